Background: an optimization exercise with open tools, aiming at small area, a short achievable clock period and few clock cycles. Do not read the settings as production practice.
Only simulation tests tie the RTL to the original design; equivalence was not proved.
Order is by start time. A run may have started before the one above it ended, and the first run may already hold edits.
Some runs may be left out. An edit can pass the tests and still lose a function that they never use.

`flow/run.sh`:
```
#!/bin/bash
# synth_recipe.tcl (not shown) runs the flow's synth.tcl, then flattens the netlist and writes it again
# the make line also repeats each setting of config.mk as NAME=value (left out here)
make -C /OpenROAD-flow-scripts/flow DESIGN_CONFIG=/design/flow/config.mk WORK_HOME=/design/flow/orfs CLKGATE_MAP_FILE= SYNTH_SCRIPT=/design/flow/synth_recipe.tcl finish
```
`flow/config.mk`:
```
export PLATFORM = sky130hd
export DESIGN_NAME = divider
export DESIGN_NICKNAME = divider
export VERILOG_FILES = /design/flow/design.v
export SDC_FILE = /design/flow/constraint.sdc
export NUM_CORES = 4
export LEC_CHECK = 0
export CAP_MARGIN = 20
export CORE_MARGIN = 2
export CORE_UTILIZATION = 40
export SLEW_MARGIN = 20
```
`flow/constraint.sdc`:
```
create_clock -name core_clock -period 4.0 [get_ports {clk}]
set_input_delay 0.8000 -clock core_clock [delete_from_list [all_inputs] [get_ports {clk}]]
set_output_delay 0.8000 -clock core_clock [all_outputs]
set_load 0.01 [all_outputs]
```
`flow/design.v`:
```
module divider (
  input clk, rst_n,
  input start,
  input [31:0] div, dsr,
  output [31:0] q, r,
  output err,
  output done
);
  wire clr_q, inc_q;
  wire clr_r, ld_r, dec_r;
  wire ld_div, ld_dsr;
  wire ld_err, clr_err;
  wire rltdsr;
  datapath dp (
    clk, rst_n,
    div, dsr,
    q, r,
    err,
    clr_q,
    inc_q,
    clr_r,
    ld_r,
    dec_r,
    ld_div,
    ld_dsr,
    ld_err,
    clr_err,
    rltdsr
  );
  controller ct (
    clk, rst_n,
    start,
    done,
    clr_q,
    inc_q,
    clr_r,
    ld_r,
    dec_r,
    ld_div,
    ld_dsr,
    ld_err,
    clr_err,
    err,
    rltdsr
  );
endmodule
module controller (
  input clk, rst_n,
  input start,
  output reg done,
  output reg clr_q,
  output reg inc_q,
  output reg clr_r,
  output reg ld_r,
  output reg dec_r,
  output reg ld_div,
  output reg ld_dsr,
  output reg ld_err,
  output reg clr_err,
  input err,
  input rltdsr
);
  parameter S0   = 3'd0;
  parameter S1   = 3'd1;
  parameter S2   = 3'd2;
  parameter S3   = 3'd3;
  parameter DONE = 3'd4;
  reg [2:0] cstate, nstate;
  always @( posedge clk )
    if( !rst_n )
      cstate <= S0;
    else
      cstate <= nstate;
  always @* begin
    done    <= 0;
    clr_q   <= 0;
    inc_q   <= 0;
    clr_r   <= 0;
    ld_r    <= 0;
    dec_r   <= 0;
    ld_div  <= 0;
    ld_dsr  <= 0;
    ld_err  <= 0;
    clr_err <= 0;
    case( cstate )
      S0 : begin
        if( start ) begin
          ld_div  <= 1;
          ld_dsr  <= 1;
          ld_err  <= 1;
          nstate  <= S1;
        end
        else begin
          ld_div  <= 0;
          ld_dsr  <= 0;
          ld_err  <= 0;
          nstate  <= S0;
        end
      end
      S1 : begin
        clr_q  <= 1;
        ld_r   <= 1;
        if( err ) begin
          clr_r  <= 1;
          nstate <= DONE;
        end
        else begin
          clr_r  <= 0;
          nstate <= S2;
        end
      end
      S2 : begin
        if( rltdsr )
          nstate <= DONE;
        else
          nstate <= S3;
      end
      S3 : begin
        if( rltdsr ) begin
          dec_r  <= 0;
          inc_q  <= 0;
          nstate <= DONE;
        end
        else begin
          dec_r  <= 1;
          inc_q  <= 1;
          nstate <= S3;
        end
      end
      DONE : begin
        done    <= 1;
        nstate  <= S0;
      end
      default : begin
        nstate <= S0;
      end
    endcase
  end
endmodule
module datapath (
  input clk, rst_n,
  input [31:0] div, dsr,
  output reg [31:0] q, r,
  output reg err,
  input clr_q,
  input inc_q,
  input clr_r,
  input ld_r,
  input dec_r,
  input ld_div,
  input ld_dsr,
  input ld_err,
  input clr_err,
  output rltdsr
);
  reg [31:0] div_reg, dsr_reg;
  wire dsr_zero;
  always @( posedge clk )
    if( !rst_n )
      q <= 32'd0;
    else
      if( clr_q )
        q <= 32'd0;
      else
        if( inc_q )
          q <= q + 32'd1;
        else
          q <= q;
  always @( posedge clk )
    if( !rst_n )
      r <= 32'd0;
    else
      if( clr_r )
        r <= 32'd0;
      else
        if( ld_r )
          r <= div_reg;
        else
          if( dec_r )
            r <= r - dsr_reg;
          else
            r <= r;
  assign rltdsr = ( r < dsr_reg );
  always @( posedge clk )
    if( !rst_n )
      div_reg <= 32'd0;
    else
      if( ld_div )
        div_reg <= div;
      else
        div_reg <= div_reg;
  always @( posedge clk )
    if( !rst_n )
      dsr_reg <= 32'd0;
    else
      if( ld_dsr )
        dsr_reg <= dsr;
      else
        dsr_reg <= dsr_reg;
  always @( posedge clk )
    if( !rst_n )
      err <= 0;
    else
      if( clr_err )
        err <= 0;
      else
        if( ld_err )
          err <= dsr_zero;
        else
          err <= err;
  assign dsr_zero = ( dsr == 32'd0 );
endmodule
```
==> results_dict.tcl, run 1 <==
set metrics [dict create \
    first_pass_iters 6 \
    yosysWarnings 2 \
    hold_viol_final 0 \
    r2r-start "dp.r[0]$_SDFFE_PP0P_" \
    viasPerCell 5.41 \
    drv_slew 0 \
    worstHoldStart "dp.div_reg[27]$_SDFFE_PN0P_" \
    die_w_um 139 \
    synth_cell_types 70 \
    final_common_cell "nand2_1" \
    drt-total-wl_um 21300 \
    drive_above_1_share_pct 6.42 \
    syn_area_per_cell_um2 7.98 \
    port_buffers 132 \
    critPathKind "reg2reg" \
    hold_path_depth 2 \
    finalSetupViolations 0 \
    grt_max_degree 56 \
    drtIter0Drc 475 \
    outcome "finished clean" \
    cp_max_fo 4 \
    r2r_setup_slack_ns 0.69 \
    ys_seq_elements 132 \
    cts.sinks 132 \
    ys_async_sr_fraction_pct 0 \
    finalClockSkew_ns 0.00647 \
    htree_levels 4 \
    fin_crit_ns 3.31 \
    dp_hpwl_um 16100 \
    wire_per_inst_um 16.7 \
    tightest_slew_ns 0.816 \
    hold_class "reg2reg" \
    min_to "dp.div_reg[27]$_SDFFE_PN0P_" \
    synth_area_um2 7310 \
    grt_usage_pct 22.2 \
    diodes 0 \
    synth_edf_count 0 \
    core-area_um2 18000 \
    ant_nets 0 \
    vias 6883 \
    fillers 1785 \
    grt_setup_unrepaired "false" \
    clockRootBuffer "clkbuf_16" \
    arrival_ns 3.60 \
    die-area_um2 19400 \
    die_height_um 139 \
    final_cell_mix "174 x nand2_1, 132 x dfxtp_1, 131 x clkdlybuf4s50_1" \
    cts_max_path_buffers 2 \
    grt_pass1_vias 6531 \
    synth_ff_type "dfxtp_1" \
    cts-resized-gates 0 \
    start_kind "register" \
    crit_required_ns 4.29 \
    post_cts_buffers 0 \
    gr-total-overflow 0 \
    grt_use_met2_pct 33.1 \
    antenna_found_initial 0 \
    gp_congestion 0.903 \
    clkLatencyLatePin_ns 0.42 \
    fin_setup_tns_ns 0 \
    cap_violations 0 \
    final_nets 1133 \
    use_met1_pct 32.5 \
    cts_tree "built" \
    initial_utilization_pct 40.7 \
    syn_to_final_growth_pct 28.6 \
    top_usage_layer "met2" \
    yosysSeqAreaShare_pct 36.2 \
    r2r_end "dp.r[26]$_SDFFE_PP0P_" \
    drc 0 \
    ctsHoldBuffers 0 \
    met3_usage_pct 4.01 \
    rows 49 \
    cts_buffers 17 \
    syn_inst 916 \
    syn_nets 1017 \
    endpoint_kind "register" \
    slew_headroom_pct 45.5 \
    clkTransAtPathRegs_ns 0.06 \
    rr_worst_depth 11 \
    io_pins 133 \
    fin_crit_sh_pct 82.7 \
    fmax_mhz 302 \
    grt_pass1_wl_um 34500 \
]
[metrics by stage]
stage	cell area (um2)	hold slack (ns)	cells	util, %	setup slack, ns
6_report	9400	0.464	1273	52.3	0.694
5_1_grt	9400	0.481	1273	52.3	0.434
4_1_cts	9400	0.467	1273	52.3	0.705
3_5_place_dp	8790	0.459	1242	49.0	0.764
3_3_place_gp	8790	0.451	1242	49.0	0.770
2_1_floorplan	7310	0.436	916	-	1.29
[worst max-delay path: stages (launching register included)]
cell,delay [ns]
dfxtp_1,0.32
inv_1,0.06
ha_1,0.22
fa_1,0.40
nand2b_1,0.18
a21oi_1,0.34
o21ai_0,0.27
a2111oi_0,0.73
nor3_1,0.14
nor3_1,0.28
xnor2_1,0.14
o21ai_0,0.09
[per-layer routing]
layer / wire, um / vias to the layer above / part of all wire (%)
met5: 0 / - / 0
met4: 367 / 0 / 1.7
met3: 1210 / 22 / 5.7
met2: 9070 / 220 / 43
met1: 10600 / 3172 / 50
li1: - / 3469 / -
[cell type report]
| cell class | count | area, um2 | share of cell area, % |
|---|---|---|---|
| Timing Repair Buffer | 141 | 1380 | 14.7 |
| Tap cell | 229 | 287 | 3.05 |
| Clock buffer | 19 | 453 | 4.82 |
| Sequential cell | 132 | 2640 | 28.1 |
| Inverter | 46 | 173 | 1.84 |
| Multi-Input combinational cell | 694 | 4310 | 45.8 |
| Clock inverter | 12 | 154 | 1.64 |
[cells in the mapped netlist (10+ instances only)]
master / instances / area (um2)
nand2_1: 174 / 653
dfxtp_1: 132 / 2640
a21boi_0: 64 / 480
a21oi_1: 62 / 310
nor2_1: 54 / 203
inv_1: 46 / 173
o21ai_0: 37 / 185
ha_1: 33 / 413
clkbuf_1: 31 / 116
xnor2_1: 30 / 263
nand3_1: 22 / 110
nor4_1: 16 / 100
xor2_1: 15 / 131
nand4_1: 14 / 87.6
nor3_1: 14 / 70.1
or3_1: 14 / 87.6
a21o_1: 13 / 97.6
and3_1: 13 / 81.3
a22oi_1: 10 / 75.1
nand2b_1: 10 / 62.6
[how the worst max path moves through the flow]
| stage | start | end | depth (start not counted) |
|---|---|---|---|
| 2_1_floorplan | dp.r[0]$_SDFFE_PP0P_ | dp.r[26]$_SDFFE_PP0P_ | 11 |
| 3_3_place_gp | dp.r[0]$_SDFFE_PP0P_ | dp.r[26]$_SDFFE_PP0P_ | 11 |
| 3_5_place_dp | dp.r[0]$_SDFFE_PP0P_ | dp.r[26]$_SDFFE_PP0P_ | 11 |
| 4_1_cts | dp.r[0]$_SDFFE_PP0P_ | dp.r[26]$_SDFFE_PP0P_ | 11 |
| 5_1_grt | dp.r[0]$_SDFFE_PP0P_ | dp.r[26]$_SDFFE_PP0P_ | 11 |
| 6_report | dp.r[0]$_SDFFE_PP0P_ | dp.r[26]$_SDFFE_PP0P_ | 11 |
[cells by family (layout without fill, tap and decap cells)]
family / after synthesis / after routing / synth area share, %
buffers and inverters: 90 / 218 / 4.98
muxes: 1 / 1 / 0.137
xor gates and xnor gates: 45 / 45 / 5.39
AOI/OAI and AO/OA: 251 / 251 / 23.8
DFF: 132 / 132 / 36.2
and+or+nand+nor: 363 / 363 / 23.6
adders and majority gates: 34 / 34 / 5.92
Testbench counts, summed over its fixed seeds: cycles 1,052,470.
Power of run 1 is not shown: the default activity estimate is doubtful for this run.
==> run 2, diff against run 1 <==
==> flow/design.v (replaced) <==
module divider (
  input clk, rst_n,
  input start,
  input [31:0] div, dsr,
  output [31:0] q, r,
  output err,
  output done
);
  wire       idle, align, iter, last, ge;
  wire       k_neg, k_zero, dsr_zero;
  datapath dp (
    .clk(clk),
    .div(div), .dsr(dsr),
    .idle(idle), .align(align), .iter(iter),
    .q(q), .r(r), .err(err),
    .ge(ge), .last(last),
    .k_neg(k_neg), .k_zero(k_zero), .dsr_zero(dsr_zero)
  );
  controller ct (
    .clk(clk), .rst_n(rst_n), .start(start),
    .k_neg(k_neg), .k_zero(k_zero), .dsr_zero(dsr_zero), .last(last),
    .idle(idle), .align(align), .iter(iter), .done(done)
  );
endmodule
module controller (
  input      clk, rst_n,
  input      start,
  input      k_neg, k_zero, dsr_zero, last,
  output     idle,
  output reg align, iter, done
);
  assign idle = !(align || iter || done);
  always @( posedge clk )
    if( !rst_n ) begin
      align <= 1'b0;
      iter  <= 1'b0;
      done  <= 1'b0;
    end
    else begin
      align <= idle && start && !dsr_zero && !k_neg && !k_zero;
      iter  <= (idle && start && !dsr_zero && k_zero) || align || (iter && !last);
      done  <= (idle && start && (dsr_zero || k_neg)) || (iter && last);
    end
endmodule
module datapath (
  input             clk,
  input      [31:0] div, dsr,
  input             idle, align, iter,
  output reg [31:0] q, r,
  output reg        err,
  output            ge, last,
  output            k_neg, k_zero, dsr_zero
);
  reg [31:0] d;       
  reg  [4:0] k;       
  function [4:0] msb;
    input [31:0] x;
    integer i;
    begin
      msb = 5'd0;
      for( i = 0; i < 32; i = i + 1 )
        if( x[i] )
          msb = i;
    end
  endfunction
  wire [5:0] kd = {1'b0, msb(div)} - {1'b0, msb(dsr)};
  assign dsr_zero = ( dsr == 32'd0 );
  assign k_neg    = kd[5];
  assign k_zero   = ( kd == 6'd0 );
  wire [32:0] diff = {1'b0, r} - {1'b0, d};
  assign ge   = !diff[32];
  assign last = ( k == 5'd0 );
  always @( posedge clk ) begin
    if( idle ) begin
      r   <= dsr_zero ? 32'd0 : div;
      d   <= dsr;
      k   <= kd[4:0];
      q   <= 32'd0;
      err <= dsr_zero;
    end
    else if( align ) begin
      d   <= d << k;
    end
    else if( iter ) begin
      if( ge )
        r <= diff[31:0];
      q <= {q[30:0], ge};
      d <= d >> 1;
      k <= k - 5'd1;
    end
  end
endmodule
==> run 2 against run 1 <==
  * Still clean on timing, DRC and antenna
  * Highest routed layer unchanged
  * Worst setup slack worse by 0.54 ns
  * Count of clock-buffer cells in the layout is 10 lower
  * Core utilization is 0.24 points higher
  * Clock skew is 0.0056 ns higher
==> results_dict.tcl, run 2 <==
set metrics [dict create \
    grt_pass1_wl_um 42500 \
    synth_ff_type "edfxtp_1" \
    grt_usage_pct 24.8 \
    r2r_end "dp.r[0]$_DFFE_PP_" \
    synth_cell_types 70 \
    synth_commonest_cells "171 x nand2_1, 94 x a21oi_1, 88 x nor2_1" \
    cts.sinks 105 \
    dp_hpwl_um 20000 \
    worstHoldStart "dp.q[1]$_SDFFE_PP0P_" \
    finalClockSkew_ns 0.0121 \
    finalSetupViolations 0 \
    rows 52 \
    fmax_mhz 260 \
    r2r-start "dp.d[0]$_DFFE_PP_" \
    crit_required_ns 4.06 \
    port_buffers 132 \
    cts_tree "built" \
    start_kind "register" \
    vias 8259 \
    tightest_slew_ns 0.967 \
    clkLatencyLatePin_ns 0.37 \
    synth_edf_count 70 \
    yosysMostFrequentCell "nand2_1" \
    top_regs "dp.d (32), dp.q (32), dp.r (32)" \
    syn_area_per_cell_um2 8.21 \
    htree_levels 3 \
    syn_inst 999 \
    drv_slew 0 \
    drt-total-wl_um 27100 \
    holdWs_ns 0.458 \
    synth.area.top_cells "edfxtp_1 26%, dfxtp_1 8.5%, nand2_1 7.8%, ha_1 5.8%, mux4_2 5.8%" \
    ys_async_sr_fraction_pct 0 \
    cp-startpoint "dp.d[0]$_DFFE_PP_" \
    diodes 0 \
    final_cell_mix "171 x nand2_1, 123 x clkdlybuf4s50_1, 92 x a21oi_1" \
    hold_viol_final 0 \
    core-area_um2 20200 \
    wire_per_inst_um 18.9 \
    cts_max_path_buffers 2 \
    cpMaxStageDelayCell "a2111oi_1" \
    rr_worst_depth 12 \
    ys_seq_elements 105 \
    initial_utilization_pct 40.7 \
    cp_max_fo 32 \
    die_w_um 147 \
    clockRootBuffer "clkbuf_16" \
    dpl_cell_area_um2 10100 \
    dp_slack_ns -0.445 \
    slew_headroom_pct 35.4 \
    synth_area_um2 8200 \
    gp_congestion 0.952 \
    crit_chain "ha_1 -> fa_1 -> nor2b_4 -> o31a_1 -> o41ai_4 -> a2111oi_1 -> o31ai_1 -> nor2b_1 -> o21ai_1 -> a21oi_1 -> o21ai_2 -> buf_12" \
    fin_crit_ns 3.84 \
    synth_top_area_share_pct 25.6 \
    antenna_found_initial 0 \
    ctsHoldBuffers 0 \
    die-area_um2 21700 \
    grt_pass1_vias 7769 \
    drtIter0Drc 632 \
    viasPerCell 5.78 \
    fin_crit_sh_pct 96.1 \
    ant_nets 0 \
    grt_max_degree 50 \
    syn_to_final_growth_pct 29.3 \
    setup_ws_ns 0.157 \
    first_pass_iters 7 \
    critPathKind "reg2reg" \
    syn_nets 1106 \
    final_common_cell "nand2_1" \
    arrival_ns 3.90 \
    min_to "dp.q[2]$_SDFFE_PP0P_" \
    hold_path_depth 2 \
    drive_above_1_share_pct 11.9 \
    gr-total-overflow 0 \
    io_pins 133 \
    r2r_setup_slack_ns 0.16 \
    final_nets 1262 \
    endpoint_kind "register" \
    die_height_um 147 \
    cap_violations 0 \
    yosysSeqAreaShare_pct 34.2 \
    clkTransAtPathRegs_ns 0.09 \
    synth_top_area_cell "edfxtp_1" \
    path_buf_inv 1 \
    yosysWarnings 2 \
    final_area_um2 10600 \
    cp_slowest_stage_delay_ns 0.74 \
    crit_family "compound AO/OA/AOI/OAI gates" \
    grt_setup_unrepaired "true" \
    outcome "finished clean" \
    hold_class "reg2reg" \
    cts_buffers 9 \
    drc 0 \
]
-- run 2: changes by cell type after synthesis, moves of 21 or more --
| cell | change |
|---|---|
| a21boi_0 | -60 |
| mux4_2 | +21 |
| a21oi_1 | +32 |
| edfxtp_1 | +70 |
| nor2_1 | +34 |
| o21ai_0 | +41 |
| dfxtp_1 | -97 |
-- run 2: metal layers --
metal,vias to the layer above,share of wire (%),track usage (%)
li1,3952,-,-
met1,3870,43,33.3
met2,383,46,39.9
met3,54,8.0,5.00
met4,0,3.4,8.80
met5,-,0,0
-- run 2: cells by family (layout without fill, tap and decap cells) --
| family | after synthesis | count (layout) | share of synthesized area [%] |
|---|---|---|---|
| AO/OA/AOI/OAI | 324 | 324 | 24.9 |
| XOR/XNOR | 30 | 30 | 3.20 |
| adder cells (fa/ha/maj) | 40 | 40 | 6.29 |
| buffers and inverters | 112 | 273 | 5.16 |
| flip-flops | 105 | 105 | 34.2 |
| multiplexers | 40 | 40 | 8.10 |
| AND/OR/NAND/NOR | 348 | 348 | 18.2 |
-- run 2: worst max-delay path by stage --
stage | end | slack (ns) | cells after the start
after floorplan | dp.r[0]$_DFFE_PP_ | 0.28 | 12
after global placement | ct.done$_SDFF_PN0_ | -0.35 | 19
after detailed placement | ct.done$_SDFF_PN0_ | -0.45 | 19
after CTS | ct.done$_SDFF_PN0_ | 0.003 | 21
after global routing | dp.k[4]$_DFFE_PP_ | -0.004 | 18
final | dp.r[0]$_DFFE_PP_ | 0.16 | 12
-- run 2: final cells by class --
class / instances / area [um2]
fillers: 1943 / 9560
multi-input cells: 782 / 5090
well taps: 270 / 338
clock buffers: 9 / 225
flip-flops and latches: 105 / 2800
repair buffers: 194 / 1820
inverters: 63 / 236
clock inverters: 7 / 88.8
-- run 2: tightest hold or removal path: stages (launching register included) --
cell and delay [ns]:
dfxtp_1 0.32, nand2_1 0.05, a21oi_1 0.05
-- run 2: through the flow --
step | instances | setup TNS [ns] | utilization (%)
floorplan | 999 | 0 | -
global placement | 1411 | -1.53 | 50.3
detailed placement | 1411 | -1.96 | 50.3
CTS | 1427 | 0 | 51.9
global route | 1430 | -0.00433 | 52.6
finish | 1430 | 0 | 52.6
-- run 2: repair_timing --
action | 4_1_cts | 5_1_grt
hold endpoints to repair | 0 | 0
buffers inserted | 0 | 3
pin swaps | 0 | 19
gates resized for setup | 2 | 33
gates cloned | 0 | 0
setup endpoints to repair | 2 | 6
Testbench counts for the RTL of run 2, summed over its fixed seeds: cycles 12,035.
Power of run 2 is not shown: the default activity estimate is doubtful for this run.
==> run 3, diff against run 2 <==
--- a/flow/config.mk
+++ b/flow/config.mk
@@ -9,3 +9,4 @@
 export CORE_MARGIN = 2
 export CORE_UTILIZATION = 40
+export SETUP_SLACK_MARGIN = 1.8
 export SLEW_MARGIN = 20
==> run 3 against run 2 <==
  * Largest cell class unchanged
  * Count of clock-buffer cells in the layout increased by 1
  * Maximum frequency is 16% higher
  * Via count grew 8.8%
  * Hold slack better by 0.0041 ns
  * Die area unchanged
  * Final cell count increased by 7.8%
  * Still clean
==> results_dict.tcl, run 3 <==
set metrics [dict create \
    outcome "finished clean" \
    core-area_um2 20200 \
    drtIter0Drc 802 \
    yosysMostFrequentCell "nand2_1" \
    finalSetupViolations 0 \
    grt_setup_unrepaired "true" \
    syn_to_final_growth_pct 52.8 \
    final_nets 1369 \
    ctsHoldBuffers 0 \
    synth_commonest_cells "171 x nand2_1, 94 x a21oi_1, 88 x nor2_1" \
    ant_nets 0 \
    hold_viol_final 0 \
    cts.sinks 105 \
    fmax_mhz 301 \
    vias 8985 \
    r2r_setup_slack_ns 0.76 \
    synth.area.top_cells "edfxtp_1 26%, dfxtp_1 8.5%, nand2_1 7.8%, ha_1 5.8%, mux4_2 5.8%" \
    final_cells 1542 \
    tightest_slew_ns 0.692 \
    viasPerCell 5.83 \
    yosysSeqAreaShare_pct 34.2 \
    yosysWarnings 2 \
    die_height_um 147 \
    wire_per_inst_um 20.9 \
    synth_top_area_cell "edfxtp_1" \
    grt_max_degree 48 \
    cts_max_path_buffers 2 \
    io_pins 133 \
    synth_top_area_share_pct 25.6 \
    gr-total-overflow 0 \
    start_kind "primary input" \
    synth_cell_types 70 \
    crit_end "ct.iter$_SDFF_PN0_" \
    endpoint_kind "register" \
    arrival_ns 3.63 \
    final_common_cell "nand2_1" \
    hold_class "reg2reg" \
    die-area_um2 21700 \
    synth_ff_type "edfxtp_1" \
    grt_pass1_vias 8447 \
    r2r-start "dp.d[0]$_DFFE_PP_" \
    die_w_um 147 \
    cap_violations 0 \
    synth_area_um2 8200 \
    cp_max_fo 2 \
    grt_pass1_wl_um 47100 \
    clkTransAtPathRegs_ns 0.08 \
    drv_slew 0 \
    drive_above_1_share_pct 30.5 \
    cts_tree "built" \
    cts_buffers 9 \
    synth_edf_count 70 \
    fin_setup_tns_ns 0 \
    dp_hpwl_um 21300 \
    initial_utilization_pct 40.7 \
    syn_nets 1106 \
    clockRootBuffer "clkbuf_16" \
    ys_async_sr_fraction_pct 0 \
    port_buffers 132 \
    rows 52 \
    drt-total-wl_um 32200 \
    antenna_found_initial 5 \
    grt_usage_pct 28.1 \
    finalClockSkew_ns 0.00797 \
    r2r_end "dp.r[1]$_DFFE_PP_" \
    syn_inst 999 \
    fin_crit_sh_pct 83.0 \
    final_cell_mix "160 x nand2_1, 119 x buf_4, 99 x clkdlybuf4s50_1" \
    crit_required_ns 4.31 \
    top_regs "dp.d (32), dp.q (32), dp.r (32)" \
    gp_congestion 0.954 \
    ys_seq_elements 105 \
    clkLatencyLatePin_ns 0.37 \
    drc 0 \
    fin_crit_ns 3.32 \
    htree_levels 3 \
    rr_worst_depth 13 \
    slew_headroom_pct 53.7 \
    syn_area_per_cell_um2 8.21 \
    cp-startpoint "dsr[2]" \
    dp.cells 1401 \
    critPathKind "in2reg" \
    first_pass_iters 5 \
]
-- run 3: cell counts after synthesis --
No cell type changed its count.
-- run 3: repair_timing --
action	in CTS	in global routing
buffers inserted	79	38
cloned	3	0
pin swaps	61	89
gates resized for setup	173	143
setup endpoints to repair	145	102
-- run 3: cells by family (layout without fill, tap and decap cells) --
kind of cell,after synthesis,count (layout),synth area share [%]
xor+xnor,30,30,3.20
other cells,0,5,0
compound gates,324,324,24.9
simple gates,348,348,18.2
mux,40,40,8.10
buf+inv,112,380,5.16
fa+ha+maj,40,40,6.29
flops,105,105,34.2
-- run 3: worst max-delay path, stage by stage --
cell and delay, ns:
buf_8 0.11, inv_4 0.05, a21oi_2 0.05, o21bai_1 0.15, a21oi_1 0.10, o21bai_1 0.19, a21oi_2 0.09, o41ai_2 0.21
buf_4 0.18, a2111oi_4 0.07, o31ai_2 0.22, ha_2 0.22, inv_2 0.05, fa_2 0.37, a21o_1 0.19, a21oi_2 0.17
xnor2_2 0.09, nor3b_2 0.19, nand2_1 0.08, nand2_1 0.05
-- run 3: routing by layer --
metal	up-vias	track usage, %	share of wire, %
li1	4175	-	-
met1	4264	38.8	41
met2	455	44.5	46
met3	91	4.41	9.0
met4	0	10.3	3.6
met5	-	0	0
-- run 3: per-stage QoR --
step / hold WS [ns] / cell area (um2) / utilization [%] / worst slack (ns)
global placement: 0.448 / 10200 / 50.8 / -0.184
CTS: 0.465 / 11700 / 58.0 / 0.602
global route: 0.486 / 12500 / 62.1 / 0.510
finish: 0.462 / 12500 / 62.1 / 0.679
detailed placement: 0.453 / 10300 / 50.8 / -0.256
floorplan: 0.481 / 8390 / - / 0.677
-- run 3: final cells by class --
class | instances | area [um2]
diodes | 5 | 12.5
clock buffers | 10 | 250
clock inverters | 6 | 65.1
fillers | 1687 | 7630
inverters | 63 | 248
multi-input cells | 782 | 5960
flip-flops and latches | 105 | 2800
well taps | 270 | 338
repair buffers | 301 | 2850
-- run 3: worst min path at each step --
stage,start,to,depth (start not counted)
after floorplan,dp.q[31]$_SDFFE_PP0P_,dp.q[31]$_SDFFE_PP0P_,2
after global placement,dp.q[31]$_SDFFE_PP0P_,dp.q[31]$_SDFFE_PP0P_,2
after detailed placement,dp.q[31]$_SDFFE_PP0P_,dp.q[31]$_SDFFE_PP0P_,2
after CTS,dp.q[31]$_SDFFE_PP0P_,dp.q[31]$_SDFFE_PP0P_,2
after global routing,dp.q[1]$_SDFFE_PP0P_,dp.q[2]$_SDFFE_PP0P_,2
final,dp.q[31]$_SDFFE_PP0P_,dp.q[31]$_SDFFE_PP0P_,2
Power of run 3 is not shown: the default activity estimate is doubtful for this run.
==> run 4, diff against run 3 <==
--- a/flow/config.mk
+++ b/flow/config.mk
@@ -9,4 +9,4 @@
 export CORE_MARGIN = 2
 export CORE_UTILIZATION = 40
-export SETUP_SLACK_MARGIN = 1.8
+export SETUP_SLACK_MARGIN = 1.2
 export SLEW_MARGIN = 20
==> run 4 against run 3 <==
  * Hold slack better by 0.0018 ns
  * Non-clock buffer count down 40
  * Final cell count fell by 2.9%
  * Synthesized cell count did not move
  * Worst setup slack worse by 0.16 ns
  * Clock skew grew 0.0050 ns
  * Sequential cell count stayed put
  * Sequential share of layout area up 1.5 points
  * Wire length decreased by 4.7%
  * Critical endpoint is now dp.d[2]$_DFFE_PP_
  * Highest routed layer unchanged
==> results_dict.tcl, run 4 <==
set metrics [dict create \
    outcome "finished clean" \
    gp_congestion 0.977 \
    synth_ff_type "edfxtp_1" \
    drc 0 \
    grt_setup_unrepaired "true" \
    clockRootBuffer "clkbuf_16" \
    cts_max_path_buffers 2 \
    ys_seq_elements 105 \
    syn_nets 1106 \
    syn_to_final_growth_pct 43.1 \
    grt_max_degree 40 \
    wire_per_inst_um 20.5 \
    dpl_cell_area_um2 10100 \
    gr-total-overflow 0 \
    dp_hpwl_um 21300 \
    syn_area_per_cell_um2 8.21 \
    cts_buffers 9 \
    antenna_found_initial 0 \
    drt-total-wl_um 30700 \
    hold_viol_final 0 \
    io_pins 133 \
    syn_inst 999 \
    hold_path_depth 2 \
    hold_class "reg2reg" \
    dp_slack_ns -0.231 \
    clkTransAtPathRegs_ns 0.09 \
    synth_area_um2 8200 \
    drtIter0Drc 876 \
    final_area_um2 11700 \
    synth_cell_types 70 \
    top_regs "dp.d (32), dp.q (32), dp.r (32)" \
    synth_commonest_cells "171 x nand2_1, 94 x a21oi_1, 88 x nor2_1" \
    setup_ws_ns 0.520 \
    htree_levels 3 \
    die_w_um 147 \
    cap_violations 0 \
    finalClockSkew_ns 0.0130 \
    grt_usage_pct 28.1 \
    ant_nets 0 \
    synth_edf_count 70 \
    finalSetupViolations 0 \
    yosysMostFrequentCell "nand2_1" \
    die-area_um2 21700 \
    grt_pass1_wl_um 47500 \
    endpoint_kind "register" \
    core-area_um2 20200 \
    ys_async_sr_fraction_pct 0 \
    fin_setup_tns_ns 0 \
    initial_utilization_pct 40.7 \
    fillers 1848 \
    ctsHoldBuffers 0 \
    tightest_slew_ns 0.907 \
    synth.area.top_cells "edfxtp_1 26%, dfxtp_1 8.5%, nand2_1 7.8%, ha_1 5.8%, mux4_2 5.8%" \
    fin_crit_ns 3.48 \
    slew_headroom_pct 39.3 \
    clkLatencyLatePin_ns 0.37 \
    first_pass_iters 7 \
    final_cell_mix "170 x nand2_1, 115 x buf_4, 102 x clkdlybuf4s50_1" \
    cts_tree "built" \
    yosysWarnings 2 \
    cpMostUsedCell "buf_4" \
    final_nets 1329 \
    drv_slew 0 \
    port_buffers 132 \
    diodes 0 \
    viasPerCell 5.85 \
    fmax_mhz 287 \
    rows 52 \
    fin_crit_sh_pct 87.0 \
    grt_pass1_vias 8466 \
    critPathKind "in2reg" \
    vias 8752 \
    synth_top_area_cell "edfxtp_1" \
    yosysSeqAreaShare_pct 34.2 \
    rr_worst_depth 13 \
    cpMaxStageDelayCell "buf_4" \
    crit_required_ns 4.22 \
    cp_max_fo 2 \
    final_cells 1497 \
    arrival_ns 3.70 \
    start_kind "primary input" \
    drive_above_1_share_pct 24.7 \
    dp.cells 1400 \
    cp_slowest_stage_delay_ns 0.13 \
    die_height_um 147 \
    cts.sinks 105 \
    final_common_cell "nand2_1" \
    synth_top_area_share_pct 25.6 \
]
-- run 4: routing by layer --
metal	vias up	track usage, %	wire (um)
met5	-	0	0
met4	0	10.2	1110
met1	4121	39.2	13200
met3	86	5.93	2720
li1	4096	-	-
met2	449	43.2	13600
-- run 4: worst paths after layout --
check	endpoint	startpoint	slack (ns)
max reg2reg	dp.r[31]$_DFFE_PP_	dp.d[0]$_DFFE_PP_	0.75
max	dp.d[2]$_DFFE_PP_	dsr[2]	0.52
min	dp.q[5]$_SDFFE_PP0P_	dp.q[4]$_SDFFE_PP0P_	0.46
min reg2reg	dp.q[5]$_SDFFE_PP0P_	dp.q[4]$_SDFFE_PP0P_	0.46
-- run 4: cell families after synthesis --
family	after synthesis	share of synthesized area (%)
adders and majority gates	40	6.29
and+or+nand+nor	348	18.2
xor gates and xnor gates	30	3.20
AOI/OAI and AO/OA	324	24.9
buffers and inverters	112	5.16
DFF	105	34.2
muxes	40	8.10
-- run 4: final cells by class --
class	count	area, um2	area share, %
Clock inverter	7	76.3	0.651
Clock buffer	9	225	1.92
Inverter	63	239	2.04
Multi-Input combinational cell	782	5670	48.3
Tap cell	270	338	2.88
Timing Repair Buffer	261	2380	20.3
Sequential cell	105	2800	23.9
-- run 4: worst max-delay path: cells and delay by family --
family / cells / cell delay (ns)
buf+inv: 24 / 2.77
compound gates: 1 / 0.10
-- run 4: what timing repair did --
item	CTS	global route
pin swaps	56	61
setup buffers	63	15
resized for setup	148	77
hold endpoints to repair	0	0
setup endpoints to repair	70	61
cloned	2	1
-- run 4: through the flow --
stage / util (%) / hold slack (ns)
finish: 58.2 / 0.463
global route: 58.2 / 0.483
CTS: 55.9 / 0.470
detailed placement: 50.2 / 0.457
global placement: 50.1 / 0.446
floorplan: - / 0.481
Power of run 4 is not shown: the default activity estimate is doubtful for this run.
==> run 5, diff against run 4 <==
==> flow/design.v (replaced) <==
module divider (
  input clk, rst_n,
  input start,
  input [31:0] div, dsr,
  output [31:0] q, r,
  output err,
  output done
);
  wire idle, align, iter, last, ge, skip;
  datapath dp (
    .clk(clk),
    .div(div), .dsr(dsr),
    .idle(idle), .align(align), .iter(iter),
    .q(q), .r(r), .err(err),
    .ge(ge), .last(last), .skip(skip)
  );
  controller ct (
    .clk(clk), .rst_n(rst_n), .start(start),
    .skip(skip), .last(last),
    .idle(idle), .align(align), .iter(iter), .done(done)
  );
endmodule
module controller (
  input      clk, rst_n,
  input      start,
  input      skip, last,
  output     idle,
  output reg align, iter, done
);
  assign idle = !(align || iter || done);
  always @( posedge clk )
    if( !rst_n ) begin
      align <= 1'b0;
      iter  <= 1'b0;
      done  <= 1'b0;
    end
    else begin
      align <= idle && start;
      iter  <= (align && !skip) || (iter && !last);
      done  <= (align && skip) || (iter && last);
    end
endmodule
module datapath (
  input             clk,
  input      [31:0] div, dsr,
  input             idle, align, iter,
  output reg [31:0] q, r,
  output reg        err,
  output            ge, last, skip
);
  reg [31:0] d;       
  reg  [4:0] k;       
  reg  [4:0] m;       
  function [4:0] msb;
    input [31:0] x;
    reg   [31:0] t, oh;
    integer i, b;
    begin
      t = x;
      for( i = 1; i < 32; i = i * 2 )
        t = t | ( t >> i );
      oh = t & ~( t >> 1 );
      for( b = 0; b < 5; b = b + 1 ) begin
        msb[b] = 1'b0;
        for( i = 0; i < 32; i = i + 1 )
          if( i & ( 1 << b ) )
            msb[b] = msb[b] | oh[i];
      end
    end
  endfunction
  wire dsr_zero = ( dsr == 32'd0 );
  wire [5:0] kd = {1'b0, k} - {1'b0, m};
  assign skip = err || kd[5];
  wire [31:0] diff;
  wire [31:0] gk [0:5];
  wire [31:0] pk [0:5];
  assign gk[0] = r & ~d;
  assign pk[0] = r | ~d;
  genvar lv, bi;
  generate
    for( lv = 0; lv < 5; lv = lv + 1 ) begin : ks
      for( bi = 0; bi < 32; bi = bi + 1 ) begin : bt
        if( bi >= (1 << lv) ) begin : comb
          assign gk[lv+1][bi] = gk[lv][bi] | ( pk[lv][bi] & gk[lv][bi - (1 << lv)] );
          assign pk[lv+1][bi] = pk[lv][bi] & pk[lv][bi - (1 << lv)];
        end
        else begin : pass
          assign gk[lv+1][bi] = gk[lv][bi];
          assign pk[lv+1][bi] = pk[lv][bi];
        end
      end
    end
  endgenerate
  wire [32:0] cy = {gk[5] | pk[5], 1'b1};
  assign diff = r ^ ~d ^ cy[31:0];
  assign ge   = cy[32];
  assign last = ( k == m );
  always @( posedge clk ) begin
    if( idle ) begin
      r   <= dsr_zero ? 32'd0 : div;
      d   <= dsr;
      k   <= msb(div);
      m   <= msb(dsr);
      q   <= 32'd0;
      err <= dsr_zero;
    end
    else if( align ) begin
      d   <= d << kd[4:0];
    end
    else if( iter ) begin
      if( ge )
        r <= diff;
      q <= {q[30:0], ge};
      d <= d >> 1;
      k <= k - 5'd1;
    end
  end
endmodule
--- a/flow/config.mk
+++ b/flow/config.mk
@@ -9,4 +9,3 @@
 export CORE_MARGIN = 2
 export CORE_UTILIZATION = 40
-export SETUP_SLACK_MARGIN = 1.2
 export SLEW_MARGIN = 20
==> run 5 against run 4 <==
  * Synthesized cell count grew 4.9%
  * Still clean
  * Design area fell by 6.0%
  * Core utilization fell by 9.0 points
  * Worst setup slack better by 0.035 ns
  * First-iteration DRC count shrank 27%
  * Register-to-register slack got worse by 0.20 ns
==> results_dict.tcl, run 5 <==
set metrics [dict create \
    outcome "finished clean" \
    cts_buffers 9 \
    ctsHoldBuffers 0 \
    antenna_found_initial 0 \
    dp_hpwl_um 22100 \
    top_layer "met4" \
    finalClockSkew_ns 0.00973 \
    finalSetupViolations 0 \
    initial_utilization_pct 40.5 \
    grt_pass1_wl_um 44700 \
    synth.area.top_cells "edfxtp_1 25%, ha_1 9.6%, dfxtp_1 7.7%, nand2_1 6.0%, inv_1 4.5%" \
    slew_headroom_pct 41.5 \
    cts_tree "built" \
    start_kind "register" \
    drtIter0Drc 640 \
    die_height_um 155 \
    tightest_slew_ns 0.873 \
    first_pass_iters 5 \
    cp_max_fo 32 \
    hold_viol_final 0 \
    wl_met2_um 13500 \
    fmax_mhz 290 \
    viasPerCell 5.78 \
    clkTransAtPathRegs_ns 0.08 \
    synth_ff_type "edfxtp_1" \
    gr-total-overflow 0 \
    syn_nets 1186 \
    core-area_um2 22400 \
    post_cts_buffers 0 \
    grt_pass1_vias 8119 \
    grt_max_degree 58 \
    drt-total-wl_um 28400 \
    ys_async_sr_fraction_pct 0 \
    fin_crit_ns 3.45 \
    diodes 0 \
    ys_seq_elements 110 \
    port_buffers 132 \
    syn_inst 1048 \
    cap_violations 0 \
    wire_per_inst_um 19.6 \
    synth_area_um2 9080 \
    top_regs "dp.d (32), dp.q (32), dp.r (32)" \
    syn_to_final_growth_pct 21.5 \
    fin_crit_sh_pct 86.1 \
    cts.sinks 110 \
    vias 8389 \
    yosysSeqAreaShare_pct 32.5 \
    fillers 2161 \
    io_pins 133 \
    die-area_um2 23900 \
    syn_area_per_cell_um2 8.66 \
    hold_class "reg2reg" \
    ant_nets 0 \
    yosysWarnings 2 \
    grt_setup_unrepaired "false" \
    clkLatencyLatePin_ns 0.36 \
    wl_met3_um 1700 \
    htree_levels 3 \
    fin_setup_tns_ns 0 \
    synth_top_area_share_pct 24.8 \
    drc 0 \
    synth_top_area_cell "edfxtp_1" \
    synth_cell_types 81 \
    synth_edf_count 75 \
    met1_length_um 12600 \
    gp_congestion 0.889 \
    clockRootBuffer "clkbuf_16" \
    final_cell_mix "146 x nand2_1, 132 x clkdlybuf4s50_1, 108 x inv_1" \
    grt_usage_pct 23.7 \
    die_w_um 155 \
    final_nets 1299 \
    yosysMostFrequentCell "nand2_1" \
    final_common_cell "nand2_1" \
    endpoint_kind "register" \
    arrival_ns 3.45 \
    drive_above_1_share_pct 7.80 \
    rows 55 \
    synth_commonest_cells "146 x nand2_1, 109 x inv_1, 81 x a21oi_1" \
    crit_required_ns 4.00 \
    drv_slew 0 \
    cts-resized-gates 0 \
    critPathKind "reg2reg" \
    cts_max_path_buffers 2 \
]
run 5: cell types whose count changed in the layout (fill, tap and decap cells not counted), sizes merged, moves of 16 or more:
cell	delta
buf	-115
inv	+45
ha	+32
clkdlybuf4s50	+30
nor2	-26
nand2	-25
mux2i	+21
o22ai	-20
o221ai	+16
run 5: path summary, 6_finish.rpt:
path / from / end / slack [ns] / cells after the start
min: dp.q[31]$_SDFFE_PP0P_ / dp.q[31]$_SDFFE_PP0P_ / 0.46 / 2
max: dp.d[0]$_DFFE_PP_ / dp.r[0]$_DFFE_PP_ / 0.55 / 10
min reg2reg: dp.q[31]$_SDFFE_PP0P_ / dp.q[31]$_SDFFE_PP0P_ / 0.46 / 2
max reg2reg: dp.d[0]$_DFFE_PP_ / dp.r[0]$_DFFE_PP_ / 0.55 / 10
run 5: layout make-up:
| class | instances | area [um2] | area share (%) |
|---|---|---|---|
| clock buffers | 10 | 229 | 2.08 |
| clock inverters | 6 | 55.1 | 0.499 |
| inverters | 109 | 410 | 3.72 |
| multi-input cells | 775 | 5510 | 50.0 |
| flip-flops and latches | 110 | 2950 | 26.8 |
| well taps | 285 | 357 | 3.23 |
| repair buffers | 156 | 1510 | 13.7 |
run 5: cells by family (layout without fill, tap and decap cells):
family                   Yosys count  in the layout  synth area share, %
XOR/XNOR                          30             30                 2.98
AO/OA/AOI/OAI                    292            292                 22.0
AND/OR/NAND/NOR                  321            321                 16.6
multiplexers                      61             61                 8.89
buffers and inverters            163            281                 7.15
adder cells (fa/ha/maj)           71             71                 9.87
flip-flops                       110            110                 32.5
run 5: layer usage:
layer / global-route usage, % / vias up
met5: 0 / -
li1: - / 4017
met3: 4.12 / 37
met4: 7.05 / 0
met1: 32.2 / 4056
met2: 38.9 / 279
run 5: per-stage QoR:
stage	setup slack, ns	utilization (%)	hold WS, ns	instances	cell area (um2)
6_report	0.555	49.1	0.460	1451	11000
4_1_cts	0.559	49.1	0.463	1451	11000
3_3_place_gp	0.439	47.9	0.452	1435	10700
2_1_floorplan	0.618	-	0.481	1048	9080
5_1_grt	0.361	49.1	0.495	1451	11000
3_5_place_dp	0.392	47.9	0.451	1435	10700
run 5: worst max-delay path: stages, from the launching register on:
cell and delay (ns):
edfxtp_1 0.51, ha_1 0.26, nor2b_4 0.14, o21a_4 0.20, o31ai_4 0.38, a211oi_4 0.16
o2111ai_2 0.32, a41oi_2 0.25, o211ai_1 0.22, a21boi_4 0.19, buf_4 0.44
Testbench counts for the RTL of run 5, summed over its fixed seeds: cycles 12,149.
Power of run 5 is not shown: the default activity estimate is doubtful for this run.
==> run 6, diff against run 5 <==
--- a/flow/design.v
+++ b/flow/design.v
@@ -72,9 +72,10 @@
   wire [5:0] kd = {1'b0, k} - {1'b0, m};
   assign skip = err || kd[5];
-  wire [31:0] diff;
-  wire [31:0] gk [0:5];
-  wire [31:0] pk [0:5];
-  assign gk[0] = r & ~d;
-  assign pk[0] = r | ~d;
+  wire [31:0] g0 = {r[31:1] & ~d[31:1], r[0] | ~d[0]};
+  wire [31:0] p0 = {r[31:1] | ~d[31:1], 1'b0};
+  wire [31:0] gl [0:5];    
+  wire [31:0] pl [0:5];
+  assign gl[0] = g0;
+  assign pl[0] = p0;
   genvar lv, bi;
   generate
@@ -82,17 +83,25 @@
       for( bi = 0; bi < 32; bi = bi + 1 ) begin : bt
         if( bi >= (1 << lv) ) begin : comb
-          assign gk[lv+1][bi] = gk[lv][bi] | ( pk[lv][bi] & gk[lv][bi - (1 << lv)] );
-          assign pk[lv+1][bi] = pk[lv][bi] & pk[lv][bi - (1 << lv)];
+          if( lv % 2 == 0 ) begin : pn
+            ks_pn c ( .gh(gl[lv][bi]), .ph(pl[lv][bi]),
+                      .gl(gl[lv][bi - (1 << lv)]), .pl(pl[lv][bi - (1 << lv)]),
+                      .g(gl[lv+1][bi]), .p(pl[lv+1][bi]) );
+          end
+          else begin : np
+            ks_np c ( .gh(gl[lv][bi]), .ph(pl[lv][bi]),
+                      .gl(gl[lv][bi - (1 << lv)]), .pl(pl[lv][bi - (1 << lv)]),
+                      .g(gl[lv+1][bi]), .p(pl[lv+1][bi]) );
+          end
         end
         else begin : pass
-          assign gk[lv+1][bi] = gk[lv][bi];
-          assign pk[lv+1][bi] = pk[lv][bi];
+          assign gl[lv+1][bi] = !gl[lv][bi];
+          assign pl[lv+1][bi] = !pl[lv][bi];
         end
       end
     end
   endgenerate
-  wire [32:0] cy = {gk[5] | pk[5], 1'b1};
-  assign diff = r ^ ~d ^ cy[31:0];
-  assign ge   = cy[32];
+  wire [32:0] cy = {~gl[5], 1'b1};
+  wire [31:0] diff = ~( r ^ d ) ^ cy[31:0];
+  assign ge = cy[32];
   assign last = ( k == m );
   always @( posedge clk ) begin
@@ -117,2 +126,16 @@
   end
 endmodule
+module ks_pn (
+  input  gh, ph, gl, pl,
+  output g, p
+);
+  assign g = !( gh || ( ph && gl ) );
+  assign p = !( ph && pl );
+endmodule
+module ks_np (
+  input  gh, ph, gl, pl,
+  output g, p
+);
+  assign g = !( gh && ( ph || gl ) );
+  assign p = !( ph || pl );
+endmodule
--- a/flow/config.mk
+++ b/flow/config.mk
@@ -9,3 +9,5 @@
 export CORE_MARGIN = 2
 export CORE_UTILIZATION = 40
+export SETUP_SLACK_MARGIN = 1.2
 export SLEW_MARGIN = 20
+export SYNTH_HIERARCHICAL = 1
==> run 6 against run 5 <==
  * Wire length rose by 28%
  * Sequential share of layout area decreased by 3.2 points
  * Core utilization increased by 2.2 points
  * Critical path type unchanged
  * Largest cell class unchanged
  * First-iteration DRC count is 25% higher
  * Still clean on timing, DRC and antenna
  * Final cell count increased by 12%
  * Highest routed layer unchanged
==> results_dict.tcl, run 6 <==
set metrics [dict create \
    grt_pass1_vias 9030 \
    clkTransAtPathRegs_ns 0.08 \
    cp_max_fo 6 \
    path_buf_inv 3 \
    cts_buffers 9 \
    syn_to_final_growth_pct 25.6 \
    tightest_slew_ns 0.734 \
    port_buffers 132 \
    top_regs "dp.d (32), dp.q (32), dp.r (32)" \
    core-area_um2 24400 \
    gp_congestion 0.970 \
    fin_crit_ns 2.82 \
    antenna_found_initial 0 \
    htree_levels 3 \
    crit_chain "inv_2 -> ha_4 -> inv_2 -> fa_2 -> buf_12 -> mux4_2 -> and2_4 -> a31o_4 -> mux2i_1 -> o221ai_1" \
    endpoint_kind "register" \
    cap_violations 0 \
    synth_area_um2 9970 \
    critPathKind "reg2reg" \
    cp-startpoint "dp.k[0]$_DFFE_PP_" \
    crit_required_ns 4.09 \
    r2r_setup_slack_ns 1.18 \
    final_cell_mix "143 x nand2_1, 126 x clkdlybuf4s50_1, 118 x inv_1" \
    drive_above_1_share_pct 21.5 \
    drt-total-wl_um 36500 \
    fin_crit_sh_pct 70.6 \
    grt_setup_unrepaired "true" \
    worstHoldStart "dp.q[31]$_SDFFE_PP0P_" \
    ant_nets 0 \
    vias 9303 \
    rows 57 \
    grt_usage_pct 27.7 \
    r2r-start "dp.k[0]$_DFFE_PP_" \
    clkLatencyLatePin_ns 0.37 \
    syn_area_per_cell_um2 8.63 \
    yosysWarnings 8 \
    initial_utilization_pct 40.9 \
    die_w_um 162 \
    gr-total-overflow 0 \
    cts.sinks 110 \
    fin_setup_tns_ns 0 \
    die_height_um 162 \
    cpMostUsedCell "inv_2" \
    io_pins 133 \
    viasPerCell 5.72 \
    crit_family "adder cells" \
    cpMaxStageDelayCell "fa_2" \
    cts_tree "built" \
    grt_pass1_wl_um 54700 \
    die-area_um2 26200 \
    clockRootBuffer "clkbuf_16" \
    outcome "finished clean" \
    final_nets 1434 \
    finalSetupViolations 0 \
    fmax_mhz 354 \
    dp_hpwl_um 28400 \
    arrival_ns 2.92 \
    final_common_cell "nand2_1" \
    hold_class "reg2reg" \
    cp_slowest_stage_delay_ns 0.55 \
    drv_slew 0 \
    first_pass_iters 6 \
    cts_max_path_buffers 2 \
    hold_viol_final 0 \
    start_kind "register" \
    drtIter0Drc 798 \
    finalClockSkew_ns 0.0133 \
    grt_max_degree 71 \
    wire_per_inst_um 22.4 \
    syn_nets 1292 \
    diodes 0 \
    slew_headroom_pct 51.1 \
    drc 0 \
    syn_inst 1155 \
]
## run 6: what timing repair did
item / 4_1_cts / 5_1_grt
endpoints found under the setup margin: 93 / 92
resized for setup: 33 / 41
gates cloned: 2 / 0
setup buffers: 11 / 11
hold endpoints to repair: 0 / 0
pin swaps: 10 / 13
hold buffers: 0 / 0
## run 6: path summary, 6_finish.rpt
kind                           end  depth (start not counted)
max             dp.d[29]$_DFFE_PP_                         10
min          dp.q[31]$_SDFFE_PP0P_                          2
max reg2reg     dp.d[29]$_DFFE_PP_                         10
min reg2reg  dp.q[31]$_SDFFE_PP0P_                          2
## run 6: per-layer routing
layer	up-vias	wire, um	global-route usage, %
met1	4378	15200	35.5
li1	4415	-	-
met4	0	2220	15.8
met3	82	2910	6.41
met2	428	16200	42.7
met5	-	0	0
## run 6: cell type report
cell class | instances | area (um2)
Timing Repair Buffer | 180 | 1850
Tap cell | 324 | 405
Inverter | 121 | 454
Multi-Input combinational cell | 875 | 6580
Fill cell | 2321 | 11900
Sequential cell | 110 | 2950
Clock buffer | 10 | 229
Clock inverter | 6 | 51.3
## run 6: through the flow
stage          instances  utilization [%]  hold WS [ns]  cell area (um2)  setup slack [ns]
6_report            1626             51.3         0.463            12500              1.18
4_1_cts             1614             50.2         0.466            12200              1.17
3_5_place_dp        1585             47.8         0.455            11700             0.524
3_3_place_gp        1585             47.8         0.445            11700             0.566
5_1_grt             1626             51.3         0.490            12500              1.10
2_1_floorplan       1155                -         0.481             9980              1.29
## run 6: worst reg2reg max path: stages, from the launching register on
cell,delay [ns]
edfxtp_1,0.42
inv_2,0.11
ha_4,0.13
inv_2,0.03
fa_2,0.55
buf_12,0.13
mux4_2,0.52
and2_4,0.16
a31o_4,0.20
mux2i_1,0.16
o221ai_1,0.15
Testbench counts for the RTL of run 6, summed over its fixed seeds: cycles 12,149.
Power of run 6 is not shown: the default activity estimate is doubtful for this run.
==> run 7, diff against run 6 <==
--- a/flow/design.v
+++ b/flow/design.v
@@ -52,36 +52,28 @@
   reg  [4:0] k;       
   reg  [4:0] m;       
-  function [4:0] msb;
-    input [31:0] x;
-    reg   [31:0] t, oh;
-    integer i, b;
-    begin
-      t = x;
-      for( i = 1; i < 32; i = i * 2 )
-        t = t | ( t >> i );
-      oh = t & ~( t >> 1 );
-      for( b = 0; b < 5; b = b + 1 ) begin
-        msb[b] = 1'b0;
-        for( i = 0; i < 32; i = i + 1 )
-          if( i & ( 1 << b ) )
-            msb[b] = msb[b] | oh[i];
-      end
-    end
-  endfunction
+  wire [4:0] msb_div, msb_dsr;
+  msb32 mdiv ( .x(div), .y(msb_div) );
+  msb32 mdsr ( .x(dsr), .y(msb_dsr) );
   wire dsr_zero = ( dsr == 32'd0 );
-  wire [5:0] kd = {1'b0, k} - {1'b0, m};
+  wire [5:0] kd;
+  sub5 ksub ( .a(k), .b(m), .y(kd) );
   assign skip = err || kd[5];
-  wire [31:0] g0 = {r[31:1] & ~d[31:1], r[0] | ~d[0]};
-  wire [31:0] p0 = {r[31:1] | ~d[31:1], 1'b0};
+  wire [31:0] sh0, sh1, sh2, sh3, sh4;
+  shl_stage #( .S(1),  .FILL(1'b1) ) st0 ( .x(d),   .s(kd[0]), .y(sh0) );
+  shl_stage #( .S(2),  .FILL(1'b0) ) st1 ( .x(sh0), .s(kd[1]), .y(sh1) );
+  shl_stage #( .S(4),  .FILL(1'b1) ) st2 ( .x(sh1), .s(kd[2]), .y(sh2) );
+  shl_stage #( .S(8),  .FILL(1'b0) ) st3 ( .x(sh2), .s(kd[3]), .y(sh3) );
+  shl_stage #( .S(16), .FILL(1'b1) ) st4 ( .x(sh3), .s(kd[4]), .y(sh4) );
   wire [31:0] gl [0:5];    
   wire [31:0] pl [0:5];
-  assign gl[0] = g0;
-  assign pl[0] = p0;
   genvar lv, bi;
   generate
+    for( bi = 0; bi < 32; bi = bi + 1 ) begin : pg
+      ks_pg0 #( .CARRY_IN( bi == 0 ) ) c ( .r(r[bi]), .d(d[bi]), .gn(gl[0][bi]), .pn(pl[0][bi]) );
+    end
     for( lv = 0; lv < 5; lv = lv + 1 ) begin : ks
       for( bi = 0; bi < 32; bi = bi + 1 ) begin : bt
         if( bi >= (1 << lv) ) begin : comb
-          if( lv % 2 == 0 ) begin : pn
+          if( lv % 2 == 1 ) begin : pn
             ks_pn c ( .gh(gl[lv][bi]), .ph(pl[lv][bi]),
                       .gl(gl[lv][bi - (1 << lv)]), .pl(pl[lv][bi - (1 << lv)]),
@@ -101,5 +93,5 @@
     end
   endgenerate
-  wire [32:0] cy = {~gl[5], 1'b1};
+  wire [32:0] cy = {gl[5], 1'b1};
   wire [31:0] diff = ~( r ^ d ) ^ cy[31:0];
   assign ge = cy[32];
@@ -107,13 +99,15 @@
   always @( posedge clk ) begin
     if( idle ) begin
-      r   <= dsr_zero ? 32'd0 : div;
+      r   <= div;
       d   <= dsr;
-      k   <= msb(div);
-      m   <= msb(dsr);
+      k   <= msb_div;
+      m   <= msb_dsr;
       q   <= 32'd0;
       err <= dsr_zero;
     end
     else if( align ) begin
-      d   <= d << kd[4:0];
+      if( err )
+        r <= 32'd0;
+      d   <= ~sh4;
     end
     else if( iter ) begin
@@ -140,2 +134,60 @@
   assign p = !( ph || pl );
 endmodule
+module ks_pg0 #( parameter CARRY_IN = 0 ) (
+  input  r, d,
+  output gn, pn
+);
+  assign gn = CARRY_IN ? ( !r && d ) : !( r && !d );
+  assign pn = CARRY_IN ? 1'b1 : ( !r && d );
+endmodule
+module sub5 (
+  input  [4:0] a, b,
+  output [5:0] y
+);
+  wire [5:0] bw;    
+  borrow5 bc ( .a(a), .b(b), .bw(bw) );
+  assign y = {bw[5], a[4:1] ^ b[4:1] ^ bw[4:1], a[0] ^ b[0]};
+endmodule
+module borrow5 (
+  input  [4:0] a, b,
+  output [5:0] bw
+);
+  wire [4:0] g = ~a & b;    
+  wire [4:0] t = ~a | b;    
+  assign bw[0] = 1'b0;
+  assign bw[1] = g[0];
+  assign bw[2] = g[1] | ( t[1] & g[0] );
+  assign bw[3] = g[2] | ( t[2] & g[1] ) | ( t[2] & t[1] & g[0] );
+  assign bw[4] = g[3] | ( t[3] & g[2] ) | ( t[3] & t[2] & g[1] ) | ( t[3] & t[2] & t[1] & g[0] );
+  assign bw[5] = g[4] | ( t[4] & bw[4] );
+endmodule
+module shl_stage #( parameter S = 1, parameter FILL = 1'b1 ) (
+  input  [31:0] x,
+  input         s,
+  output [31:0] y
+);
+  assign y = s ? {~x[31-S:0], {S{FILL}}} : ~x;
+endmodule
+module msb32 (
+  input  [31:0] x,
+  output [4:0]  y
+);
+  function [4:0] msb;
+    input [31:0] x;
+    reg   [31:0] t, oh;
+    integer i, b;
+    begin
+      t = x;
+      for( i = 1; i < 32; i = i * 2 )
+        t = t | ( t >> i );
+      oh = t & ~( t >> 1 );
+      for( b = 0; b < 5; b = b + 1 ) begin
+        msb[b] = 1'b0;
+        for( i = 0; i < 32; i = i + 1 )
+          if( i & ( 1 << b ) )
+            msb[b] = msb[b] | oh[i];
+      end
+    end
+  endfunction
+  assign y = msb(x);
+endmodule
--- a/flow/config.mk
+++ b/flow/config.mk
@@ -9,5 +9,5 @@
 export CORE_MARGIN = 2
 export CORE_UTILIZATION = 40
-export SETUP_SLACK_MARGIN = 1.2
+export SETUP_SLACK_MARGIN = 1.3
 export SLEW_MARGIN = 20
 export SYNTH_HIERARCHICAL = 1
==> run 7 against run 6 <==
  * Still clean
  * Wire length shrank 6.5%
  * Final cell count grew 1.4%
  * Register-to-register slack better by 0.07 ns
  * Synthesized area grew 3.4%
  * Global-route usage shrank 3.0 points
  * Via count increased by 0.59%
  * Worst setup slack improved by 0.071 ns
  * Maximum frequency is 2.6% higher
  * Largest cell class unchanged
  * Highest routed layer unchanged
==> results_dict.tcl, run 7 <==
set metrics [dict create \
    start_kind "register" \
    met3_usage_pct 4.27 \
    grt_usage_pct 24.7 \
    final_common_cell "nand2_1" \
    path_buf_inv 2 \
    cp_max_fo 8 \
    die-area_um2 27100 \
    clkTransAtPathRegs_ns 0.09 \
    ant_nets 0 \
    syn_inst 1194 \
    cts_max_path_buffers 2 \
    top_usage_layer "met2" \
    holdWs_ns 0.470 \
    crit_required_ns 4.10 \
    syn_to_final_growth_pct 20.3 \
    finalClockSkew_ns 0.00875 \
    syn_area_per_cell_um2 8.63 \
    cpMaxStageDelayCell "edfxtp_1" \
    syn_nets 1262 \
    arrival_ns 2.85 \
    drc 0 \
    tightest_slew_ns 0.775 \
    clkLatencyLatePin_ns 0.37 \
    grt_pass1_wl_um 50800 \
    hold_path_depth 2 \
    fin_crit_sh_pct 68.8 \
    die_height_um 164 \
    rr_worst_depth 10 \
    drive_above_1_share_pct 20.1 \
    slew_headroom_pct 48.3 \
    outcome "finished clean" \
    grt_setup_unrepaired "true" \
    hold_viol_final 0 \
    final_area_um2 12400 \
    finalSetupViolations 0 \
    drv_slew 0 \
    core-area_um2 25300 \
    grt_use_met2_pct 36.9 \
    first_pass_iters 5 \
    vias 9358 \
    hold_class "reg2reg" \
    cts.sinks 110 \
    final_nets 1381 \
    min_to "dp.q[31]$_SDFFE_PP0P_" \
    fin_setup_tns_ns 0 \
    path_depth 10 \
    synth_area_um2 10300 \
    use_met1_pct 36.7 \
    wire_per_inst_um 20.7 \
    top_regs "dp.d (32), dp.q (32), dp.r (32)" \
    viasPerCell 5.67 \
    grt_max_degree 146 \
    yosysWarnings 9 \
    r2r-start "dp.m[0]$_DFFE_PP_" \
    fmax_mhz 363 \
    endpoint_kind "register" \
    port_buffers 132 \
    ctsHoldBuffers 0 \
    initial_utilization_pct 40.8 \
    r2r_setup_slack_ns 1.25 \
    cts_buffers 9 \
    clockRootBuffer "clkbuf_16" \
    fin_crit_ns 2.75 \
    antenna_found_initial 1 \
    dpl_cell_area_um2 11700 \
    drtIter0Drc 1008 \
    cap_violations 0 \
    critPathKind "reg2reg" \
    crit_family "adder cells" \
    gp_congestion 0.921 \
    cp_slowest_stage_delay_ns 0.43 \
    crit_chain "nor2b_4 -> maj3_2 -> o21a_1 -> maj3_2 -> xor3_2 -> buf_12 -> mux2i_1 -> inv_1 -> mux2i_1 -> o21ai_0" \
    dp_hpwl_um 25900 \
    drt-total-wl_um 34100 \
    io_pins 133 \
    r2r_end "dp.d[29]$_DFFE_PP_" \
    die_w_um 164 \
    rows 58 \
    cp-startpoint "dp.m[0]$_DFFE_PP_" \
    final_cell_mix "215 x nand2_1, 130 x clkdlybuf4s50_1, 116 x mux2i_1" \
    worstHoldStart "dp.q[31]$_SDFFE_PP0P_" \
    gr-total-overflow 0 \
    cts_tree "built" \
    htree_levels 3 \
    grt_pass1_vias 8627 \
]
[run 7: how the worst max path moves through the flow]
stage	endpoint	slack, ns
after floorplan	dp.d[29]$_DFFE_PP_	1.51
after global placement	dp.d[25]$_DFFE_PP_	1.0
after detailed placement	dp.d[29]$_DFFE_PP_	0.89
after CTS	dp.d[29]$_DFFE_PP_	1.27
after global routing	dp.d[29]$_DFFE_PP_	1.12
final	dp.d[29]$_DFFE_PP_	1.25
[run 7: worst reg2reg max path, stage by stage, from the launching register on]
cell	delay [ns]
edfxtp_1	0.43
nor2b_4	0.16
maj3_2	0.34
o21a_1	0.22
maj3_2	0.31
xor3_2	0.34
buf_12	0.19
mux2i_1	0.24
inv_1	0.06
mux2i_1	0.12
o21ai_0	0.09
[run 7: area by class of cell]
| class | instances | area (um2) |
|---|---|---|
| clock buffer | 9 | 225 |
| sequential | 110 | 2950 |
| clock inverter | 7 | 88.8 |
| antenna | 1 | 2.50 |
| multi-input combinational | 997 | 6900 |
| inverter | 29 | 109 |
| tap | 330 | 413 |
| timing repair buffer | 166 | 1700 |
| fill | 2484 | 12900 |
[run 7: what timing repair did]
action                     4_1_cts  5_1_grt
setup buffers                    7        7
pin swaps                        1        2
gates resized for setup         11       60
setup endpoints to repair       64       65
gates cloned                     0        3
[run 7: layer usage]
metal | part of all wire (%) | routed length, um | vias up
met1 | 47 | 16200 | 4421
met5 | 0 | 0 | -
met2 | 43 | 14600 | 389
met4 | 2.2 | 743 | 0
li1 | - | - | 4500
met3 | 7.8 | 2650 | 48
[run 7: through the flow]
stage	utilization [%]	std cells	setup slack [ns]
global route	49.1	1648	1.12
CTS	47.9	1638	1.27
finish	49.1	1649	1.25
detailed placement	46.3	1615	0.891
global placement	46.3	1615	1.00
floorplan	-	1194	1.51
Testbench counts for the RTL of run 7, summed over its fixed seeds: cycles 12,149.
Power of run 7 is not shown: the default activity estimate is doubtful for this run.
==> run 8, diff against run 7 <==
==> flow/flow/run.sh (new file) <==
#!/bin/bash
# The standard layout, with the port buffers that ORFS inserts before global
# placement made as sky130_fd_sc_hd__buf_1 cells rather than the default
# delay buffers; timing repair still resizes them where a path needs it.
set -euo pipefail
bash standard.sh 'BUFFER_PORTS_ARGS=-buffer_cell sky130_fd_sc_hd__buf_1' finish > standard_flow.log 2>&1
==> flow/standard.sh (new file) <==
#!/bin/bash
# synth_recipe.tcl (not shown) runs the flow's synth.tcl, then flattens the netlist and writes it again
# the make line also repeats each setting of config.mk as NAME=value (left out here)
make -C /OpenROAD-flow-scripts/flow DESIGN_CONFIG=/design/flow/config.mk WORK_HOME=/design/flow/orfs CLKGATE_MAP_FILE= SYNTH_SCRIPT=/design/flow/synth_recipe.tcl "${@:-finish}"
--- a/flow/config.mk
+++ b/flow/config.mk
@@ -8,5 +8,5 @@
 export CAP_MARGIN = 20
 export CORE_MARGIN = 2
-export CORE_UTILIZATION = 40
+export CORE_UTILIZATION = 60
 export SETUP_SLACK_MARGIN = 1.3
 export SLEW_MARGIN = 20
removed: flow/run.sh
==> run 8 against run 7 <==
  * Synthesized cell count stayed put
  * Register-to-register slack worse by 0.22 ns
  * Critical path type unchanged
  * Worst setup slack worse by 0.22 ns
  * Still clean on timing, DRC and antenna
  * Final cell count down 5.3%
  * Clock skew increased by 0.0018 ns
==> results_dict.tcl, run 8 <==
set metrics [dict create \
    arrival_ns 3.07 \
    grt_pass1_wl_um 48300 \
    die-area_um2 18200 \
    drc 0 \
    final_nets 1403 \
    dp_hpwl_um 23600 \
    critPathKind "reg2reg" \
    cap_violations 0 \
    grt_pass1_vias 8563 \
    rows 47 \
    syn_nets 1262 \
    ant_nets 0 \
    htree_levels 3 \
    syn_inst 1194 \
    grt_max_degree 113 \
    die_height_um 135 \
    antenna_found_initial 1 \
    fmax_mhz 337 \
    vias 9835 \
    finalSetupViolations 0 \
    wire_per_inst_um 21.8 \
    viasPerCell 6.30 \
    slew_headroom_pct 25.9 \
    endpoint_kind "register" \
    gr-total-overflow 0 \
    drt-total-wl_um 34000 \
    crit_chain "buf_6 -> xor2_4 -> buf_12 -> buf_12 -> mux2i_4 -> mux2i_1 -> mux2i_1 -> mux2i_1 -> mux2i_1 -> nand2_1 -> o21ai_0 -> o21ai_1" \
    outcome "finished clean" \
    cts.sinks 110 \
    cp_max_fo 8 \
    tightest_slew_ns 1.11 \
    cpMaxStageDelayCell "edfxtp_1" \
    gp_congestion 1.01 \
    final_cell_mix "216 x nand2_1, 132 x buf_1, 96 x mux2i_1" \
    top_regs "dp.d (32), dp.q (32), dp.r (32)" \
    clockRootBuffer "clkbuf_16" \
    initial_utilization_pct 61.7 \
    drive_above_1_share_pct 22.5 \
    fin_crit_sh_pct 74.2 \
    core-area_um2 16700 \
    yosysWarnings 9 \
    syn_area_per_cell_um2 8.63 \
    crit_family "multiplexers" \
    fin_crit_ns 2.97 \
    grt_setup_unrepaired "true" \
    drtIter0Drc 1007 \
    die_w_um 135 \
    start_kind "register" \
    drv_slew 0 \
    cts_tree "built" \
    hold_viol_final 0 \
    grt_usage_pct 34.4 \
    crit_required_ns 4.10 \
    first_pass_iters 6 \
    cpMostUsedCell "mux2i_1" \
    syn_to_final_growth_pct 14.6 \
    fin_setup_tns_ns 0 \
    clkTransAtPathRegs_ns 0.09 \
    final_common_cell "nand2_1" \
    port_buffers 132 \
    cts_buffers 9 \
    synth_area_um2 10300 \
    hold_class "reg2reg" \
    cts_max_path_buffers 2 \
    finalClockSkew_ns 0.0105 \
    cp_slowest_stage_delay_ns 0.48 \
    io_pins 133 \
    clkLatencyLatePin_ns 0.38 \
    path_buf_inv 3 \
]
## run 8: routing by layer
metal	vias to the layer above	wire length [um]	share of wire, %	global-route usage (%)
li1	4554	-	-	-
met1	4545	14500	43	51.5
met2	641	14300	42	50.4
met3	95	4070	12	6.72
met4	0	1140	3.4	9.61
met5	-	0	0	0
## run 8: metrics by stage
step / utilization [%] / hold slack (ns) / std cells / setup WS [ns] / instance area [um2]
final: 70.7 / 0.469 / 1561 / 1.03 / 11800
after detailed placement: 63.9 / 0.463 / 1500 / 1.07 / 10700
after global routing: 70.7 / 0.490 / 1560 / 1.02 / 11800
after global placement: 63.9 / 0.442 / 1500 / 1.10 / 10700
after floorplan: - / 0.481 / 1194 / 1.51 / 10300
after CTS: 66.7 / 0.476 / 1526 / 1.31 / 11100
## run 8: worst reg2reg max path, stage by stage, from the launching register on
cell and delay [ns]:
edfxtp_1 0.48, buf_6 0.18, xor2_4 0.23, buf_12 0.19, buf_12 0.12, mux2i_4 0.23, mux2i_1 0.17, mux2i_1 0.36
mux2i_1 0.20, mux2i_1 0.18, nand2_1 0.11, o21ai_0 0.16, o21ai_1 0.08
## run 8: repair_timing
item	CTS	global route
gates cloned	2	5
setup endpoints to repair	32	63
pin swaps	0	8
buffers inserted	8	29
hold buffers	0	0
gates resized for setup	11	82
## run 8: layout make-up
cell class	instances	area (um2)
Antenna cell	1	2.50
Sequential cell	110	2950
Tap cell	220	275
Clock inverter	7	93.8
Clock buffer	9	225
Multi-Input combinational cell	998	7070
Inverter	29	109
Fill cell	1384	4890
Timing Repair Buffer	187	1080
## run 8: worst paths after layout
| check | from | end | slack, ns | cells past startpoint |
|---|---|---|---|---|
| worst min-delay path | dp.q[31]$_SDFFE_PP0P_ | dp.q[31]$_SDFFE_PP0P_ | 0.47 | 2 |
| worst max register to register | dp.k[0]$_DFFE_PP_ | dp.d[24]$_DFFE_PP_ | 1.03 | 12 |
| worst max-delay path | dp.k[0]$_DFFE_PP_ | dp.d[24]$_DFFE_PP_ | 1.03 | 12 |
| worst min register to register | dp.q[31]$_SDFFE_PP0P_ | dp.q[31]$_SDFFE_PP0P_ | 0.47 | 2 |
Power of run 8 is not shown: the default activity estimate is doubtful for this run.
==> run 9, diff against run 8 <==
--- a/flow/design.v
+++ b/flow/design.v
@@ -74,5 +74,16 @@
     for( lv = 0; lv < 5; lv = lv + 1 ) begin : ks
       for( bi = 0; bi < 32; bi = bi + 1 ) begin : bt
-        if( bi >= (1 << lv) ) begin : comb
+        if( bi >= (1 << lv) && ( bi < (2 << lv) || lv == 4 ) ) begin : gonly
+          if( lv % 2 == 1 ) begin : pn
+            ks_pn_g c ( .gh(gl[lv][bi]), .ph(pl[lv][bi]), .gl(gl[lv][bi - (1 << lv)]),
+                        .g(gl[lv+1][bi]) );
+          end
+          else begin : np
+            ks_np_g c ( .gh(gl[lv][bi]), .ph(pl[lv][bi]), .gl(gl[lv][bi - (1 << lv)]),
+                        .g(gl[lv+1][bi]) );
+          end
+          assign pl[lv+1][bi] = 1'b0;
+        end
+        else if( bi >= (1 << lv) ) begin : comb
           if( lv % 2 == 1 ) begin : pn
             ks_pn c ( .gh(gl[lv][bi]), .ph(pl[lv][bi]),
@@ -88,5 +99,5 @@
         else begin : pass
           assign gl[lv+1][bi] = !gl[lv][bi];
-          assign pl[lv+1][bi] = !pl[lv][bi];
+          assign pl[lv+1][bi] = 1'b0;
         end
       end
@@ -94,11 +105,18 @@
   endgenerate
   wire [32:0] cy = {gl[5], 1'b1};
-  wire [31:0] diff = ~( r ^ d ) ^ cy[31:0];
+  wire [31:1] diff_h;
+  xor_late #( .W(31) ) dx ( .x(~( r[31:1] ^ d[31:1] )), .c(cy[31:1]), .y(diff_h) );
+  wire [31:0] diff = {diff_h, r[0] ^ d[0]};
   assign ge = cy[32];
   assign last = ( k == m );
+  wire [31:0] d_next;
+  sel_late #( .W(32) ) dsel ( .s(align), .an(sh4), .b(idle ? dsr : {1'b0, d[31:1]}), .y(d_next) );
+  always @( posedge clk ) begin
+    if( idle || align || iter )
+      d <= d_next;
+  end
   always @( posedge clk ) begin
     if( idle ) begin
       r   <= div;
-      d   <= dsr;
       k   <= msb_div;
       m   <= msb_dsr;
@@ -109,5 +127,4 @@
       if( err )
         r <= 32'd0;
-      d   <= ~sh4;
     end
     else if( iter ) begin
@@ -115,5 +132,4 @@
         r <= diff;
       q <= {q[30:0], ge};
-      d <= d >> 1;
       k <= k - 5'd1;
     end
@@ -127,4 +143,16 @@
   assign p = !( ph && pl );
 endmodule
+module ks_pn_g (
+  input  gh, ph, gl,
+  output g
+);
+  assign g = !( gh || ( ph && gl ) );
+endmodule
+module ks_np_g (
+  input  gh, ph, gl,
+  output g
+);
+  assign g = !( gh && ( ph || gl ) );
+endmodule
 module ks_np (
   input  gh, ph, gl, pl,
@@ -145,20 +173,36 @@
   output [5:0] y
 );
-  wire [5:0] bw;    
-  borrow5 bc ( .a(a), .b(b), .bw(bw) );
-  assign y = {bw[5], a[4:1] ^ b[4:1] ^ bw[4:1], a[0] ^ b[0]};
-endmodule
-module borrow5 (
-  input  [4:0] a, b,
-  output [5:0] bw
-);
-  wire [4:0] g = ~a & b;    
-  wire [4:0] t = ~a | b;    
-  assign bw[0] = 1'b0;
-  assign bw[1] = g[0];
-  assign bw[2] = g[1] | ( t[1] & g[0] );
-  assign bw[3] = g[2] | ( t[2] & g[1] ) | ( t[2] & t[1] & g[0] );
-  assign bw[4] = g[3] | ( t[3] & g[2] ) | ( t[3] & t[2] & g[1] ) | ( t[3] & t[2] & t[1] & g[0] );
-  assign bw[5] = g[4] | ( t[4] & bw[4] );
+  wire [4:0] gl [0:3];    
+  wire [4:0] pl [0:3];
+  genvar lv, bi;
+  generate
+    for( bi = 0; bi < 5; bi = bi + 1 ) begin : pg
+      ks_pg0 #( .CARRY_IN( bi == 0 ) ) c ( .r(a[bi]), .d(b[bi]), .gn(gl[0][bi]), .pn(pl[0][bi]) );
+    end
+    for( lv = 0; lv < 3; lv = lv + 1 ) begin : ks
+      for( bi = 0; bi < 5; bi = bi + 1 ) begin : bt
+        if( bi >= (1 << lv) ) begin : comb
+          if( lv % 2 == 1 ) begin : pn
+            ks_pn c ( .gh(gl[lv][bi]), .ph(pl[lv][bi]),
+                      .gl(gl[lv][bi - (1 << lv)]), .pl(pl[lv][bi - (1 << lv)]),
+                      .g(gl[lv+1][bi]), .p(pl[lv+1][bi]) );
+          end
+          else begin : np
+            ks_np c ( .gh(gl[lv][bi]), .ph(pl[lv][bi]),
+                      .gl(gl[lv][bi - (1 << lv)]), .pl(pl[lv][bi - (1 << lv)]),
+                      .g(gl[lv+1][bi]), .p(pl[lv+1][bi]) );
+          end
+        end
+        else begin : pass
+          assign gl[lv+1][bi] = !gl[lv][bi];
+          assign pl[lv+1][bi] = 1'b0;
+        end
+      end
+    end
+  endgenerate
+  wire [5:0] cy = {gl[3], 1'b1};
+  wire [4:1] yl;
+  xor_late #( .W(4) ) yx ( .x(~( a[4:1] ^ b[4:1] )), .c(cy[4:1]), .y(yl) );
+  assign y = {!cy[5], yl, a[0] ^ b[0]};
 endmodule
 module shl_stage #( parameter S = 1, parameter FILL = 1'b1 ) (
@@ -192,2 +236,15 @@
   assign y = msb(x);
 endmodule
+module xor_late #( parameter W = 1 ) (
+  input  [W-1:0] x, c,
+  output [W-1:0] y
+);
+  assign y = x ^ c;
+endmodule
+module sel_late #( parameter W = 1 ) (
+  input          s,
+  input  [W-1:0] an, b,
+  output [W-1:0] y
+);
+  assign y = s ? ~an : b;
+endmodule
==> run 9 against run 8 <==
  * Clock skew down 0.0027 ns
  * Critical endpoint is now dp.d[29]$_DFFE_PP_
  * Wire length down 10%
  * Critical path type unchanged
  * Critical path depth shrank 2
  * Sequential share of layout area rose by 0.74 points
  * Global-route usage shrank 1.4 points
  * Core utilization down 3.9 points
==> results_dict.tcl, run 9 <==
set metrics [dict create \
    dp_hpwl_um 23700 \
    ctsHoldBuffers 0 \
    final_cell_mix "160 x mux2i_1, 132 x buf_1, 126 x nand2_1" \
    vias 9068 \
    dpl_cell_area_um2 11000 \
    cts_buffers 9 \
    gp_congestion 0.940 \
    fmax_mhz 389 \
    grt_pass1_wl_um 46500 \
    final_nets 1337 \
    hold_viol_final 0 \
    r2r_end "dp.d[29]$_DFFE_PP_" \
    wire_per_inst_um 20.4 \
    yosysWarnings 10 \
    first_pass_iters 4 \
    finalClockSkew_ns 0.00778 \
    outcome "finished clean" \
    postLayoutCoreUtil_pct 66.8 \
    diodes 0 \
    hold_class "reg2reg" \
    initial_utilization_pct 60.9 \
    grt_max_degree 61 \
    syn_inst 1147 \
    syn_nets 1215 \
    final_common_cell "mux2i_1" \
    slew_headroom_pct 51.0 \
    drive_above_1_share_pct 21.6 \
    min_to "dp.q[31]$_SDFFE_PP0P_" \
    grt_setup_unrepaired "false" \
    cts_max_path_buffers 2 \
    start_kind "register" \
    die_height_um 136 \
    hold_path_depth 2 \
    syn_to_final_growth_pct 9.56 \
    top_regs "dp.d (32), dp.q (32), dp.r (32)" \
    drc 0 \
    die_w_um 136 \
    r2r_setup_slack_ns 1.43 \
    cp_max_fo 32 \
    viasPerCell 6.05 \
    fin_setup_tns_ns 0 \
    grt_pass1_vias 8560 \
    ant_nets 0 \
    worstHoldStart "dp.q[31]$_SDFFE_PP0P_" \
    endpoint_kind "register" \
    rows 48 \
    die-area_um2 18500 \
    port_buffers 132 \
    holdWs_ns 0.463 \
    io_pins 133 \
    critPathKind "reg2reg" \
    drv_slew 0 \
    syn_area_per_cell_um2 9.12 \
    fin_crit_ns 2.57 \
    drtIter0Drc 643 \
    synth_area_um2 10500 \
    grt_usage_pct 33.0 \
    final_area_um2 11500 \
    cts.sinks 110 \
    cts_tree "built" \
    htree_levels 3 \
    cap_violations 0 \
    gr-total-overflow 0 \
    arrival_ns 2.78 \
    tightest_slew_ns 0.735 \
    core-area_um2 17200 \
    antenna_found_initial 0 \
    r2r-start "dp.k[0]$_DFFE_PP_" \
    drt-total-wl_um 30600 \
    fin_crit_sh_pct 64.2 \
    finalSetupViolations 0 \
    crit_required_ns 4.21 \
    clockRootBuffer "clkbuf_16" \
    clkTransAtPathRegs_ns 0.08 \
    clkLatencyLatePin_ns 0.37 \
    rr_worst_depth 10 \
]
## run 9: layout make-up
class	count	area (um2)
fillers	1525	5710
multi-input cells	923	6960
clock buffers	10	229
inverters	68	255
clock inverters	6	52.6
repair buffers	157	732
flip-flops and latches	110	2950
well taps	225	282
## run 9: timing repair
action | 4_1_cts | 5_1_grt
endpoints found under the setup margin | 55 | 62
setup buffers | 3 | 6
gates resized for setup | 3 | 12
gates cloned | 2 | 0
pin swaps | 2 | 0
## run 9: stage by stage
step,instances,setup WS (ns)
floorplan,1147,1.37
global placement,1472,1.11
detailed placement,1472,1.09
CTS,1493,1.29
global route,1499,1.30
finish,1499,1.43
## run 9: critical path, cell delays in order (launching register included)
cell and delay [ns]:
edfxtp_1 0.45, buf_12 0.17, nor2b_4 0.14, inv_1 0.13
xor2_4 0.20, buf_12 0.24, mux2i_1 0.32, mux2i_1 0.17
mux2i_2 0.28, mux2i_1 0.13, mux2i_1 0.15
## run 9: how the worst max path moves through the flow
stage                                  from                  to  slack [ns]
after global placement    dp.k[0]$_DFFE_PP_  dp.d[24]$_DFFE_PP_        1.11
after detailed placement  dp.k[0]$_DFFE_PP_  dp.d[24]$_DFFE_PP_        1.09
after global routing      dp.d[1]$_DFFE_PP_   dp.r[1]$_DFFE_PP_        1.30
final                     dp.k[0]$_DFFE_PP_  dp.d[29]$_DFFE_PP_        1.43
after floorplan           dp.d[1]$_DFFE_PP_   dp.r[0]$_DFFE_PP_        1.37
after CTS                 dp.m[0]$_DFFE_PP_  dp.d[18]$_DFFE_PP_        1.29
## run 9: per-layer routing
metal	GRT usage [%]	wire length, um	share of wire, %
met4	13.2	1080	3.5
met3	5.63	1650	5.4
met1	43.6	13600	45
met2	53.9	14200	47
met5	0	0	0
Testbench counts for the RTL of run 9, summed over its fixed seeds: cycles 12,149.
Power of run 9 is not shown: the default activity estimate is doubtful for this run.
==> run 10, diff against run 9 <==
--- a/flow/config.mk
+++ b/flow/config.mk
@@ -8,5 +8,5 @@
 export CAP_MARGIN = 20
 export CORE_MARGIN = 2
-export CORE_UTILIZATION = 60
+export CORE_UTILIZATION = 45
 export SETUP_SLACK_MARGIN = 1.3
 export SLEW_MARGIN = 20
==> run 10 against run 9 <==
  * Still clean on timing, DRC and antenna
  * Global-route usage decreased by 7.1 points
  * Synthesized area unchanged
  * Hold slack got worse by 0.0059 ns
  * Design area increased by 1.3%
  * Sequential share of layout area decreased by 0.34 points
  * Final cell count increased by 4.5%
  * First-iteration DRC count increased by 21%
  * Via count decreased by 1.5%
  * Core utilization decreased by 16 points
  * Clock skew increased by 0.0030 ns
  * Critical endpoint is now dp.d[27]$_DFFE_PP_
==> results_dict.tcl, run 10 <==
set metrics [dict create \
    final_cell_mix "158 x mux2i_1, 132 x buf_1, 126 x nand2_1" \
    fin_crit_sh_pct 66.3 \
    final_nets 1344 \
    fin_setup_tns_ns 0 \
    htree_levels 3 \
    die-area_um2 24500 \
    finalSetupViolations 0 \
    gr-total-overflow 0 \
    fillers 2255 \
    clkTransAtPathRegs_ns 0.09 \
    top_regs "dp.d (32), dp.q (32), dp.r (32)" \
    finalClockSkew_ns 0.0108 \
    syn_inst 1147 \
    cts_tree "built" \
    tightest_slew_ns 0.811 \
    first_pass_iters 5 \
    core-area_um2 22700 \
    outcome "finished clean" \
    cp_slowest_stage_delay_ns 0.43 \
    hold_class "reg2reg" \
    slew_headroom_pct 45.9 \
    wire_per_inst_um 20.4 \
    port_buffers 132 \
    cpMostUsedCell "mux2i_1" \
    endpoint_kind "register" \
    clockRootBuffer "clkbuf_16" \
    crit_required_ns 4.21 \
    r2r_setup_slack_ns 1.35 \
    grt_pass1_vias 8361 \
    cp_max_fo 9 \
    initial_utilization_pct 46.1 \
    worstHoldStart "dp.q[31]$_SDFFE_PP0P_" \
    syn_to_final_growth_pct 11.0 \
    arrival_ns 2.86 \
    ant_nets 0 \
    fmax_mhz 377 \
    r2r_end "dp.d[27]$_DFFE_PP_" \
    gp_congestion 0.946 \
    grt_pass1_wl_um 48500 \
    drive_above_1_share_pct 22.2 \
    syn_area_per_cell_um2 9.12 \
    r2r-start "dp.k[0]$_DFFE_PP_" \
    cts_max_path_buffers 2 \
    antenna_found_initial 0 \
    syn_nets 1215 \
    vias 8936 \
    fin_crit_ns 2.65 \
    die_w_um 157 \
    dp_hpwl_um 24900 \
    cts.sinks 110 \
    min_to "dp.q[31]$_SDFFE_PP0P_" \
    cts_buffers 9 \
    clkLatencyLatePin_ns 0.37 \
    diodes 0 \
    io_pins 133 \
    viasPerCell 5.71 \
    start_kind "register" \
    die_height_um 157 \
    yosysWarnings 10 \
    drtIter0Drc 777 \
    rr_worst_depth 11 \
    drv_slew 0 \
    critPathKind "reg2reg" \
    hold_viol_final 0 \
    hold_path_depth 2 \
    drt-total-wl_um 32000 \
    grt_max_degree 67 \
    final_common_cell "mux2i_1" \
    rows 55 \
    drc 0 \
    grt_usage_pct 25.9 \
    cap_violations 0 \
    crit_chain "buf_4 -> nor2b_4 -> inv_1 -> xor2_4 -> buf_12 -> buf_4 -> mux2i_1 -> mux2i_1 -> mux2i_1 -> mux2i_1 -> mux2i_1" \
    cpMaxStageDelayCell "edfxtp_1" \
    synth_area_um2 10500 \
    grt_setup_unrepaired "true" \
]
==> run 10: per-layer routing <==
layer | global-route usage [%] | share of wire (%)
met3 | 3.79 | 6.6
met4 | 7.25 | 1.9
met2 | 38.8 | 44
met1 | 38.5 | 48
met5 | 0 | 0
==> run 10: worst max path at each step <==
stage	from	end	slack, ns
after floorplan	dp.d[1]$_DFFE_PP_	dp.r[0]$_DFFE_PP_	1.37
after global placement	dp.k[0]$_DFFE_PP_	dp.d[29]$_DFFE_PP_	0.92
after detailed placement	dp.k[0]$_DFFE_PP_	dp.d[29]$_DFFE_PP_	0.85
after CTS	dp.k[0]$_DFFE_PP_	dp.d[26]$_DFFE_PP_	1.27
after global routing	dp.k[0]$_DFFE_PP_	dp.d[27]$_DFFE_PP_	1.25
final	dp.k[0]$_DFFE_PP_	dp.d[27]$_DFFE_PP_	1.35
==> run 10: what timing repair did <==
action	4_1_cts	5_1_grt
buffers inserted	11	5
setup endpoints to repair	58	59
hold buffers	0	0
gates cloned	1	0
pin swaps	2	1
gates resized for setup	4	11
==> run 10: critical path, delay by kind of cell, from the launching register on <==
family        cells  cell delay, ns
simple gates      1            0.16
buf+inv           4            0.57
mux               5            1.13
flops             1            0.43
xor+xnor          1            0.17
==> run 10: layout make-up <==
| class | instances | area, um2 | share of cell area (%) |
|---|---|---|---|
| Clock inverter | 7 | 81.3 | 0.700 |
| Multi-Input combinational cell | 922 | 6940 | 59.8 |
| Timing Repair Buffer | 165 | 805 | 6.92 |
| Sequential cell | 110 | 2950 | 25.4 |
| Inverter | 68 | 255 | 2.20 |
| Clock buffer | 9 | 225 | 1.94 |
| Tap cell | 285 | 357 | 3.07 |
==> run 10: metrics by stage <==
| stage | std cells | worst slack, ns | hold WS (ns) | utilization, % | instance area (um2) |
|---|---|---|---|---|---|
| detailed placement | 1533 | 0.849 | 0.450 | 48.7 | 11100 |
| global route | 1566 | 1.25 | 0.486 | 51.2 | 11600 |
| CTS | 1561 | 1.27 | 0.462 | 50.8 | 11500 |
| global placement | 1533 | 0.916 | 0.441 | 48.7 | 11100 |
| finish | 1566 | 1.35 | 0.457 | 51.2 | 11600 |
| floorplan | 1147 | 1.37 | 0.481 | - | 10500 |
Power of run 10 is not shown: the default activity estimate is doubtful for this run.
==> run 11, diff against run 10 <==
--- a/flow/design.v
+++ b/flow/design.v
@@ -52,4 +52,5 @@
   reg  [4:0] k;       
   reg  [4:0] m;       
+  reg  [1:0] kdl;     
   wire [4:0] msb_div, msb_dsr;
   msb32 mdiv ( .x(div), .y(msb_div) );
@@ -60,9 +61,10 @@
   assign skip = err || kd[5];
   wire [31:0] sh0, sh1, sh2, sh3, sh4;
-  shl_stage #( .S(1),  .FILL(1'b1) ) st0 ( .x(d),   .s(kd[0]), .y(sh0) );
-  shl_stage #( .S(2),  .FILL(1'b0) ) st1 ( .x(sh0), .s(kd[1]), .y(sh1) );
+  shl_stage #( .S(1),  .FILL(1'b1) ) st0 ( .x(d),   .s(kdl[0]), .y(sh0) );
+  shl_stage #( .S(2),  .FILL(1'b0) ) st1 ( .x(sh0), .s(kdl[1]), .y(sh1) );
   shl_stage #( .S(4),  .FILL(1'b1) ) st2 ( .x(sh1), .s(kd[2]), .y(sh2) );
   shl_stage #( .S(8),  .FILL(1'b0) ) st3 ( .x(sh2), .s(kd[3]), .y(sh3) );
   shl_stage #( .S(16), .FILL(1'b1) ) st4 ( .x(sh3), .s(kd[4]), .y(sh4) );
+  wire r_load = idle || ( align && err );
   wire [31:0] gl [0:5];    
   wire [31:0] pl [0:5];
@@ -70,5 +72,6 @@
   generate
     for( bi = 0; bi < 32; bi = bi + 1 ) begin : pg
-      ks_pg0 #( .CARRY_IN( bi == 0 ) ) c ( .r(r[bi]), .d(d[bi]), .gn(gl[0][bi]), .pn(pl[0][bi]) );
+      ks_pg0e #( .CARRY_IN( bi == 0 ), .FORCE( bi == 31 ) ) c (
+        .r(r[bi]), .d(d[bi]), .en(iter), .f(r_load), .gn(gl[0][bi]), .pn(pl[0][bi]) );
     end
     for( lv = 0; lv < 5; lv = lv + 1 ) begin : ks
@@ -117,18 +120,16 @@
   end
   always @( posedge clk ) begin
+    if( ge )
+      r <= idle ? div : ( iter ? diff : 32'd0 );
+  end
+  always @( posedge clk ) begin
     if( idle ) begin
-      r   <= div;
       k   <= msb_div;
+      kdl <= {msb_div[1] ^ msb_dsr[1] ^ ( !msb_div[0] && msb_dsr[0] ), msb_div[0] ^ msb_dsr[0]};
       m   <= msb_dsr;
       q   <= 32'd0;
       err <= dsr_zero;
     end
-    else if( align ) begin
-      if( err )
-        r <= 32'd0;
-    end
     else if( iter ) begin
-      if( ge )
-        r <= diff;
       q <= {q[30:0], ge};
       k <= k - 5'd1;
@@ -161,4 +162,12 @@
   assign g = !( gh && ( ph || gl ) );
   assign p = !( ph || pl );
+endmodule
+module ks_pg0e #( parameter CARRY_IN = 0, parameter FORCE = 0 ) (
+  input  r, d, en, f,
+  output gn, pn
+);
+  wire g = CARRY_IN ? ( r || !d ) : ( r && !d );
+  assign gn = !( ( g && en ) || ( FORCE && f ) );
+  assign pn = CARRY_IN ? 1'b1 : ( !r && d );
 endmodule
 module ks_pg0 #( parameter CARRY_IN = 0 ) (
--- a/flow/config.mk
+++ b/flow/config.mk
@@ -8,5 +8,5 @@
 export CAP_MARGIN = 20
 export CORE_MARGIN = 2
-export CORE_UTILIZATION = 45
+export CORE_UTILIZATION = 60
 export SETUP_SLACK_MARGIN = 1.3
 export SLEW_MARGIN = 20
==> run 11 against run 10 <==
  * Still clean
  * Core utilization increased by 16 points
  * Global-route usage is 8.0 points higher
  * Hold slack improved by 0.064 ns
  * First-iteration DRC count grew 0.90%
  * Final cell count decreased by 6.6%
  * Maximum frequency rose by 1.5%
  * Critical path depth is 2 lower
  * Sequential cell count increased by 2
  * Critical path type is now in2reg
  * Critical endpoint is now dp.kdl[1]$_DFFE_PP_
==> results_dict.tcl, run 11 <==
set metrics [dict create \
    outcome "finished clean" \
    cts_tree "built" \
    first_pass_iters 5 \
    die-area_um2 18500 \
    finalClockSkew_ns 0.0163 \
    viasPerCell 6.06 \
    die_w_um 136 \
    cp_max_fo 7 \
    r2r_setup_slack_ns 1.40 \
    slew_headroom_pct 43.4 \
    crit_chain "buf_1 -> nor4_4 -> and4_1 -> nand3_2 -> o221a_1 -> nand4_1 -> ha_1 -> xnor2_1 -> xnor2_1" \
    drive_above_1_share_pct 18.1 \
    vias 8860 \
    core-area_um2 17200 \
    ctsHoldBuffers 0 \
    synth_area_um2 10500 \
    io_pins 133 \
    die_height_um 136 \
    cts.sinks 112 \
    crit_family "simple AND/OR/NAND/NOR gates" \
    final_cell_mix "194 x mux2i_1, 132 x buf_1, 121 x nor2_1" \
    cts_max_path_buffers 2 \
    drt-total-wl_um 31700 \
    yosysWarnings 10 \
    initial_utilization_pct 60.9 \
    grt_use_met2_pct 49.9 \
    fin_crit_sh_pct 65.3 \
    syn_area_per_cell_um2 9.41 \
    fillers 1496 \
    fin_setup_tns_ns 0 \
    rr_worst_depth 9 \
    start_kind "primary input" \
    worstHoldStart "dp.q[31]$_SDFFE_PP0P_" \
    final_nets 1301 \
    met3_usage_pct 8.13 \
    cpMostUsedCell "xnor2_1" \
    syn_nets 1180 \
    rows 48 \
    top_regs "dp.d (32), dp.q (32), dp.r (32)" \
    cpMaxStageDelayCell "nor4_4" \
    syn_to_final_growth_pct 9.60 \
    drv_slew 0 \
    cp-startpoint "dsr[30]" \
    grt_setup_unrepaired "true" \
    antenna_found_initial 2 \
    grt_pass1_vias 8227 \
    drtIter0Drc 784 \
    syn_inst 1111 \
    cap_violations 0 \
    fmax_mhz 383 \
    hold_class "reg2reg" \
    use_met1_pct 49.2 \
    gp_congestion 0.942 \
    port_buffers 132 \
    clkTransAtPathRegs_ns 0.09 \
    hold_path_depth 2 \
    ant_nets 0 \
    gr-total-overflow 0 \
    tightest_slew_ns 0.847 \
    r2r-start "dp.m[0]$_DFFE_PP_" \
    dp_hpwl_um 24100 \
    min_to "dp.q[31]$_SDFFE_PP0P_" \
    critPathKind "in2reg" \
    grt_max_degree 66 \
    grt_usage_pct 33.9 \
    drc 0 \
    crit_required_ns 4.13 \
    arrival_ns 2.74 \
    clkLatencyLatePin_ns 0.37 \
    grt_pass1_wl_um 47400 \
    wire_per_inst_um 21.7 \
    fin_crit_ns 2.61 \
    cts_buffers 9 \
    final_common_cell "mux2i_1" \
    hold_viol_final 0 \
    htree_levels 3 \
    top_usage_layer "met2" \
    r2r_end "dp.d[23]$_DFFE_PP_" \
    cp_slowest_stage_delay_ns 0.43 \
    path_buf_inv 1 \
    endpoint_kind "register" \
    clockRootBuffer "clkbuf_16" \
    finalSetupViolations 0 \
]
## run 11: layout make-up
| cell class | instances | area, um2 | share of cell area (%) |
|---|---|---|---|
| Multi-Input combinational cell | 882 | 6860 | 59.8 |
| Sequential cell | 112 | 3020 | 26.3 |
| Timing Repair Buffer | 154 | 708 | 6.18 |
| Tap cell | 225 | 282 | 2.46 |
| Inverter | 73 | 274 | 2.39 |
| Clock buffer | 9 | 225 | 1.97 |
| Clock inverter | 7 | 93.8 | 0.819 |
| Antenna cell | 1 | 2.50 | 0.0218 |
## run 11: per-stage QoR
step | utilization (%) | setup slack (ns) | hold WS (ns) | instances | area (um2)
floorplan | - | 1.34 | 0.508 | 1111 | 10500
global placement | 63.7 | 0.893 | 0.475 | 1436 | 10900
detailed placement | 63.7 | 0.887 | 0.505 | 1436 | 10900
CTS | 66.0 | 1.32 | 0.529 | 1456 | 11300
global route | 66.7 | 1.29 | 0.551 | 1462 | 11500
finish | 66.7 | 1.39 | 0.521 | 1463 | 11500
## run 11: how the worst max path moves through the flow
stage | to | slack, ns | cells past startpoint
global route | dp.d[29]$_DFFE_PP_ | 1.29 | 9
CTS | dp.kdl[1]$_DFFE_PP_ | 1.32 | 10
floorplan | dp.kdl[1]$_DFFE_PP_ | 1.34 | 10
finish | dp.kdl[1]$_DFFE_PP_ | 1.39 | 9
global placement | dp.kdl[1]$_DFFE_PP_ | 0.89 | 10
detailed placement | dp.kdl[1]$_DFFE_PP_ | 0.89 | 10
## run 11: timing repair
item                                    4_1_cts  5_1_grt
gates resized for setup                       6       10
pin swaps                                     1        3
endpoints found under the setup margin       51       61
buffers inserted                              3        6
cloned                                        1        0
## run 11: routing by layer
| layer | part of all wire [%] | vias up |
|---|---|---|
| met3 | 9.1 | 49 |
| met1 | 45 | 4182 |
| met5 | 0 | - |
| met4 | 2.7 | 0 |
| li1 | - | 4239 |
| met2 | 43 | 390 |
## run 11: tightest hold or removal path, delay by kind of cell, from the launching register on
| kind | cells | cell delay, ns |
|---|---|---|
| AND/OR/NAND/NOR | 1 | 0.08 |
| flip-flops | 1 | 0.34 |
| multiplexers | 1 | 0.07 |
Testbench counts for the RTL of run 11, summed over its fixed seeds: cycles 12,149.
Power of run 11 is not shown: the default activity estimate is doubtful for this run.
==> run 12, diff against run 11 <==
--- a/flow/design.v
+++ b/flow/design.v
@@ -52,5 +52,4 @@
   reg  [4:0] k;       
   reg  [4:0] m;       
-  reg  [1:0] kdl;     
   wire [4:0] msb_div, msb_dsr;
   msb32 mdiv ( .x(div), .y(msb_div) );
@@ -61,10 +60,9 @@
   assign skip = err || kd[5];
   wire [31:0] sh0, sh1, sh2, sh3, sh4;
-  shl_stage #( .S(1),  .FILL(1'b1) ) st0 ( .x(d),   .s(kdl[0]), .y(sh0) );
-  shl_stage #( .S(2),  .FILL(1'b0) ) st1 ( .x(sh0), .s(kdl[1]), .y(sh1) );
+  shl_stage #( .S(1),  .FILL(1'b1) ) st0 ( .x(d),   .s(kd[0]), .y(sh0) );
+  shl_stage #( .S(2),  .FILL(1'b0) ) st1 ( .x(sh0), .s(kd[1]), .y(sh1) );
   shl_stage #( .S(4),  .FILL(1'b1) ) st2 ( .x(sh1), .s(kd[2]), .y(sh2) );
   shl_stage #( .S(8),  .FILL(1'b0) ) st3 ( .x(sh2), .s(kd[3]), .y(sh3) );
   shl_stage #( .S(16), .FILL(1'b1) ) st4 ( .x(sh3), .s(kd[4]), .y(sh4) );
-  wire r_load = idle || ( align && err );
   wire [31:0] gl [0:5];    
   wire [31:0] pl [0:5];
@@ -72,6 +70,5 @@
   generate
     for( bi = 0; bi < 32; bi = bi + 1 ) begin : pg
-      ks_pg0e #( .CARRY_IN( bi == 0 ), .FORCE( bi == 31 ) ) c (
-        .r(r[bi]), .d(d[bi]), .en(iter), .f(r_load), .gn(gl[0][bi]), .pn(pl[0][bi]) );
+      ks_pg0 #( .CARRY_IN( bi == 0 ) ) c ( .r(r[bi]), .d(d[bi]), .gn(gl[0][bi]), .pn(pl[0][bi]) );
     end
     for( lv = 0; lv < 5; lv = lv + 1 ) begin : ks
@@ -120,16 +117,18 @@
   end
   always @( posedge clk ) begin
-    if( ge )
-      r <= idle ? div : ( iter ? diff : 32'd0 );
-  end
-  always @( posedge clk ) begin
     if( idle ) begin
+      r   <= div;
       k   <= msb_div;
-      kdl <= {msb_div[1] ^ msb_dsr[1] ^ ( !msb_div[0] && msb_dsr[0] ), msb_div[0] ^ msb_dsr[0]};
       m   <= msb_dsr;
       q   <= 32'd0;
       err <= dsr_zero;
     end
+    else if( align ) begin
+      if( err )
+        r <= 32'd0;
+    end
     else if( iter ) begin
+      if( ge )
+        r <= diff;
       q <= {q[30:0], ge};
       k <= k - 5'd1;
@@ -162,12 +161,4 @@
   assign g = !( gh && ( ph || gl ) );
   assign p = !( ph || pl );
-endmodule
-module ks_pg0e #( parameter CARRY_IN = 0, parameter FORCE = 0 ) (
-  input  r, d, en, f,
-  output gn, pn
-);
-  wire g = CARRY_IN ? ( r || !d ) : ( r && !d );
-  assign gn = !( ( g && en ) || ( FORCE && f ) );
-  assign pn = CARRY_IN ? 1'b1 : ( !r && d );
 endmodule
 module ks_pg0 #( parameter CARRY_IN = 0 ) (
--- a/flow/config.mk
+++ b/flow/config.mk
@@ -9,5 +9,5 @@
 export CORE_MARGIN = 2
 export CORE_UTILIZATION = 60
-export SETUP_SLACK_MARGIN = 1.3
+export SETUP_SLACK_MARGIN = 1.0
 export SLEW_MARGIN = 20
 export SYNTH_HIERARCHICAL = 1
==> run 12 against run 11 <==
  * Design area fell by 1.3%
  * Wire length is 3.9% lower
  * Synthesized cell count grew 3.2%
  * Critical path type is now reg2reg
==> results_dict.tcl, run 12 <==
set metrics [dict create \
    outcome "finished clean" \
    final_nets 1328 \
    antenna_found_initial 0 \
    gp_congestion 0.940 \
    cts_buffers 9 \
    dp.cells 1472 \
    crit_chain "nor2b_4 -> o21ai_2 -> xor2_4 -> buf_4 -> mux2i_1 -> mux2i_1 -> mux2i_1 -> mux2i_1" \
    cpMaxStageDelayCell "edfxtp_1" \
    drc 0 \
    diodes 0 \
    fmax_mhz 347 \
    final_cell_mix "161 x mux2i_1, 132 x buf_1, 126 x nand2_1" \
    hold_class "reg2reg" \
    port_buffers 132 \
    dp_hpwl_um 23700 \
    endpoint_kind "register" \
    arrival_ns 2.98 \
    final_common_cell "mux2i_1" \
    viasPerCell 6.02 \
    cts.sinks 110 \
    syn_area_per_cell_um2 9.12 \
    drive_above_1_share_pct 20.6 \
    gr-total-overflow 0 \
    rr_worst_depth 8 \
    critPathKind "reg2reg" \
    crit_required_ns 4.09 \
    finalSetupViolations 0 \
    finalClockSkew_ns 0.00821 \
    cts_max_path_buffers 2 \
    wl_met2_um 14300 \
    fin_setup_tns_ns 0 \
    fillers 1558 \
    clkTransAtPathRegs_ns 0.08 \
    synth_area_um2 10500 \
    die_height_um 136 \
    slew_headroom_pct 39.9 \
    rows 48 \
    dp_slack_ns 1.09 \
    clockRootBuffer "clkbuf_16" \
    drv_slew 0 \
    die_w_um 136 \
    grt_setup_unrepaired "false" \
    final_cells 1490 \
    io_pins 133 \
    ant_nets 0 \
    cts_tree "built" \
    tightest_slew_ns 0.901 \
    drt-total-wl_um 30500 \
    top_regs "dp.d (32), dp.q (32), dp.r (32)" \
    drtIter0Drc 731 \
    syn_to_final_growth_pct 8.02 \
    cp_slowest_stage_delay_ns 0.58 \
    grt_max_degree 61 \
    cap_violations 0 \
    yosysWarnings 10 \
    grt_pass1_wl_um 45900 \
    wire_per_inst_um 20.5 \
    wl_met3_um 1620 \
    syn_nets 1215 \
    hold_viol_final 0 \
    grt_pass1_vias 8453 \
    htree_levels 3 \
    fin_crit_sh_pct 72.1 \
    setup_ws_ns 1.12 \
    clkLatencyLatePin_ns 0.37 \
    met1_length_um 13600 \
    vias 8967 \
    fin_crit_ns 2.88 \
    first_pass_iters 4 \
    top_layer "met4" \
    initial_utilization_pct 60.9 \
    cpMostUsedCell "mux2i_1" \
    die-area_um2 18500 \
    start_kind "register" \
    syn_inst 1147 \
    core-area_um2 17200 \
    hold_path_depth 2 \
    grt_usage_pct 32.5 \
    cp_max_fo 32 \
]
[run 12: through the flow]
step	cell area (um2)	hold WS (ns)	utilization (%)
6_report	11300	0.463	65.8
5_1_grt	11300	0.483	65.8
4_1_cts	11300	0.464	65.6
3_5_place_dp	11000	0.453	64.0
3_3_place_gp	11000	0.445	64.0
2_1_floorplan	10500	0.481	-
[run 12: timing repair]
action                     CTS  global route
hold buffers                 0             0
resized for setup            0             1
setup endpoints to repair    0            11
buffers inserted             0             0
[run 12: final timing paths]
| check | from | endpoint | slack, ns |
|---|---|---|---|
| worst max register to register | dp.m[0]$_DFFE_PP_ | dp.d[29]$_DFFE_PP_ | 1.12 |
| worst min register to register | dp.q[31]$_SDFFE_PP0P_ | dp.q[31]$_SDFFE_PP0P_ | 0.46 |
| worst min-delay path | dp.q[31]$_SDFFE_PP0P_ | dp.q[31]$_SDFFE_PP0P_ | 0.46 |
| worst max-delay path | dp.m[0]$_DFFE_PP_ | dp.d[29]$_DFFE_PP_ | 1.12 |
[run 12: final cells by class]
type	instances	area (um2)	share of cell area, %
inverter	68	255	2.26
multi-input combinational	923	6910	61.2
clock inverter	6	52.6	0.465
timing repair buffer	148	619	5.48
tap	225	282	2.49
clock buffer	10	229	2.03
sequential	110	2950	26.1
[run 12: layer usage]
layer,vias to the layer above,track usage (%)
met5,-,0
met4,0,11.3
met3,56,5.33
met2,289,53.5
met1,4318,43.4
li1,4304,-
[run 12: critical path, delay by kind of cell, from the launching register on]
family                 cells  cell delay [ns]
multiplexers               4             0.85
flip-flops                 1             0.58
buffers and inverters      1             0.45
AO/OA/AOI/OAI              1             0.32
AND/OR/NAND/NOR            1             0.22
XOR/XNOR                   1             0.17
Testbench counts for the RTL of run 12, summed over its fixed seeds: cycles 12,149.
Power of run 12 is not shown: the default activity estimate is doubtful for this run.
==> run 13, diff against run 12 <==
--- a/flow/design.v
+++ b/flow/design.v
@@ -52,4 +52,5 @@
   reg  [4:0] k;       
   reg  [4:0] m;       
+  reg  [1:0] kdl;     
   wire [4:0] msb_div, msb_dsr;
   msb32 mdiv ( .x(div), .y(msb_div) );
@@ -60,9 +61,10 @@
   assign skip = err || kd[5];
   wire [31:0] sh0, sh1, sh2, sh3, sh4;
-  shl_stage #( .S(1),  .FILL(1'b1) ) st0 ( .x(d),   .s(kd[0]), .y(sh0) );
-  shl_stage #( .S(2),  .FILL(1'b0) ) st1 ( .x(sh0), .s(kd[1]), .y(sh1) );
+  shl_stage #( .S(1),  .FILL(1'b1) ) st0 ( .x(d),   .s(kdl[0]), .y(sh0) );
+  shl_stage #( .S(2),  .FILL(1'b0) ) st1 ( .x(sh0), .s(kdl[1]), .y(sh1) );
   shl_stage #( .S(4),  .FILL(1'b1) ) st2 ( .x(sh1), .s(kd[2]), .y(sh2) );
   shl_stage #( .S(8),  .FILL(1'b0) ) st3 ( .x(sh2), .s(kd[3]), .y(sh3) );
   shl_stage #( .S(16), .FILL(1'b1) ) st4 ( .x(sh3), .s(kd[4]), .y(sh4) );
+  wire r_load = idle || ( align && err );
   wire [31:0] gl [0:5];    
   wire [31:0] pl [0:5];
@@ -70,5 +72,6 @@
   generate
     for( bi = 0; bi < 32; bi = bi + 1 ) begin : pg
-      ks_pg0 #( .CARRY_IN( bi == 0 ) ) c ( .r(r[bi]), .d(d[bi]), .gn(gl[0][bi]), .pn(pl[0][bi]) );
+      ks_pg0e #( .CARRY_IN( bi == 0 ), .FORCE( bi == 31 ) ) c (
+        .r(r[bi]), .d(d[bi]), .en(iter), .f(r_load), .gn(gl[0][bi]), .pn(pl[0][bi]) );
     end
     for( lv = 0; lv < 5; lv = lv + 1 ) begin : ks
@@ -112,23 +115,19 @@
   wire [31:0] d_next;
   sel_late #( .W(32) ) dsel ( .s(align), .an(sh4), .b(idle ? dsr : {1'b0, d[31:1]}), .y(d_next) );
+  always @( posedge clk )
+    d <= d_next;
   always @( posedge clk ) begin
-    if( idle || align || iter )
-      d <= d_next;
+    if( ge )
+      r <= idle ? div : ( iter ? diff : 32'd0 );
   end
   always @( posedge clk ) begin
     if( idle ) begin
-      r   <= div;
       k   <= msb_div;
+      kdl <= {msb_div[1] ^ msb_dsr[1] ^ ( !msb_div[0] && msb_dsr[0] ), msb_div[0] ^ msb_dsr[0]};
       m   <= msb_dsr;
       q   <= 32'd0;
       err <= dsr_zero;
     end
-    else if( align ) begin
-      if( err )
-        r <= 32'd0;
-    end
     else if( iter ) begin
-      if( ge )
-        r <= diff;
       q <= {q[30:0], ge};
       k <= k - 5'd1;
@@ -161,4 +160,12 @@
   assign g = !( gh && ( ph || gl ) );
   assign p = !( ph || pl );
+endmodule
+module ks_pg0e #( parameter CARRY_IN = 0, parameter FORCE = 0 ) (
+  input  r, d, en, f,
+  output gn, pn
+);
+  wire g = CARRY_IN ? ( r || !d ) : ( r && !d );
+  assign gn = !( ( g && en ) || ( FORCE && f ) );
+  assign pn = CARRY_IN ? 1'b1 : ( !r && d );
 endmodule
 module ks_pg0 #( parameter CARRY_IN = 0 ) (
--- a/flow/config.mk
+++ b/flow/config.mk
@@ -9,5 +9,5 @@
 export CORE_MARGIN = 2
 export CORE_UTILIZATION = 60
-export SETUP_SLACK_MARGIN = 1.0
+export SETUP_SLACK_MARGIN = 1.3
 export SLEW_MARGIN = 20
 export SYNTH_HIERARCHICAL = 1
==> run 13 against run 12 <==
  * Still clean on timing, DRC and antenna
  * Critical path depth increased by 1
  * Hold slack improved by 0.044 ns
  * Final cell count decreased by 2.3%
  * Die area decreased by 3.1%
  * Sequential cell count increased by 2
  * Worst setup slack improved by 0.23 ns
  * Synthesized cell count decreased by 3.2%
  * Sequential share of layout area decreased by 1.7 points
  * Design area decreased by 2.5%
  * Synthesized area decreased by 3.2%
  * Maximum frequency increased by 8.5%
  * Highest routed layer unchanged
==> results_dict.tcl, run 13 <==
set metrics [dict create \
    slew_headroom_pct 42.0 \
    critPathKind "in2reg" \
    die_height_um 134 \
    fin_crit_sh_pct 66.4 \
    grt_pass1_vias 8133 \
    syn_area_per_cell_um2 9.13 \
    grt_usage_pct 33.4 \
    initial_utilization_pct 61.3 \
    ctsHoldBuffers 0 \
    cts_max_path_buffers 2 \
    syn_nets 1179 \
    grt_pass1_wl_um 46100 \
    htree_levels 3 \
    drt-total-wl_um 30000 \
    syn_to_final_growth_pct 8.82 \
    fmax_mhz 376 \
    final_cell_mix "194 x mux2i_1, 132 x buf_1, 121 x nor2_1" \
    grt_max_degree 65 \
    rows 47 \
    gr-total-overflow 0 \
    yosysWarnings 10 \
    cts_tree "built" \
    cts_buffers 9 \
    die-area_um2 17900 \
    start_kind "primary input" \
    arrival_ns 2.77 \
    antenna_found_initial 1 \
    wire_per_inst_um 20.6 \
    clkTransAtPathRegs_ns 0.09 \
    port_buffers 132 \
    fillers 1477 \
    syn_inst 1110 \
    gp_congestion 1.02 \
    final_common_cell "mux2i_1" \
    core-area_um2 16500 \
    crit_required_ns 4.12 \
    drtIter0Drc 874 \
    fin_setup_tns_ns 0 \
    synth_area_um2 10100 \
    final_nets 1299 \
    cp_max_fo 6 \
    drv_slew 0 \
    hold_viol_final 0 \
    grt_setup_unrepaired "true" \
    drc 0 \
    ant_nets 0 \
    tightest_slew_ns 0.869 \
    finalSetupViolations 0 \
    viasPerCell 6.03 \
    holdWs_ns 0.508 \
    endpoint_kind "register" \
    hold_class "reg2reg" \
    dp_hpwl_um 23600 \
    first_pass_iters 5 \
    fin_crit_ns 2.66 \
    die_w_um 134 \
    final_area_um2 11000 \
    r2r_setup_slack_ns 1.43 \
    finalClockSkew_ns 0.0100 \
    drive_above_1_share_pct 17.8 \
    dpl_cell_area_um2 10600 \
    vias 8780 \
    top_regs "dp.d (32), dp.q (32), dp.r (32)" \
    io_pins 133 \
    clkLatencyLatePin_ns 0.37 \
    cap_violations 0 \
    cts.sinks 112 \
    outcome "finished clean" \
    clockRootBuffer "clkbuf_16" \
]
==> run 13: repair_timing <==
item / 4_1_cts / 5_1_grt
endpoints found under the hold margin: 0 / 0
setup endpoints to repair: 24 / 35
pin swaps: 2 / 2
resized for setup: 3 / 3
setup buffers: 2 / 8
==> run 13: area by class of cell <==
cell class	count	area, um2	area share (%)
clock buffers	9	225	2.04
inverters	73	274	2.48
well taps	220	275	2.50
multi-input cells	880	6780	61.5
diodes	1	2.50	0.0227
clock inverters	7	85.1	0.772
flip-flops and latches	112	2700	24.5
repair buffers	154	688	6.24
==> run 13: layer usage <==
layer	routed length (um)	global-route usage, %
met5	0	0
met4	859	10.6
met3	3030	8.05
met2	12700	49.4
met1	13500	48.0
==> run 13: metrics by stage <==
stage               util [%]  setup slack, ns  cells
floorplan                  -             1.34   1110
global placement        64.2            0.843   1429
detailed placement      64.2            0.837   1429
CTS                     66.2             1.30   1447
global route            66.7             1.22   1455
finish                  66.7             1.34   1456
==> run 13: final timing paths <==
| kind | depth (start not counted) | end | start |
|---|---|---|---|
| max | 9 | dp.kdl[1]$_DFFE_PP_ | dsr[24] |
| min | 2 | dp.q[31]$_SDFFE_PP0P_ | dp.q[31]$_SDFFE_PP0P_ |
| max reg2reg | 7 | dp.d[26]$_DFF_P_ | dp.k[2]$_DFFE_PP_ |
| min reg2reg | 2 | dp.q[31]$_SDFFE_PP0P_ | dp.q[31]$_SDFFE_PP0P_ |
==> run 13: critical path, stage by stage <==
cell and delay, ns:
buf_1 0.12, nor4_2 0.52, and4_1 0.44, nand3_2 0.13
o221a_1 0.23, nand4_1 0.14, ha_1 0.18, xnor2_1 0.13
xnor2_1 0.08
Testbench counts for the RTL of run 13, summed over its fixed seeds: cycles 12,149.
Power of run 13 is not shown: the default activity estimate is doubtful for this run.
==> run 14, diff against run 13 <==
--- a/flow/design.v
+++ b/flow/design.v
@@ -25,10 +25,9 @@
   input      start,
   input      skip, last,
-  output     idle,
-  output reg align, iter, done
-);
-  assign idle = !(align || iter || done);
+  output reg idle, align, iter, done
+);
   always @( posedge clk )
     if( !rst_n ) begin
+      idle  <= 1'b1;
       align <= 1'b0;
       iter  <= 1'b0;
@@ -36,4 +35,5 @@
     end
     else begin
+      idle  <= (idle && !start) || done;
       align <= idle && start;
       iter  <= (align && !skip) || (iter && !last);
==> run 14 against run 13 <==
  * Sequential cell count rose by 1
  * First-iteration DRC count fell by 7.7%
  * Count of clock-buffer cells in the layout rose by 10
  * Critical path depth rose by 1
  * Hold slack got worse by 0.056 ns
  * Final cell count rose by 0.62%
  * Core utilization rose by 1.1 points
  * Design area rose by 1.9%
  * Global-route usage rose by 0.69 points
  * Sequential share of layout area fell by 0.25 points
  * Non-clock buffer count fell by 10
  * Worst setup slack got worse by 0.012 ns
  * Critical endpoint unchanged
==> results_dict.tcl, run 14 <==
set metrics [dict create \
    outcome "finished clean" \
    grt_max_degree 84 \
    met1_length_um 13700 \
    initial_utilization_pct 61.3 \
    die_height_um 134 \
    drive_above_1_share_pct 18.3 \
    clockRootBuffer "clkbuf_16" \
    dp_hpwl_um 23600 \
    syn_nets 1181 \
    cts.sinks 113 \
    drc 0 \
    ant_nets 0 \
    die_w_um 134 \
    endpoint_kind "register" \
    syn_to_final_growth_pct 10.6 \
    ctsHoldBuffers 0 \
    fin_crit_sh_pct 66.7 \
    grt_pass1_vias 8329 \
    syn_inst 1112 \
    fin_setup_tns_ns 0 \
    synth_area_um2 10200 \
    critPathKind "in2reg" \
    cts_tree "built" \
    tightest_slew_ns 0.935 \
    cts_max_path_buffers 2 \
    gr-total-overflow 0 \
    core-area_um2 16600 \
    hold_viol_final 0 \
    drtIter0Drc 807 \
    fillers 1410 \
    antenna_found_initial 2 \
    fmax_mhz 375 \
    rows 47 \
    crit_required_ns 4.17 \
    grt_pass1_wl_um 46800 \
    r2r_setup_slack_ns 1.45 \
    first_pass_iters 6 \
    top_regs "dp.d (32), dp.q (32), dp.r (32)" \
    port_buffers 132 \
    start_kind "primary input" \
    arrival_ns 2.84 \
    finalClockSkew_ns 0.00996 \
    cts_buffers 17 \
    fin_crit_ns 2.67 \
    syn_area_per_cell_um2 9.14 \
    grt_usage_pct 34.1 \
    slew_headroom_pct 37.7 \
    clkTransAtPathRegs_ns 0.06 \
    vias 8870 \
    finalSetupViolations 0 \
    cp_max_fo 6 \
    cap_violations 0 \
    multi_input_area_um2 6790 \
    viasPerCell 6.05 \
    seq_area_um2 2720 \
    io_pins 133 \
    wl_met3_um 2710 \
    htree_levels 4 \
    hold_class "reg2reg" \
    yosysWarnings 10 \
    grt_setup_unrepaired "true" \
    final_nets 1299 \
    drv_slew 0 \
    clkLatencyLatePin_ns 0.42 \
    drt-total-wl_um 30500 \
    wl_met2_um 13100 \
    wire_per_inst_um 20.9 \
    final_cell_mix "194 x mux2i_1, 132 x buf_1, 121 x nor2_1" \
    top_layer "met4" \
    gp_congestion 0.992 \
    die-area_um2 18000 \
    final_common_cell "mux2i_1" \
]
[run 14: through the flow]
step           hold slack [ns]  util [%]  setup slack, ns  cell area (um2)  std cells
2_1_floorplan            0.486         -             1.34            10200       1112
3_3_place_gp             0.434      64.0            0.819            10600       1430
3_5_place_dp             0.432      64.0            0.784            10600       1430
4_1_cts                  0.452      67.6             1.30            11200       1462
5_1_grt                  0.492      67.8             1.24            11200       1463
6_report                 0.452      67.8             1.33            11200       1465
[run 14: critical path: stages]
cell and delay (ns):
buf_1 0.15, nor4_4 0.48, and4_2 0.40, nand3_2 0.10, o221a_1 0.25, nand4_1 0.11, inv_1 0.06, ha_1 0.20
xnor2_1 0.21, xnor2_1 0.08
[run 14: repair_timing]
action                     CTS  global route
setup endpoints to repair   34            47
gates resized for setup      3             4
setup buffers                0             1
pin swaps                    0             1
[run 14: cell type report]
| type | instances | share of cell area (%) |
|---|---|---|
| Sequential cell | 113 | 24.2 |
| Antenna cell | 2 | 0.0445 |
| Inverter | 73 | 2.44 |
| Clock buffer | 19 | 4.23 |
| Multi-Input combinational cell | 881 | 60.4 |
| Timing Repair Buffer | 144 | 5.24 |
| Clock inverter | 13 | 0.968 |
| Tap cell | 220 | 2.45 |
[run 14: worst paths after layout]
kind                                         start             endpoint  cells past startpoint
worst max-delay path                       div[24]  dp.kdl[1]$_DFFE_PP_                     10
worst max register to register   dp.k[2]$_DFFE_PP_     dp.d[24]$_DFF_P_                      7
worst min register to register  ct.done$_SDFF_PN0_   ct.idle$_SDFF_PN1_                      1
worst min-delay path            ct.done$_SDFF_PN0_   ct.idle$_SDFF_PN1_                      1
[run 14: metal layers]
| layer | up-vias | GRT usage, % |
|---|---|---|
| li1 | 4238 | - |
| met1 | 4169 | 47.7 |
| met2 | 394 | 50.5 |
| met3 | 69 | 7.94 |
| met4 | 0 | 14.2 |
| met5 | - | 0 |
Testbench counts for the RTL of run 14, summed over its fixed seeds: cycles 12,149.
Power of run 14 is not shown: the default activity estimate is doubtful for this run.
==> run 15, diff against run 14 <==
--- a/flow/design.v
+++ b/flow/design.v
@@ -25,9 +25,10 @@
   input      start,
   input      skip, last,
-  output reg idle, align, iter, done
-);
+  output     idle,
+  output reg align, iter, done
+);
+  assign idle = !(align || iter || done);
   always @( posedge clk )
     if( !rst_n ) begin
-      idle  <= 1'b1;
       align <= 1'b0;
       iter  <= 1'b0;
@@ -35,5 +36,4 @@
     end
     else begin
-      idle  <= (idle && !start) || done;
       align <= idle && start;
       iter  <= (align && !skip) || (iter && !last);
--- a/flow/config.mk
+++ b/flow/config.mk
@@ -9,5 +9,5 @@
 export CORE_MARGIN = 2
 export CORE_UTILIZATION = 60
-export SETUP_SLACK_MARGIN = 1.3
+export SETUP_SLACK_MARGIN = 1.6
 export SLEW_MARGIN = 20
 export SYNTH_HIERARCHICAL = 1
==> run 15 against run 14 <==
  * Still clean on timing, DRC and antenna
  * Critical path depth down 1
  * Hold slack better by 0.060 ns
  * Global-route usage up 1.2 points
  * Clock skew down 0.00063 ns
  * Count of clock-buffer cells in the layout down 9
  * Register-to-register slack better by 0.22 ns
  * Final cell count up 0.82%
  * Via count up 1.8%
  * Synthesized cell count down 0.18%
==> results_dict.tcl, run 15 <==
set metrics [dict create \
    outcome "finished clean" \
    antenna_found_initial 0 \
    clkLatencyLatePin_ns 0.37 \
    slew_headroom_pct 42.6 \
    syn_to_final_growth_pct 13.2 \
    grt_pass1_vias 8545 \
    rows 47 \
    gp_congestion 1.00 \
    htree_levels 3 \
    multi_input_area_um2 6980 \
    clockRootBuffer "clkbuf_16" \
    tightest_slew_ns 0.859 \
    cts.sinks 112 \
    cts_buffers 9 \
    drv_slew 0 \
    finalClockSkew_ns 0.00934 \
    dp_hpwl_um 24000 \
    fillers 1429 \
    start_kind "primary input" \
    drtIter0Drc 932 \
    r2r-start "dp.k[2]$_DFFE_PP_" \
    fin_crit_sh_pct 63.2 \
    cap_violations 0 \
    final_common_cell "mux2i_1" \
    die_w_um 134 \
    critPathKind "in2reg" \
    hold_viol_final 0 \
    worstHoldStart "dp.q[31]$_SDFFE_PP0P_" \
    cp_max_fo 5 \
    crit_required_ns 4.12 \
    clkTransAtPathRegs_ns 0.09 \
    fin_crit_ns 2.53 \
    seq_area_um2 2700 \
    core-area_um2 16500 \
    syn_area_per_cell_um2 9.13 \
    yosysWarnings 10 \
    die_height_um 134 \
    cts_max_path_buffers 2 \
    arrival_ns 2.65 \
    first_pass_iters 5 \
    fmax_mhz 396 \
    port_buffers 132 \
    ant_nets 0 \
    syn_nets 1179 \
    endpoint_kind "register" \
    grt_setup_unrepaired "true" \
    finalSetupViolations 0 \
    drive_above_1_share_pct 22.6 \
    vias 9032 \
    grt_pass1_wl_um 48500 \
    cts_tree "built" \
    gr-total-overflow 0 \
    grt_usage_pct 35.3 \
    drt-total-wl_um 31500 \
    grt_max_degree 70 \
    final_nets 1321 \
    wire_per_inst_um 21.3 \
    hold_class "reg2reg" \
    initial_utilization_pct 61.3 \
    top_regs "dp.d (32), dp.q (32), dp.r (32)" \
    final_cell_mix "192 x mux2i_1, 118 x nor2_1, 118 x buf_1" \
    cp-startpoint "dsr[14]" \
    die-area_um2 17900 \
    fin_setup_tns_ns 0 \
    ctsHoldBuffers 0 \
    drc 0 \
    syn_inst 1110 \
    io_pins 133 \
    viasPerCell 6.12 \
    diodes 0 \
    synth_area_um2 10100 \
]
run 15: routing by layer:
metal	share of wire, %	vias to the layer above	wire length, um	GRT usage (%)
met2	43	436	13700	53.5
met1	45	4297	14300	50.9
li1	-	4250	-	-
met5	0	-	0	0
met3	8.8	49	2780	6.88
met4	2.4	0	769	10.8
run 15: final timing paths:
check | end | slack, ns | cells after the start
max reg2reg | dp.d[23]$_DFF_P_ | 1.67 | 7
max | dp.kdl[1]$_DFFE_PP_ | 1.47 | 9
min reg2reg | dp.q[31]$_SDFFE_PP0P_ | 0.51 | 2
min | dp.q[31]$_SDFFE_PP0P_ | 0.51 | 2
run 15: cell type report:
type	count	area share [%]
clock buffers	10	2.08
clock inverters	6	0.632
inverters	73	2.39
multi-input cells	881	60.8
flip-flops and latches	112	23.5
well taps	220	2.40
repair buffers	175	8.16
run 15: metrics by stage:
stage | std cells | hold WS (ns) | area [um2] | setup WS [ns] | utilization, %
2_1_floorplan | 1110 | 0.521 | 10200 | 1.40 | -
5_1_grt | 1477 | 0.536 | 11500 | 1.45 | 69.4
3_3_place_gp | 1429 | 0.475 | 10600 | 0.884 | 64.3
6_report | 1477 | 0.512 | 11500 | 1.47 | 69.4
4_1_cts | 1464 | 0.508 | 11300 | 1.53 | 68.2
3_5_place_dp | 1429 | 0.487 | 10600 | 0.859 | 64.3
run 15: critical path, cell delays in order:
cell	delay, ns
buf_1	0.21
nor2_1	0.17
and4bb_2	0.29
and4_2	0.19
o31ai_1	0.18
nand4_1	0.28
ha_4	0.27
xnor2_2	0.13
xnor2_1	0.13
run 15: what timing repair did:
action | 4_1_cts | 5_1_grt
pin swaps | 16 | 10
gates resized for setup | 35 | 36
endpoints found under the setup margin | 101 | 59
setup buffers | 18 | 13
gates cloned | 1 | 0
hold endpoints to repair | 0 | 0
Testbench counts for the RTL of run 15, summed over its fixed seeds: cycles 12,149.
Power of run 15 is not shown: the default activity estimate is doubtful for this run.
==> run 16, diff against run 15 <==
--- a/flow/config.mk
+++ b/flow/config.mk
@@ -9,5 +9,6 @@
 export CORE_MARGIN = 2
 export CORE_UTILIZATION = 60
-export SETUP_SLACK_MARGIN = 1.6
+export PLACE_DENSITY = 0.75
+export SETUP_SLACK_MARGIN = 1.3
 export SLEW_MARGIN = 20
 export SYNTH_HIERARCHICAL = 1
==> run 16 against run 15 <==
  * Global-route usage shrank 1.8 points
  * Still clean
  * Largest cell class unchanged
  * Worst setup slack worse by 0.14 ns
  * Wire length is 3.6% lower
  * Synthesized cell count unchanged
  * Clock skew is 0.0099 ns higher
  * Hold slack better by 0.010 ns
  * First-iteration DRC count increased by 8.7%
  * Synthesized area is the same
  * Sequential cell count stayed put
  * Die area did not move
  * Core utilization fell by 2.5 points
==> results_dict.tcl, run 16 <==
set metrics [dict create \
    outcome "finished clean" \
    syn_area_per_cell_um2 9.13 \
    fin_crit_ns 2.66 \
    cts.sinks 112 \
    dp_slack_ns 0.826 \
    gp_congestion 0.970 \
    syn_to_final_growth_pct 9.16 \
    endpoint_kind "register" \
    final_area_um2 11100 \
    syn_inst 1110 \
    finalClockSkew_ns 0.0192 \
    port_buffers 132 \
    drc 0 \
    start_kind "primary input" \
    fin_setup_tns_ns 0 \
    die_height_um 134 \
    viasPerCell 6.09 \
    grt_pass1_wl_um 46600 \
    arrival_ns 2.80 \
    grt_usage_pct 33.5 \
    wire_per_inst_um 20.8 \
    ctsHoldBuffers 0 \
    fmax_mhz 375 \
    setup_ws_ns 1.34 \
    multi_input_area_um2 6800 \
    cts_max_path_buffers 2 \
    drtIter0Drc 1013 \
    synth_area_um2 10100 \
    finalSetupViolations 0 \
    grt_setup_unrepaired "true" \
    cts_buffers 9 \
    grt_max_degree 116 \
    drive_above_1_share_pct 18.0 \
    antenna_found_initial 2 \
    htree_levels 3 \
    core-area_um2 16500 \
    yosysWarnings 10 \
    cap_violations 0 \
    ant_nets 0 \
    syn_nets 1179 \
    final_common_cell "mux2i_1" \
    die-area_um2 17900 \
    slew_headroom_pct 41.6 \
    critPathKind "in2reg" \
    first_pass_iters 6 \
    cts_tree "built" \
    vias 8874 \
    crit_required_ns 4.13 \
    cp_max_fo 6 \
    tightest_slew_ns 0.875 \
    drt-total-wl_um 30400 \
    hold_class "reg2reg" \
    final_cell_mix "194 x mux2i_1, 132 x buf_1, 121 x nor2_1" \
    grt_pass1_vias 8333 \
    final_nets 1300 \
    io_pins 133 \
    hold_viol_final 0 \
    drv_slew 0 \
    rows 47 \
    gr-total-overflow 0 \
    clkTransAtPathRegs_ns 0.09 \
    clockRootBuffer "clkbuf_16" \
    postLayoutCoreUtil_pct 66.9 \
    initial_utilization_pct 61.3 \
    fin_crit_sh_pct 66.6 \
    fillers 1357 \
    dpl_cell_area_um2 10600 \
    dp_hpwl_um 23400 \
    die_w_um 134 \
    top_regs "dp.d (32), dp.q (32), dp.r (32)" \
    seq_area_um2 2700 \
    clkLatencyLatePin_ns 0.38 \
]
## run 16: metrics by stage
step	instances	hold slack, ns
floorplan	1110	0.501
global placement	1432	0.477
detailed placement	1432	0.512
CTS	1452	0.530
global route	1456	0.551
finish	1457	0.522
## run 16: path summary, 6_finish.rpt
kind,slack (ns),cells after the start,to,start
worst min register to register,0.52,2,dp.q[2]$_SDFFE_PP0P_,dp.q[1]$_SDFFE_PP0P_
worst max-delay path,1.34,10,dp.kdl[1]$_DFFE_PP_,div[30]
worst max register to register,1.45,8,dp.d[24]$_DFF_P_,dp.m[2]$_DFFE_PP_
worst min-delay path,0.52,2,dp.q[2]$_SDFFE_PP0P_,dp.q[1]$_SDFFE_PP0P_
## run 16: worst max-delay path, cell delays in order
cell and delay [ns]:
buf_1 0.19, nor4_4 0.45, and4_4 0.36, nand3_2 0.09
o221a_1 0.25, nand4_1 0.12, inv_1 0.06, ha_1 0.20
xnor2_1 0.19, xnor2_1 0.09
## run 16: per-layer routing
layer	track usage, %	up-vias	wire [um]
li1	-	4227	-
met1	47.7	4164	13700
met2	51.2	423	13200
met3	5.33	58	2540
met4	12.4	2	915
met5	0	-	11
## run 16: final cells by class
type,count,area share (%)
multi-input cells,881,61.5
repair buffers,154,6.35
diodes,1,0.0226
well taps,220,2.49
clock inverters,7,0.758
clock buffers,9,2.04
flip-flops and latches,112,24.4
inverters,73,2.48
## run 16: timing repair
action / CTS / global route
resized for setup: 3 / 3
hold endpoints to repair: 0 / 0
setup endpoints to repair: 24 / 15
setup buffers: 4 / 3
pin swaps: 2 / 2
cloned: 0 / 1
Power of run 16 is not shown: the default activity estimate is doubtful for this run.
==> run 17, diff against run 16 <==
--- a/flow/design.v
+++ b/flow/design.v
@@ -52,5 +52,5 @@
   reg  [4:0] k;       
   reg  [4:0] m;       
-  reg  [1:0] kdl;     
+  reg        kdl;     
   wire [4:0] msb_div, msb_dsr;
   msb32 mdiv ( .x(div), .y(msb_div) );
@@ -61,6 +61,6 @@
   assign skip = err || kd[5];
   wire [31:0] sh0, sh1, sh2, sh3, sh4;
-  shl_stage #( .S(1),  .FILL(1'b1) ) st0 ( .x(d),   .s(kdl[0]), .y(sh0) );
-  shl_stage #( .S(2),  .FILL(1'b0) ) st1 ( .x(sh0), .s(kdl[1]), .y(sh1) );
+  shl_stage #( .S(1),  .FILL(1'b1) ) st0 ( .x(d),   .s(kdl), .y(sh0) );
+  shl_stage #( .S(2),  .FILL(1'b0) ) st1 ( .x(sh0), .s(kd[1]), .y(sh1) );
   shl_stage #( .S(4),  .FILL(1'b1) ) st2 ( .x(sh1), .s(kd[2]), .y(sh2) );
   shl_stage #( .S(8),  .FILL(1'b0) ) st3 ( .x(sh2), .s(kd[3]), .y(sh3) );
@@ -124,5 +124,5 @@
     if( idle ) begin
       k   <= msb_div;
-      kdl <= {msb_div[1] ^ msb_dsr[1] ^ ( !msb_div[0] && msb_dsr[0] ), msb_div[0] ^ msb_dsr[0]};
+      kdl <= msb_div[0] ^ msb_dsr[0];
       m   <= msb_dsr;
       q   <= 32'd0;
--- a/flow/config.mk
+++ b/flow/config.mk
@@ -9,6 +9,5 @@
 export CORE_MARGIN = 2
 export CORE_UTILIZATION = 60
-export PLACE_DENSITY = 0.75
-export SETUP_SLACK_MARGIN = 1.3
+export SETUP_SLACK_MARGIN = 1.6
 export SLEW_MARGIN = 20
 export SYNTH_HIERARCHICAL = 1
==> run 17 against run 16 <==
  * Still clean on timing, DRC and antenna
  * Via count increased by 1.7%
  * Non-clock buffer count increased by 25
  * Maximum frequency increased by 2.4%
  * Core utilization increased by 3.0 points
  * Sequential share of layout area decreased by 1.2 points
  * Count of clock-buffer cells in the layout unchanged
  * Clock skew about the same
  * Design area increased by 4.4%
  * Wire length increased by 3.5%
  * Die area decreased by 0.48%
  * Hold slack got worse by 0.0088 ns
==> results_dict.tcl, run 17 <==
set metrics [dict create \
    outcome "finished clean" \
    hold_path_depth 2 \
    die_w_um 134 \
    endpoint_kind "register" \
    first_pass_iters 5 \
    syn_area_per_cell_um2 9.11 \
    fin_setup_tns_ns 0 \
    r2r_setup_slack_ns 1.40 \
    final_cell_mix "185 x mux2i_1, 132 x buf_1, 116 x nor2_1" \
    drtIter0Drc 913 \
    fmax_mhz 384 \
    cpMostUsedCell "mux2i_1" \
    seq_area_um2 2670 \
    final_common_cell "mux2i_1" \
    dp.cells 1428 \
    r2r-start "dp.k[0]$_DFFE_PP_" \
    drt-total-wl_um 31400 \
    gp_congestion 0.967 \
    clkLatencyLatePin_ns 0.37 \
    syn_to_final_growth_pct 14.5 \
    finalClockSkew_ns 0.0196 \
    rr_worst_depth 10 \
    port_buffers 132 \
    postLayoutCoreUtil_pct 69.9 \
    drive_above_1_share_pct 21.8 \
    core-area_um2 16500 \
    cp_slowest_stage_delay_ns 0.49 \
    cts_tree "built" \
    crit_required_ns 4.29 \
    drv_slew 0 \
    slew_headroom_pct 40.2 \
    viasPerCell 6.10 \
    dp_hpwl_um 23300 \
    fin_crit_ns 2.60 \
    clkTransAtPathRegs_ns 0.08 \
    cts.sinks 111 \
    io_pins 133 \
    final_nets 1323 \
    cpMaxStageDelayCell "edfxtp_1" \
    final_area_um2 11500 \
    htree_levels 3 \
    cap_violations 0 \
    min_to "dp.q[31]$_SDFFE_PP0P_" \
    vias 9027 \
    hold_viol_final 0 \
    syn_inst 1107 \
    wire_per_inst_um 21.2 \
    fin_crit_sh_pct 65.0 \
    syn_nets 1175 \
    final_cells 1480 \
    yosysWarnings 10 \
    grt_setup_unrepaired "true" \
    gr-total-overflow 0 \
    multi_input_area_um2 7040 \
    critPathKind "reg2reg" \
    synth_area_um2 10100 \
    cts_buffers 9 \
    hold_class "reg2reg" \
    start_kind "register" \
    die-area_um2 17900 \
    crit_chain "nor2b_4 -> clkinvlp_4 -> buf_12 -> xor2_4 -> clkbuf_16 -> mux2i_2 -> mux2i_1 -> mux2i_1 -> mux2i_1 -> mux2i_1" \
    drc 0 \
    initial_utilization_pct 61.0 \
    cp_max_fo 5 \
    rows 47 \
    dpl_cell_area_um2 10600 \
    worstHoldStart "dp.q[31]$_SDFFE_PP0P_" \
    ant_nets 0 \
    finalSetupViolations 0 \
    die_height_um 134 \
    grt_usage_pct 34.5 \
    top_regs "dp.d (32), dp.q (32), dp.r (32)" \
    clockRootBuffer "clkbuf_16" \
    ctsHoldBuffers 0 \
    r2r_end "dp.d[28]$_DFF_P_" \
    antenna_found_initial 0 \
    grt_max_degree 66 \
    grt_pass1_vias 8366 \
    cts_max_path_buffers 2 \
    fillers 1390 \
    diodes 0 \
    arrival_ns 2.89 \
    grt_pass1_wl_um 47500 \
    tightest_slew_ns 0.895 \
]
==> run 17: area by class of cell <==
class	instances	area share (%)
repair buffers	179	8.63
well taps	220	2.38
clock buffers	9	1.95
clock inverters	7	0.650
multi-input cells	884	60.9
inverters	70	2.33
flip-flops and latches	111	23.1
==> run 17: layer usage <==
| layer | GRT usage [%] | share of wire [%] | up-vias |
|---|---|---|---|
| met3 | 6.09 | 8.9 | 49 |
| met4 | 10.8 | 2.5 | 0 |
| li1 | - | - | 4277 |
| met2 | 52.5 | 44 | 487 |
| met5 | 0 | 0 | - |
| met1 | 49.9 | 45 | 4214 |
==> run 17: per-stage QoR <==
stage	setup WS, ns	hold WS (ns)
3_5_place_dp	1.18	0.494
2_1_floorplan	1.61	0.498
4_1_cts	1.58	0.519
3_3_place_gp	1.18	0.479
6_report	1.40	0.513
5_1_grt	1.33	0.541
==> run 17: worst max-delay path by stage <==
| stage | from | end | slack [ns] | depth (start not counted) |
|---|---|---|---|---|
| detailed placement | div[24] | dp.k[0]$_DFFE_PP_ | 1.18 | 8 |
| floorplan | ct.iter$_SDFF_PN0_ | dp.r[0]$_DFFE_PP_ | 1.61 | 6 |
| global placement | div[24] | dp.k[0]$_DFFE_PP_ | 1.18 | 8 |
| CTS | dp.m[1]$_DFFE_PP_ | dp.d[26]$_DFF_P_ | 1.58 | 10 |
| finish | dp.k[0]$_DFFE_PP_ | dp.d[28]$_DFF_P_ | 1.40 | 10 |
| global route | dp.k[0]$_DFFE_PP_ | dp.d[29]$_DFF_P_ | 1.33 | 10 |
==> run 17: critical path: cells and delay by family, from the launching register on <==
family	cells	cell delay [ns]
xor+xnor	1	0.22
mux	5	0.97
simple gates	1	0.23
flops	1	0.49
buf+inv	3	0.60
==> run 17: what timing repair did <==
| action | CTS | global route |
|---|---|---|
| buffers inserted | 11 | 21 |
| gates resized for setup | 17 | 30 |
| endpoints found under the setup margin | 103 | 76 |
| pin swaps | 4 | 4 |
| cloned | 3 | 1 |
Testbench counts for the RTL of run 17, summed over its fixed seeds: cycles 12,149.
Power of run 17 is not shown: the default activity estimate is doubtful for this run.
==> run 18, diff against run 17 <==
--- a/flow/config.mk
+++ b/flow/config.mk
@@ -9,5 +9,5 @@
 export CORE_MARGIN = 2
 export CORE_UTILIZATION = 60
-export SETUP_SLACK_MARGIN = 1.6
+export SETUP_SLACK_MARGIN = 2.0
 export SLEW_MARGIN = 20
 export SYNTH_HIERARCHICAL = 1
==> run 18 against run 17 <==
  * Via count is 12% higher
  * Sequential share of layout area is 3.5 points lower
  * Non-clock buffer count is 83 higher
  * Core utilization is 13 points higher
  * Largest cell class unchanged
==> results_dict.tcl, run 18 <==
set metrics [dict create \
    cts_tree "built" \
    port_buffers 132 \
    first_pass_iters 7 \
    syn_inst 1107 \
    grt_setup_unrepaired "true" \
    gr-total-overflow 0 \
    r2r_end "dp.d[24]$_DFF_P_" \
    fmax_mhz 419 \
    arrival_ns 2.67 \
    gp_congestion 0.971 \
    rows 47 \
    endpoint_kind "register" \
    viasPerCell 6.45 \
    r2r_setup_slack_ns 1.62 \
    drc 0 \
    final_common_cell "mux2i_1" \
    fin_crit_ns 2.38 \
    syn_to_final_growth_pct 36.6 \
    rr_worst_depth 10 \
    initial_utilization_pct 61.0 \
    clkLatencyLatePin_ns 0.38 \
    finalClockSkew_ns 0.0178 \
    hold_viol_final 0 \
    io_pins 133 \
    wire_per_inst_um 23.9 \
    cts_buffers 9 \
    r2r-start "dp.m[1]$_DFFE_PP_" \
    core-area_um2 16500 \
    die_w_um 134 \
    die_height_um 134 \
    drtIter0Drc 1304 \
    tightest_slew_ns 0.728 \
    diodes 0 \
    ctsHoldBuffers 0 \
    clkTransAtPathRegs_ns 0.08 \
    final_cells 1563 \
    cp-startpoint "dp.m[1]$_DFFE_PP_" \
    cp_max_fo 5 \
    final_cell_mix "145 x mux2i_1, 89 x buf_1, 84 x buf_4" \
    grt_usage_pct 37.9 \
    postLayoutCoreUtil_pct 83.3 \
    cts.sinks 111 \
    fin_setup_tns_ns 0 \
    hold_class "reg2reg" \
    final_nets 1406 \
    grt_pass1_vias 9082 \
    grt_pass1_wl_um 51800 \
    synth_area_um2 10100 \
    slew_headroom_pct 51.4 \
    antenna_found_initial 0 \
    grt_max_degree 58 \
    fillers 924 \
    start_kind "register" \
    dp.cells 1429 \
    cts_max_path_buffers 2 \
    drt-total-wl_um 37300 \
    crit_required_ns 4.29 \
    outcome "finished clean" \
    vias 10100 \
    dp_hpwl_um 22900 \
    finalSetupViolations 0 \
    drv_slew 0 \
    yosysWarnings 10 \
    fin_crit_sh_pct 59.6 \
    die-area_um2 17900 \
    drive_above_1_share_pct 42.9 \
    syn_nets 1175 \
    ant_nets 0 \
    syn_area_per_cell_um2 9.11 \
    critPathKind "reg2reg" \
    htree_levels 3 \
    clockRootBuffer "clkbuf_16" \
    crit_end "dp.d[24]$_DFF_P_" \
    cap_violations 0 \
    top_regs "dp.d (32), dp.q (32), dp.r (32)" \
    dp_slack_ns 1.08 \
    setup_ws_ns 1.62 \
]
-- run 18: layout make-up --
cell class	count	area (um2)	share of cell area, %
clock inverters	6	75.1	0.545
inverters	70	263	1.91
well taps	220	275	2.00
flip-flops and latches	111	2700	19.6
repair buffers	262	2170	15.7
multi-input cells	884	8040	58.4
clock buffers	10	250	1.82
-- run 18: worst min-delay path by stage --
| stage | startpoint | to | slack [ns] | cells after the start |
|---|---|---|---|---|
| global placement | dp.q[31]$_SDFFE_PP0P_ | dp.q[31]$_SDFFE_PP0P_ | 0.48 | 2 |
| finish | dp.q[31]$_SDFFE_PP0P_ | dp.q[31]$_SDFFE_PP0P_ | 0.51 | 2 |
| floorplan | ct.align$_SDFF_PN0_ | ct.iter$_SDFF_PN0_ | 0.52 | 2 |
| CTS | dp.q[31]$_SDFFE_PP0P_ | dp.q[31]$_SDFFE_PP0P_ | 0.52 | 2 |
| detailed placement | dp.q[31]$_SDFFE_PP0P_ | dp.q[31]$_SDFFE_PP0P_ | 0.49 | 2 |
| global route | dp.q[3]$_SDFFE_PP0P_ | dp.q[3]$_SDFFE_PP0P_ | 0.56 | 2 |
-- run 18: worst max-delay path: stages (launching register included) --
cell	delay, ns
edfxtp_1	0.52
xnor2_4	0.26
xor2_4	0.19
buf_12	0.16
buf_8	0.14
buf_16	0.14
mux2i_2	0.26
mux2i_1	0.12
mux2i_1	0.23
mux2i_2	0.13
mux2i_1	0.16
-- run 18: timing repair --
action	4_1_cts	5_1_grt
gates cloned	11	2
endpoints found under the setup margin	104	106
endpoints found under the hold margin	0	0
setup buffers	68	37
resized for setup	277	147
pin swaps	53	57
-- run 18: layer usage --
layer  vias up  routed length [um]  GRT usage (%)
met3       147                4180           10.2
met5         -                   0              0
met4         0                1710           14.1
li1       4444                   -              -
met2       692               17100           60.1
met1      4806               14400           49.8
-- run 18: stage by stage --
stage | instance area, um2 | hold slack (ns)
2_1_floorplan | 10200 | 0.521
3_3_place_gp | 10600 | 0.479
3_5_place_dp | 10600 | 0.493
4_1_cts | 12800 | 0.518
5_1_grt | 13800 | 0.556
6_report | 13800 | 0.513
Power of run 18 is not shown: the default activity estimate is doubtful for this run.
==> run 19, diff against run 18 <==
--- a/flow/design.v
+++ b/flow/design.v
@@ -52,5 +52,6 @@
   reg  [4:0] k;       
   reg  [4:0] m;       
-  reg        kdl;     
+  reg  [1:0] kdl;     
+  reg        kdb;     
   wire [4:0] msb_div, msb_dsr;
   msb32 mdiv ( .x(div), .y(msb_div) );
@@ -61,6 +62,6 @@
   assign skip = err || kd[5];
   wire [31:0] sh0, sh1, sh2, sh3, sh4;
-  shl_stage #( .S(1),  .FILL(1'b1) ) st0 ( .x(d),   .s(kdl), .y(sh0) );
-  shl_stage #( .S(2),  .FILL(1'b0) ) st1 ( .x(sh0), .s(kd[1]), .y(sh1) );
+  shl_stage #( .S(1),  .FILL(1'b1) ) st0 ( .x(d),   .s(kdl[0]), .y(sh0) );
+  shl_stage #( .S(2),  .FILL(1'b0) ) st1 ( .x(sh0), .s(kdl[1] ^ kdb), .y(sh1) );
   shl_stage #( .S(4),  .FILL(1'b1) ) st2 ( .x(sh1), .s(kd[2]), .y(sh2) );
   shl_stage #( .S(8),  .FILL(1'b0) ) st3 ( .x(sh2), .s(kd[3]), .y(sh3) );
@@ -124,5 +125,6 @@
     if( idle ) begin
       k   <= msb_div;
-      kdl <= msb_div[0] ^ msb_dsr[0];
+      kdl <= {msb_div[1] ^ msb_dsr[1], msb_div[0] ^ msb_dsr[0]};
+      kdb <= !msb_div[0] && msb_dsr[0];
       m   <= msb_dsr;
       q   <= 32'd0;
--- a/flow/config.mk
+++ b/flow/config.mk
@@ -9,5 +9,5 @@
 export CORE_MARGIN = 2
 export CORE_UTILIZATION = 60
-export SETUP_SLACK_MARGIN = 2.0
+export SETUP_SLACK_MARGIN = 1.6
 export SLEW_MARGIN = 20
 export SYNTH_HIERARCHICAL = 1
==> run 19 against run 18 <==
  * First-iteration DRC count shrank 36%
  * Largest cell class unchanged
  * Critical path depth shrank 2
  * Final cell count shrank 5.3%
  * Count of clock-buffer cells in the layout grew 10
  * Still clean
  * Worst setup slack lost 0.0084 ns
  * Design area shrank 16%
  * Sequential share of layout area grew 3.9 points
==> results_dict.tcl, run 19 <==
set metrics [dict create \
    grt_usage_pct 35.5 \
    port_buffers 132 \
    top_regs "dp.d (32), dp.q (32), dp.r (32)" \
    fin_crit_sh_pct 59.8 \
    crit_family "compound AO/OA/AOI/OAI gates" \
    die_w_um 134 \
    core-area_um2 16600 \
    cts.sinks 113 \
    cts_max_path_buffers 2 \
    htree_levels 4 \
    vias 9029 \
    tightest_slew_ns 0.914 \
    grt_max_degree 71 \
    final_cell_mix "190 x mux2i_1, 131 x buf_1, 118 x nor2_1" \
    min_to "dp.q[26]$_SDFFE_PP0P_" \
    cpMostUsedCell "o21ai_2" \
    final_area_um2 11600 \
    wire_per_inst_um 21.3 \
    fmax_mhz 418 \
    ctsHoldBuffers 0 \
    die-area_um2 18000 \
    fin_setup_tns_ns 0 \
    cap_violations 0 \
    drt-total-wl_um 31600 \
    final_nets 1315 \
    slew_headroom_pct 38.9 \
    clockRootBuffer "clkbuf_16" \
    grt_setup_unrepaired "true" \
    endpoint_kind "register" \
    viasPerCell 6.10 \
    r2r_setup_slack_ns 1.61 \
    fin_crit_ns 2.39 \
    clkTransAtPathRegs_ns 0.06 \
    gr-total-overflow 0 \
    final_cells 1480 \
    cts_tree "built" \
    crit_chain "o21ai_2 -> o21ai_4 -> inv_1 -> o21ai_2 -> a21oi_2 -> o21ai_1 -> xor2_1 -> a22o_1" \
    drtIter0Drc 834 \
    arrival_ns 2.57 \
    cpMaxStageDelayCell "dfxtp_4" \
    final_common_cell "mux2i_1" \
    syn_to_final_growth_pct 14.2 \
    initial_utilization_pct 61.2 \
    syn_inst 1111 \
    r2r-start "ct.iter$_SDFF_PN0_" \
    cts_buffers 17 \
    rows 47 \
    gp_congestion 0.988 \
    worstHoldStart "dp.q[25]$_SDFFE_PP0P_" \
    synth_area_um2 10200 \
    crit_required_ns 4.17 \
    rr_worst_depth 8 \
    hold_viol_final 0 \
    hold_class "reg2reg" \
    r2r_end "dp.r[30]$_DFFE_PP_" \
    die_height_um 134 \
    dpl_cell_area_um2 10700 \
    dp.cells 1429 \
    syn_area_per_cell_um2 9.14 \
    cp_slowest_stage_delay_ns 0.52 \
    syn_nets 1180 \
    ant_nets 0 \
    hold_path_depth 2 \
    io_pins 133 \
    finalSetupViolations 0 \
    dp_hpwl_um 23800 \
    antenna_found_initial 2 \
    dp_slack_ns 1.16 \
    outcome "finished clean" \
    start_kind "register" \
    cp_max_fo 19 \
    grt_pass1_wl_um 48200 \
    drive_above_1_share_pct 21.3 \
    first_pass_iters 5 \
    drc 0 \
    grt_pass1_vias 8518 \
    finalClockSkew_ns 0.00967 \
    path_buf_inv 1 \
    fillers 1427 \
    drv_slew 0 \
    yosysWarnings 10 \
    clkLatencyLatePin_ns 0.42 \
    setup_ws_ns 1.61 \
    critPathKind "reg2reg" \
]
[run 19: layout make-up]
class | count | area [um2] | area share [%]
sequential | 113 | 2730 | 23.5
inverter | 72 | 273 | 2.35
clock inverter | 12 | 141 | 1.22
tap | 220 | 275 | 2.37
multi-input combinational | 882 | 6930 | 59.8
antenna | 1 | 2.50 | 0.0216
clock buffer | 20 | 478 | 4.12
timing repair buffer | 160 | 769 | 6.63
[run 19: what timing repair did]
action,CTS,global route
setup buffers,11,6
gates resized for setup,6,31
endpoints found under the setup margin,74,64
pin swaps,3,6
gates cloned,1,0
[run 19: worst max-delay path by stage]
stage	from	to	slack (ns)	depth (start not counted)
5_1_grt	dp.k[2]$_DFFE_PP_	dp.d[30]$_DFF_P_	1.51	10
3_5_place_dp	div[30]	dp.kdl[0]$_DFFE_PP_	1.16	9
6_report	ct.iter$_SDFF_PN0_	dp.r[30]$_DFFE_PP_	1.61	8
3_3_place_gp	div[30]	dp.kdl[0]$_DFFE_PP_	1.19	9
4_1_cts	dp.m[2]$_DFFE_PP_	dp.d[30]$_DFF_P_	1.60	10
2_1_floorplan	div[31]	dp.kdl[0]$_DFFE_PP_	1.55	9
[run 19: metrics by stage]
stage / util (%) / hold WS (ns)
final: 69.9 / 0.521
after detailed placement: 64.3 / 0.496
after floorplan: - / 0.521
after global routing: 69.9 / 0.547
after CTS: 69.0 / 0.521
after global placement: 64.3 / 0.480
[run 19: tightest hold or removal path, delay by kind of cell (launching register included)]
| family | cells | cell delay [ns] |
|---|---|---|
| AND/OR/NAND/NOR | 1 | 0.07 |
| flip-flops | 1 | 0.34 |
| multiplexers | 1 | 0.08 |
[run 19: routing by layer]
metal / routed length, um / part of all wire, % / global-route usage (%) / vias up
li1: - / - / - / 4270
met1: 13900 / 44 / 48.8 / 4252
met2: 13700 / 43 / 53.5 / 437
met3: 2970 / 9.4 / 10.4 / 68
met4: 963 / 3.0 / 12.2 / 2
met5: 10 / 0.032 / 0 / -
Testbench counts for the RTL of run 19, summed over its fixed seeds: cycles 12,149.
Power of run 19 is not shown: the default activity estimate is doubtful for this run.
==> run 20, diff against run 19 <==
--- a/flow/design.v
+++ b/flow/design.v
@@ -53,5 +53,4 @@
   reg  [4:0] m;       
   reg  [1:0] kdl;     
-  reg        kdb;     
   wire [4:0] msb_div, msb_dsr;
   msb32 mdiv ( .x(div), .y(msb_div) );
@@ -63,5 +62,5 @@
   wire [31:0] sh0, sh1, sh2, sh3, sh4;
   shl_stage #( .S(1),  .FILL(1'b1) ) st0 ( .x(d),   .s(kdl[0]), .y(sh0) );
-  shl_stage #( .S(2),  .FILL(1'b0) ) st1 ( .x(sh0), .s(kdl[1] ^ kdb), .y(sh1) );
+  shl_stage #( .S(2),  .FILL(1'b0) ) st1 ( .x(sh0), .s(kdl[1]), .y(sh1) );
   shl_stage #( .S(4),  .FILL(1'b1) ) st2 ( .x(sh1), .s(kd[2]), .y(sh2) );
   shl_stage #( .S(8),  .FILL(1'b0) ) st3 ( .x(sh2), .s(kd[3]), .y(sh3) );
@@ -125,6 +124,5 @@
     if( idle ) begin
       k   <= msb_div;
-      kdl <= {msb_div[1] ^ msb_dsr[1], msb_div[0] ^ msb_dsr[0]};
-      kdb <= !msb_div[0] && msb_dsr[0];
+      kdl <= {msb_div[1] ^ msb_dsr[1] ^ ( !msb_div[0] && msb_dsr[0] ), msb_div[0] ^ msb_dsr[0]};
       m   <= msb_dsr;
       q   <= 32'd0;
--- a/flow/config.mk
+++ b/flow/config.mk
@@ -9,5 +9,5 @@
 export CORE_MARGIN = 2
 export CORE_UTILIZATION = 60
-export SETUP_SLACK_MARGIN = 1.6
+export SETUP_SLACK_MARGIN = 1.75
 export SLEW_MARGIN = 20
 export SYNTH_HIERARCHICAL = 1
==> run 20 against run 19 <==
  * Still clean on timing, DRC and antenna
  * Non-clock buffer count rose by 33
  * Synthesized cell count barely moved
  * Die area fell by 0.22%
  * First-iteration DRC count rose by 8.6%
  * Final cell count rose by 1.0%
  * Maximum frequency fell by 2.1%
  * Count of clock-buffer cells in the layout fell by 10
  * Hold slack improved by 0.0021 ns
  * Critical endpoint is now dp.kdl[1]$_DFFE_PP_
  * Largest cell class unchanged
  * Highest routed layer unchanged
==> results_dict.tcl, run 20 <==
set metrics [dict create \
    outcome "finished clean" \
    arrival_ns 2.56 \
    clkTransAtPathRegs_ns 0.08 \
    crit_required_ns 4.12 \
    r2r_setup_slack_ns 1.65 \
    syn_to_final_growth_pct 19.0 \
    finalClockSkew_ns 0.0179 \
    drive_above_1_share_pct 30.7 \
    cp_max_fo 5 \
    cts_max_path_buffers 2 \
    critPathKind "in2reg" \
    drt-total-wl_um 32700 \
    yosysWarnings 10 \
    initial_utilization_pct 61.3 \
    hold_class "reg2reg" \
    cap_violations 0 \
    antenna_found_initial 4 \
    synth_area_um2 10100 \
    dp_hpwl_um 23600 \
    core-area_um2 16500 \
    die_height_um 134 \
    tightest_slew_ns 0.896 \
    wire_per_inst_um 21.9 \
    die-area_um2 17900 \
    vias 9185 \
    hold_path_depth 2 \
    fmax_mhz 409 \
    top_regs "dp.d (32), dp.q (32), dp.r (32)" \
    cts_tree "built" \
    worstHoldStart "dp.q[29]$_SDFFE_PP0P_" \
    final_cell_mix "177 x mux2i_1, 105 x nor2_1, 94 x buf_1" \
    fillers 1289 \
    clockRootBuffer "clkbuf_16" \
    drc 0 \
    rr_worst_depth 10 \
    grt_pass1_vias 8370 \
    fin_crit_sh_pct 61.1 \
    grt_setup_unrepaired "true" \
    fin_setup_tns_ns 0 \
    io_pins 133 \
    viasPerCell 6.14 \
    rows 47 \
    clkLatencyLatePin_ns 0.37 \
    syn_nets 1179 \
    r2r-start "dp.k[0]$_DFFE_PP_" \
    grt_max_degree 76 \
    r2r_end "dp.d[23]$_DFF_P_" \
    syn_inst 1110 \
    cp-startpoint "dsr[14]" \
    min_to "dp.q[29]$_SDFFE_PP0P_" \
    endpoint_kind "register" \
    gr-total-overflow 0 \
    fin_crit_ns 2.44 \
    start_kind "primary input" \
    die_w_um 134 \
    grt_pass1_wl_um 47700 \
    htree_levels 3 \
    drtIter0Drc 906 \
    ant_nets 0 \
    final_common_cell "mux2i_1" \
    drv_slew 0 \
    ctsHoldBuffers 0 \
    hold_viol_final 0 \
    gp_congestion 0.995 \
    cts_buffers 9 \
    final_nets 1338 \
    syn_area_per_cell_um2 9.13 \
    grt_usage_pct 34.7 \
    port_buffers 132 \
    first_pass_iters 5 \
    finalSetupViolations 0 \
    cts.sinks 112 \
    slew_headroom_pct 40.1 \
]
## run 20: changes by cell type in the layout (fill, tap and decap cells not counted), sizes merged
| cell | change |
|---|---|
| buf | +20 |
| clkbuf | +3 |
| xor2 | -3 |
| bufinv | -2 |
| inv | -2 |
| xnor2 | +2 |
| clkinv | -1 |
| edfxtp | -1 |
| mux2i | +1 |
| nand2 | -1 |
| o21ai | -1 |
## run 20: repair_timing
item | in CTS | in global routing
setup endpoints to repair | 138 | 78
gates resized for setup | 86 | 112
pin swaps | 18 | 22
buffers inserted | 23 | 25
gates cloned | 0 | 3
## run 20: worst max-delay path by stage
| stage | slack (ns) | endpoint | cells past startpoint |
|---|---|---|---|
| 2_1_floorplan | 1.40 | dp.kdl[1]$_DFFE_PP_ | 10 |
| 3_3_place_gp | 0.94 | dp.kdl[1]$_DFFE_PP_ | 10 |
| 3_5_place_dp | 0.92 | dp.kdl[1]$_DFFE_PP_ | 10 |
| 4_1_cts | 1.62 | dp.kdl[1]$_DFFE_PP_ | 10 |
| 5_1_grt | 1.50 | dp.kdl[1]$_DFFE_PP_ | 9 |
| 6_report | 1.56 | dp.kdl[1]$_DFFE_PP_ | 9 |
## run 20: cell type report
class	instances	area, um2	area share (%)
multi-input combinational	880	7220	59.8
sequential	112	2720	22.6
timing repair buffer	193	1260	10.5
tap	220	275	2.28
inverter	73	274	2.27
clock buffer	10	250	2.07
clock inverter	6	57.6	0.477
antenna	1	2.50	0.0207
## run 20: critical path, cell delays in order
cell	delay, ns
buf_2	0.14
nor2_1	0.38
and4bb_2	0.37
and4_2	0.24
o31ai_2	0.06
nand4_1	0.20
ha_4	0.17
xnor2_2	0.10
xnor2_1	0.09
## run 20: metrics by stage
stage	hold slack (ns)	cells	cell area (um2)	setup WS, ns	util [%]
after CTS	0.527	1466	11400	1.62	68.9
final	0.523	1495	12100	1.56	73.0
after detailed placement	0.496	1427	10600	0.921	64.2
after floorplan	0.521	1110	10200	1.40	-
after global placement	0.475	1427	10600	0.943	64.2
after global routing	0.555	1494	12100	1.50	73.0
## run 20: layer usage
layer  global-route usage, %  vias up  share of wire, %
met3                    5.74       81               8.6
li1                        -     4309                 -
met4                    12.4        6               3.3
met1                    50.5     4323                45
met5                       0        -              0.12
met2                    52.0      466                43
Testbench counts for the RTL of run 20, summed over its fixed seeds: cycles 12,149.
Power of run 20 is not shown: the default activity estimate is doubtful for this run.
==> run 21, diff against run 20 <==
--- a/flow/design.v
+++ b/flow/design.v
@@ -53,4 +53,5 @@
   reg  [4:0] m;       
   reg  [1:0] kdl;     
+  reg        kdb;     
   wire [4:0] msb_div, msb_dsr;
   msb32 mdiv ( .x(div), .y(msb_div) );
@@ -62,5 +63,5 @@
   wire [31:0] sh0, sh1, sh2, sh3, sh4;
   shl_stage #( .S(1),  .FILL(1'b1) ) st0 ( .x(d),   .s(kdl[0]), .y(sh0) );
-  shl_stage #( .S(2),  .FILL(1'b0) ) st1 ( .x(sh0), .s(kdl[1]), .y(sh1) );
+  shl_stage #( .S(2),  .FILL(1'b0) ) st1 ( .x(sh0), .s(kdl[1] ^ kdb), .y(sh1) );
   shl_stage #( .S(4),  .FILL(1'b1) ) st2 ( .x(sh1), .s(kd[2]), .y(sh2) );
   shl_stage #( .S(8),  .FILL(1'b0) ) st3 ( .x(sh2), .s(kd[3]), .y(sh3) );
@@ -108,7 +109,9 @@
   endgenerate
   wire [32:0] cy = {gl[5], 1'b1};
-  wire [31:1] diff_h;
-  xor_late #( .W(31) ) dx ( .x(~( r[31:1] ^ d[31:1] )), .c(cy[31:1]), .y(diff_h) );
-  wire [31:0] diff = {diff_h, r[0] ^ d[0]};
+  wire [31:0] r_other = idle ? div : 32'd0;
+  wire [31:1] r_data_h;
+  xor_sel #( .W(31) ) dx ( .s(iter), .x(~( r[31:1] ^ d[31:1] )), .c(cy[31:1]),
+                           .b(r_other[31:1]), .y(r_data_h) );
+  wire [31:0] r_data = {r_data_h, iter ? r[0] ^ d[0] : r_other[0]};
   assign ge = cy[32];
   assign last = ( k == m );
@@ -119,10 +122,11 @@
   always @( posedge clk ) begin
     if( ge )
-      r <= idle ? div : ( iter ? diff : 32'd0 );
+      r <= r_data;
   end
   always @( posedge clk ) begin
     if( idle ) begin
       k   <= msb_div;
-      kdl <= {msb_div[1] ^ msb_dsr[1] ^ ( !msb_div[0] && msb_dsr[0] ), msb_div[0] ^ msb_dsr[0]};
+      kdl <= {msb_div[1] ^ msb_dsr[1], msb_div[0] ^ msb_dsr[0]};
+      kdb <= !msb_div[0] && msb_dsr[0];
       m   <= msb_dsr;
       q   <= 32'd0;
@@ -249,4 +253,11 @@
   assign y = x ^ c;
 endmodule
+module xor_sel #( parameter W = 1 ) (
+  input          s,
+  input  [W-1:0] x, c, b,
+  output [W-1:0] y
+);
+  assign y = s ? x ^ c : b;
+endmodule
 module sel_late #( parameter W = 1 ) (
   input          s,
--- a/flow/config.mk
+++ b/flow/config.mk
@@ -9,5 +9,5 @@
 export CORE_MARGIN = 2
 export CORE_UTILIZATION = 60
-export SETUP_SLACK_MARGIN = 1.75
+export SETUP_SLACK_MARGIN = 1.6
 export SLEW_MARGIN = 20
 export SYNTH_HIERARCHICAL = 1
==> run 21 against run 20 <==
  * Register-to-register slack about the same
  * Critical path depth unchanged
  * Non-clock buffer count down 19
  * Core utilization down 2.9 points
  * Sequential cell count up 1
==> results_dict.tcl, run 21 <==
set metrics [dict create \
    drc 0 \
    vias 9210 \
    top_regs "dp.d (32), dp.q (32), dp.r (32)" \
    wl_met3_um 2570 \
    critPathKind "in2reg" \
    first_pass_iters 6 \
    slew_headroom_pct 54.2 \
    top_layer "met4" \
    fin_crit_ns 2.36 \
    finalSetupViolations 0 \
    syn_area_per_cell_um2 9.03 \
    arrival_ns 2.56 \
    syn_nets 1246 \
    drv_slew 0 \
    antenna_found_initial 0 \
    die_height_um 137 \
    clkTransAtPathRegs_ns 0.06 \
    gr-total-overflow 0 \
    fin_crit_sh_pct 59.1 \
    ant_nets 0 \
    diodes 0 \
    cpMostUsedCell "inv_1" \
    finalClockSkew_ns 0.00919 \
    clkLatencyLatePin_ns 0.43 \
    cts_tree "built" \
    dp_hpwl_um 23300 \
    syn_inst 1177 \
    r2r_setup_slack_ns 1.65 \
    final_cell_mix "189 x mux2i_1, 150 x nor2_1, 128 x buf_1" \
    io_pins 133 \
    cpMaxStageDelayCell "nor4_4" \
    clockRootBuffer "clkbuf_16" \
    hold_viol_final 0 \
    grt_usage_pct 33.4 \
    met1_length_um 14700 \
    viasPerCell 5.89 \
    final_cells 1563 \
    rows 48 \
    dpl_cell_area_um2 11100 \
    cap_violations 0 \
    cp_max_fo 5 \
    die_w_um 137 \
    wire_per_inst_um 20.3 \
    grt_max_degree 68 \
    cp_slowest_stage_delay_ns 0.39 \
    gp_congestion 0.955 \
    path_buf_inv 3 \
    crit_chain "buf_2 -> nor4_4 -> and4_4 -> nand3_4 -> o221a_1 -> nand4_1 -> inv_1 -> ha_1 -> inv_1" \
    port_buffers 132 \
    fin_setup_tns_ns 0 \
    wl_met2_um 13900 \
    crit_family "simple AND/OR/NAND/NOR gates" \
    syn_to_final_growth_pct 14.1 \
    start_kind "primary input" \
    synth_area_um2 10600 \
    dp.cells 1500 \
    grt_pass1_vias 8422 \
    hold_class "reg2reg" \
    cts_buffers 17 \
    grt_pass1_wl_um 47400 \
    drive_above_1_share_pct 22.8 \
    tightest_slew_ns 0.687 \
    htree_levels 4 \
    fmax_mhz 423 \
    initial_utilization_pct 61.4 \
    drtIter0Drc 829 \
    crit_required_ns 4.19 \
    final_common_cell "mux2i_1" \
    cts_max_path_buffers 2 \
    core-area_um2 17300 \
    final_area_um2 12100 \
    drt-total-wl_um 31700 \
    endpoint_kind "register" \
    die-area_um2 18800 \
    final_nets 1394 \
    cts.sinks 113 \
    grt_setup_unrepaired "true" \
    yosysWarnings 10 \
    ctsHoldBuffers 0 \
    outcome "finished clean" \
]
-- run 21: layer usage --
layer,vias up,track usage [%]
li1,4457,-
met1,4334,48.0
met2,384,50.2
met3,35,7.15
met4,0,9.68
met5,-,0
-- run 21: timing repair --
action / CTS / global route
cloned: 3 / 0
endpoints found under the hold margin: 0 / 0
gates resized for setup: 9 / 29
setup endpoints to repair: 98 / 73
pin swaps: 5 / 12
buffers inserted: 9 / 19
-- run 21: stage by stage --
stage / util (%) / hold slack [ns] / setup slack (ns)
2_1_floorplan: - / 0.498 / 1.55
3_3_place_gp: 64.1 / 0.484 / 0.915
3_5_place_dp: 64.1 / 0.486 / 0.816
4_1_cts: 68.7 / 0.503 / 1.60
5_1_grt: 70.1 / 0.553 / 1.57
6_report: 70.1 / 0.510 / 1.64
-- run 21: final timing paths --
| kind | from | end | cells past startpoint |
|---|---|---|---|
| worst min register to register | dp.q[31]$_SDFFE_PP0P_ | dp.q[31]$_SDFFE_PP0P_ | 2 |
| worst max register to register | dp.kdb$_DFFE_PP_ | dp.d[22]$_DFF_P_ | 7 |
| worst max-delay path | div[27] | dp.kdl[0]$_DFFE_PP_ | 9 |
| worst min-delay path | dp.q[31]$_SDFFE_PP0P_ | dp.q[31]$_SDFFE_PP0P_ | 2 |
-- run 21: worst reg2reg max path, delay by kind of cell, from the launching register on --
family | cells | cell delay (ns)
muxes | 4 | 0.89
buffers and inverters | 1 | 0.20
xor gates and xnor gates | 1 | 0.37
DFF | 1 | 0.58
and+or+nand+nor | 1 | 0.26
-- run 21: cell type report --
class / instances / area, um2
Timing Repair Buffer: 174 / 878
Clock inverter: 8 / 65.1
Tap cell: 225 / 282
Multi-Input combinational cell: 947 / 7380
Inverter: 72 / 273
Sequential cell: 113 / 2730
Clock buffer: 24 / 526
Fill cell: 1428 / 5170
Testbench counts for the RTL of run 21, summed over its fixed seeds: cycles 12,149.
Power of run 21 is not shown: the default activity estimate is doubtful for this run.
==> run 22, diff against run 21 <==
--- a/flow/design.v
+++ b/flow/design.v
@@ -109,9 +109,7 @@
   endgenerate
   wire [32:0] cy = {gl[5], 1'b1};
-  wire [31:0] r_other = idle ? div : 32'd0;
-  wire [31:1] r_data_h;
-  xor_sel #( .W(31) ) dx ( .s(iter), .x(~( r[31:1] ^ d[31:1] )), .c(cy[31:1]),
-                           .b(r_other[31:1]), .y(r_data_h) );
-  wire [31:0] r_data = {r_data_h, iter ? r[0] ^ d[0] : r_other[0]};
+  wire [31:1] diff_h;
+  xor_late #( .W(31) ) dx ( .x(~( r[31:1] ^ d[31:1] )), .c(cy[31:1]), .y(diff_h) );
+  wire [31:0] diff = {diff_h, r[0] ^ d[0]};
   assign ge = cy[32];
   assign last = ( k == m );
@@ -122,5 +120,5 @@
   always @( posedge clk ) begin
     if( ge )
-      r <= r_data;
+      r <= idle ? div : ( iter ? diff : 32'd0 );
   end
   always @( posedge clk ) begin
@@ -253,11 +251,4 @@
   assign y = x ^ c;
 endmodule
-module xor_sel #( parameter W = 1 ) (
-  input          s,
-  input  [W-1:0] x, c, b,
-  output [W-1:0] y
-);
-  assign y = s ? x ^ c : b;
-endmodule
 module sel_late #( parameter W = 1 ) (
   input          s,
--- a/flow/config.mk
+++ b/flow/config.mk
@@ -9,5 +9,5 @@
 export CORE_MARGIN = 2
 export CORE_UTILIZATION = 60
-export SETUP_SLACK_MARGIN = 1.6
+export SETUP_SLACK_MARGIN = 1.5
 export SLEW_MARGIN = 20
 export SYNTH_HIERARCHICAL = 1
==> run 22 against run 21 <==
  * Sequential cell count unchanged
  * Wire length increased by 0.45%
  * Sequential share of layout area increased by 0.93 points
  * Core utilization is 0.066 points higher
  * Via count is 2.5% lower
==> results_dict.tcl, run 22 <==
set metrics [dict create \
    top_regs "dp.d (32), dp.q (32), dp.r (32)" \
    drc 0 \
    tightest_slew_ns 0.878 \
    grt_pass1_wl_um 47600 \
    first_pass_iters 6 \
    grt_use_met2_pct 53.2 \
    htree_levels 4 \
    cts_tree "built" \
    clkTransAtPathRegs_ns 0.06 \
    arrival_ns 2.62 \
    cts_max_path_buffers 2 \
    cts.sinks 113 \
    final_common_cell "mux2i_1" \
    final_nets 1320 \
    syn_area_per_cell_um2 9.14 \
    drv_slew 0 \
    min_to "dp.q[31]$_SDFFE_PP0P_" \
    use_met1_pct 49.0 \
    rr_worst_depth 9 \
    io_pins 133 \
    dp_hpwl_um 23500 \
    syn_to_final_growth_pct 14.6 \
    hold_class "reg2reg" \
    fin_crit_ns 2.43 \
    drive_above_1_share_pct 20.0 \
    gr-total-overflow 0 \
    slew_headroom_pct 41.4 \
    r2r_end "dp.d[25]$_DFF_P_" \
    ant_nets 0 \
    critPathKind "in2reg" \
    finalClockSkew_ns 0.0109 \
    yosysWarnings 10 \
    start_kind "primary input" \
    initial_utilization_pct 61.2 \
    die-area_um2 18000 \
    die_w_um 134 \
    top_usage_layer "met2" \
    fin_crit_sh_pct 60.8 \
    core-area_um2 16600 \
    final_cell_mix "192 x mux2i_1, 132 x buf_1, 120 x nor2_1" \
    grt_setup_unrepaired "false" \
    port_buffers 132 \
    cap_violations 0 \
    rows 47 \
    vias 8979 \
    r2r-start "dp.k[2]$_DFFE_PP_" \
    endpoint_kind "register" \
    viasPerCell 6.04 \
    hold_viol_final 0 \
    worstHoldStart "dp.q[31]$_SDFFE_PP0P_" \
    die_height_um 134 \
    syn_nets 1180 \
    fmax_mhz 411 \
    cts_buffers 17 \
    antenna_found_initial 2 \
    clockRootBuffer "clkbuf_16" \
    fillers 1394 \
    crit_required_ns 4.19 \
    clkLatencyLatePin_ns 0.43 \
    grt_max_degree 63 \
    cp_max_fo 6 \
    r2r_setup_slack_ns 1.59 \
    hold_path_depth 2 \
    ctsHoldBuffers 0 \
    grt_usage_pct 35.0 \
    wire_per_inst_um 21.4 \
    grt_pass1_vias 8409 \
    outcome "finished clean" \
    synth_area_um2 10200 \
    fin_setup_tns_ns 0 \
    gp_congestion 0.974 \
    drt-total-wl_um 31800 \
    finalSetupViolations 0 \
    syn_inst 1111 \
    met3_usage_pct 8.24 \
    drtIter0Drc 918 \
]
## run 22: changes by cell type in the layout (fill, tap and decap cells not counted), sizes merged, moves of 4 or more
cell      before  now
clkbuf        26   19
xor2          11   43
buf          172  163
a22o           0   32
and2          32    1
xnor2         70   39
nor2         154  123
clkinvlp       1    5
a21oi         94   63
## run 22: what timing repair did
item	4_1_cts	5_1_grt
cloned	3	0
endpoints found under the setup margin	61	29
pin swaps	4	5
gates resized for setup	5	9
buffers inserted	6	11
## run 22: layout make-up
type | count | area, um2 | share of cell area (%)
Multi-Input combinational cell | 884 | 6920 | 59.5
Sequential cell | 113 | 2730 | 23.4
Timing Repair Buffer | 163 | 852 | 7.32
Clock buffer | 19 | 454 | 3.90
Tap cell | 220 | 275 | 2.36
Inverter | 72 | 270 | 2.32
Clock inverter | 13 | 134 | 1.15
Antenna cell | 2 | 5.00 | 0.0430
## run 22: how the worst max path moves through the flow
stage,endpoint,startpoint
6_report,dp.kdl[0]$_DFFE_PP_,div[24]
5_1_grt,dp.kdl[0]$_DFFE_PP_,dsr[24]
4_1_cts,dp.d[25]$_DFF_P_,dp.k[2]$_DFFE_PP_
3_5_place_dp,dp.kdl[0]$_DFFE_PP_,div[24]
3_3_place_gp,dp.kdl[0]$_DFFE_PP_,div[24]
2_1_floorplan,dp.kdl[0]$_DFFE_PP_,div[24]
## run 22: stage by stage
step                      setup slack, ns  hold WS, ns  cell area (um2)  utilization [%]  std cells
after global placement               1.08        0.484            10700             64.3       1432
after global routing                 1.51        0.541            11600             70.2       1484
after floorplan                      1.50        0.498            10200                -       1111
final                                1.57        0.493            11600             70.2       1486
after detailed placement             1.04        0.486            10700             64.3       1432
after CTS                            1.51        0.500            11400             69.0       1473
## run 22: worst max-delay path, cell delays in order
cell     delay [ns]
buf_1          0.13
nor4_4         0.47
and4_2         0.39
nand3_2        0.10
o221a_1        0.24
nand4_1        0.12
inv_1          0.05
ha_1           0.27
inv_1          0.03
## run 22: layer usage
layer | share of wire (%) | up-vias
li1 | - | 4284
met4 | 2.8 | 0
met2 | 43 | 418
met1 | 45 | 4218
met5 | 0 | -
met3 | 8.8 | 59
Testbench counts for the RTL of run 22, summed over its fixed seeds: cycles 12,149.
Power of run 22 is not shown: the default activity estimate is doubtful for this run.
==> run 23, diff against run 22 <==
--- a/flow/config.mk
+++ b/flow/config.mk
@@ -8,6 +8,6 @@
 export CAP_MARGIN = 20
 export CORE_MARGIN = 2
-export CORE_UTILIZATION = 60
-export SETUP_SLACK_MARGIN = 1.5
+export CORE_UTILIZATION = 70
+export SETUP_SLACK_MARGIN = 1.6
 export SLEW_MARGIN = 20
 export SYNTH_HIERARCHICAL = 1
==> run 23 against run 22 <==
  * Synthesized area unchanged
  * Wire length increased by 2.3%
  * Critical endpoint is now dp.k[1]$_DFFE_PP_
  * Synthesized cell count unchanged
  * Sequential share of layout area increased by 0.27 points
  * Still clean
==> results_dict.tcl, run 23 <==
set metrics [dict create \
    fillers 997 \
    grt_max_degree 61 \
    drv_slew 0 \
    cts.sinks 113 \
    drc 0 \
    gp_congestion 1.06 \
    slew_headroom_pct 31.6 \
    antenna_found_initial 1 \
    die_height_um 124 \
    arrival_ns 2.67 \
    cts_buffers 17 \
    ant_nets 0 \
    drive_above_1_share_pct 21.0 \
    grt_pass1_vias 8910 \
    grt_pass1_wl_um 49700 \
    fin_crit_sh_pct 59.9 \
    finalClockSkew_ns 0.0140 \
    wire_per_inst_um 22.5 \
    viasPerCell 6.51 \
    hold_class "reg2reg" \
    ctsHoldBuffers 0 \
    syn_area_per_cell_um2 9.14 \
    fin_crit_ns 2.40 \
    initial_utilization_pct 70.7 \
    rr_worst_depth 3 \
    gr-total-overflow 0 \
    clkTransAtPathRegs_ns 0.06 \
    htree_levels 4 \
    syn_nets 1180 \
    io_pins 133 \
    final_nets 1316 \
    hold_viol_final 0 \
    finalSetupViolations 0 \
    clockRootBuffer "clkbuf_16" \
    fin_setup_tns_ns 0 \
    die-area_um2 15500 \
    final_cell_mix "193 x mux2i_1, 130 x buf_1, 118 x nor2_1" \
    core-area_um2 14400 \
    clkLatencyLatePin_ns 0.44 \
    drt-total-wl_um 32500 \
    diodes 0 \
    cts_max_path_buffers 2 \
    top_regs "dp.d (32), dp.q (32), dp.r (32)" \
    cap_violations 0 \
    fmax_mhz 417 \
    tightest_slew_ns 1.02 \
    hold_path_depth 2 \
    crit_required_ns 4.27 \
    outcome "finished clean" \
    cts_tree "built" \
    yosysWarnings 10 \
    grt_usage_pct 41.2 \
    syn_inst 1111 \
    cp_max_fo 5 \
    endpoint_kind "register" \
    rows 44 \
    vias 9405 \
    first_pass_iters 6 \
    synth_area_um2 10200 \
    drtIter0Drc 1297 \
    syn_to_final_growth_pct 13.5 \
    grt_setup_unrepaired "true" \
    die_w_um 124 \
    start_kind "primary input" \
    final_common_cell "mux2i_1" \
    port_buffers 132 \
    dp_hpwl_um 23600 \
    critPathKind "in2reg" \
]
[run 23: path summary, 6_finish.rpt]
kind	startpoint	end	slack, ns
worst max-delay path	div[27]	dp.k[1]$_DFFE_PP_	1.60
worst min-delay path	dp.q[31]$_SDFFE_PP0P_	dp.q[31]$_SDFFE_PP0P_	0.50
worst max register to register	ct.iter$_SDFF_PN0_	dp.r[31]$_DFFE_PP_	1.62
worst min register to register	dp.q[31]$_SDFFE_PP0P_	dp.q[31]$_SDFFE_PP0P_	0.50
[run 23: worst max-delay path, cell delays in order]
cell and delay, ns:
clkbuf_2 0.14, nor4_4 0.49, nand4_1 0.26, nor4_1 0.46
nor3_1 0.11, nand4_1 0.21, nand2_1 0.09, o21ai_0 0.10
[run 23: repair_timing]
item	4_1_cts	5_1_grt
gates cloned	1	1
resized for setup	6	27
pin swaps	4	6
setup buffers	12	6
setup endpoints to repair	81	71
[run 23: per-layer routing]
metal,vias to the layer above,wire [um],global-route usage [%]
li1,4270,-,-
met1,4367,13500,55.9
met2,644,14000,61.9
met3,122,3570,11.1
met4,2,1480,17.8
met5,-,13,0
[run 23: cell type report]
| type | instances | area [um2] | area share, % |
|---|---|---|---|
| Timing Repair Buffer | 160 | 797 | 6.91 |
| Tap cell | 184 | 230 | 2.00 |
| Clock inverter | 14 | 130 | 1.13 |
| Sequential cell | 113 | 2730 | 23.7 |
| Clock buffer | 18 | 450 | 3.91 |
| Multi-Input combinational cell | 883 | 6920 | 60.0 |
| Inverter | 72 | 270 | 2.34 |
[run 23: metrics by stage]
step	util (%)	hold slack, ns	cells	worst slack (ns)	area, um2
finish	80.2	0.501	1444	1.60	11500
floorplan	-	0.521	1111	1.55	10200
global route	80.2	0.545	1444	1.56	11500
CTS	79.2	0.502	1437	1.61	11400
detailed placement	73.8	0.488	1392	1.09	10600
global placement	73.8	0.482	1392	1.15	10600
Power of run 23 is not shown: the default activity estimate is doubtful for this run.
==> run 24, diff against run 23 <==
--- a/flow/design.v
+++ b/flow/design.v
@@ -226,22 +226,33 @@
   output [4:0]  y
 );
-  function [4:0] msb;
-    input [31:0] x;
-    reg   [31:0] t, oh;
-    integer i, b;
-    begin
-      t = x;
-      for( i = 1; i < 32; i = i * 2 )
-        t = t | ( t >> i );
-      oh = t & ~( t >> 1 );
-      for( b = 0; b < 5; b = b + 1 ) begin
-        msb[b] = 1'b0;
-        for( i = 0; i < 32; i = i + 1 )
-          if( i & ( 1 << b ) )
-            msb[b] = msb[b] | oh[i];
+  wire [7:0] v;
+  wire [1:0] p [0:7];
+  genvar n;
+  generate
+    for( n = 0; n < 8; n = n + 1 ) begin : nb
+      nib_msb e ( .x(x[4*n+3:4*n]), .v(v[n]), .p(p[n]) );
+    end
+  endgenerate
+  reg [2:0] hi;
+  reg [1:0] lo;
+  integer i;
+  always @* begin
+    hi = 3'd0;
+    lo = p[0];
+    for( i = 1; i < 8; i = i + 1 )
+      if( v[i] ) begin
+        hi = i;
+        lo = p[i];
       end
-    end
-  endfunction
-  assign y = msb(x);
+  end
+  assign y = {hi, lo};
+endmodule
+module nib_msb (
+  input  [3:0] x,
+  output       v,
+  output [1:0] p
+);
+  assign v = |x;
+  assign p = {x[3] | x[2], x[3] | ( !x[2] && x[1] )};
 endmodule
 module xor_late #( parameter W = 1 ) (
--- a/flow/config.mk
+++ b/flow/config.mk
@@ -8,5 +8,5 @@
 export CAP_MARGIN = 20
 export CORE_MARGIN = 2
-export CORE_UTILIZATION = 70
+export CORE_UTILIZATION = 60
 export SETUP_SLACK_MARGIN = 1.6
 export SLEW_MARGIN = 20
==> run 24 against run 23 <==
  * Maximum frequency shrank 11%
  * Sequential share of layout area grew 0.099 points
  * Hold slack lost 0.0096 ns
  * Still clean on timing, DRC and antenna
  * Non-clock buffer count grew 2
  * Core utilization shrank 10 points
  * Critical path depth is the same
==> results_dict.tcl, run 24 <==
set metrics [dict create \
    cp_max_fo 2 \
    io_pins 133 \
    cts_max_path_buffers 2 \
    initial_utilization_pct 60.6 \
    port_buffers 132 \
    cpMaxStageDelayCell "a222oi_1" \
    endpoint_kind "register" \
    drv_slew 0 \
    clkTransAtPathRegs_ns 0.06 \
    crit_chain "buf_6 -> or2_1 -> or3_4 -> mux2_4 -> a222oi_1 -> o21ai_1 -> a31o_1 -> xor2_1" \
    synth_area_um2 9940 \
    core-area_um2 16400 \
    viasPerCell 5.90 \
    syn_area_per_cell_um2 9.14 \
    grt_usage_pct 32.5 \
    grt_setup_unrepaired "true" \
    drt-total-wl_um 29400 \
    arrival_ns 2.86 \
    critPathKind "in2reg" \
    slew_headroom_pct 59.5 \
    drc 0 \
    vias 8610 \
    fin_crit_ns 2.69 \
    path_buf_inv 1 \
    final_area_um2 11500 \
    grt_max_degree 118 \
    crit_required_ns 4.17 \
    dpl_cell_area_um2 10500 \
    yosysWarnings 10 \
    r2r_setup_slack_ns 1.65 \
    die-area_um2 17600 \
    syn_inst 1087 \
    cts_buffers 17 \
    cts_tree "built" \
    gr-total-overflow 0 \
    hold_path_depth 2 \
    fin_crit_sh_pct 67.3 \
    fin_setup_tns_ns 0 \
    r2r_end "dp.r[25]$_DFFE_PP_" \
    antenna_found_initial 0 \
    r2r-start "dp.d[8]$_DFF_P_" \
    outcome "finished clean" \
    cp_slowest_stage_delay_ns 0.49 \
    clkLatencyLatePin_ns 0.43 \
    finalClockSkew_ns 0.0173 \
    worstHoldStart "dp.q[31]$_SDFFE_PP0P_" \
    cts.sinks 113 \
    postLayoutCoreUtil_pct 69.9 \
    syn_nets 1156 \
    first_pass_iters 5 \
    drtIter0Drc 752 \
    drive_above_1_share_pct 21.5 \
    grt_pass1_vias 7773 \
    die_height_um 133 \
    ant_nets 0 \
    final_cell_mix "190 x mux2i_1, 129 x buf_1, 105 x nor2_1" \
    die_w_um 133 \
    hold_viol_final 0 \
    cap_violations 0 \
    dp_hpwl_um 21500 \
    fmax_mhz 371 \
    gp_congestion 0.963 \
    ctsHoldBuffers 0 \
    min_to "dp.q[31]$_SDFFE_PP0P_" \
    top_regs "dp.d (32), dp.q (32), dp.r (32)" \
    htree_levels 4 \
    final_nets 1296 \
    wire_per_inst_um 20.1 \
    rows 47 \
    clockRootBuffer "clkbuf_16" \
    diodes 0 \
    syn_to_final_growth_pct 15.4 \
    fillers 1406 \
    tightest_slew_ns 0.608 \
    start_kind "primary input" \
    final_common_cell "mux2i_1" \
    hold_class "reg2reg" \
    finalSetupViolations 0 \
    crit_family "compound AO/OA/AOI/OAI gates" \
    rr_worst_depth 8 \
    holdWs_ns 0.492 \
    grt_pass1_wl_um 44300 \
]
run 24: cell type report:
type	instances	area [um2]	area share (%)
Sequential cell	113	2730	23.8
Clock buffer	19	464	4.05
Multi-Input combinational cell	853	6770	59.0
Tap cell	220	275	2.40
Inverter	80	300	2.62
Clock inverter	13	98.8	0.862
Timing Repair Buffer	162	830	7.23
run 24: through the flow:
stage          setup WS (ns)  instances
6_report                1.31       1460
5_1_grt                 1.24       1460
4_1_cts                 1.32       1452
2_1_floorplan           1.37       1087
3_3_place_gp           0.882       1407
3_5_place_dp           0.843       1407
run 24: how the worst max path moves through the flow:
stage / endpoint / from / depth (start not counted)
after floorplan: dp.kdl[1]$_DFFE_PP_ / div[6] / 7
after global placement: dp.k[1]$_DFFE_PP_ / div[6] / 9
after detailed placement: dp.kdl[1]$_DFFE_PP_ / div[6] / 8
after CTS: dp.kdl[1]$_DFFE_PP_ / div[6] / 8
after global routing: dp.kdl[1]$_DFFE_PP_ / div[6] / 8
final: dp.kdl[1]$_DFFE_PP_ / div[6] / 8
run 24: what timing repair did:
item                                    CTS  global route
buffers inserted                         12             6
endpoints found under the setup margin   95            79
resized for setup                        28            29
pin swaps                                12             6
cloned                                    1             2
run 24: worst reg2reg max path: stages, from the launching register on:
cell and delay [ns]:
dfxtp_1 0.51, nor2b_1 0.29, nor2_1 0.14, a21oi_2 0.24
o21ai_2 0.11, a21oi_2 0.20, o21ai_1 0.20, xor2_1 0.20
a22o_1 0.20
run 24: routing by layer:
metal | GRT usage, % | up-vias | wire, um
met3 | 5.86 | 25 | 1900
li1 | - | 4134 | -
met5 | 0 | - | 0
met1 | 47.8 | 4089 | 14200
met2 | 49.2 | 362 | 13000
met4 | 8.18 | 0 | 310
Testbench counts for the RTL of run 24, summed over its fixed seeds: cycles 12,149.
Power of run 24 is not shown: the default activity estimate is doubtful for this run.
==> run 25, diff against run 24 <==
--- a/flow/design.v
+++ b/flow/design.v
@@ -25,10 +25,9 @@
   input      start,
   input      skip, last,
-  output     idle,
-  output reg align, iter, done
-);
-  assign idle = !(align || iter || done);
+  output reg idle, align, iter, done
+);
   always @( posedge clk )
     if( !rst_n ) begin
+      idle  <= 1'b1;
       align <= 1'b0;
       iter  <= 1'b0;
@@ -36,4 +35,5 @@
     end
     else begin
+      idle  <= (idle && !start) || done;
       align <= idle && start;
       iter  <= (align && !skip) || (iter && !last);
@@ -226,33 +226,22 @@
   output [4:0]  y
 );
-  wire [7:0] v;
-  wire [1:0] p [0:7];
-  genvar n;
-  generate
-    for( n = 0; n < 8; n = n + 1 ) begin : nb
-      nib_msb e ( .x(x[4*n+3:4*n]), .v(v[n]), .p(p[n]) );
-    end
-  endgenerate
-  reg [2:0] hi;
-  reg [1:0] lo;
-  integer i;
-  always @* begin
-    hi = 3'd0;
-    lo = p[0];
-    for( i = 1; i < 8; i = i + 1 )
-      if( v[i] ) begin
-        hi = i;
-        lo = p[i];
+  function [4:0] msb;
+    input [31:0] x;
+    reg   [31:0] t, oh;
+    integer i, b;
+    begin
+      t = x;
+      for( i = 1; i < 32; i = i * 2 )
+        t = t | ( t >> i );
+      oh = t & ~( t >> 1 );
+      for( b = 0; b < 5; b = b + 1 ) begin
+        msb[b] = 1'b0;
+        for( i = 0; i < 32; i = i + 1 )
+          if( i & ( 1 << b ) )
+            msb[b] = msb[b] | oh[i];
       end
-  end
-  assign y = {hi, lo};
-endmodule
-module nib_msb (
-  input  [3:0] x,
-  output       v,
-  output [1:0] p
-);
-  assign v = |x;
-  assign p = {x[3] | x[2], x[3] | ( !x[2] && x[1] )};
+    end
+  endfunction
+  assign y = msb(x);
 endmodule
 module xor_late #( parameter W = 1 ) (
==> run 25 against run 24 <==
  * Non-clock buffer count up 4
  * Largest cell class unchanged
  * Wire length up 14%
  * Synthesized cell count up 2.4%
  * Final cell count up 2.1%
  * Sequential cell count up 1
  * Synthesized area up 2.5%
  * Still clean
  * Die area up 2.4%
  * Maximum frequency up 12%
  * Core utilization up 0.21 points
==> results_dict.tcl, run 25 <==
set metrics [dict create \
    outcome "finished clean" \
    viasPerCell 6.25 \
    fmax_mhz 417 \
    syn_to_final_growth_pct 14.1 \
    gr-total-overflow 0 \
    final_cells 1491 \
    fin_crit_sh_pct 60.0 \
    wl_met2_um 14400 \
    ctsHoldBuffers 0 \
    vias 9316 \
    grt_usage_pct 36.4 \
    path_buf_inv 2 \
    final_common_cell "mux2i_1" \
    initial_utilization_pct 61.4 \
    synth_area_um2 10200 \
    port_buffers 132 \
    yosysWarnings 10 \
    slew_headroom_pct 40.7 \
    endpoint_kind "register" \
    htree_levels 4 \
    syn_nets 1182 \
    final_nets 1326 \
    core-area_um2 16600 \
    grt_pass1_vias 8664 \
    hold_class "reg2reg" \
    drive_above_1_share_pct 21.4 \
    fin_setup_tns_ns 0 \
    grt_setup_unrepaired "true" \
    grt_max_degree 61 \
    clockRootBuffer "clkbuf_16" \
    wl_met3_um 3810 \
    crit_chain "buf_1 -> nor4_2 -> and4_1 -> nand3_2 -> o221a_1 -> nand4_1 -> ha_1 -> inv_1" \
    cts_buffers 17 \
    final_cell_mix "190 x mux2i_1, 132 x buf_1, 120 x nor2_1" \
    rows 47 \
    cts_tree "built" \
    drc 0 \
    met1_length_um 14100 \
    cts.sinks 114 \
    start_kind "primary input" \
    clkTransAtPathRegs_ns 0.06 \
    gp_congestion 0.975 \
    drv_slew 0 \
    cap_violations 0 \
    top_regs "dp.d (32), dp.q (32), dp.r (32)" \
    crit_required_ns 4.30 \
    first_pass_iters 7 \
    ant_nets 0 \
    antenna_found_initial 1 \
    syn_area_per_cell_um2 9.15 \
    tightest_slew_ns 0.885 \
    finalSetupViolations 0 \
    drt-total-wl_um 33500 \
    fin_crit_ns 2.40 \
    die-area_um2 18000 \
    cpMaxStageDelayCell "nor4_2" \
    arrival_ns 2.70 \
    die_w_um 134 \
    cp_slowest_stage_delay_ns 0.46 \
    cp_max_fo 6 \
    top_layer "met4" \
    holdWs_ns 0.460 \
    crit_family "simple AND/OR/NAND/NOR gates" \
    critPathKind "in2reg" \
    die_height_um 134 \
    finalClockSkew_ns 0.0137 \
    io_pins 133 \
    wire_per_inst_um 22.5 \
    clkLatencyLatePin_ns 0.43 \
    drtIter0Drc 1020 \
    syn_inst 1113 \
    grt_pass1_wl_um 49800 \
    dp_hpwl_um 24500 \
    cts_max_path_buffers 2 \
    hold_viol_final 0 \
    dp.cells 1433 \
]
-- run 25: metrics by stage --
stage	area (um2)	setup WS, ns	utilization (%)
after floorplan	10200	1.55	-
after global placement	10700	1.11	64.4
after detailed placement	10700	1.02	64.4
after CTS	11400	1.59	69.0
after global routing	11600	1.52	70.1
final	11600	1.60	70.1
-- run 25: timing repair --
item | CTS | global route
gates cloned | 3 | 1
gates resized for setup | 12 | 16
setup endpoints to repair | 67 | 54
endpoints found under the hold margin | 0 | 0
pin swaps | 6 | 4
buffers inserted | 9 | 12
-- run 25: layout make-up --
cell class / instances / area (um2)
multi-input combinational: 886 / 6970
fill: 1396 / 4960
sequential: 114 / 2760
antenna: 1 / 2.50
clock inverter: 14 / 118
clock buffer: 18 / 439
tap: 220 / 275
inverter: 72 / 270
timing repair buffer: 166 / 796
-- run 25: worst register-to-register path: cells and delay by family, from the launching register on --
kind                      cells  cell delay, ns
buffers and inverters         3            0.56
xor gates and xnor gates      2            0.42
muxes                         4            0.75
DFF                           1            0.49
-- run 25: per-layer routing --
layer | track usage (%) | vias to the layer above
li1 | - | 4287
met1 | 50.1 | 4347
met2 | 54.4 | 588
met3 | 10.4 | 94
met4 | 13.7 | 0
met5 | 0 | -
-- run 25: worst paths after layout --
path,startpoint,endpoint,slack (ns),depth (start not counted)
worst min-delay path,ct.done$_SDFF_PN0_,ct.idle$_SDFF_PN1_,0.46,1
worst max register to register,dp.k[2]$_DFFE_PP_,dp.d[20]$_DFF_P_,1.64,9
worst max-delay path,dsr[21],dp.kdl[0]$_DFFE_PP_,1.60,8
worst min register to register,ct.done$_SDFF_PN0_,ct.idle$_SDFF_PN1_,0.46,1
Testbench counts for the RTL of run 25, summed over its fixed seeds: cycles 12,149.
Power of run 25 is not shown: the default activity estimate is doubtful for this run.
==> run 26, diff against run 25 <==
--- a/flow/design.v
+++ b/flow/design.v
@@ -25,9 +25,10 @@
   input      start,
   input      skip, last,
-  output reg idle, align, iter, done
-);
+  output     idle,
+  output reg align, iter, done
+);
+  assign idle = !(align || iter || done);
   always @( posedge clk )
     if( !rst_n ) begin
-      idle  <= 1'b1;
       align <= 1'b0;
       iter  <= 1'b0;
@@ -35,5 +36,4 @@
     end
     else begin
-      idle  <= (idle && !start) || done;
       align <= idle && start;
       iter  <= (align && !skip) || (iter && !last);
--- a/flow/config.mk
+++ b/flow/config.mk
@@ -6,8 +6,8 @@
 export NUM_CORES = 4
 export LEC_CHECK = 0
-export CAP_MARGIN = 20
+export CAP_MARGIN = 5
 export CORE_MARGIN = 2
 export CORE_UTILIZATION = 60
 export SETUP_SLACK_MARGIN = 1.6
-export SLEW_MARGIN = 20
+export SLEW_MARGIN = 5
 export SYNTH_HIERARCHICAL = 1
==> run 26 against run 25 <==
  * Still clean on timing, DRC and antenna
  * Synthesized cell count is 0.18% lower
  * Die area is 0.26% lower
  * Maximum frequency is 0.23% higher
==> results_dict.tcl, run 26 <==
set metrics [dict create \
    finalClockSkew_ns 0.00967 \
    tightest_slew_ns 0.914 \
    gp_congestion 0.988 \
    seq_area_um2 2730 \
    rows 47 \
    path_buf_inv 1 \
    fin_crit_sh_pct 59.8 \
    drive_above_1_share_pct 21.3 \
    grt_usage_pct 35.5 \
    cpMostUsedCell "o21ai_2" \
    ant_nets 0 \
    cap_violations 0 \
    slew_headroom_pct 38.9 \
    start_kind "register" \
    syn_inst 1111 \
    cp_slowest_stage_delay_ns 0.52 \
    final_area_um2 11600 \
    top_regs "dp.d (32), dp.q (32), dp.r (32)" \
    initial_utilization_pct 61.2 \
    final_nets 1315 \
    cts_tree "built" \
    syn_to_final_growth_pct 14.2 \
    fin_crit_ns 2.39 \
    synth_area_um2 10200 \
    finalSetupViolations 0 \
    yosysWarnings 10 \
    cts_buffers 17 \
    core-area_um2 16600 \
    ctsHoldBuffers 0 \
    grt_setup_unrepaired "true" \
    die_w_um 134 \
    cts_max_path_buffers 2 \
    first_pass_iters 5 \
    drt-total-wl_um 31600 \
    vias 9029 \
    critPathKind "reg2reg" \
    drtIter0Drc 834 \
    cts.sinks 113 \
    crit_required_ns 4.17 \
    clkTransAtPathRegs_ns 0.06 \
    hold_viol_final 0 \
    final_common_cell "mux2i_1" \
    crit_chain "o21ai_2 -> o21ai_4 -> inv_1 -> o21ai_2 -> a21oi_2 -> o21ai_1 -> xor2_1 -> a22o_1" \
    arrival_ns 2.57 \
    clockRootBuffer "clkbuf_16" \
    final_cell_mix "190 x mux2i_1, 131 x buf_1, 118 x nor2_1" \
    die-area_um2 18000 \
    fmax_mhz 418 \
    htree_levels 4 \
    cp_max_fo 19 \
    gr-total-overflow 0 \
    setup_ws_ns 1.61 \
    syn_area_per_cell_um2 9.14 \
    grt_pass1_wl_um 48200 \
    syn_nets 1180 \
    grt_max_degree 71 \
    drc 0 \
    wire_per_inst_um 21.3 \
    endpoint_kind "register" \
    viasPerCell 6.10 \
    drv_slew 0 \
    fillers 1427 \
    die_height_um 134 \
    cpMaxStageDelayCell "dfxtp_4" \
    clkLatencyLatePin_ns 0.42 \
    hold_class "reg2reg" \
    io_pins 133 \
    holdWs_ns 0.521 \
    port_buffers 132 \
    dp_slack_ns 1.16 \
    grt_pass1_vias 8518 \
    crit_family "compound AO/OA/AOI/OAI gates" \
    dpl_cell_area_um2 10700 \
    multi_input_area_um2 6930 \
    fin_setup_tns_ns 0 \
    antenna_found_initial 2 \
    dp_hpwl_um 23800 \
    outcome "finished clean" \
]
run 26: worst min-delay path, stage by stage, from the launching register on:
cell	delay, ns
dfxtp_1	0.34
mux2i_1	0.08
nor2_1	0.07
run 26: layout make-up:
cell class	instances	share of cell area (%)
inverters	72	2.35
multi-input cells	882	59.8
clock buffers	20	4.12
clock inverters	12	1.22
diodes	1	0.0216
well taps	220	2.37
repair buffers	160	6.63
flip-flops and latches	113	23.5
run 26: final timing paths:
kind,start,cells past startpoint,slack [ns],end
worst max register to register,ct.iter$_SDFF_PN0_,8,1.61,dp.r[30]$_DFFE_PP_
worst min register to register,dp.q[25]$_SDFFE_PP0P_,2,0.52,dp.q[26]$_SDFFE_PP0P_
worst max-delay path,ct.iter$_SDFF_PN0_,8,1.61,dp.r[30]$_DFFE_PP_
worst min-delay path,dp.q[25]$_SDFFE_PP0P_,2,0.52,dp.q[26]$_SDFFE_PP0P_
run 26: stage by stage:
| stage | utilization (%) | std cells |
|---|---|---|
| 2_1_floorplan | - | 1111 |
| 3_3_place_gp | 64.3 | 1429 |
| 3_5_place_dp | 64.3 | 1429 |
| 4_1_cts | 69.0 | 1473 |
| 5_1_grt | 69.9 | 1479 |
| 6_report | 69.9 | 1480 |
run 26: what timing repair did:
action	in CTS	in global routing
cloned	1	0
pin swaps	3	6
setup buffers	11	6
gates resized for setup	6	31
setup endpoints to repair	74	64
run 26: metal layers:
| metal | GRT usage (%) | part of all wire [%] | up-vias |
|---|---|---|---|
| li1 | - | - | 4270 |
| met1 | 48.8 | 44 | 4252 |
| met2 | 53.5 | 43 | 437 |
| met3 | 10.4 | 9.4 | 68 |
| met4 | 12.2 | 3.0 | 2 |
| met5 | 0 | 0.032 | - |
Testbench counts for the RTL of run 26, summed over its fixed seeds: cycles 12,149.
Power of run 26 is not shown: the default activity estimate is doubtful for this run.
==> run 27, diff against run 26 <==
--- a/flow/config.mk
+++ b/flow/config.mk
@@ -6,8 +6,9 @@
 export NUM_CORES = 4
 export LEC_CHECK = 0
-export CAP_MARGIN = 5
+export CAP_MARGIN = 20
 export CORE_MARGIN = 2
 export CORE_UTILIZATION = 60
+export GPL_ROUTABILITY_DRIVEN = 0
 export SETUP_SLACK_MARGIN = 1.6
-export SLEW_MARGIN = 5
+export SLEW_MARGIN = 20
 export SYNTH_HIERARCHICAL = 1
==> run 27 against run 26 <==
  * Critical path depth increased by 1
  * Sequential cell count did not move
  * Worst setup slack better by 0.050 ns
  * Non-clock buffer count is 1 lower
  * Maximum frequency grew 2.1%
  * Synthesized cell count unchanged
  * Final cell count decreased by 0.14%
  * First-iteration DRC count is 8.9% higher
  * Critical endpoint is now dp.kdl[0]$_DFFE_PP_
  * Highest routed layer is now met4
==> results_dict.tcl, run 27 <==
set metrics [dict create \
    finalClockSkew_ns 0.0166 \
    fillers 1406 \
    cap_violations 0 \
    drt-total-wl_um 31200 \
    fin_setup_tns_ns 0 \
    cts.sinks 113 \
    grt_setup_unrepaired "true" \
    fmax_mhz 427 \
    drc 0 \
    final_nets 1314 \
    clkTransAtPathRegs_ns 0.06 \
    ctsHoldBuffers 0 \
    wire_per_inst_um 21.1 \
    start_kind "primary input" \
    endpoint_kind "register" \
    cts_max_path_buffers 2 \
    hold_viol_final 0 \
    fin_crit_ns 2.34 \
    vias 8925 \
    critPathKind "in2reg" \
    final_cell_mix "182 x mux2i_1, 131 x buf_1, 118 x nor2_1" \
    tightest_slew_ns 0.899 \
    clockRootBuffer "clkbuf_16" \
    rows 47 \
    io_pins 133 \
    die_w_um 134 \
    crit_required_ns 4.18 \
    drv_slew 0 \
    syn_inst 1111 \
    cts_buffers 17 \
    ant_nets 0 \
    hold_class "reg2reg" \
    arrival_ns 2.52 \
    core-area_um2 16600 \
    crit_chain "clkbuf_2 -> nor4_4 -> and4_4 -> nand3_2 -> o221a_1 -> nand4_1 -> inv_1 -> ha_1 -> inv_1" \
    finalSetupViolations 0 \
    final_common_cell "mux2i_1" \
    syn_nets 1180 \
    antenna_found_initial 0 \
    cpMaxStageDelayCell "nor4_4" \
    grt_max_degree 60 \
    yosysWarnings 10 \
    cp_max_fo 5 \
    top_regs "dp.d (32), dp.q (32), dp.r (32)" \
    dp_hpwl_um 23500 \
    htree_levels 4 \
    first_pass_iters 5 \
    drtIter0Drc 908 \
    drive_above_1_share_pct 21.1 \
    cts_tree "built" \
    slew_headroom_pct 39.9 \
    viasPerCell 6.04 \
    grt_pass1_vias 8279 \
    cpMostUsedCell "inv_1" \
    initial_utilization_pct 61.2 \
    clkLatencyLatePin_ns 0.43 \
    cp_slowest_stage_delay_ns 0.45 \
    synth_area_um2 10200 \
    diodes 0 \
    port_buffers 132 \
    fin_crit_sh_pct 58.6 \
    multi_input_area_um2 6950 \
    gr-total-overflow 0 \
    syn_area_per_cell_um2 9.14 \
    grt_usage_pct 34.8 \
    outcome "finished clean" \
    seq_area_um2 2730 \
    grt_pass1_wl_um 47600 \
    die-area_um2 18000 \
    syn_to_final_growth_pct 14.2 \
    die_height_um 134 \
]
-- run 27: final cells by class --
class	count	share of cell area [%]
sequential	113	23.5
timing repair buffer	159	6.71
inverter	72	2.33
clock buffer	21	4.07
clock inverter	11	1.09
tap	220	2.37
multi-input combinational	882	59.9
-- run 27: final timing paths --
check / from / to / slack (ns) / depth (start not counted)
worst max register to register: dp.m[0]$_DFFE_PP_ / dp.d[29]$_DFF_P_ / 1.66 / 9
worst min-delay path: dp.q[31]$_SDFFE_PP0P_ / dp.q[31]$_SDFFE_PP0P_ / 0.49 / 2
worst max-delay path: div[27] / dp.kdl[0]$_DFFE_PP_ / 1.66 / 9
worst min register to register: dp.q[31]$_SDFFE_PP0P_ / dp.q[31]$_SDFFE_PP0P_ / 0.49 / 2
-- run 27: through the flow --
stage | hold WS, ns | cells | utilization [%] | cell area (um2) | setup slack (ns)
after floorplan | 0.521 | 1111 | - | 10200 | 1.55
after global placement | 0.476 | 1429 | 64.3 | 10700 | 1.20
after detailed placement | 0.485 | 1429 | 64.3 | 10700 | 1.17
after CTS | 0.499 | 1468 | 68.6 | 11400 | 1.59
after global routing | 0.551 | 1478 | 70.0 | 11600 | 1.55
final | 0.495 | 1478 | 70.0 | 11600 | 1.66
-- run 27: per-layer routing --
| metal | track usage, % | wire (um) | vias up |
|---|---|---|---|
| met5 | 0 | 0 | - |
| met4 | 14.3 | 1110 | 0 |
| met3 | 7.41 | 2810 | 60 |
| met2 | 51.2 | 13300 | 438 |
| met1 | 49.7 | 14000 | 4175 |
| li1 | - | - | 4252 |
-- run 27: worst max-delay path, delay by kind of cell --
| family | cells | cell delay [ns] |
|---|---|---|
| AND/OR/NAND/NOR | 4 | 0.97 |
| adder cells (fa/ha/maj) | 1 | 0.27 |
| buffers and inverters | 3 | 0.24 |
| AO/OA/AOI/OAI | 1 | 0.24 |
-- run 27: repair_timing --
item,in CTS,in global routing
setup buffers,6,9
resized for setup,8,29
pin swaps,2,8
gates cloned,1,1
setup endpoints to repair,64,65
Power of run 27 is not shown: the default activity estimate is doubtful for this run.
==> run 28, diff against run 27 <==
--- a/flow/config.mk
+++ b/flow/config.mk
@@ -8,5 +8,5 @@
 export CAP_MARGIN = 20
 export CORE_MARGIN = 2
-export CORE_UTILIZATION = 60
+export CORE_UTILIZATION = 70
 export GPL_ROUTABILITY_DRIVEN = 0
 export SETUP_SLACK_MARGIN = 1.6
==> run 28 against run 27 <==
  * Core utilization rose by 12 points
  * Via count rose by 6.6%
  * Global-route usage rose by 5.2 points
  * Wire length rose by 4.2%
  * Final cell count fell by 1.4%
  * Synthesized cell count did not move
  * Sequential share of layout area fell by 0.37 points
==> results_dict.tcl, run 28 <==
set metrics [dict create \
    top_regs "dp.d (32), dp.q (32), dp.r (32)" \
    core-area_um2 14400 \
    drv_slew 0 \
    drtIter0Drc 1065 \
    syn_inst 1111 \
    r2r_end "dp.d[19]$_DFF_P_" \
    outcome "finished clean" \
    grt_pass1_vias 8627 \
    final_nets 1330 \
    fin_crit_sh_pct 60.8 \
    syn_nets 1180 \
    drive_above_1_share_pct 21.5 \
    fin_setup_tns_ns 0 \
    ant_nets 0 \
    first_pass_iters 8 \
    crit_required_ns 4.19 \
    min_to "dp.q[31]$_SDFFE_PP0P_" \
    grt_max_degree 64 \
    cap_violations 0 \
    vias 9516 \
    multi_input_area_um2 7020 \
    cts.sinks 113 \
    hold_path_depth 2 \
    die_w_um 124 \
    hold_viol_final 0 \
    cts_tree "built" \
    grt_usage_pct 40.0 \
    die-area_um2 15500 \
    r2r-start "dp.kdb$_DFFE_PP_" \
    finalSetupViolations 0 \
    critPathKind "in2reg" \
    syn_to_final_growth_pct 16.0 \
    drt-total-wl_um 32500 \
    syn_area_per_cell_um2 9.14 \
    rr_worst_depth 8 \
    final_common_cell "mux2i_1" \
    clockRootBuffer "clkbuf_16" \
    wire_per_inst_um 22.3 \
    rows 44 \
    grt_pass1_wl_um 48100 \
    fillers 948 \
    yosysWarnings 10 \
    grt_setup_unrepaired "true" \
    viasPerCell 6.53 \
    drc 0 \
    r2r_setup_slack_ns 1.61 \
    dp_hpwl_um 23000 \
    endpoint_kind "register" \
    worstHoldStart "dp.q[31]$_SDFFE_PP0P_" \
    port_buffers 132 \
    seq_area_um2 2730 \
    finalClockSkew_ns 0.00965 \
    ctsHoldBuffers 0 \
    cts_buffers 17 \
    clkLatencyLatePin_ns 0.43 \
    arrival_ns 2.62 \
    fin_crit_ns 2.43 \
    final_cell_mix "188 x mux2i_1, 132 x buf_1, 120 x nor2_1" \
    clkTransAtPathRegs_ns 0.06 \
    start_kind "primary input" \
    cp_max_fo 6 \
    gr-total-overflow 0 \
    synth_area_um2 10200 \
    antenna_found_initial 0 \
    hold_class "reg2reg" \
    cts_max_path_buffers 2 \
    diodes 0 \
    htree_levels 4 \
    die_height_um 124 \
    initial_utilization_pct 70.7 \
    fmax_mhz 411 \
    io_pins 133 \
    slew_headroom_pct 47.1 \
    tightest_slew_ns 0.790 \
]
run 28: area by class of cell:
class	count	share of cell area, %
multi-input cells	885	59.6
inverters	72	2.29
repair buffers	172	7.83
flip-flops and latches	113	23.1
clock buffers	23	4.42
well taps	184	1.95
clock inverters	9	0.775
run 28: stage by stage:
| step | cell area (um2) | util, % | hold slack [ns] | setup WS [ns] | instances |
|---|---|---|---|---|---|
| CTS | 11500 | 79.9 | 0.509 | 1.58 | 1438 |
| finish | 11800 | 82.0 | 0.508 | 1.57 | 1458 |
| detailed placement | 10600 | 73.8 | 0.497 | 1.16 | 1392 |
| global placement | 10600 | 73.8 | 0.475 | 1.17 | 1392 |
| floorplan | 10200 | - | 0.521 | 1.55 | 1111 |
| global route | 11800 | 82.0 | 0.540 | 1.48 | 1458 |
run 28: timing repair:
action | 4_1_cts | 5_1_grt
setup endpoints to repair | 73 | 30
pin swaps | 4 | 6
gates cloned | 3 | 1
resized for setup | 13 | 22
buffers inserted | 11 | 19
run 28: worst max path at each step:
stage / slack [ns] / start / endpoint / depth (start not counted)
CTS: 1.58 / dp.kdl[1]$_DFFE_PP_ / dp.d[29]$_DFF_P_ / 7
global route: 1.48 / div[31] / dp.kdl[0]$_DFFE_PP_ / 9
finish: 1.57 / div[31] / dp.kdl[0]$_DFFE_PP_ / 9
global placement: 1.17 / div[30] / dp.kdl[0]$_DFFE_PP_ / 9
floorplan: 1.55 / div[31] / dp.kdl[0]$_DFFE_PP_ / 9
detailed placement: 1.16 / div[30] / dp.kdl[0]$_DFFE_PP_ / 9
run 28: per-layer routing:
metal | global-route usage, % | vias up | part of all wire [%] | wire length [um]
met3 | 10.3 | 138 | 12 | 3760
met4 | 18.4 | 0 | 4.7 | 1540
met2 | 58.6 | 629 | 43 | 13900
li1 | - | 4301 | - | -
met1 | 55.4 | 4448 | 41 | 13300
met5 | 0 | - | 0 | 0
run 28: worst max-delay path, cell delays in order:
cell and delay [ns]:
buf_1 0.17, nor4_4 0.50, nand4_1 0.25, nor3_2 0.28
a21oi_1 0.12, nand4_1 0.14, inv_1 0.06, ha_1 0.27
inv_1 0.03
Power of run 28 is not shown: the default activity estimate is doubtful for this run.
==> run 29, diff against run 28 <==
--- a/flow/design.v
+++ b/flow/design.v
@@ -25,10 +25,9 @@
   input      start,
   input      skip, last,
-  output     idle,
-  output reg align, iter, done
-);
-  assign idle = !(align || iter || done);
+  output reg idle, align, iter, done
+);
   always @( posedge clk )
     if( !rst_n ) begin
+      idle  <= 1'b1;
       align <= 1'b0;
       iter  <= 1'b0;
@@ -36,4 +35,5 @@
     end
     else begin
+      idle  <= (idle && !start) || done;
       align <= idle && start;
       iter  <= (align && !skip) || (iter && !last);
--- a/flow/config.mk
+++ b/flow/config.mk
@@ -8,5 +8,5 @@
 export CAP_MARGIN = 20
 export CORE_MARGIN = 2
-export CORE_UTILIZATION = 70
+export CORE_UTILIZATION = 60
 export GPL_ROUTABILITY_DRIVEN = 0
 export SETUP_SLACK_MARGIN = 1.6
==> run 29 against run 28 <==
  * Sequential share of layout area is 0.31 points higher
  * Synthesized cell count grew 0.18%
  * Wire length shrank 2.8%
  * Clock skew decreased by 0.00075 ns
  * Design area down 0.44%
  * Via count is 5.5% lower
  * Worst setup slack better by 0.061 ns
  * Critical path depth stayed put
  * Non-clock buffer count down 5
  * Synthesized area grew 0.27%
  * First-iteration DRC count is 1.8% lower
  * Hold slack lost 0.038 ns
==> results_dict.tcl, run 29 <==
set metrics [dict create \
    outcome "finished clean" \
    viasPerCell 6.03 \
    gr-total-overflow 0 \
    drive_above_1_share_pct 21.6 \
    vias 8992 \
    syn_area_per_cell_um2 9.15 \
    ant_nets 0 \
    cpMaxStageDelayCell "edfxtp_1" \
    fmax_mhz 422 \
    setup_ws_ns 1.63 \
    critPathKind "reg2reg" \
    top_regs "dp.d (32), dp.q (32), dp.r (32)" \
    final_cell_mix "187 x mux2i_1, 129 x buf_1, 120 x nor2_1" \
    die_height_um 134 \
    hold_class "reg2reg" \
    slew_headroom_pct 42.9 \
    cts_buffers 17 \
    syn_inst 1113 \
    final_nets 1326 \
    start_kind "register" \
    crit_required_ns 4.28 \
    first_pass_iters 5 \
    cp_slowest_stage_delay_ns 0.55 \
    cpMostUsedCell "mux2i_1" \
    wire_per_inst_um 21.2 \
    tightest_slew_ns 0.855 \
    grt_pass1_vias 8173 \
    cp_max_fo 8 \
    die-area_um2 18000 \
    multi_input_area_um2 7000 \
    endpoint_kind "register" \
    cts.sinks 114 \
    dp_slack_ns 0.999 \
    syn_nets 1182 \
    dp.cells 1433 \
    clockRootBuffer "clkbuf_16" \
    ctsHoldBuffers 0 \
    finalClockSkew_ns 0.00889 \
    finalSetupViolations 0 \
    diodes 0 \
    rows 47 \
    crit_chain "nor2b_4 -> o21ai_4 -> buf_12 -> xor2_4 -> buf_4 -> mux2i_1 -> mux2i_1 -> mux2i_1 -> mux2i_1" \
    fin_crit_sh_pct 59.2 \
    grt_pass1_wl_um 47400 \
    seq_area_um2 2750 \
    grt_setup_unrepaired "true" \
    fin_setup_tns_ns 0 \
    drv_slew 0 \
    cts_tree "built" \
    htree_levels 4 \
    arrival_ns 2.65 \
    fin_crit_ns 2.37 \
    port_buffers 132 \
    core-area_um2 16600 \
    io_pins 133 \
    die_w_um 134 \
    initial_utilization_pct 61.4 \
    dp_hpwl_um 23500 \
    fillers 1382 \
    grt_usage_pct 34.5 \
    antenna_found_initial 0 \
    hold_viol_final 0 \
    synth_area_um2 10200 \
    grt_max_degree 62 \
    syn_to_final_growth_pct 15.2 \
    clkTransAtPathRegs_ns 0.06 \
    cap_violations 0 \
    yosysWarnings 10 \
    drc 0 \
    drt-total-wl_um 31600 \
    cts_max_path_buffers 2 \
    final_cells 1490 \
    drtIter0Drc 1046 \
    final_common_cell "mux2i_1" \
    clkLatencyLatePin_ns 0.43 \
]
[run 29: critical path: cells and delay by family, from the launching register on]
family / cells / cell delay [ns]
mux: 4 / 0.73
flops: 1 / 0.55
buf+inv: 2 / 0.38
xor+xnor: 1 / 0.27
compound gates: 1 / 0.20
simple gates: 1 / 0.09
[run 29: layout make-up]
class / count / area share (%)
Multi-Input combinational cell: 885 / 59.6
Sequential cell: 114 / 23.5
Timing Repair Buffer: 167 / 7.15
Clock buffer: 19 / 4.05
Tap cell: 220 / 2.35
Inverter: 72 / 2.30
Clock inverter: 13 / 1.06
[run 29: worst paths after layout]
| kind | startpoint | end | slack (ns) | cells past startpoint |
|---|---|---|---|---|
| max reg2reg | dp.k[1]$_DFFE_PP_ | dp.d[21]$_DFF_P_ | 1.63 | 9 |
| min reg2reg | ct.done$_SDFF_PN0_ | ct.idle$_SDFF_PN1_ | 0.47 | 1 |
| min | ct.done$_SDFF_PN0_ | ct.idle$_SDFF_PN1_ | 0.47 | 1 |
| max | dp.k[1]$_DFFE_PP_ | dp.d[21]$_DFF_P_ | 1.63 | 9 |
[run 29: metal layers]
layer	wire [um]	global-route usage, %	part of all wire [%]	vias up
met5	0	0	0	-
met4	709	10.3	2.2	0
met3	2550	6.80	8.1	50
met2	14000	52.3	44	422
met1	14400	49.9	45	4235
li1	-	-	-	4285
[run 29: metrics by stage]
step	utilization (%)	instance area (um2)	hold slack [ns]
2_1_floorplan	-	10200	0.486
3_3_place_gp	64.4	10700	0.468
3_5_place_dp	64.4	10700	0.455
4_1_cts	69.4	11500	0.482
5_1_grt	70.7	11700	0.498
6_report	70.7	11700	0.470
[run 29: what timing repair did]
action                     4_1_cts  5_1_grt
setup endpoints to repair       66       49
gates cloned                     3        0
pin swaps                        7        5
gates resized for setup         10       30
buffers inserted                10       12
Testbench counts for the RTL of run 29, summed over its fixed seeds: cycles 12,149.
Power of run 29 is not shown: the default activity estimate is doubtful for this run.

==> re-timing with driven ports <==
The flow's constraints put no driver on any port. The routed layouts listed below were extracted and timed again, unchanged, in two steps.
Step 1 (the two cells are an assumption about what drives the block):
set clk [get_ports {clk}]
set_driving_cell -lib_cell sky130_fd_sc_hd__clkbuf_16 $clk
set_driving_cell -lib_cell sky130_fd_sc_hd__buf_2 [delete_from_list [all_inputs] $clk]
Step 2 adds t to the input delays and takes it off the output delays; t is the mean of the earliest and latest rising clock arrival at the registers after step 1. Input paths then give back, and output paths get back, about the clock's delay inside the block.
Slacks: no drivers / after step 1 / after step 2; pairs: no drivers / after step 1.
run	t (ns)	setup slack, ns	hold slack, ns	worst setup path after step 2	latest minus earliest clock arrival (ns)
run 1	0.456	0.694 / 0.694 / 0.694	0.464 / 0.464 / 0.464	register to register	0.007 / 0.007
run 2	0.415	0.157 / 0.157 / -0.170	0.458 / 0.458 / 0.458	input to register	0.012 / 0.012
run 3	0.411	0.679 / 0.674 / 0.263	0.462 / 0.462 / 0.462	input to register	0.008 / 0.008
run 4	0.415	0.520 / 0.513 / 0.098	0.463 / 0.463 / 0.463	input to register	0.013 / 0.013
run 5	0.406	0.555 / 0.555 / 0.294	0.460 / 0.460 / 0.460	input to register	0.009 / 0.010
run 6	0.407	1.176 / 1.176 / 0.850	0.463 / 0.463 / 0.463	input to register	0.014 / 0.013
run 7	0.405	1.248 / 1.248 / 1.031	0.470 / 0.470 / 0.470	input to register	0.010 / 0.010
run 8	0.415	1.030 / 1.030 / 1.030	0.469 / 0.469 / 0.469	register to register	0.010 / 0.010
run 9	0.410	1.432 / 1.432 / 1.225	0.463 / 0.463 / 0.463	input to register	0.008 / 0.008
run 10	0.412	1.348 / 1.348 / 1.146	0.457 / 0.457 / 0.457	input to register	0.011 / 0.011
run 11	0.415	1.388 / 1.395 / 1.002	0.521 / 0.521 / 0.521	input to register	0.016 / 0.016
run 12	0.410	1.117 / 1.117 / 1.117	0.463 / 0.463 / 0.463	register to register	0.008 / 0.008
run 13	0.410	1.343 / 1.369 / 0.959	0.508 / 0.508 / 0.508	input to register	0.010 / 0.010
run 14	0.466	1.332 / 1.357 / 0.891	0.452 / 0.452 / 0.452	input to register	0.010 / 0.010
run 15	0.413	1.473 / 1.472 / 1.058	0.512 / 0.512 / 0.512	input to register	0.010 / 0.009
run 16	0.416	1.336 / 1.360 / 0.944	0.522 / 0.522 / 0.522	input to register	0.019 / 0.020
run 17	0.404	1.399 / 1.399 / 1.314	0.513 / 0.513 / 0.513	input to register	0.019 / 0.020
run 18	0.414	1.616 / 1.616 / 1.408	0.513 / 0.513 / 0.513	input to register	0.018 / 0.018
run 19	0.466	1.607 / 1.607 / 1.226	0.521 / 0.521 / 0.521	input to register	0.010 / 0.010
run 20	0.407	1.557 / 1.585 / 1.178	0.523 / 0.523 / 0.523	input to register	0.018 / 0.018
run 21	0.473	1.637 / 1.648 / 1.185	0.510 / 0.510 / 0.510	input to register	0.010 / 0.011
run 22	0.470	1.568 / 1.589 / 1.122	0.493 / 0.493 / 0.493	input to register	0.011 / 0.011
run 23	0.476	1.602 / 1.617 / 1.152	0.501 / 0.501 / 0.501	input to register	0.014 / 0.015
run 24	0.464	1.307 / 1.321 / 0.858	0.492 / 0.492 / 0.492	input to register	0.018 / 0.017
run 25	0.468	1.602 / 1.623 / 1.155	0.460 / 0.460 / 0.460	input to register	0.015 / 0.015
run 26	0.466	1.607 / 1.607 / 1.226	0.521 / 0.521 / 0.521	input to register	0.010 / 0.010
run 27	0.467	1.658 / 1.661 / 1.208	0.495 / 0.495 / 0.495	input to register	0.017 / 0.016
run 28	0.467	1.570 / 1.584 / 1.117	0.508 / 0.508 / 0.508	input to register	0.010 / 0.010
run 29	0.470	1.631 / 1.631 / 1.198	0.470 / 0.470 / 0.470	input to register	0.009 / 0.009
Met with ideal ports but missed after step 2: setup timing in run 2. For run 28, which loses most, drivers alone change the setup slack by +0.014 ns; drivers and shift together by -0.453 ns.
